This is an optimization exercise on Yosys and OpenROAD, whose aim is small area, not a production implementation.
RTL that was checked went through simulation tests only; none was proved equivalent to the original.
Order is by start time. A run may have started before the one above it ended, and the first run may already hold edits.
Some runs may be left out. An edit can pass the tests and still lose a function that they never use.
The RTL of runs 1 to 3 was laid out without a check of its function.

==> flow/design.v <==
`timescale 1ns / 1ps
module WcaCicInterp
(
	input wire clock,
	input wire reset,
	input wire enable,
	input wire strobe_cic,
	input wire strobe_if,
	input wire [3:0] log2_rate,
	input  wire [15:0] data_in,
	output wire [15:0] data_out
);
reg [24+15:0] comb1;
reg [24+15:0] comb2;
reg [24+15:0] comb3;
reg [24+15:0] pipe1;
reg [24+15:0] pipe2;
reg [24+15:0] pipe3;
reg [24+15:0] integ1;  
reg [24+15:0] integ2;
reg [24+ 15:0] integ3;
always @(posedge clock)
	if(reset | ~enable)
		begin
			pipe1 <= 0;
			pipe2 <= 0;
			pipe3 <= 0;
			comb1 <= 0;
			comb2 <= 0;
			comb3 <= 0;	
		end
	else if (strobe_cic)
		begin
			comb1 <= data_in;
			pipe1 <= data_in - comb1;
			comb2 <= pipe1;
			pipe2 <= pipe1 - comb2;
			comb3 <= pipe2;
			pipe3 <= pipe2 - comb3;
		end
reg [15:0] data_store;
always @(posedge clock)
	if(reset | ~enable)
		begin
			integ1 <= 0;
			integ2 <= 0;
			integ3 <= 0;
		end
	else if (strobe_if)
		begin
			integ1 <= integ1 + pipe3; 
			integ2 <= integ2 + integ1; 
			integ3 <= integ3 + integ2; 
			case(log2_rate)
				4'h1:  data_store <= integ3[18:3];
				4'h2:  data_store <= integ3[21:6];
				4'h3:  data_store <= integ3[24:9];
				4'h4:  data_store <= integ3[27:12];
				4'h5:  data_store <= integ3[30:15];
				4'h6:  data_store <= integ3[33:18];
				4'h7:  data_store <= integ3[36:21];
				4'h8:  data_store <= integ3[39:24];
				default: data_store <= integ3[15:0];
			endcase
		end
assign data_out = data_store;
endmodule
`timescale 1 ns/100 ps
module WcaCordic12 (reset,ngreset,clock, strobeData, X0, Y0, A0, XN, YN, AN);
  parameter BIT_WIDTH   = 12;
  parameter ITERATIONS  = 12;
  parameter MODE        = 0;  
  input clock, reset, ngreset,strobeData;
  input signed  [BIT_WIDTH-1:0] X0, Y0, A0;
  output signed [BIT_WIDTH-1:0] XN, YN, AN;
  wire signed [BIT_WIDTH-1:0] x_w [ITERATIONS-1:1];
  wire signed [BIT_WIDTH-1:0] y_w [ITERATIONS-1:1];
  wire signed [BIT_WIDTH-1:0] a_w [ITERATIONS-1:1];
    localparam [143:0] arctanLUT = { 12'h0, 12'h1, 12'h1, 12'h3, 12'h5, 12'ha, 12'h14, 12'h29, 12'h51, 12'ha0, 12'h12e,  12'h200  };
    CordicCalc #(0,MODE,BIT_WIDTH) pcc_0(.reset(reset), .ngreset(ngreset), .clock(clock), .strobeData( strobeData),
               .X0(X0), .Y0(Y0), .A0(A0), .aRom(arctanLUT[BIT_WIDTH-1:0]),
               .XN(x_w[1]), .YN(y_w[1]), .AN(a_w[1])  );
    genvar i;
    generate for(i=1; i<ITERATIONS-1; i=i+1) begin: pcc_1
      CordicCalc #(i,MODE,BIT_WIDTH) pcc_1(.reset(reset), .ngreset(ngreset), .clock(clock), .strobeData( strobeData),
               .X0(x_w[i]), .Y0(y_w[i]), .A0(a_w[i]), .aRom(arctanLUT[(i+1)*BIT_WIDTH-1:i*BIT_WIDTH]),
               .XN(x_w[i+1]), .YN(y_w[i+1]), .AN(a_w[i+1])  );
    end
	endgenerate 
    CordicCalc #(ITERATIONS-1,MODE,BIT_WIDTH) pcc_2(.reset(reset),.ngreset(ngreset),.clock(clock), .strobeData( strobeData),
               .X0(x_w[ITERATIONS-1]), .Y0(y_w[ITERATIONS-1]), .A0(a_w[ITERATIONS-1]), 
               .aRom(arctanLUT[ITERATIONS*BIT_WIDTH-1:(ITERATIONS-1)*BIT_WIDTH]),
               .XN(XN), .YN(YN), .AN(AN)  );
endmodule
module CordicCalc(reset,ngreset,clock, strobeData, X0, Y0, A0, XN, YN, AN, aRom);
  parameter RSHIFT = 0;
  parameter MODE = 0;    
  parameter BIT_WIDTH = 12;
  input reset, ngreset, clock, strobeData;
  input  signed [BIT_WIDTH-1:0] X0, Y0, A0;
  input  signed [BIT_WIDTH-1:0] aRom;
  output signed [BIT_WIDTH-1:0] XN, YN, AN;
  wire d;
  reg signed [BIT_WIDTH-1:0] XN, YN, AN;
  assign d = (MODE==0)? A0[BIT_WIDTH-1] : ~Y0[BIT_WIDTH-1];  
  always @ (posedge clock) begin
      if(reset) begin
        AN <=  0;
        XN <=  0;
        YN <=  0;
      end
      else
        if (d & strobeData)    begin 
          AN <=  A0 + aRom; 
          XN <=  X0 + (Y0>>>RSHIFT);
          YN <=  Y0 - (X0>>>RSHIFT);
        end
        else if (strobeData)      begin 
          AN <=  A0 - aRom; 
          XN <=  X0 - (Y0>>>RSHIFT);
          YN <=  Y0 + (X0>>>RSHIFT);
        end       
  end   
endmodule
module WcaUpConverter
(
	input              	clock,
	input              	reset,
	input              	enable,
	input  	wire [7:0]  	cfg,				 
	input  	wire       		strobe_cic,   	 
	input  	wire [31:0] 	phase_cordic, 	 
	input		wire [3:0]  	log2_rate,
	input	  wire			strobe_if,
	input   wire	[31:0] iq_bb_in,
	output  reg		[23:0] iq_if_out
  );
  parameter MODE  =  4'hB; 		 
	wire  aclr = cfg[1];  
	wire [15:0] ihb_in = iq_bb_in[15:0];
	wire [15:0] qhb_in = iq_bb_in[31:16];
	wire [11:0] icor_in;
	wire [11:0] qcor_in;
	wire [23:0] cor_out;
	wire [15:0] icic_in;
	wire [15:0] qcic_in;
	wire hb_strobe_out;
	wire cic_strobe_out;
assign icic_in 		= ihb_in; 
assign qcic_in 		= qhb_in;
generate if( MODE & 3'h2)
  begin
  	wire [15:0] icic_out;
   wire [15:0] qcic_out;
   reg [15:0] icic_latch;
	reg [15:0] qcic_latch;
	WcaCicInterp cic_i (
	 .clock(clock), 
    .reset(reset | aclr), 
    .enable(enable), 
    .strobe_cic(strobe_cic), 
    .strobe_if(strobe_if), 
    .log2_rate(log2_rate), 
    .data_in(icic_in), 
    .data_out(icic_out)
    );
	WcaCicInterp cic_q (
    .clock(clock), 
    .reset(reset | aclr), 
    .enable(enable), 
    .strobe_cic(strobe_cic), 
    .strobe_if(strobe_if), 
    .log2_rate(log2_rate), 
    .data_in(qcic_in), 
    .data_out(qcic_out)
    );
	always @(posedge clock)
	begin
		if( strobe_if)
		 begin
			icic_latch<= icic_out;
			qcic_latch<= qcic_out;
		 end
	end	 
	wire bypassCic    	=  MODE[3] & cfg[3];
   assign icor_in 		= (bypassCic) ? icic_in[15:4] : icic_latch[15:4];
	assign qcor_in 		= (bypassCic) ? qcic_in[15:4] : qcic_latch[15:4] ;
	end
else 
 begin 
    assign icor_in 			= icic_in[15:4] ;
    assign qcor_in 			= qcic_in[15:4] ;
  end   
endgenerate
generate if( MODE & 3'h1)
  begin
  wire [11:0] icordicout_internal;
  wire [11:0] qcordicout_internal;
    reg [11:0] X0;
    reg [11:0] Y0;
    reg [11:0] A0;
    always @(posedge clock) 
     case({strobe_if, phase_cordic[31:30]})
       3'b101 :   
        begin            
            X0 <= -qcor_in;
            Y0 <= icor_in;
            A0 <= phase_cordic[31:20] - 12'h400;                    
        end
       3'b110 :  
        begin
            X0 <= qcor_in;
            Y0 <= -icor_in;
            A0 <= phase_cordic[31:20] + 12'h400;                    
        end
       3'b100:  
			begin
            X0 <= icor_in;
            Y0 <= qcor_in;
            A0 <= phase_cordic [31:20];
        end
       3'b111:  
			begin
            X0 <= icor_in;
            Y0 <= qcor_in;
            A0 <= phase_cordic [31:20];
        end
    endcase
    WcaCordic12  #(12,12,0) cordic
    ( 
       .ngreset(1'b1), .clock(clock),.reset(reset | aclr), .strobeData(strobe_if),
       .X0(X0), .Y0(Y0),.A0(A0),
       .XN(icordicout_internal), .YN(qcordicout_internal), .AN() 
    );	 
	wire bypassCordic    = MODE[3] & cfg[2];
	assign cor_out = (bypassCordic) ? {qcor_in, icor_in} : {qcordicout_internal, icordicout_internal};
  end
else  
  begin
    assign cor_out = {qcor_in, icor_in};
  end
endgenerate 
	always @(posedge clock)
	begin
		if( strobe_if)	iq_if_out <= cor_out;
	end
endmodule  
==> flow/run.sh <==
#!/bin/bash
# synth_recipe.tcl (not shown) runs the flow's synth.tcl, then flattens the netlist and writes it again
# the make line also repeats each setting of config.mk as NAME=value (left out here)
make -C /OpenROAD-flow-scripts/flow DESIGN_CONFIG=/design/flow/config.mk WORK_HOME=/design/flow/orfs CLKGATE_MAP_FILE= SYNTH_SCRIPT=/design/flow/synth_recipe.tcl finish
==> flow/config.mk <==
export PLATFORM = sky130hd
export DESIGN_NAME = WcaUpConverter
export DESIGN_NICKNAME = WcaUpConverter
export VERILOG_FILES = /design/flow/design.v
export SDC_FILE = /design/flow/constraint.sdc
export NUM_CORES = 4
export LEC_CHECK = 0
export CAP_MARGIN = 20
export CORE_MARGIN = 2
export CORE_UTILIZATION = 40
export SLEW_MARGIN = 20
==> flow/constraint.sdc <==
create_clock -name core_clock -period 8.0 [get_ports {clock}]
set_input_delay 1.6000 -clock core_clock [delete_from_list [all_inputs] [get_ports {clock}]]
set_output_delay 1.6000 -clock core_clock [all_outputs]
set_load 0.01 [all_outputs]
==> results.cfg, run 1 <==
[finish]
n_fill_cell = 18400
mostFrequentLayoutCells = nor2_1 (1236), dfxtp_1 (988), ha_1 (793), a21oi_1 (790), nand2_1 (592)
nets = 9881
mostFrequentLayoutCell = nor2_1
register_area_mm2 = 0.0230
multi_input_area_mm2 = 0.0487
finalInstanceArea_mm2 = 0.0828
drive_gt1_frac = 0.0402
area_growth_pct = 10.3

[worst_setup_path]
crit_path_max_incr_delay_ns = 0.95
slowest_stage = mux2i_1
crit_arrival_ns = 5.77
critPathKind = input port to flip-flop
crit_fanout = 53
worstPathRequired_ns = 8.63
crit_top_cell = o21ai_0
cp-end-kind = flip-flop
cp_cell_sequence = buf_8 -> nand2_1 -> mux2i_1 -> ha_1 -> o21ai_0 -> a21boi_0 -> o21ai_0 -> a21boi_0 -> o21ai_0 -> a21boi_0 -> o21ai_0 -> a21oi_1 -> xnor2_1 -> a21oi_1
start_kind = input port

[die]
rows = 159
die_h_um = 437
core_area_mm2 = 0.187
die_w_um = 437
top_level_ports = 105
initial_utilization = 0.401
die-area_mm2 = 0.191

[routing]
drtPass1Iterations = 10
detail-route-antenna-nets = 0
route.detailed.drc = 0
via_per_inst = 5.36
drt_iter0_markers = 3617
vias = 62000
routed_wl_mm = 193
routedWlPerCell_um = 16.7

[placed_design]
place_ws_ns = 2.08
numPortBuffers = 79
finalWeightedCongestion = 0.900
postPlaceCellArea_mm2 = 0.0782
post-dp-hpwl_mm = 143

[synthesis]
synth_edf_count = 108
syn_nets = 9986
yosys_most_used_dff = dfxtp_1
synth_area_leaders = dfxtp_1 (26%), ha_1 (13%), mux2i_1 (7.0%)
ys_types = 92
postSynthAreaPerCell_um2 = 8.29
yosysWarnings = 15
yosysSeqAreaShare = 0.307
synth_top_cell_area_share = 0.263
ys_ff_latch = 1096
synthCells = 9061
yosysTopAreaCell = dfxtp_1
synthArstFlopShare = 0
syn-cell-area_mm2 = 0.0751

[sta]
slew_violations = 0
rsz0062_at_grt = no
finalWorstSetupSlack_ns = 2.87
period_needed_ns = 5.13
max_freq_mhz = 195
tightest_slew_ns = 1.09
fin_hold_ws_ns = 0.416
skew_ns = 0.0309
slew_headroom = 0.268
final-setup-viol-count = 0
hold_violations = 0
fin_crit_sh = 0.642
fin_tns_setup_ns = 0

[cts]
cts_root_buf = clkbuf_16
postCtsHoldBufs = 0
tritoncts = built
numClockSinks = 1096
htree_levels = 4
clk_path_buf_depth = 3
clkSlewWorstSetupHoldPaths_ns = 0.06
cts_setup_buffers = 0
numCtsBuffers = 136
insertion_delay_ns = 0.78
ctsResizeCount = 0

[grt]
grt_usage = 0.198
grt_max_degree = 158
grt.overflow.total = 0
grt_pass1_vias = 60500
grt_pass1_wl_mm = 314
antenna_found_initial = 13

[outcome]
status = complete, no violations

[min_path]
hold_path.class = flip-flop to flip-flop

[run]
max_cap_violations = 0
[synth_stat cells, drive strengths merged, types with 13 or more instances]
cell and n:
inv 534, a22o 30, nand2 595, a211oi 126, o211ai 23, nor2b 101, nand4 59, a31oi 59
mux2 13, ha 793, and2 22, nand3 134, nor2 1240, dfxtp 988, a21o 297, o22ai 20
nand2b 75, clkbuf 339, or4 15, o21bai 137, fa 51, a221oi 23, and3 39, a22oi 51
o21ai 573, xnor2 454, or3 44, o31a 14, o31ai 50, edfxtp 108, mux2i 527, nor4 16
o21a 55, nand3b 15, or2 16, a21oi 792, buf 51, a21boi 54, xor2 217, nor3 131
[area by class of cell]
type	instances	share of cell area
clock inverter	55	0.00668
inverter	538	0.0245
timing repair buffer	147	0.0166
clock buffer	193	0.0487
antenna	2	0.0000604
sequential	1096	0.278
tap	2495	0.0377
multi-input combinational	7037	0.588
[critical path: cells and delay by family]
family / cells / cell delay (ns)
AOI/OAI and AO/OA: 9 / 1.50
xor gates and xnor gates: 1 / 0.17
adders and majority gates: 1 / 0.42
buffers and inverters: 1 / 0.38
muxes: 1 / 0.95
and+or+nand+nor: 1 / 0.66
[final timing paths]
kind	cells after the start	start	slack (ns)	endpoint
max	14	strobe_if	2.87	genblk2.cordic.pcc_1[10].pcc_1.YN[11]
min reg2reg	0	genblk1.cic_q.data_store[6]	0.42	genblk1.qcic_latch[6]
min	0	genblk1.cic_q.data_store[6]	0.42	genblk1.qcic_latch[6]
max reg2reg	13	genblk2.cordic.pcc_1[9].pcc_1.AN[11]	4.01	genblk2.cordic.pcc_1[10].pcc_1.YN[11]
[kinds of logic after synthesis]
family,Yosys count,synth area share
flops,1096,0.307
simple gates,2537,0.147
buf+inv,928,0.0467
xor+xnor,672,0.0785
compound gates,2444,0.203
fa+ha+maj,844,0.146
mux,540,0.0722
[stage by stage]
step	instances	utilization
final	11600	0.442
after global routing	11600	0.442
after CTS	11600	0.442
after detailed placement	11300	0.418
after global placement	11300	0.418
after floorplan	9061	-
[state kept, by name, summed over array words and instances (netlist names), 40 cells and up]
| register | flops |
|---|---|
| genblk1.cic_i.pipe3 | 40 |
| genblk1.cic_i.pipe2 | 40 |
| genblk1.cic_i.comb3 | 40 |
| genblk1.cic_q.integ1 | 40 |
| genblk1.cic_q.pipe3 | 40 |
| genblk2.cordic.pcc_1.pcc_1.AN | 109 |
| genblk2.cordic.pcc_1.pcc_1.YN | 120 |
| genblk1.cic_i.integ2 | 40 |
| genblk1.cic_i.integ3 | 40 |
| genblk1.cic_q.integ2 | 40 |
| genblk1.cic_q.pipe2 | 40 |
| genblk1.cic_q.integ3 | 40 |
| genblk1.cic_i.integ1 | 40 |
| genblk1.cic_q.comb3 | 40 |
| genblk2.cordic.pcc_1.pcc_1.XN | 120 |
[routing by layer]
layer / track usage / wire length (um) / vias to the layer above
met1: 0.253 / 89000 / 28800
met3: 0.0241 / 6700 / 324
met5: 0 / 0 / -
met4: 0.0709 / 6310 / 0
met2: 0.342 / 91200 / 1104
li1: - / - / 31800
Power of run 1 is not shown: the default activity estimate is doubtful for this run.
==> run 2: changes to the inputs <==
==> flow/design.v (replaced) <==
module WcaCicInterp
(
	input  wire        clock,
	input  wire        reset,
	input  wire        strobe_cic,
	input  wire        strobe_if,
	input  wire [3:0]  log2_rate,
	input  wire [15:0] data_in,
	output reg  [11:0] data_out
);
	reg [15:0] ncomb1;
	reg [16:0] pipe1, ncomb2;
	reg [17:0] pipe2, ncomb3;
	reg [18:0] pipe3;
	wire [16:0] d1;
	wire [17:0] d2;
	wire [18:0] d3;
	WcaAddInc #(17, 9) sub1 (.a({1'b0, data_in}), .b({1'b1, ncomb1}), .ci(1'b1), .s(d1));
	WcaAddInc #(18, 10) sub2 (.a({pipe1[16], pipe1}), .b({ncomb2[16], ncomb2}), .ci(1'b1), .s(d2));
	WcaAddInc #(19, 10) sub3 (.a({pipe2[17], pipe2}), .b({ncomb3[17], ncomb3}), .ci(1'b1), .s(d3));
	always @(posedge clock)
		if (reset) begin
			ncomb1 <= ~16'd0; pipe1 <= 0; ncomb2 <= ~17'd0; pipe2 <= 0; ncomb3 <= ~18'd0; pipe3 <= 0;
		end else if (strobe_cic) begin
			ncomb1 <= ~data_in;
			pipe1  <= d1;
			ncomb2 <= ~pipe1;
			pipe2  <= d2;
			ncomb3 <= ~pipe2;
			pipe3  <= d3;
		end
	reg [39:0] integ1, integ2, integ3;
	wire [39:0] s1, s2, s3;
	WcaAdd40 add1 (.a(integ1), .b({{21{pipe3[18]}}, pipe3}), .s(s1));
	WcaAdd40 add2 (.a(integ2), .b(integ1), .s(s2));
	WcaAdd40 add3 (.a(integ3), .b(integ2), .s(s3));
	always @(posedge clock)
		if (reset) begin
			integ1 <= 0; integ2 <= 0; integ3 <= 0;
		end else if (strobe_if) begin
			integ1 <= s1;
			integ2 <= s2;
			integ3 <= s3;
			case (log2_rate)
				4'h1: data_out <= integ3[18:7];
				4'h2: data_out <= integ3[21:10];
				4'h3: data_out <= integ3[24:13];
				4'h4: data_out <= integ3[27:16];
				4'h5: data_out <= integ3[30:19];
				4'h6: data_out <= integ3[33:22];
				4'h7: data_out <= integ3[36:25];
				4'h8: data_out <= integ3[39:28];
				default: data_out <= integ3[15:4];
			endcase
		end
endmodule
module WcaRipple #(parameter W = 8)
(
	input  wire [W-1:0] a,
	input  wire [W-1:0] b,
	input  wire         ci,
	output wire [W-1:0] s,
	output wire         co
);
	wire [W:0] c;
	assign c[0] = ci;
	genvar k;
	generate for (k = 0; k < W; k = k + 1) begin : gb
		assign s[k]   = a[k] ^ b[k] ^ c[k];
		assign c[k+1] = (a[k] & b[k]) | (a[k] & c[k]) | (b[k] & c[k]);
	end endgenerate
	assign co = c[W];
endmodule
module WcaIncSeg #(parameter W = 8)
(
	input  wire [W-1:0] a,
	input  wire [W-1:0] b,
	input  wire         ci,
	output wire [W-1:0] s,
	output wire         co
);
	wire [W-1:0] s0;
	wire         c0;
	WcaRipple #(W) r (.a(a), .b(b), .ci(1'b0), .s(s0), .co(c0));
	wire [W:0] p;
	assign p[0] = 1'b1;
	genvar k;
	generate for (k = 0; k < W; k = k + 1) begin : gb
		assign s[k]   = s0[k] ^ (ci & p[k]);
		assign p[k+1] = p[k] & s0[k];
	end endgenerate
	assign co = c0 | (ci & p[W]);
endmodule
module WcaAddInc #(parameter W = 16, parameter L = 8)
(
	input  wire [W-1:0] a,
	input  wire [W-1:0] b,
	input  wire         ci,
	output wire [W-1:0] s
);
	wire c1;
	WcaRipple #(L)     g0 (.a(a[L-1:0]), .b(b[L-1:0]), .ci(ci), .s(s[L-1:0]), .co(c1));
	WcaIncSeg #(W - L) g1 (.a(a[W-1:L]), .b(b[W-1:L]), .ci(c1), .s(s[W-1:L]), .co());
endmodule
module WcaAdd40
(
	input  wire [39:0] a,
	input  wire [39:0] b,
	output wire [39:0] s
);
	wire c1, c2;
	WcaRipple #(12) g0 (.a(a[11:0]),  .b(b[11:0]),  .ci(1'b0), .s(s[11:0]),  .co(c1));
	WcaIncSeg #(14) g1 (.a(a[25:12]), .b(b[25:12]), .ci(c1),   .s(s[25:12]), .co(c2));
	WcaIncSeg #(14) g2 (.a(a[39:26]), .b(b[39:26]), .ci(c2),   .s(s[39:26]), .co());
endmodule
module WcaCordic12
(
	input  wire        clock,
	input  wire        reset,
	input  wire        strobe,
	input  wire [11:0] X0,
	input  wire [11:0] Y0,
	input  wire [10:0] A0,
	output wire [11:0] XN,
	output wire [11:0] YN,
	output wire        zero
);
	reg [11:0] x1, x2, x3, x4, x5, x6, x7, x8, x9, x10, x11, x12;
	reg [11:0] y1, y2, y3, y4, y5, y6, y7, y8, y9, y10, y11, y12;
	reg [9:0] a1;
	reg [9:0] a2;
	reg [8:0] a3;
	reg [7:0] a4;
	reg [6:0] a5;
	reg [5:0] a6;
	reg [4:0] a7;
	reg [3:0] a8;
	reg [2:0] a9;
	reg [1:0] a10;
	reg       a11;
	wire d0 = A0[10], d1 = a1[9], d2 = a2[9], d3 = a3[8], d4 = a4[7], d5 = a5[6];
	wire d6 = a6[5], d7 = a7[4], d8 = a8[3], d9 = a9[2], d10 = a10[1], d11 = a11;
	wire [11:0] nx1, ny1;
	WcaRipple #(12) ax1 (.a(X0), .b(Y0 ^ {12{~d0}}), .ci(~d0), .s(nx1), .co());
	WcaRipple #(12) ay1 (.a(Y0), .b(X0 ^ {12{d0}}), .ci(d0), .s(ny1), .co());
	wire [11:0] nx2, ny2;
	WcaRipple #(12) ax2 (.a(x1), .b({{1{y1[11]}}, y1[11:1]} ^ {12{~d1}}), .ci(~d1), .s(nx2), .co());
	WcaRipple #(12) ay2 (.a(y1), .b({{1{x1[11]}}, x1[11:1]} ^ {12{d1}}), .ci(d1), .s(ny2), .co());
	wire [11:0] nx3, ny3;
	WcaRipple #(12) ax3 (.a(x2), .b({{2{y2[11]}}, y2[11:2]} ^ {12{~d2}}), .ci(~d2), .s(nx3), .co());
	WcaRipple #(12) ay3 (.a(y2), .b({{2{x2[11]}}, x2[11:2]} ^ {12{d2}}), .ci(d2), .s(ny3), .co());
	wire [11:0] nx4, ny4;
	WcaRipple #(12) ax4 (.a(x3), .b({{3{y3[11]}}, y3[11:3]} ^ {12{~d3}}), .ci(~d3), .s(nx4), .co());
	WcaRipple #(12) ay4 (.a(y3), .b({{3{x3[11]}}, x3[11:3]} ^ {12{d3}}), .ci(d3), .s(ny4), .co());
	wire [11:0] nx5, ny5;
	WcaRipple #(12) ax5 (.a(x4), .b({{4{y4[11]}}, y4[11:4]} ^ {12{~d4}}), .ci(~d4), .s(nx5), .co());
	WcaRipple #(12) ay5 (.a(y4), .b({{4{x4[11]}}, x4[11:4]} ^ {12{d4}}), .ci(d4), .s(ny5), .co());
	wire [11:0] nx6, ny6;
	WcaRipple #(12) ax6 (.a(x5), .b({{5{y5[11]}}, y5[11:5]} ^ {12{~d5}}), .ci(~d5), .s(nx6), .co());
	WcaRipple #(12) ay6 (.a(y5), .b({{5{x5[11]}}, x5[11:5]} ^ {12{d5}}), .ci(d5), .s(ny6), .co());
	wire [11:0] nx7, ny7;
	WcaRipple #(12) ax7 (.a(x6), .b({{6{y6[11]}}, y6[11:6]} ^ {12{~d6}}), .ci(~d6), .s(nx7), .co());
	WcaRipple #(12) ay7 (.a(y6), .b({{6{x6[11]}}, x6[11:6]} ^ {12{d6}}), .ci(d6), .s(ny7), .co());
	wire [11:0] nx8, ny8;
	WcaRipple #(12) ax8 (.a(x7), .b({{7{y7[11]}}, y7[11:7]} ^ {12{~d7}}), .ci(~d7), .s(nx8), .co());
	WcaRipple #(12) ay8 (.a(y7), .b({{7{x7[11]}}, x7[11:7]} ^ {12{d7}}), .ci(d7), .s(ny8), .co());
	wire [11:0] nx9, ny9;
	WcaRipple #(12) ax9 (.a(x8), .b({{8{y8[11]}}, y8[11:8]} ^ {12{~d8}}), .ci(~d8), .s(nx9), .co());
	WcaRipple #(12) ay9 (.a(y8), .b({{8{x8[11]}}, x8[11:8]} ^ {12{d8}}), .ci(d8), .s(ny9), .co());
	wire [11:0] nx10, ny10;
	WcaRipple #(12) ax10 (.a(x9), .b({{9{y9[11]}}, y9[11:9]} ^ {12{~d9}}), .ci(~d9), .s(nx10), .co());
	WcaRipple #(12) ay10 (.a(y9), .b({{9{x9[11]}}, x9[11:9]} ^ {12{d9}}), .ci(d9), .s(ny10), .co());
	wire [11:0] nx11, ny11;
	WcaRipple #(12) ax11 (.a(x10), .b({{10{y10[11]}}, y10[11:10]} ^ {12{~d10}}), .ci(~d10), .s(nx11), .co());
	WcaRipple #(12) ay11 (.a(y10), .b({{10{x10[11]}}, x10[11:10]} ^ {12{d10}}), .ci(d10), .s(ny11), .co());
	wire [11:0] nx12, ny12;
	WcaRipple #(12) ax12 (.a(x11), .b({{11{y11[11]}}, y11[11:11]} ^ {12{~d11}}), .ci(~d11), .s(nx12), .co());
	WcaRipple #(12) ay12 (.a(y11), .b({{11{x11[11]}}, x11[11:11]} ^ {12{d11}}), .ci(d11), .s(ny12), .co());
	always @(posedge clock)
		if (strobe) begin
			x1 <= nx1; y1 <= ny1;
			x2 <= nx2; y2 <= ny2;
			x3 <= nx3; y3 <= ny3;
			x4 <= nx4; y4 <= ny4;
			x5 <= nx5; y5 <= ny5;
			x6 <= nx6; y6 <= ny6;
			x7 <= nx7; y7 <= ny7;
			x8 <= nx8; y8 <= ny8;
			x9 <= nx9; y9 <= ny9;
			x10 <= nx10; y10 <= ny10;
			x11 <= nx11; y11 <= ny11;
			x12 <= nx12; y12 <= ny12;
			a1  <= d0  ? A0[9:0] + 10'h200 : A0[9:0] - 10'h200;
			a2  <= d1  ? a1 + 10'h12e : a1 - 10'h12e;
			a3  <= d2  ? a2[8:0] + 9'h0a0 : a2[8:0] - 9'h0a0;
			a4  <= d3  ? a3[7:0] + 8'h51 : a3[7:0] - 8'h51;
			a5  <= d4  ? a4[6:0] + 7'h29 : a4[6:0] - 7'h29;
			a6  <= d5  ? a5[5:0] + 6'h14 : a5[5:0] - 6'h14;
			a7  <= d6  ? a6[4:0] + 5'h0a : a6[4:0] - 5'h0a;
			a8  <= d7  ? a7[3:0] + 4'h5 : a7[3:0] - 4'h5;
			a9  <= d8  ? a8[2:0] + 3'h3 : a8[2:0] - 3'h3;
			a10 <= d9  ? a9[1:0] + 2'h1 : a9[1:0] - 2'h1;
			a11 <= d10 ? a10[0] ^ 1'b1 : a10[0] ^ 1'b1;
		end
	reg [3:0] cnt;
	always @(posedge clock)
		if (reset)
			cnt <= 4'd0;
		else if (strobe && cnt != 4'd12)
			cnt <= cnt + 4'd1;
	assign zero = (cnt != 4'd12);
	assign XN = x12;
	assign YN = y12;
endmodule
module WcaUpConverter
(
	input              clock,
	input              reset,
	input              enable,
	input  wire [7:0]  cfg,
	input  wire        strobe_cic,
	input  wire [31:0] phase_cordic,
	input  wire [3:0]  log2_rate,
	input  wire        strobe_if,
	input  wire [31:0] iq_bb_in,
	output reg  [23:0] iq_if_out
);
	wire aclr     = cfg[1];
	wire rst_cic  = reset | aclr | ~enable;
	wire rst_cor  = reset | aclr;
	wire [11:0] icic_out, qcic_out;
	WcaCicInterp cic_i (.clock(clock), .reset(rst_cic), .strobe_cic(strobe_cic), .strobe_if(strobe_if),
		.log2_rate(log2_rate), .data_in(iq_bb_in[15:0]), .data_out(icic_out));
	WcaCicInterp cic_q (.clock(clock), .reset(rst_cic), .strobe_cic(strobe_cic), .strobe_if(strobe_if),
		.log2_rate(log2_rate), .data_in(iq_bb_in[31:16]), .data_out(qcic_out));
	reg [11:0] icic_latch, qcic_latch;
	always @(posedge clock)
		if (strobe_if) begin
			icic_latch <= icic_out;
			qcic_latch <= qcic_out;
		end
	wire [11:0] icor_in = cfg[3] ? iq_bb_in[15:4]  : icic_latch;
	wire [11:0] qcor_in = cfg[3] ? iq_bb_in[31:20] : qcic_latch;
	reg [11:0] X0, Y0;
	reg [10:0] A0;
	always @(posedge clock)
		if (strobe_if) begin
			case (phase_cordic[31:30])
				2'b01:   begin X0 <= -qcor_in; Y0 <= icor_in;  end
				2'b10:   begin X0 <= qcor_in;  Y0 <= -icor_in; end
				default: begin X0 <= icor_in;  Y0 <= qcor_in;  end
			endcase
			A0 <= {phase_cordic[31], phase_cordic[29:20]};
		end
	wire [11:0] xn, yn;
	wire        zero;
	WcaCordic12 cordic (.clock(clock), .reset(rst_cor), .strobe(strobe_if),
		.X0(X0), .Y0(Y0), .A0(A0), .XN(xn), .YN(yn), .zero(zero));
	always @(posedge clock)
		if (strobe_if)
			iq_if_out <= cfg[2] ? {qcor_in, icor_in} : (zero ? 24'd0 : {yn, xn});
endmodule
==> run 2 against run 1 <==
  * Now fails the layout checks on antenna violations
  * Die area fell by 29%
  * Worst hold slack about the same
  * Synthesized cell count fell by 47%
  * Sequential share of layout area is 11 points higher
  * Routed wire length shrank 45%
  * Register-to-register slack lost 3.7 ns
  * Final cell count down 42%
  * Count of clock-buffer cells in the layout fell by 56
  * Via count decreased by 48%
  * Synthesized area is 30% lower
  * Global-route usage down 3.6 points
  * Worst setup slack worse by 2.6 ns
  * Critical endpoint is now cic_q.integ3[35]
==> results.cfg, run 2 <==
[outcome]
status = failed layout checks
violatedChecks = antenna violations

[synthesis]
synth_top_family_by_area = adder cells
synth_edf_count = 460
muxShareOfSynthArea = 0.0450
yosysWarnings = 3
yosysTopAreaCell = edfxtp_1
synth_fa_ha_area_frac = 0.231
synth_compound_area_frac = 0.0657
synthCells = 4786
synth_area_leaders = edfxtp_1 (26%), fa_1 (21%), dfxtp_1 (17%)
yosysSeqAreaShare = 0.434
yosys_most_used_dff = edfxtp_1
synth_xor_area_frac = 0.0650
ys_top_cells_by_count = inv_1 (841), fa_1 (556), edfxtp_1 (460), dfxtp_1 (454), nor2_1 (405)
synth_top_cell_area_share = 0.262
ys_ff_latch = 914
yosysMostFrequentCell = inv_1
syn-cell-area_mm2 = 0.0528
syn_nets = 5507
synthArstFlopShare = 0
ys_types = 68
postSynthAreaPerCell_um2 = 11.0
yosys.area_share.simple = 0.0855

[run]
max_cap_violations = 0

[grt]
grt_pass1_wl_mm = 176
antenna_found_initial = 4
grt_max_degree = 212
grt_pass1_vias = 32600
grt.overflow.total = 0
grt_usage = 0.162

[sta]
hold_violations = 0
slew_headroom = 0.234
period_needed_ns = 7.68
finalWorstSetupSlack_ns = 0.315
skew_ns = 0.0408
slew_violations = 0
max_freq_mhz = 130
tightest_slew_ns = 1.15
fin_crit_sh = 0.961
final-setup-viol-count = 0

[die]
core_area_mm2 = 0.131
die_h_um = 367
top_level_ports = 105
die-area_mm2 = 0.135
die_w_um = 367
initial_utilization = 0.402
rows = 133

[cts]
numClockSinks = 914
clkSlewWorstSetupHoldPaths_ns = 0.06
insertion_delay_ns = 0.72
htree_levels = 3
clk_path_buf_depth = 3
numCtsBuffers = 101
tritoncts = built
cts_root_buf = clkbuf_16

[routing]
route.detailed.drc = 0
via_per_inst = 4.82
vias = 32200
drtPass1Iterations = 9
routed_wl_mm = 106
routedWlPerCell_um = 15.9
drt_iter0_markers = 2396
detail-route-antenna-nets = 1

[worst_setup_path]
critPathKind = flip-flop to flip-flop
crit_arrival_ns = 8.26
cp-end-kind = flip-flop
start_kind = flip-flop
crit_fanout = 6
worstPathRequired_ns = 8.58

[placed_design]
post-dp-hpwl_mm = 76.0
place_ws_ns = -0.222
numPortBuffers = 79
finalWeightedCongestion = 0.822

[finish]
drive_gt1_frac = 0.0648
area_growth_pct = 12.3
mostFrequentLayoutCell = inv_1
mostFrequentLayoutCells = inv_1 (839), fa_1 (530), edfxtp_1 (460), dfxtp_1 (454), nor2_1 (404)
nets = 5557

[min_path]
hold_path.class = flip-flop to flip-flop
[run 2: changes by cell type after synthesis, sizes merged, moves of 188 or more]
cell and change:
nor2 -835, ha -709, a21oi -670, dfxtp -534
fa +505, o21ai -400, edfxtp +352, mux2i -318
inv +307, a21o -280, nand2 -259, xnor2 -259
clkbuf -188
[run 2: layer usage]
layer / GRT usage / vias up / share of wire
met5: 0 / - / 0.00032
li1: - / 15600 / -
met1: 0.236 / 15800 / 0.48
met2: 0.252 / 648 / 0.45
met4: 0.0414 / 4 / 0.020
met3: 0.0276 / 141 / 0.049
[run 2: area by class of cell]
cell class	instances	area (um2)
fillers	12000	72000
clock inverters	50	657
clock buffers	137	2810
flip-flops and latches	914	22900
well taps	1755	2200
multi-input cells	2832	26200
diodes	5	12.5
inverters	844	3170
repair buffers	143	1360
[run 2: final timing paths]
path / from / end / slack [ns] / cells past startpoint
setup reg to reg: cic_q.integ2[12] / cic_q.integ3[35] / 0.32 / 23
setup / recovery: cic_q.integ2[12] / cic_q.integ3[35] / 0.32 / 23
hold / removal: A0[1] / cordic.a1[1] / 0.42 / 0
hold reg to reg: A0[1] / cordic.a1[1] / 0.42 / 0
[run 2: critical path: stages, from the launching register on]
cell      delay, ns
dfxtp_1        0.36
ha_1           0.16
inv_1          0.05
fa_1           0.44
fa_1           0.48
fa_2           0.42
fa_1           0.47
fa_2           0.42
fa_2           0.40
fa_2           0.40
fa_1           0.45
fa_1           0.46
fa_1           0.46
fa_2           0.41
fa_1           0.50
or4_1          0.45
nor4_2         0.28
buf_4          0.19
a21o_4         0.15
buf_4          0.13
nand4b_1       0.11
xor2_1         0.16
mux2i_1        0.13
nor2_1         0.06
[run 2: timing repair]
item                                    4_1_cts  5_1_grt
pin swaps                                     4       10
buffers inserted                              2        1
endpoints found under the setup margin       16       67
resized for setup                            10       36
hold buffers                                  0        0
[run 2: cell families (layout without fill, tap and decap cells)]
logic type | after synthesis | count (layout)
and+or+nand+nor | 1024 | 1024
xor gates and xnor gates | 392 | 392
buffers and inverters | 1040 | 1174
other | 0 | 5
DFF | 914 | 914
adders and majority gates | 640 | 640
AOI/OAI and AO/OA | 542 | 542
muxes | 234 | 234
[run 2: stage by stage]
stage                     hold WS [ns]  utilization  TNS (ns)  std cells  instance area [um2]
final                            0.416        0.452         0       6680                59300
after global routing             0.426        0.451    -0.243       6675                59300
after CTS                        0.417        0.450         0       6673                59100
after detailed placement         0.405        0.423     -1.33       6484                55600
after global placement           0.400        0.423    -0.351       6484                55600
after floorplan                  0.400            -         0       4786                52800
Power of run 2 is not shown: the default activity estimate is doubtful for this run.
==> run 3: changes to the inputs <==
==> flow/flow/run.sh (new file) <==
#!/bin/bash
# Layout flow: the standard layout (standard.sh), with one change to
# synthesis: yosys 'synth' runs with -noabc, so its generic ABC pass does not
# restructure the explicitly written ripple-carry adders before extract_fa
# maps them to full-adder cells (that pass leaves them with an inverter on an
# input and on the sum of most bits). Registers, their names and cell types
# are the same as in the standard synthesis. Each tool's output is logged
# here (make.log) and by ORFS under orfs/logs/.
set -euo pipefail
here=$(pwd)
std_first='proc synth {args} { yosys synth -nofsm -noshare {*}$args }'
if [[ "$(head -1 synth_recipe.tcl)" != "$std_first" ]]; then
  echo "unexpected first line in synth_recipe.tcl" >&2
  exit 1
fi
{ echo 'proc synth {args} { yosys synth -nofsm -noshare -noabc {*}$args }'; tail -n +2 synth_recipe.tcl; } > "$here/synth_recipe_noabc.tcl"
sed "s#SYNTH_SCRIPT=[^ ]*#SYNTH_SCRIPT=$here/synth_recipe_noabc.tcl#" standard.sh > "$here/standard_noabc.sh"
grep -q "SYNTH_SCRIPT=$here/synth_recipe_noabc.tcl" "$here/standard_noabc.sh"
bash "$here/standard_noabc.sh" > "$here/make.log" 2>&1
==> flow/standard.sh (new file) <==
#!/bin/bash
# synth_recipe.tcl (not shown) runs the flow's synth.tcl, then flattens the netlist and writes it again
# the make line also repeats each setting of config.mk as NAME=value (left out here)
make -C /OpenROAD-flow-scripts/flow DESIGN_CONFIG=/design/flow/config.mk WORK_HOME=/design/flow/orfs CLKGATE_MAP_FILE= SYNTH_SCRIPT=/design/flow/synth_recipe.tcl "${@:-finish}"
--- a/flow/config.mk
+++ b/flow/config.mk
@@ -8,4 +8,4 @@
 export CAP_MARGIN = 20
 export CORE_MARGIN = 2
-export CORE_UTILIZATION = 40
+export CORE_UTILIZATION = 60
 export SLEW_MARGIN = 20
removed: flow/run.sh
==> run 3 against run 2 <==
  * Now clean on timing, DRC and antenna
  * Global-route usage rose by 8.3 points
  * Worst setup slack improved by 0.040 ns
  * Sequential share of layout area is 2.4 points higher
  * Largest cell class unchanged
  * Final area down 5.9%
  * First-iteration DRC count fell by 4.5%
  * Via count decreased by 7.1%
  * Critical endpoint is now cic_q.integ2[39]
==> results.cfg, run 3 <==
[synthesis]
yosysWarnings = 3
yosysTopAreaCell = edfxtp_1
synth_edf_count = 460
ys_ff_latch = 914
yosysMostFrequentCell = fa_1
synth_area_leaders = edfxtp_1 (27%), fa_1 (23%), dfxtp_1 (18%)
ys_top_cells_by_count = fa_1 (578), edfxtp_1 (460), dfxtp_1 (454), nand2_1 (330), nor2_1 (327)
ys_types = 66
synth_top_cell_area_share = 0.273
synthArstFlopShare = 0
syn-cell-area_mm2 = 0.0506
syn_nets = 4826
yosysSeqAreaShare = 0.453
postSynthAreaPerCell_um2 = 12.4
yosys_most_used_dff = edfxtp_1
synthCells = 4063

[die]
core_area_mm2 = 0.0836
die_w_um = 294
top_level_ports = 105
initial_utilization = 0.605
die_h_um = 294
die-area_mm2 = 0.0866
rows = 106

[sta]
skew_ns = 0.0320
tightest_slew_ns = 1.16
fin_crit_sh = 0.956
slew_headroom = 0.229
final-setup-viol-count = 0
period_needed_ns = 7.65
slew_violations = 0
hold_violations = 0
max_freq_mhz = 131
rsz0062_at_grt = no
fin_tns_setup_ns = 0

[finish]
area_growth_pct = 10.3
mostFrequentLayoutCells = fa_1 (570), edfxtp_1 (460), dfxtp_1 (454), nand2_1 (330), nor2_1 (326)
mostFrequentLayoutCell = fa_1
nets = 4856
drive_gt1_frac = 0.0611
insertedDiodeCount = 0

[cts]
clk_path_buf_depth = 3
numCtsBuffers = 99
insertion_delay_ns = 0.66
numClockSinks = 914
htree_levels = 3
cts_root_buf = clkbuf_16
clkSlewWorstSetupHoldPaths_ns = 0.06
postCtsHoldBufs = 0
tritoncts = built

[worst_setup_path]
crit_arrival_ns = 8.21
start_kind = flip-flop
worstPathRequired_ns = 8.57
crit_fanout = 11
cp-end-kind = flip-flop
critPathKind = flip-flop to flip-flop

[grt]
grt.overflow.total = 0
grt_pass1_wl_mm = 168
grt_max_degree = 213
grt_usage = 0.245
antenna_found_initial = 6
grt_pass1_vias = 31100

[placed_design]
numPortBuffers = 79
post-dp-hpwl_mm = 73.7
finalWeightedCongestion = 0.856

[routing]
routedWlPerCell_um = 19.3
via_per_inst = 5.70
detail-route-antenna-nets = 0
vias = 29900
drtPass1Iterations = 7
routed_wl_mm = 102
drt_iter0_markers = 2289
route.detailed.drc = 0

[min_path]
hold_path.class = flip-flop to flip-flop

[run]
max_cap_violations = 0

[outcome]
status = complete, no violations
## run 3: path summary, 6_finish.rpt
path | start | end | slack [ns] | depth (start not counted)
min reg2reg | cic_i.data_out[11] | icic_latch[11] | 0.41 | 0
min | cic_i.data_out[11] | icic_latch[11] | 0.41 | 0
max reg2reg | cic_q.integ2[12] | cic_q.integ2[39] | 0.35 | 19
max | cic_q.integ2[12] | cic_q.integ2[39] | 0.35 | 19
## run 3: kinds of logic (layout without fill, tap and decap cells)
| group | count (synthesis) | in the layout | synth area share |
|---|---|---|---|
| compound gates | 614 | 614 | 0.0770 |
| fa+ha+maj | 682 | 682 | 0.255 |
| buf+inv | 340 | 451 | 0.0257 |
| mux | 192 | 192 | 0.0385 |
| xor+xnor | 419 | 419 | 0.0726 |
| flops | 914 | 914 | 0.453 |
| simple gates | 902 | 902 | 0.0788 |
## run 3: timing repair
action / CTS / global route
setup buffers: 0 / 1
resized for setup: 1 / 18
hold endpoints to repair: 0 / 0
pin swaps: 0 / 2
endpoints found under the setup margin: 1 / 30
## run 3: area by class of cell
| type | count | area (um2) |
|---|---|---|
| fill | 6094 | 27800 |
| multi-input combinational | 2809 | 26500 |
| sequential | 914 | 22900 |
| clock buffer | 140 | 2780 |
| tap | 1080 | 1350 |
| timing repair buffer | 125 | 1200 |
| inverter | 144 | 542 |
| clock inverter | 42 | 472 |
## run 3: metal layers
metal / GRT usage / routed length [um]
met3: 0.0416 / 6080
met2: 0.377 / 46400
met5: 0 / 21
met4: 0.0571 / 1730
met1: 0.369 / 47400
## run 3: metrics by stage
step | instance area (um2) | worst slack (ns) | instances | hold slack, ns | utilization
6_report | 55800 | 0.355 | 5254 | 0.412 | 0.667
5_1_grt | 55800 | 0.00402 | 5254 | 0.427 | 0.667
4_1_cts | 55600 | 0.0105 | 5252 | 0.415 | 0.666
3_5_place_dp | 52400 | -0.0107 | 5070 | 0.405 | 0.627
3_3_place_gp | 52400 | 0.254 | 5070 | 0.402 | 0.627
2_1_floorplan | 50600 | 0.576 | 4063 | 0.400 | -
## run 3: worst max-delay path, cell delays in order (launching register included)
cell and delay (ns):
dfxtp_1 0.33, ha_1 0.22, fa_1 0.42, fa_1 0.44, fa_1 0.43, fa_1 0.43
fa_1 0.42, fa_1 0.42, fa_1 0.43, fa_1 0.45, fa_1 0.45, fa_1 0.43
fa_1 0.42, fa_1 0.43, fa_1 0.58, and4_4 0.25, a21oi_4 0.11, or4_4 0.57
a31o_1 0.22, a21oi_1 0.11
Power of run 3 is not shown: the default activity estimate is doubtful for this run.
==> run 4: changes to the inputs <==
--- a/flow/design.v
+++ b/flow/design.v
@@ -30,28 +30,79 @@
 			pipe3  <= d3;
 		end
-	reg [39:0] integ1, integ2, integ3;
-	wire [39:0] s1, s2, s3;
-	WcaAdd40 add1 (.a(integ1), .b({{21{pipe3[18]}}, pipe3}), .s(s1));
-	WcaAdd40 add2 (.a(integ2), .b(integ1), .s(s2));
-	WcaAdd40 add3 (.a(integ3), .b(integ2), .s(s3));
+	reg [12:0] i1_0, i2_0, i3_0;
+	reg [12:0] i1_1, i2_1, i3_1;
+	reg [13:0] i1_2, i2_2, i3_2;
+	reg        k1_0, k2_0, k3_0, k1_1, k2_1, k3_1;
+	reg [5:0]  p3d1;
+	reg        p3d2;
+	wire [12:0] s1_0, s2_0, s3_0, s1_1, s2_1, s3_1;
+	wire [13:0] s1_2, s2_2, s3_2;
+	wire        c1_0, c2_0, c3_0, c1_1, c2_1, c3_1;
+	WcaRipple #(13) a1_0 (.a(i1_0), .b(pipe3[12:0]), .ci(1'b0), .s(s1_0), .co(c1_0));
+	WcaRipple #(13) a2_0 (.a(i2_0), .b(i1_0), .ci(1'b0), .s(s2_0), .co(c2_0));
+	WcaRipple #(13) a3_0 (.a(i3_0), .b(i2_0), .ci(1'b0), .s(s3_0), .co(c3_0));
+	WcaRipple #(13) a1_1 (.a(i1_1), .b({{7{p3d1[5]}}, p3d1}), .ci(k1_0), .s(s1_1), .co(c1_1));
+	WcaRipple #(13) a2_1 (.a(i2_1), .b(i1_1), .ci(k2_0), .s(s2_1), .co(c2_1));
+	WcaRipple #(13) a3_1 (.a(i3_1), .b(i2_1), .ci(k3_0), .s(s3_1), .co(c3_1));
+	WcaRipple #(14) a1_2 (.a(i1_2), .b({14{p3d2}}), .ci(k1_1), .s(s1_2), .co());
+	WcaRipple #(14) a2_2 (.a(i2_2), .b(i1_2), .ci(k2_1), .s(s2_2), .co());
+	WcaRipple #(14) a3_2 (.a(i3_2), .b(i2_2), .ci(k3_1), .s(s3_2), .co());
 	always @(posedge clock)
 		if (reset) begin
-			integ1 <= 0; integ2 <= 0; integ3 <= 0;
+			i1_0 <= 0; i2_0 <= 0; i3_0 <= 0;
+			i1_1 <= 0; i2_1 <= 0; i3_1 <= 0;
+			i1_2 <= 0; i2_2 <= 0; i3_2 <= 0;
+			k1_0 <= 0; k2_0 <= 0; k3_0 <= 0; k1_1 <= 0; k2_1 <= 0; k3_1 <= 0;
+			p3d1 <= 0; p3d2 <= 0;
 		end else if (strobe_if) begin
-			integ1 <= s1;
-			integ2 <= s2;
-			integ3 <= s3;
-			case (log2_rate)
-				4'h1: data_out <= integ3[18:7];
-				4'h2: data_out <= integ3[21:10];
-				4'h3: data_out <= integ3[24:13];
-				4'h4: data_out <= integ3[27:16];
-				4'h5: data_out <= integ3[30:19];
-				4'h6: data_out <= integ3[33:22];
-				4'h7: data_out <= integ3[36:25];
-				4'h8: data_out <= integ3[39:28];
-				default: data_out <= integ3[15:4];
-			endcase
-		end
+			i1_0 <= s1_0; i2_0 <= s2_0; i3_0 <= s3_0;
+			i1_1 <= s1_1; i2_1 <= s2_1; i3_1 <= s3_1;
+			i1_2 <= s1_2; i2_2 <= s2_2; i3_2 <= s3_2;
+			k1_0 <= c1_0; k2_0 <= c2_0; k3_0 <= c3_0; k1_1 <= c1_1; k2_1 <= c2_1; k3_1 <= c3_1;
+			p3d1 <= pipe3[18:13];
+			p3d2 <= p3d1[5];
+		end
+	wire [39:0] lo = {14'd0, s3_1, i3_0};
+	reg  [11:0] part;
+	always @(*)
+		case (log2_rate)
+			4'h1: part = lo[18:7];
+			4'h2: part = lo[21:10];
+			4'h3: part = lo[24:13];
+			4'h4: part = lo[27:16];
+			4'h5: part = lo[30:19];
+			4'h6: part = lo[33:22];
+			4'h7: part = lo[36:25];
+			4'h8: part = lo[39:28];
+			default: part = lo[15:4];
+		endcase
+	reg [11:0] data_store;
+	reg [3:0]  rate_d;
+	reg        pend;
+	wire [39:0] hi = {s3_2, 26'd0};
+	reg  [11:0] hsel;
+	reg  [11:0] hmask;
+	always @(*)
+		case (rate_d)
+			4'h1: begin hsel = hi[18:7];  hmask = 12'h000; end
+			4'h2: begin hsel = hi[21:10]; hmask = 12'h000; end
+			4'h3: begin hsel = hi[24:13]; hmask = 12'h000; end
+			4'h4: begin hsel = hi[27:16]; hmask = 12'hc00; end
+			4'h5: begin hsel = hi[30:19]; hmask = 12'hf80; end
+			4'h6: begin hsel = hi[33:22]; hmask = 12'hff0; end
+			4'h7: begin hsel = hi[36:25]; hmask = 12'hffe; end
+			4'h8: begin hsel = hi[39:28]; hmask = 12'hfff; end
+			default: begin hsel = hi[15:4]; hmask = 12'h000; end
+		endcase
+	wire [11:0] done = pend ? ((data_store & ~hmask) | (hsel & hmask)) : data_store;
+	always @(posedge clock) begin
+		pend <= strobe_if & ~reset;
+		if (strobe_if & ~reset) begin
+			data_store <= part;
+			rate_d     <= log2_rate;
+		end else if (pend)
+			data_store <= done;
+	end
+	assign data_out = done;
 endmodule
 module WcaRipple #(parameter W = 8)
==> run 4 against run 3 <==
  * Worst hold slack got worse by 0.014 ns
  * Via count decreased by 5.1%
  * Fmax increased by 1.0%
  * Routed wire length fell by 0.59%
  * Critical path depth shrank 2
  * Core utilization shrank 0.32 points
  * Global-route usage fell by 0.21 points
  * Final cell count shrank 3.4%
  * Largest cell class unchanged
  * Highest routed layer is now met4
==> results.cfg, run 4 <==
[outcome]
status = complete, no violations

[sta]
tightest_slew_ns = 1.24
final-setup-viol-count = 0
slew_violations = 0
period_needed_ns = 7.57
hold_violations = 0
rsz0062_at_grt = no
fin_tns_setup_ns = 0
fin_crit_sh = 0.946
slew_headroom = 0.174
skew_ns = 0.0293
max_freq_mhz = 132

[run]
max_cap_violations = 0

[worst_setup_path]
cp-end-kind = flip-flop
worstPathRequired_ns = 8.41
reg2reg_depth = 17
r2r-end = cic_i.data_store[3]
crit_arrival_ns = 7.98
rr_startpoint = cic_i.i3_1[0]
r2r_slack_ns = 0.43
crit_fanout = 5
critPathKind = flip-flop to flip-flop
start_kind = flip-flop

[finish]
top_register = iq_if_out
nets = 4660
largest_register_ff_count = 24
area_growth_pct = 9.90
largestRegisters = iq_if_out (24), cic_i.pipe3 (19), cic_q.pipe3 (19)
insertedDiodeCount = 0
drive_gt1_frac = 0.0631
finalInstanceArea_mm2 = 0.0554
mostFrequentLayoutCells = fa_1 (590), dfxtp_1 (481), edfxtp_1 (464), nor2_1 (424), mux2i_1 (346)
mostFrequentLayoutCell = fa_1

[synthesis]
postSynthAreaPerCell_um2 = 13.0
synthCells = 3889
synth_top_cell_area_share = 0.276
syn_nets = 4640
syn-cell-area_mm2 = 0.0504
synthArstFlopShare = 0
synth_edf_count = 464
synth_area_leaders = edfxtp_1 (28%), fa_1 (23%), dfxtp_1 (19%)
yosysTopAreaCell = edfxtp_1
yosysMostFrequentCell = fa_1
ys_types = 74
ys_ff_latch = 945
yosysWarnings = 4
ys_top_cells_by_count = fa_1 (590), dfxtp_1 (481), edfxtp_1 (464), nor2_1 (424), mux2i_1 (348)
yosysSeqAreaShare = 0.467
yosys_most_used_dff = dfxtp_1

[cts]
ctsResizeCount = 0
cts_setup_buffers = 0
numCtsBuffers = 100
cts_root_buf = clkbuf_16
insertion_delay_ns = 0.68
numClockSinks = 945
htree_levels = 3
clk_path_buf_depth = 3
postCtsHoldBufs = 0
tritoncts = built
clkSlewWorstSetupHoldPaths_ns = 0.06

[routing]
via_per_inst = 5.60
routed_wl_mm = 101
route.detailed.drc = 0
detail-route-antenna-nets = 0
vias = 28400
routedWlPerCell_um = 19.9
drt_iter0_markers = 1971
drtPass1Iterations = 5

[placed_design]
finalWeightedCongestion = 0.884
numPortBuffers = 79
post-dp-hpwl_mm = 73.7
postPlaceCellArea_mm2 = 0.0521

[grt]
grt.overflow.total = 0
antenna_found_initial = 3
grt_pass1_vias = 29600
grt_usage = 0.243
grt_pass1_wl_mm = 163
grt_max_degree = 187

[die]
die_h_um = 294
top_level_ports = 105
die-area_mm2 = 0.0864
core_area_mm2 = 0.0834
rows = 106
die_w_um = 294
initial_utilization = 0.604

[min_path]
hold_path.class = flip-flop to flip-flop
worstHoldStart = cordic.a5[1]
holdPathEnd = cordic.a6[1]
holdPathStages = 0
run 4: cell types whose count changed after synthesis, sizes merged, moves of 24 or more:
cell and delta:
mux2i +177, xnor2 -111, nor2 +97, a211oi -81, a21oi -73, nand2 -48
nand4 -42, xor2 -37, nand3 -33, o21ai -33, clkbuf -32, buf +31
dfxtp +27, ha -24
run 4: layout make-up:
| class | count | area [um2] |
|---|---|---|
| sequential | 945 | 23600 |
| inverter | 135 | 507 |
| clock buffer | 142 | 2850 |
| tap | 1080 | 1350 |
| multi-input combinational | 2614 | 25600 |
| timing repair buffer | 113 | 1100 |
| clock inverter | 44 | 460 |
| fill | 6043 | 28000 |
run 4: how the worst max path moves through the flow:
stage	start	endpoint	slack (ns)
after floorplan	cic_q.i3_1[0]	cic_q.data_store[3]	1.02
after global placement	cic_i.i3_1[0]	cic_i.data_store[3]	0.55
after detailed placement	cic_i.i3_1[0]	cic_i.data_store[3]	0.43
after CTS	cic_i.i3_1[0]	cic_i.data_store[3]	0.38
after global routing	cic_i.i3_1[0]	cic_i.data_store[3]	0.09
final	cic_i.i3_1[0]	cic_i.data_store[3]	0.43
run 4: cells by family (layout without fill, tap and decap cells):
group	Yosys count	after routing	share of synthesized area
xor gates and xnor gates	271	271	0.0471
DFF	945	945	0.467
adders and majority gates	670	670	0.254
muxes	390	390	0.0789
buffers and inverters	330	434	0.0259
and+or+nand+nor	834	834	0.0690
AOI/OAI and AO/OA	449	449	0.0576
run 4: critical path, stage by stage (launching register included):
cell,delay [ns]
dfxtp_1,0.33
fa_1,0.44
fa_1,0.43
fa_1,0.44
fa_1,0.43
fa_1,0.53
fa_1,0.47
fa_1,0.43
fa_1,0.42
fa_1,0.45
fa_1,0.44
fa_1,0.43
fa_1,0.43
fa_1,0.61
a22oi_1,0.23
nor2_1,0.06
a2111oi_0,0.52
o21ba_2,0.24
run 4: layer usage:
metal  global-route usage  vias up  wire length [um]
li1                     -    13300                 -
met1                0.356    14300             45800
met2                0.372      713             46100
met3               0.0509      144              6510
met4               0.0668        0              2500
met5                    0        -                 0
run 4: metrics by stage:
stage                util  hold WS [ns]  worst slack (ns)  instances
finish              0.664         0.399             0.433       5073
global route        0.664         0.411            0.0880       5073
CTS                 0.664         0.398             0.377       5073
detailed placement  0.624         0.405             0.427       4887
global placement    0.624         0.401             0.552       4887
floorplan               -         0.400              1.02       3889
Power of run 4 is not shown: the default activity estimate is doubtful for this run.
==> run 5: changes to the inputs <==
--- a/flow/config.mk
+++ b/flow/config.mk
@@ -9,3 +9,4 @@
 export CORE_MARGIN = 2
 export CORE_UTILIZATION = 60
+export CTS_BUF_LIST = sky130_fd_sc_hd__clkbuf_4 sky130_fd_sc_hd__clkbuf_8
 export SLEW_MARGIN = 20
==> run 5 against run 4 <==
  * Worst setup slack got worse by 0.031 ns
  * Sequential cell count unchanged
  * Register-to-register slack lost 0.03 ns
  * Clock skew rose by 0.011 ns
  * Count of clock-buffer cells in the layout rose by 112
  * Final area is essentially flat
  * Non-clock buffer count did not move
  * Synthesized area unchanged
  * Sequential share of layout area about the same
  * First-iteration DRC count decreased by 10%
  * Fmax decreased by 0.41%
==> results.cfg, run 5 <==
[die]
die_h_um = 294
initial_utilization = 0.604
top_level_ports = 105
die-area_mm2 = 0.0864
rows = 106
die_w_um = 294
core_area_mm2 = 0.0834

[placed_design]
numPortBuffers = 79
finalWeightedCongestion = 0.884
post-dp-hpwl_mm = 73.7
postPlaceCellArea_mm2 = 0.0521
place_ws_ns = 0.427

[cts]
ctsResizeCount = 0
clkSlewWorstSetupHoldPaths_ns = 0.06
cts_root_buf = clkbuf_8
numClockSinks = 945
numCtsBuffers = 162
clk_path_buf_depth = 3
cts_setup_buffers = 0
htree_levels = 4
postCtsHoldBufs = 0
tritoncts = built
insertion_delay_ns = 0.85

[synthesis]
syn-cell-area_mm2 = 0.0504
yosysTopAreaCell = edfxtp_1
yosysMostFrequentCell = fa_1
ys_types = 74
syn_nets = 4640
postSynthAreaPerCell_um2 = 13.0
yosysSeqAreaShare = 0.467
yosysWarnings = 4
synthArstFlopShare = 0
yosys_most_used_dff = dfxtp_1
synth_edf_count = 464
ys_top_cells_by_count = fa_1 (590), dfxtp_1 (481), edfxtp_1 (464), nor2_1 (424), mux2i_1 (348)
synthCells = 3889
synth_area_leaders = edfxtp_1 (28%), fa_1 (23%), dfxtp_1 (19%)
ys_ff_latch = 945
synth_top_cell_area_share = 0.276

[worst_setup_path]
crit_top_cell = fa_1
crit_fanout = 5
crit_buf_inv = 0
cp_cell_sequence = fa_1 -> fa_1 -> fa_1 -> fa_1 -> fa_1 -> fa_1 -> fa_1 -> fa_1 -> fa_1 -> fa_1 -> fa_1 -> fa_1 -> fa_1 -> a22oi_1 -> nor2_1 -> a2111oi_0 -> o21ba_2
cp-end-kind = flip-flop
start_kind = flip-flop
rr_startpoint = cic_i.i3_1[0]
crit_path_start = cic_i.i3_1[0]
critPathKind = flip-flop to flip-flop
cp_top_family = adder cells
reg2reg_depth = 17
crit_path_max_incr_delay_ns = 0.62
worstPathRequired_ns = 8.57
r2r-end = cic_i.data_store[3]
r2r_slack_ns = 0.40
slowest_stage = fa_1
crit_arrival_ns = 8.17

[min_path]
hold_path.class = flip-flop to flip-flop
worstHoldStart = A0[2]
holdPathEnd = cordic.a1[2]
holdPathStages = 0

[finish]
area_growth_pct = 9.86
largest_register_ff_count = 24
mostFrequentLayoutCells = fa_1 (590), dfxtp_1 (481), edfxtp_1 (464), nor2_1 (424), mux2i_1 (346)
finalInstanceArea_mm2 = 0.0554
mostFrequentLayoutCell = fa_1
drive_gt1_frac = 0.0907
largestRegisters = iq_if_out (24), cic_i.pipe3 (19), cic_q.pipe3 (19)
nets = 4722
top_register = iq_if_out

[grt]
grt.overflow.total = 0
grt_pass1_wl_mm = 164
antenna_found_initial = 4
grt_usage = 0.245
grt_max_degree = 187
grt_pass1_vias = 30100

[routing]
detail-route-antenna-nets = 0
drtPass1Iterations = 5
routed_wl_mm = 101
vias = 28500
routedWlPerCell_um = 19.5
route.detailed.drc = 0
via_per_inst = 5.52
drt_iter0_markers = 1771

[sta]
period_needed_ns = 7.60
rsz0062_at_grt = no
final-setup-viol-count = 0
finalWorstSetupSlack_ns = 0.401
fin_crit_sh = 0.950
fin_tns_setup_ns = 0
tightest_slew_ns = 1.27
hold_violations = 0
slew_violations = 0
max_freq_mhz = 132
slew_headroom = 0.153
skew_ns = 0.0405

[outcome]
status = complete, no violations

[run]
max_cap_violations = 0
run 5: cell counts after synthesis:
Identical to the previous run, type by type.
run 5: how the worst max path moves through the flow:
stage	end	slack [ns]	depth (start not counted)
floorplan	cic_q.data_store[3]	1.02	18
global placement	cic_i.data_store[3]	0.55	17
detailed placement	cic_i.data_store[3]	0.43	17
CTS	cic_i.data_store[3]	0.37	17
global route	cic_i.data_store[3]	0.1	17
finish	cic_i.data_store[3]	0.40	17
run 5: layout make-up:
type | count | area (um2)
multi-input combinational | 2614 | 25600
timing repair buffer | 113 | 1100
inverter | 135 | 507
sequential | 945 | 23600
clock inverter | 29 | 225
clock buffer | 254 | 3060
fill | 6100 | 28000
tap | 1080 | 1350
antenna | 1 | 2.50
run 5: routing by layer:
| metal | track usage | up-vias | wire [um] |
|---|---|---|---|
| met3 | 0.0621 | 156 | 6830 |
| met5 | 0 | - | 0 |
| met1 | 0.351 | 14200 | 45800 |
| met2 | 0.368 | 714 | 45800 |
| met4 | 0.0842 | 0 | 2550 |
| li1 | - | 13400 | - |
run 5: metrics by stage:
stage | hold slack, ns | cells | util
detailed placement | 0.405 | 4887 | 0.624
global route | 0.424 | 5171 | 0.664
finish | 0.410 | 5171 | 0.664
global placement | 0.401 | 4887 | 0.624
floorplan | 0.400 | 3889 | -
CTS | 0.414 | 5170 | 0.664
run 5: cells by family (layout without fill, tap and decap cells):
logic type      count (synthesis)  count (layout)  synth area share
other cells                     0               1                 0
fa+ha+maj                     670             670             0.254
mux                           390             390            0.0789
flops                         945             945             0.467
buf+inv                       330             531            0.0259
xor+xnor                      271             271            0.0471
compound gates                449             449            0.0576
simple gates                  834             834            0.0690
run 5: worst reg2reg max path, stage by stage (launching register included):
cell	delay, ns
dfxtp_1	0.33
fa_1	0.44
fa_1	0.43
fa_1	0.44
fa_1	0.43
fa_1	0.52
fa_1	0.47
fa_1	0.43
fa_1	0.42
fa_1	0.44
fa_1	0.43
fa_1	0.43
fa_1	0.44
fa_1	0.62
a22oi_1	0.22
nor2_1	0.06
a2111oi_0	0.54
o21ba_2	0.24
Power of run 5 is not shown: the default activity estimate is doubtful for this run.
==> run 6: changes to the inputs <==
--- a/flow/config.mk
+++ b/flow/config.mk
@@ -9,4 +9,5 @@
 export CORE_MARGIN = 2
 export CORE_UTILIZATION = 60
-export CTS_BUF_LIST = sky130_fd_sc_hd__clkbuf_4 sky130_fd_sc_hd__clkbuf_8
+export CTS_CLUSTER_DIAMETER = 150
+export CTS_CLUSTER_SIZE = 30
 export SLEW_MARGIN = 20
==> run 6 against run 5 <==
  * Final area is 4.0% lower
  * Still clean
  * First-iteration DRC count is 5.8% higher
  * Critical path depth stayed put
  * Sequential cell count stayed put
  * Core utilization is 2.7 points lower
==> results.cfg, run 6 <==
[sta]
slew_violations = 0
period_needed_ns = 7.62
final-setup-viol-count = 0
fin_tns_setup_ns = 0
max_freq_mhz = 131
fin_crit_sh = 0.953
tightest_slew_ns = 1.23
skew_ns = 0.0295
hold_violations = 0
slew_headroom = 0.181
rsz0062_at_grt = no

[routing]
routed_wl_mm = 98.5
drt_iter0_markers = 1873
route.detailed.drc = 0
drtPass1Iterations = 6
detail-route-antenna-nets = 0
via_per_inst = 5.65
routedWlPerCell_um = 19.9
vias = 27900

[cts]
insertion_delay_ns = 0.61
cts_setup_buffers = 0
tritoncts = built
postCtsHoldBufs = 0
ctsResizeCount = 0
htree_levels = 2
clkSlewWorstSetupHoldPaths_ns = 0.12
clk_path_buf_depth = 3
numClockSinks = 945
cts_root_buf = clkbuf_16
numCtsBuffers = 37

[finish]
top_register = iq_if_out
largestRegisters = iq_if_out (24), cic_i.pipe3 (19), cic_q.pipe3 (19)
area_growth_pct = 5.42
register_area_mm2 = 0.0236
nets = 4597
mostFrequentLayoutCells = fa_1 (590), dfxtp_1 (481), edfxtp_1 (464), nor2_1 (424), mux2i_1 (346)
n_fill_cell = 6279
mostFrequentLayoutCell = fa_1
multi_input_area_mm2 = 0.0256
insertedDiodeCount = 0
largest_register_ff_count = 24
layoutNonFillerInstCount = 4944
drive_gt1_frac = 0.0362

[synthesis]
yosysWarnings = 4
ys_ff_latch = 945
synth_top_cell_area_share = 0.276
syn_nets = 4640
synthCells = 3889
yosysTopAreaCell = edfxtp_1
yosysMostFrequentCell = fa_1
synth_edf_count = 464
synthArstFlopShare = 0
postSynthAreaPerCell_um2 = 13.0
yosys_most_used_dff = dfxtp_1
yosysSeqAreaShare = 0.467
ys_types = 74
synth_area_leaders = edfxtp_1 (28%), fa_1 (23%), dfxtp_1 (19%)
syn-cell-area_mm2 = 0.0504
ys_top_cells_by_count = fa_1 (590), dfxtp_1 (481), edfxtp_1 (464), nor2_1 (424), mux2i_1 (348)

[grt]
grt_pass1_wl_mm = 160
grt_usage = 0.237
grt_pass1_vias = 28800
grt_max_degree = 187
antenna_found_initial = 4
grt.overflow.total = 0

[die]
rows = 106
core_area_mm2 = 0.0834
die_h_um = 294
die_w_um = 294
die-area_mm2 = 0.0864
top_level_ports = 105
initial_utilization = 0.604

[worst_setup_path]
worstPathRequired_ns = 8.39
crit_arrival_ns = 8.01
critPathKind = flip-flop to flip-flop
crit_fanout = 5
start_kind = flip-flop
cp-end-kind = flip-flop

[run]
max_cap_violations = 0

[placed_design]
finalWeightedCongestion = 0.884
dpl.cell_count = 4887
post-dp-hpwl_mm = 73.7
numPortBuffers = 79

[outcome]
status = complete, no violations

[min_path]
hold_path.class = flip-flop to flip-flop
[run 6: cell families after synthesis]
group                    after synthesis  share of synthesized area
AO/OA/AOI/OAI                        449                     0.0576
XOR/XNOR                             271                     0.0471
adder cells (fa/ha/maj)              670                      0.254
buffers and inverters                330                     0.0259
flip-flops                           945                      0.467
multiplexers                         390                     0.0789
AND/OR/NAND/NOR                      834                     0.0690
[run 6: area by class of cell]
type / instances / share of cell area
multi-input cells: 2614 / 0.481
flip-flops and latches: 945 / 0.443
well taps: 1080 / 0.0254
repair buffers: 113 / 0.0208
clock buffers: 55 / 0.0191
inverters: 135 / 0.00954
clock inverters: 2 / 0.000612
[run 6: per-layer routing]
metal	wire length [um]	track usage	share of wire	vias to the layer above
met5	0	0	0	-
met4	1680	0.0436	0.017	0
met3	5500	0.0323	0.056	91
met2	45100	0.366	0.46	597
met1	46300	0.364	0.47	14100
li1	-	-	-	13100
[run 6: path summary, 6_finish.rpt]
kind | from | to | slack [ns] | cells past startpoint
max | cic_i.i3_1[0] | cic_i.data_store[3] | 0.38 | 17
min | A0[2] | cordic.a1[2] | 0.43 | 0
max reg2reg | cic_i.i3_1[0] | cic_i.data_store[3] | 0.38 | 17
min reg2reg | A0[2] | cordic.a1[2] | 0.43 | 0
[run 6: worst max-delay path: stages (launching register included)]
cell	delay (ns)
dfxtp_1	0.35
fa_1	0.44
fa_1	0.43
fa_1	0.44
fa_1	0.43
fa_1	0.52
fa_1	0.47
fa_1	0.43
fa_1	0.42
fa_1	0.45
fa_1	0.43
fa_1	0.43
fa_1	0.43
fa_1	0.61
a22oi_1	0.22
nor2_1	0.06
a2111oi_0	0.61
o21ba_2	0.25
[run 6: stage by stage]
step           utilization  hold WS [ns]  worst slack (ns)  instance area [um2]
2_1_floorplan            -         0.400              1.02                50400
3_3_place_gp         0.624         0.401             0.552                52100
3_5_place_dp         0.624         0.405             0.427                52100
4_1_cts              0.637         0.431             0.406                53100
5_1_grt              0.637         0.438             0.126                53100
6_report             0.637         0.429             0.380                53100
Power of run 6 is not shown: the default activity estimate is doubtful for this run.
==> run 7: changes to the inputs <==
--- a/flow/flow/run.sh
+++ b/flow/flow/run.sh
@@ -5,5 +5,8 @@
 # maps them to full-adder cells (that pass leaves them with an inverter on an
 # input and on the sum of most bits). Registers, their names and cell types
-# are the same as in the standard synthesis. Each tool's output is logged
+# are the same as in the standard synthesis. Every input and output port is
+# still buffered, with the smallest buffer (buf_1) instead of the cell
+# buffer_ports picks by default (clkdlybuf4s50_1, 2.7x the area); the
+# resizer still upsizes or adds buffers where timing, slew or fanout need it. Each tool's output is logged
 # here (make.log) and by ORFS under orfs/logs/.
 set -euo pipefail
@@ -17,3 +20,3 @@
 sed "s#SYNTH_SCRIPT=[^ ]*#SYNTH_SCRIPT=$here/synth_recipe_noabc.tcl#" standard.sh > "$here/standard_noabc.sh"
 grep -q "SYNTH_SCRIPT=$here/synth_recipe_noabc.tcl" "$here/standard_noabc.sh"
-bash "$here/standard_noabc.sh" > "$here/make.log" 2>&1
+BUFFER_PORTS_ARGS="-buffer_cell sky130_fd_sc_hd__buf_1" bash "$here/standard_noabc.sh" > "$here/make.log" 2>&1
--- a/flow/config.mk
+++ b/flow/config.mk
@@ -9,5 +9,5 @@
 export CORE_MARGIN = 2
 export CORE_UTILIZATION = 60
-export CTS_CLUSTER_DIAMETER = 150
-export CTS_CLUSTER_SIZE = 30
+export CTS_CLUSTER_DIAMETER = 120
+export CTS_CLUSTER_SIZE = 22
 export SLEW_MARGIN = 20
==> run 7 against run 6 <==
  * Still clean
  * Synthesized area stayed put
  * Fmax is 4.0% higher
  * Global-route usage is 0.073 points higher
  * Sequential share of layout area is 0.098 points higher
  * Final area is 0.22% lower
  * Core utilization is 0.14 points lower
  * Via count is 0.63% higher
  * Final cell count is 0.57% higher
  * Register-to-register slack better by 0.29 ns
  * Non-clock buffer count is 5 higher
  * Critical endpoint is now cic_q.data_store[3]
==> results.cfg, run 7 <==
[synthesis]
syn_nets = 4640
ys_top_cells_by_count = fa_1 (590), dfxtp_1 (481), edfxtp_1 (464), nor2_1 (424), mux2i_1 (348)
synth_area_leaders = edfxtp_1 (28%), fa_1 (23%), dfxtp_1 (19%)
yosysMostFrequentCell = fa_1
yosysTopAreaCell = edfxtp_1
yosysWarnings = 4
synthCells = 3889
synthArstFlopShare = 0
yosysSeqAreaShare = 0.467
ys_types = 74
synth_edf_count = 464
yosys_most_used_dff = dfxtp_1
postSynthAreaPerCell_um2 = 13.0
syn-cell-area_mm2 = 0.0504
ys_ff_latch = 945
synth_top_cell_area_share = 0.276

[sta]
final-setup-viol-count = 0
fin_hold_ws_ns = 0.426
tightest_slew_ns = 1.30
slew_violations = 0
max_freq_mhz = 136
slew_headroom = 0.134
finalWorstSetupSlack_ns = 0.670
hold_violations = 0
fin_tns_setup_ns = 0
fin_crit_sh = 0.916
period_needed_ns = 7.33
skew_ns = 0.0220
rsz0062_at_grt = no

[die]
top_level_ports = 105
initial_utilization = 0.604
rows = 106
die_h_um = 294
core_area_mm2 = 0.0834
die-area_mm2 = 0.0864
die_w_um = 294

[routing]
route.detailed.drc = 0
routedWlPerCell_um = 20.0
via_per_inst = 5.65
detail-route-antenna-nets = 0
routed_wl_mm = 99.4
drt_iter0_markers = 1973
vias = 28100
drtPass1Iterations = 5

[finish]
largestRegisters = iq_if_out (24), cic_i.pipe3 (19), cic_q.pipe3 (19)
register_area_mm2 = 0.0236
finalInstanceArea_mm2 = 0.0530
multi_input_area_mm2 = 0.0256
top_register = iq_if_out
mostFrequentLayoutCell = fa_1
nets = 4614
area_growth_pct = 5.18
n_fill_cell = 6273
drive_gt1_frac = 0.0409
largest_register_ff_count = 24
mostFrequentLayoutCells = fa_1 (590), dfxtp_1 (481), edfxtp_1 (464), nor2_1 (424), mux2i_1 (347)

[worst_setup_path]
worstPathRequired_ns = 8.37
r2r-end = cic_q.data_store[3]
cp-end-kind = flip-flop
r2r_slack_ns = 0.67
rr_startpoint = cic_q.i3_1[0]
start_kind = flip-flop
crit_arrival_ns = 7.70
reg2reg_depth = 18
critPathKind = flip-flop to flip-flop
crit_fanout = 5

[placed_design]
numPortBuffers = 79
place_ws_ns = 0.630
post-dp-hpwl_mm = 73.4
postPlaceCellArea_mm2 = 0.0517
finalWeightedCongestion = 0.856

[min_path]
holdPathStages = 0
hold_path.class = flip-flop to flip-flop
holdPathEnd = cordic.a1[3]
worstHoldStart = A0[3]

[grt]
antenna_found_initial = 11
grt_max_degree = 211
grt_pass1_vias = 28700
grt_pass1_wl_mm = 161
grt_usage = 0.237
grt.overflow.total = 0

[cts]
numCtsBuffers = 49
clkSlewWorstSetupHoldPaths_ns = 0.10
htree_levels = 2
clk_path_buf_depth = 3
postCtsHoldBufs = 0
insertion_delay_ns = 0.63
numClockSinks = 945
cts_setup_buffers = 0
tritoncts = built
cts_root_buf = clkbuf_16
ctsResizeCount = 0

[run]
max_cap_violations = 0

[outcome]
status = complete, no violations
[run 7: per-stage QoR]
| step | utilization | instances |
|---|---|---|
| after floorplan | - | 3889 |
| after detailed placement | 0.619 | 4892 |
| after CTS | 0.635 | 4968 |
| after global routing | 0.636 | 4969 |
| final | 0.636 | 4972 |
| after global placement | 0.619 | 4892 |
[run 7: layer usage]
metal  vias up  part of all wire  global-route usage
met5         -           0.00027                   0
met4         4             0.016              0.0426
met3       105             0.052              0.0282
met2       574              0.46               0.373
met1     14300              0.47               0.363
li1      13200                 -                   -
[run 7: area by class of cell]
cell class | instances | area share
clock buffers | 72 | 0.0248
multi-input cells | 2614 | 0.482
well taps | 1080 | 0.0255
flip-flops and latches | 945 | 0.444
repair buffers | 118 | 0.0127
diodes | 4 | 0.000189
clock inverters | 4 | 0.000849
inverters | 135 | 0.00956
[run 7: critical path: stages, from the launching register on]
cell	delay (ns)
dfxtp_1	0.33
fa_1	0.44
fa_1	0.42
fa_1	0.43
fa_1	0.43
fa_1	0.42
fa_1	0.43
fa_1	0.43
fa_1	0.43
fa_1	0.42
fa_1	0.44
fa_1	0.43
fa_1	0.43
fa_1	0.57
mux2_2	0.30
and3_1	0.17
a221oi_1	0.23
o2bb2ai_1	0.22
a21oi_1	0.11
[run 7: cell families (layout without fill, tap and decap cells)]
logic type	count (synthesis)	after routing	share of synthesized area
muxes	390	390	0.0789
DFF	945	945	0.467
xor gates and xnor gates	271	271	0.0471
buffers and inverters	330	329	0.0259
AOI/OAI and AO/OA	449	449	0.0576
and+or+nand+nor	834	834	0.0690
adders and majority gates	670	670	0.254
other	0	4	0
[run 7: how the worst max path moves through the flow]
stage | to | depth (start not counted) | startpoint
final | cic_q.data_store[3] | 18 | cic_q.i3_1[0]
after global routing | cic_q.data_store[3] | 18 | cic_q.i3_1[0]
after detailed placement | cic_q.data_store[3] | 18 | cic_q.i3_1[0]
after CTS | cic_q.data_store[3] | 18 | cic_q.i3_1[0]
after floorplan | cic_q.data_store[3] | 18 | cic_q.i3_1[0]
after global placement | cic_i.data_store[3] | 17 | cic_i.i3_1[0]
Power of run 7 is not shown: the default activity estimate is doubtful for this run.
==> run 8: changes to the inputs <==
--- a/flow/config.mk
+++ b/flow/config.mk
@@ -8,6 +8,6 @@
 export CAP_MARGIN = 20
 export CORE_MARGIN = 2
-export CORE_UTILIZATION = 60
+export CORE_UTILIZATION = 70
 export CTS_CLUSTER_DIAMETER = 120
-export CTS_CLUSTER_SIZE = 22
+export CTS_CLUSTER_SIZE = 24
 export SLEW_MARGIN = 20
==> run 8 against run 7 <==
  * First-iteration DRC count rose by 27%
  * Register-to-register slack got worse by 0.15 ns
  * Routed wire length fell by 0.75%
  * Clock skew rose by 0.012 ns
  * Fmax fell by 2.0%
  * Count of clock-buffer cells in the layout fell by 6
  * Die area fell by 14%
  * Final area fell by 0.46%
  * Final cell count fell by 2.8%
  * Worst setup slack got worse by 0.15 ns
  * Critical path type unchanged
  * Critical endpoint is now cic_i.data_store[3]
==> results.cfg, run 8 <==
[grt]
grt_usage = 0.275
grt.overflow.total = 0
antenna_found_initial = 4
grt_max_degree = 213
grt_pass1_wl_mm = 160
grt_pass1_vias = 29400

[synthesis]
yosysSeqAreaShare = 0.467
syn-cell-area_mm2 = 0.0504
ys_top_cells_by_count = fa_1 (590), dfxtp_1 (481), edfxtp_1 (464), nor2_1 (424), mux2i_1 (348)
ys_types = 74
synth_top_cell_area_share = 0.276
syn_nets = 4640
synth_edf_count = 464
yosysTopAreaCell = edfxtp_1
yosys_most_used_dff = dfxtp_1
ys_ff_latch = 945
postSynthAreaPerCell_um2 = 13.0
synthArstFlopShare = 0
synthCells = 3889
yosysWarnings = 4
synth_area_leaders = edfxtp_1 (28%), fa_1 (23%), dfxtp_1 (19%)
yosysMostFrequentCell = fa_1

[worst_setup_path]
cp_top_family = adder cells
crit_arrival_ns = 7.87
cp-end-kind = flip-flop
crit_path_max_incr_delay_ns = 0.60
crit_buf_inv = 0
worstPathRequired_ns = 8.39
cp_cell_sequence = fa_1 -> fa_1 -> fa_1 -> fa_1 -> fa_1 -> fa_1 -> fa_1 -> fa_1 -> fa_1 -> fa_1 -> fa_1 -> fa_1 -> fa_1 -> a22oi_1 -> nor2_1 -> a2111oi_0 -> o21ba_2
start_kind = flip-flop
rr_startpoint = cic_i.i3_1[0]
critPathKind = flip-flop to flip-flop
crit_top_cell = fa_1
crit_path_start = cic_i.i3_1[0]
crit_fanout = 5
slowest_stage = fa_1

[die]
initial_utilization = 0.706
die-area_mm2 = 0.0742
rows = 98
die_w_um = 272
top_level_ports = 105
die_h_um = 272
core_area_mm2 = 0.0714

[finish]
nets = 4610
mostFrequentLayoutCells = fa_1 (590), dfxtp_1 (481), edfxtp_1 (464), nor2_1 (424), mux2i_1 (348)
drive_gt1_frac = 0.0399
layoutNonFillerInstCount = 4833
largest_register_ff_count = 24
mostFrequentLayoutCell = fa_1
top_register = iq_if_out
largestRegisters = iq_if_out (24), cic_i.pipe3 (19), cic_q.pipe3 (19)
area_growth_pct = 4.69

[sta]
finalWorstSetupSlack_ns = 0.518
tightest_slew_ns = 1.18
slew_headroom = 0.216
final-setup-viol-count = 0
fin_crit_sh = 0.935
period_needed_ns = 7.48
max_freq_mhz = 134
slew_violations = 0
fin_tns_setup_ns = 0
rsz0062_at_grt = no
hold_violations = 0
skew_ns = 0.0341

[placed_design]
numPortBuffers = 79
place_ws_ns = 0.501
finalWeightedCongestion = 0.865
dpl.cell_count = 4759
post-dp-hpwl_mm = 72.5

[min_path]
hold_path.class = flip-flop to flip-flop
worstHoldStart = cordic.a2[3]

[routing]
vias = 28300
routedWlPerCell_um = 20.4
drt_iter0_markers = 2503
detail-route-antenna-nets = 0
drtPass1Iterations = 6
via_per_inst = 5.85
routed_wl_mm = 98.6
route.detailed.drc = 0

[cts]
numClockSinks = 945
htree_levels = 2
ctsResizeCount = 0
postCtsHoldBufs = 0
clk_path_buf_depth = 3
cts_setup_buffers = 0
numCtsBuffers = 45
tritoncts = built
cts_root_buf = clkbuf_16
insertion_delay_ns = 0.64
clkSlewWorstSetupHoldPaths_ns = 0.10

[run]
max_cap_violations = 0

[outcome]
status = complete, no violations
[run 8: final timing paths]
| check | endpoint | cells past startpoint | slack (ns) |
|---|---|---|---|
| setup / recovery | cic_i.data_store[3] | 17 | 0.52 |
| hold reg to reg | cordic.a3[3] | 0 | 0.43 |
| setup reg to reg | cic_i.data_store[3] | 17 | 0.52 |
| hold / removal | cordic.a3[3] | 0 | 0.43 |
[run 8: logic make-up after synthesis]
| logic type | share of synthesized area |
|---|---|
| AOI/OAI and AO/OA | 0.0576 |
| DFF | 0.467 |
| xor gates and xnor gates | 0.0471 |
| and+or+nand+nor | 0.0690 |
| muxes | 0.0789 |
| buffers and inverters | 0.0259 |
| adders and majority gates | 0.254 |
[run 8: stage by stage]
stage	hold slack, ns	utilization	instance area, um2
final	0.425	0.740	52800
after global routing	0.433	0.740	52800
after CTS	0.427	0.739	52700
after detailed placement	0.405	0.721	51400
after global placement	0.401	0.721	51400
after floorplan	0.400	-	50400
[run 8: worst register-to-register path, cell delays in order (launching register included)]
cell and delay, ns:
dfxtp_1 0.34, fa_1 0.44, fa_1 0.44, fa_1 0.43
fa_1 0.44, fa_1 0.49, fa_1 0.44, fa_1 0.43
fa_1 0.44, fa_1 0.43, fa_1 0.42, fa_1 0.44
fa_1 0.43, fa_1 0.61, a22oi_1 0.22, nor2_1 0.05
a2111oi_0 0.51, o21ba_2 0.23
[run 8: layout make-up]
class	instances	area, um2
multi-input cells	2614	25600
flip-flops and latches	945	23600
fillers	4552	18600
clock buffers	66	1200
well taps	950	1190
repair buffers	118	689
inverters	135	507
clock inverters	4	53.8
diodes	1	2.50
[run 8: layer usage]
layer / vias to the layer above / GRT usage / routed length, um
li1: 13100 / - / -
met1: 14300 / 0.402 / 42900
met2: 703 / 0.437 / 46900
met3: 121 / 0.0513 / 6630
met4: 4 / 0.0648 / 2210
met5: - / 0 / 22
Power of run 8 is not shown: the default activity estimate is doubtful for this run.
==> run 9: changes to the inputs <==
--- a/flow/design.v
+++ b/flow/design.v
@@ -19,15 +19,14 @@
 	WcaAddInc #(18, 10) sub2 (.a({pipe1[16], pipe1}), .b({ncomb2[16], ncomb2}), .ci(1'b1), .s(d2));
 	WcaAddInc #(19, 10) sub3 (.a({pipe2[17], pipe2}), .b({ncomb3[17], ncomb3}), .ci(1'b1), .s(d3));
-	always @(posedge clock)
-		if (reset) begin
-			ncomb1 <= ~16'd0; pipe1 <= 0; ncomb2 <= ~17'd0; pipe2 <= 0; ncomb3 <= ~18'd0; pipe3 <= 0;
-		end else if (strobe_cic) begin
-			ncomb1 <= ~data_in;
-			pipe1  <= d1;
-			ncomb2 <= ~pipe1;
-			pipe2  <= d2;
-			ncomb3 <= ~pipe2;
-			pipe3  <= d3;
-		end
+	wire ldc = strobe_cic & ~reset;
+	wire hdc = ~strobe_cic & ~reset;
+	always @(posedge clock) begin
+		ncomb1 <= ({16{ldc}} & ~data_in) | ({16{hdc}} & ncomb1) | {16{reset}};
+		pipe1  <= ({17{ldc}} & d1)       | ({17{hdc}} & pipe1);
+		ncomb2 <= ({17{ldc}} & ~pipe1)   | ({17{hdc}} & ncomb2) | {17{reset}};
+		pipe2  <= ({18{ldc}} & d2)       | ({18{hdc}} & pipe2);
+		ncomb3 <= ({18{ldc}} & ~pipe2)   | ({18{hdc}} & ncomb3) | {18{reset}};
+		pipe3  <= ({19{ldc}} & d3)       | ({19{hdc}} & pipe3);
+	end
 	reg [12:0] i1_0, i2_0, i3_0;
 	reg [12:0] i1_1, i2_1, i3_1;
@@ -48,19 +47,21 @@
 	WcaRipple #(14) a2_2 (.a(i2_2), .b(i1_2), .ci(k2_1), .s(s2_2), .co());
 	WcaRipple #(14) a3_2 (.a(i3_2), .b(i2_2), .ci(k3_1), .s(s3_2), .co());
-	always @(posedge clock)
-		if (reset) begin
-			i1_0 <= 0; i2_0 <= 0; i3_0 <= 0;
-			i1_1 <= 0; i2_1 <= 0; i3_1 <= 0;
-			i1_2 <= 0; i2_2 <= 0; i3_2 <= 0;
-			k1_0 <= 0; k2_0 <= 0; k3_0 <= 0; k1_1 <= 0; k2_1 <= 0; k3_1 <= 0;
-			p3d1 <= 0; p3d2 <= 0;
-		end else if (strobe_if) begin
-			i1_0 <= s1_0; i2_0 <= s2_0; i3_0 <= s3_0;
-			i1_1 <= s1_1; i2_1 <= s2_1; i3_1 <= s3_1;
-			i1_2 <= s1_2; i2_2 <= s2_2; i3_2 <= s3_2;
-			k1_0 <= c1_0; k2_0 <= c2_0; k3_0 <= c3_0; k1_1 <= c1_1; k2_1 <= c2_1; k3_1 <= c3_1;
-			p3d1 <= pipe3[18:13];
-			p3d2 <= p3d1[5];
-		end
+	wire ldi = strobe_if & ~reset;
+	wire hdi = ~strobe_if & ~reset;
+	always @(posedge clock) begin
+		i1_0 <= ({13{ldi}} & s1_0) | ({13{hdi}} & i1_0);
+		i2_0 <= ({13{ldi}} & s2_0) | ({13{hdi}} & i2_0);
+		i3_0 <= ({13{ldi}} & s3_0) | ({13{hdi}} & i3_0);
+		i1_1 <= ({13{ldi}} & s1_1) | ({13{hdi}} & i1_1);
+		i2_1 <= ({13{ldi}} & s2_1) | ({13{hdi}} & i2_1);
+		i3_1 <= ({13{ldi}} & s3_1) | ({13{hdi}} & i3_1);
+		i1_2 <= ({14{ldi}} & s1_2) | ({14{hdi}} & i1_2);
+		i2_2 <= ({14{ldi}} & s2_2) | ({14{hdi}} & i2_2);
+		i3_2 <= ({14{ldi}} & s3_2) | ({14{hdi}} & i3_2);
+		{k1_0, k2_0, k3_0, k1_1, k2_1, k3_1} <= ({6{ldi}} & {c1_0, c2_0, c3_0, c1_1, c2_1, c3_1})
+		                                      | ({6{hdi}} & {k1_0, k2_0, k3_0, k1_1, k2_1, k3_1});
+		p3d1 <= ({6{ldi}} & pipe3[18:13]) | ({6{hdi}} & p3d1);
+		p3d2 <= (ldi & p3d1[5]) | (hdi & p3d2);
+	end
 	wire [39:0] lo = {14'd0, s3_1, i3_0};
 	reg  [11:0] part;
@@ -174,6 +175,5 @@
 	input  wire [10:0] A0,
 	output wire [11:0] XN,
-	output wire [11:0] YN,
-	output wire        zero
+	output wire [11:0] YN
 );
 	reg [11:0] x1, x2, x3, x4, x5, x6, x7, x8, x9, x10, x11, x12;
@@ -228,37 +228,43 @@
 	WcaRipple #(12) ax12 (.a(x11), .b({{11{y11[11]}}, y11[11:11]} ^ {12{~d11}}), .ci(~d11), .s(nx12), .co());
 	WcaRipple #(12) ay12 (.a(y11), .b({{11{x11[11]}}, x11[11:11]} ^ {12{d11}}), .ci(d11), .s(ny12), .co());
-	always @(posedge clock)
-		if (strobe) begin
-			x1 <= nx1; y1 <= ny1;
-			x2 <= nx2; y2 <= ny2;
-			x3 <= nx3; y3 <= ny3;
-			x4 <= nx4; y4 <= ny4;
-			x5 <= nx5; y5 <= ny5;
-			x6 <= nx6; y6 <= ny6;
-			x7 <= nx7; y7 <= ny7;
-			x8 <= nx8; y8 <= ny8;
-			x9 <= nx9; y9 <= ny9;
-			x10 <= nx10; y10 <= ny10;
-			x11 <= nx11; y11 <= ny11;
-			x12 <= nx12; y12 <= ny12;
-			a1  <= d0  ? A0[9:0] + 10'h200 : A0[9:0] - 10'h200;
-			a2  <= d1  ? a1 + 10'h12e : a1 - 10'h12e;
-			a3  <= d2  ? a2[8:0] + 9'h0a0 : a2[8:0] - 9'h0a0;
-			a4  <= d3  ? a3[7:0] + 8'h51 : a3[7:0] - 8'h51;
-			a5  <= d4  ? a4[6:0] + 7'h29 : a4[6:0] - 7'h29;
-			a6  <= d5  ? a5[5:0] + 6'h14 : a5[5:0] - 6'h14;
-			a7  <= d6  ? a6[4:0] + 5'h0a : a6[4:0] - 5'h0a;
-			a8  <= d7  ? a7[3:0] + 4'h5 : a7[3:0] - 4'h5;
-			a9  <= d8  ? a8[2:0] + 3'h3 : a8[2:0] - 3'h3;
-			a10 <= d9  ? a9[1:0] + 2'h1 : a9[1:0] - 2'h1;
-			a11 <= d10 ? a10[0] ^ 1'b1 : a10[0] ^ 1'b1;
-		end
-	reg [3:0] cnt;
-	always @(posedge clock)
-		if (reset)
-			cnt <= 4'd0;
-		else if (strobe && cnt != 4'd12)
-			cnt <= cnt + 4'd1;
-	assign zero = (cnt != 4'd12);
+	wire ld = strobe & ~reset;
+	wire hd = ~strobe & ~reset;
+	always @(posedge clock) begin
+		x1 <= ({12{ld}} & nx1) | ({12{hd}} & x1);
+		y1 <= ({12{ld}} & ny1) | ({12{hd}} & y1);
+		x2 <= ({12{ld}} & nx2) | ({12{hd}} & x2);
+		y2 <= ({12{ld}} & ny2) | ({12{hd}} & y2);
+		x3 <= ({12{ld}} & nx3) | ({12{hd}} & x3);
+		y3 <= ({12{ld}} & ny3) | ({12{hd}} & y3);
+		x4 <= ({12{ld}} & nx4) | ({12{hd}} & x4);
+		y4 <= ({12{ld}} & ny4) | ({12{hd}} & y4);
+		x5 <= ({12{ld}} & nx5) | ({12{hd}} & x5);
+		y5 <= ({12{ld}} & ny5) | ({12{hd}} & y5);
+		x6 <= ({12{ld}} & nx6) | ({12{hd}} & x6);
+		y6 <= ({12{ld}} & ny6) | ({12{hd}} & y6);
+		x7 <= ({12{ld}} & nx7) | ({12{hd}} & x7);
+		y7 <= ({12{ld}} & ny7) | ({12{hd}} & y7);
+		x8 <= ({12{ld}} & nx8) | ({12{hd}} & x8);
+		y8 <= ({12{ld}} & ny8) | ({12{hd}} & y8);
+		x9 <= ({12{ld}} & nx9) | ({12{hd}} & x9);
+		y9 <= ({12{ld}} & ny9) | ({12{hd}} & y9);
+		x10 <= ({12{ld}} & nx10) | ({12{hd}} & x10);
+		y10 <= ({12{ld}} & ny10) | ({12{hd}} & y10);
+		x11 <= ({12{ld}} & nx11) | ({12{hd}} & x11);
+		y11 <= ({12{ld}} & ny11) | ({12{hd}} & y11);
+		x12 <= ({12{ld}} & nx12) | ({12{hd}} & x12);
+		y12 <= ({12{ld}} & ny12) | ({12{hd}} & y12);
+		a1 <= ({10{ld}} & (d0  ? A0[9:0] + 10'h200 : A0[9:0] - 10'h200)) | ({10{hd}} & a1);
+		a2 <= ({10{ld}} & (d1  ? a1 + 10'h12e : a1 - 10'h12e)) | ({10{hd}} & a2);
+		a3 <= ({9{ld}} & (d2  ? a2[8:0] + 9'h0a0 : a2[8:0] - 9'h0a0)) | ({9{hd}} & a3);
+		a4 <= ({8{ld}} & (d3  ? a3[7:0] + 8'h51 : a3[7:0] - 8'h51)) | ({8{hd}} & a4);
+		a5 <= ({7{ld}} & (d4  ? a4[6:0] + 7'h29 : a4[6:0] - 7'h29)) | ({7{hd}} & a5);
+		a6 <= ({6{ld}} & (d5  ? a5[5:0] + 6'h14 : a5[5:0] - 6'h14)) | ({6{hd}} & a6);
+		a7 <= ({5{ld}} & (d6  ? a6[4:0] + 5'h0a : a6[4:0] - 5'h0a)) | ({5{hd}} & a7);
+		a8 <= ({4{ld}} & (d7  ? a7[3:0] + 4'h5 : a7[3:0] - 4'h5)) | ({4{hd}} & a8);
+		a9 <= ({3{ld}} & (d8  ? a8[2:0] + 3'h3 : a8[2:0] - 3'h3)) | ({3{hd}} & a9);
+		a10 <= ({2{ld}} & (d9  ? a9[1:0] + 2'h1 : a9[1:0] - 2'h1)) | ({2{hd}} & a10);
+		a11 <= (ld & (d10 ? a10[0] ^ 1'b1 : a10[0] ^ 1'b1)) | (hd & a11);
+	end
 	assign XN = x12;
 	assign YN = y12;
@@ -305,9 +311,8 @@
 		end
 	wire [11:0] xn, yn;
-	wire        zero;
 	WcaCordic12 cordic (.clock(clock), .reset(rst_cor), .strobe(strobe_if),
-		.X0(X0), .Y0(Y0), .A0(A0), .XN(xn), .YN(yn), .zero(zero));
+		.X0(X0), .Y0(Y0), .A0(A0), .XN(xn), .YN(yn));
 	always @(posedge clock)
 		if (strobe_if)
-			iq_if_out <= cfg[2] ? {qcor_in, icor_in} : (zero ? 24'd0 : {yn, xn});
+			iq_if_out <= cfg[2] ? {qcor_in, icor_in} : {yn, xn};
 endmodule
==> flow/flow/run.sh (replaced) <==
#!/bin/bash
# Layout flow: the standard layout (standard.sh) with these changes:
# - synthesis: yosys 'synth' runs with -noabc, so its generic ABC pass does
#   not restructure the explicitly written ripple-carry adders before
#   extract_fa maps them to full-adder cells; and the final ABC mapping uses
#   flow/abc.script (area-oriented mapping, &nf -a) instead of ORFS's speed
#   script. Registers, their names and cell types are those of the standard
#   synthesis; only the combinational mapping differs.
# - every input and output port is still buffered, with the smallest buffer
#   (buf_1) instead of the cell buffer_ports picks by default
#   (clkdlybuf4s50_1); the resizer still upsizes or adds buffers where
#   timing, slew or fanout need it.
# Each tool's output is logged here (make.log) and by ORFS under orfs/logs/.
set -euo pipefail
here=$(pwd)
flowdir=$(cd "$(dirname "${BASH_SOURCE[0]}")" && pwd)
std_first='proc synth {args} { yosys synth -nofsm -noshare {*}$args }'
if [[ "$(head -1 synth_recipe.tcl)" != "$std_first" ]]; then
  echo "unexpected first line in synth_recipe.tcl" >&2
  exit 1
fi
cp "$flowdir/abc.script" "$here/abc_custom.script"
{
  echo 'proc synth {args} { yosys synth -nofsm -noshare -noabc {*}$args }'
  echo "proc abc {args} { set i [lsearch -exact \$args -script]; if {\$i >= 0} { lset args [expr {\$i+1}] $here/abc_custom.script }; yosys abc {*}\$args }"
  tail -n +2 synth_recipe.tcl
} > "$here/synth_recipe_custom.tcl"
sed "s#SYNTH_SCRIPT=[^ ]*#SYNTH_SCRIPT=$here/synth_recipe_custom.tcl#" standard.sh > "$here/standard_custom.sh"
grep -q "SYNTH_SCRIPT=$here/synth_recipe_custom.tcl" "$here/standard_custom.sh"
BUFFER_PORTS_ARGS="-buffer_cell sky130_fd_sc_hd__buf_1" bash "$here/standard_custom.sh" > "$here/make.log" 2>&1
==> flow/flow/abc.script (new file) <==
&get -n
&st
&dch
&nf -a
&put
topo
stime -c
dnsize -c
==> run 9 against run 8 <==
  * Register-to-register slack improved by 0.33 ns
  * Core utilization grew 1.3 points
  * Count of clock-buffer cells in the layout fell by 1
  * Die area down 8.4%
  * Routed wire length grew 1.7%
==> results.cfg, run 9 <==
[finish]
mostFrequentLayoutCells = dfxtp_1 (830), a22o_1 (612), fa_1 (590), nand2_1 (208), a21oi_1 (168)
mostFrequentLayoutCell = dfxtp_1
layoutNonFillerInstCount = 4626
largest_register_ff_count = 24
finalInstanceArea_mm2 = 0.0493
largestRegisters = iq_if_out (24), cic_i.pipe3 (19), cic_q.pipe3 (19)
insertedDiodeCount = 0
top_register = iq_if_out
area_growth_pct = 6.93
nets = 4491
drive_gt1_frac = 0.0311

[placed_design]
finalWeightedCongestion = 0.902
dpl.cell_count = 4557
post-dp-hpwl_mm = 71.8
postPlaceCellArea_mm2 = 0.0480
numPortBuffers = 79

[grt]
grt.overflow.total = 0
grt_usage = 0.304
grt_pass1_wl_mm = 164
antenna_found_initial = 1
grt_pass1_vias = 30900
grt_max_degree = 205

[worst_setup_path]
critPathKind = flip-flop to flip-flop
reg2reg_depth = 18
cp-end-kind = flip-flop
start_kind = flip-flop
crit_arrival_ns = 7.54
worstPathRequired_ns = 8.39
crit_fanout = 2

[min_path]
hold_path.class = flip-flop to flip-flop
holdPathStages = 1

[synthesis]
yosysSeqAreaShare = 0.432
yosysMostFrequentCell = dfxtp_1
synthArstFlopShare = 0
ys_top_cells_by_count = dfxtp_1 (830), a22o_1 (612), fa_1 (590), nand2_1 (210), a21oi_1 (168)
syn-cell-area_mm2 = 0.0461
ys_types = 57
synth_top_cell_area_share = 0.360
synthCells = 3568
syn_nets = 4317
yosysTopAreaCell = dfxtp_1
ys_ff_latch = 941
synth_area_leaders = dfxtp_1 (36%), fa_1 (26%), a22o_1 (12%)
postSynthAreaPerCell_um2 = 12.9
yosysWarnings = 4
yosys_most_used_dff = dfxtp_1
synth_edf_count = 111

[die]
initial_utilization = 0.704
core_area_mm2 = 0.0655
die_h_um = 261
top_level_ports = 105
die-area_mm2 = 0.0680
rows = 94
die_w_um = 261

[sta]
fin_hold_ws_ns = 0.447
period_needed_ns = 7.15
slew_headroom = 0.244
final-setup-viol-count = 0
hold_violations = 0
slew_violations = 0
skew_ns = 0.0265
tightest_slew_ns = 1.13
fin_crit_sh = 0.894
max_freq_mhz = 140
rsz0062_at_grt = no

[cts]
clkSlewWorstSetupHoldPaths_ns = 0.10
numClockSinks = 941
insertion_delay_ns = 0.63
cts_setup_buffers = 0
numCtsBuffers = 45
postCtsHoldBufs = 0
clk_path_buf_depth = 3
htree_levels = 2
ctsResizeCount = 0
cts_root_buf = clkbuf_16
tritoncts = built

[outcome]
status = complete, no violations

[routing]
vias = 29500
drtPass1Iterations = 5
drt_iter0_markers = 2308
routed_wl_mm = 100
route.detailed.drc = 0
routedWlPerCell_um = 21.7
via_per_inst = 6.38
detail-route-antenna-nets = 0

[run]
max_cap_violations = 0
[run 9: changes by cell type after synthesis, moves of 103 or more]
cell / delta
inv_1: -134
dfxtp_1: +349
edfxtp_1: -353
mux2i_1: -324
clkinv_1: +103
clkbuf_1: -130
nor2_1: -270
a22o_1: +601
a21oi_1: +119
[run 9: worst max-delay path, stage by stage (launching register included)]
cell	delay, ns
dfxtp_1	0.35
fa_1	0.45
fa_1	0.43
fa_1	0.47
fa_1	0.45
fa_1	0.44
fa_1	0.43
fa_1	0.43
fa_1	0.43
fa_1	0.43
fa_1	0.44
fa_1	0.43
fa_1	0.45
fa_1	0.43
xor2_1	0.17
xnor2_1	0.18
o21ai_0	0.11
o22a_1	0.22
a21o_1	0.18
[run 9: kinds of logic (layout without fill, tap and decap cells)]
group | Yosys count | in the layout | share of synthesized area
adders and majority gates | 668 | 668 | 0.277
buffers and inverters | 104 | 298 | 0.00846
muxes | 52 | 52 | 0.0120
DFF | 941 | 941 | 0.432
and+or+nand+nor | 461 | 461 | 0.0435
AOI/OAI and AO/OA | 1108 | 1108 | 0.182
xor gates and xnor gates | 234 | 234 | 0.0444
[run 9: layout make-up]
class                           count  area, um2
Clock buffer                       65       1240
Clock inverter                      2       28.8
Fill cell                        4285      16200
Inverter                          104        403
Multi-Input combinational cell   2523      25900
Sequential cell                   941      19900
Tap cell                          864       1080
Timing Repair Buffer              127        723
[run 9: through the flow]
step | util | setup WS [ns] | TNS (ns)
floorplan | - | -0.147 | -41.69
global placement | 0.733 | 0.990 | 0
detailed placement | 0.733 | 0.880 | 0
CTS | 0.752 | 0.815 | 0
global route | 0.753 | 0.624 | 0
finish | 0.753 | 0.849 | 0
[run 9: worst paths after layout]
kind,start,end,slack [ns]
worst max register to register,cic_q.i3_2[0],cic_q.data_store[11],0.85
worst min register to register,A0[9],cordic.a1[9],0.45
worst max-delay path,cic_q.i3_2[0],cic_q.data_store[11],0.85
worst min-delay path,A0[9],cordic.a1[9],0.45
[run 9: layer usage]
layer	routed length [um]	global-route usage	part of all wire	up-vias
li1	-	-	-	13400
met3	4070	0.0309	0.041	198
met1	41400	0.407	0.41	15200
met4	4540	0.128	0.045	2
met2	50300	0.510	0.50	712
met5	11	0	0.00011	-
Power of run 9 is not shown: the default activity estimate is doubtful for this run.
==> run 10: changes to the inputs <==
==> flow/flow/abc.script (replaced) <==
&get -n
&st
&dch
&nf -a
&put
topo
stime -c
buffer -c
upsize -c
dnsize -c
==> run 10 against run 9 <==
  * Die area grew 2.4%
  * Via count grew 0.51%
  * Global-route usage grew 0.27 points
  * Sequential cell count is the same
  * Critical path depth is the same
  * Final area grew 0.14%
  * Sequential share of layout area shrank 0.055 points
  * First-iteration DRC count grew 22%
  * Routed wire length grew 3.4%
  * Critical endpoint is now cic_i.data_store[11]
  * Largest cell class unchanged
  * Highest routed layer unchanged
==> results.cfg, run 10 <==
[synthesis]
yosysMostFrequentCell = dfxtp_1
synth_edf_count = 111
yosysTopAreaCell = dfxtp_1
yosysSeqAreaShare = 0.422
yosysWarnings = 4
syn-cell-area_mm2 = 0.0472
synthArstFlopShare = 0
ys_top_cells_by_count = dfxtp_1 (830), a22o_1 (612), fa_1 (590), nand2_1 (210), clkbuf_1 (194)
synth_area_leaders = dfxtp_1 (35%), fa_1 (25%), a22o_1 (11%)
ys_types = 73
synthCells = 3817
yosys_most_used_dff = dfxtp_1
ys_ff_latch = 941
postSynthAreaPerCell_um2 = 12.4
syn_nets = 4566
synth_top_cell_area_share = 0.352

[grt]
grt_usage = 0.306
grt_pass1_vias = 30900
grt_max_degree = 181
grt.overflow.total = 0
antenna_found_initial = 6
grt_pass1_wl_mm = 169

[routing]
drtPass1Iterations = 8
routed_wl_mm = 104
drt_iter0_markers = 2820
detail-route-antenna-nets = 0
route.detailed.drc = 0
vias = 29600
routedWlPerCell_um = 22.4
via_per_inst = 6.40

[sta]
fin_tns_setup_ns = 0
slew_headroom = 0.275
hold_violations = 0
final-setup-viol-count = 0
period_needed_ns = 7.08
rsz0062_at_grt = no
slew_violations = 0
max_freq_mhz = 141
fin_hold_ws_ns = 0.458
tightest_slew_ns = 1.09
fin_crit_sh = 0.885
skew_ns = 0.0260

[worst_setup_path]
reg2reg_depth = 18
critPathKind = flip-flop to flip-flop
start_kind = flip-flop
cp-end-kind = flip-flop
crit_arrival_ns = 7.47
worstPathRequired_ns = 8.39
crit_fanout = 2

[outcome]
status = complete, no violations

[finish]
drive_gt1_frac = 0.0436
mostFrequentLayoutCell = dfxtp_1
nets = 4487
largestRegisters = iq_if_out (24), cic_i.pipe3 (19), cic_q.pipe3 (19)
area_growth_pct = 4.54
finalInstanceArea_mm2 = 0.0494
top_register = iq_if_out
largest_register_ff_count = 24
mostFrequentLayoutCells = dfxtp_1 (829), a22o_1 (612), fa_1 (590), nand2_1 (208), a21oi_1 (166)

[placed_design]
finalWeightedCongestion = 0.890
post-dp-hpwl_mm = 74.8
numPortBuffers = 79
postPlaceCellArea_mm2 = 0.0481

[cts]
htree_levels = 2
numClockSinks = 941
clkSlewWorstSetupHoldPaths_ns = 0.10
postCtsHoldBufs = 0
insertion_delay_ns = 0.62
clk_path_buf_depth = 3
tritoncts = built
cts_root_buf = clkbuf_16
numCtsBuffers = 45
ctsResizeCount = 0
cts_setup_buffers = 0

[die]
die_w_um = 264
core_area_mm2 = 0.0670
top_level_ports = 105
initial_utilization = 0.705
die-area_mm2 = 0.0696
rows = 95
die_h_um = 264

[min_path]
hold_path.class = flip-flop to flip-flop
holdPathStages = 1

[run]
max_cap_violations = 0
==> run 10: metrics by stage <==
step / instances / util / setup slack (ns)
after global placement: 4561 / 0.717 / 1.01
final: 4635 / 0.737 / 0.919
after floorplan: 3817 / - / 1.25
after global routing: 4635 / 0.737 / 0.625
after CTS: 4628 / 0.736 / 0.862
after detailed placement: 4561 / 0.717 / 0.895
==> run 10: critical path, stage by stage (launching register included) <==
cell	delay, ns
dfxtp_1	0.34
fa_1	0.45
fa_1	0.43
fa_1	0.44
fa_1	0.43
fa_1	0.43
fa_1	0.42
fa_1	0.44
fa_1	0.43
fa_1	0.44
fa_1	0.46
fa_1	0.45
fa_1	0.43
fa_1	0.42
xor2_1	0.16
xnor2_1	0.18
o21ai_0	0.11
o22a_1	0.21
a21o_1	0.18
==> run 10: final cells by class <==
| cell class | instances | area, um2 |
|---|---|---|
| multi-input cells | 2523 | 26000 |
| flip-flops and latches | 941 | 20000 |
| fillers | 4532 | 17600 |
| clock buffers | 65 | 1240 |
| well taps | 873 | 1090 |
| repair buffers | 123 | 694 |
| inverters | 104 | 398 |
| clock inverters | 2 | 28.8 |
| diodes | 4 | 10.0 |
==> run 10: metal layers <==
metal | GRT usage | up-vias | routed length (um)
met5 | 0 | - | 30
met4 | 0.119 | 4 | 4590
met3 | 0.0303 | 175 | 4400
met2 | 0.517 | 765 | 51900
met1 | 0.415 | 15300 | 42800
li1 | - | 13400 | -
==> run 10: path summary, 6_finish.rpt <==
path	endpoint	slack (ns)	start
hold reg to reg	cic_q.ncomb2[0]	0.46	cic_q.pipe1[0]
setup / recovery	cic_i.data_store[11]	0.92	cic_i.i3_2[0]
setup reg to reg	cic_i.data_store[11]	0.92	cic_i.i3_2[0]
hold / removal	cic_q.ncomb2[0]	0.46	cic_q.pipe1[0]
==> run 10: logic make-up after synthesis <==
group,Yosys count,share of synthesized area
AND/OR/NAND/NOR,461,0.0432
XOR/XNOR,234,0.0434
multiplexers,52,0.0127
AO/OA/AOI/OAI,1108,0.178
buffers and inverters,353,0.0300
adder cells (fa/ha/maj),668,0.271
flip-flops,941,0.422
Power of run 10 is not shown: the default activity estimate is doubtful for this run.
==> run 11: changes to the inputs <==
==> flow/flow/abc.script (replaced) <==
&get -n
&st
&dch
&nf -a
&st
&dc2
&dch
&nf -a
&put
topo
stime -c
buffer -c
upsize -c
dnsize -c
==> run 11 against run 10 <==
  * Still clean on timing, DRC and antenna
  * Core utilization up 0.69 points
  * Synthesized cell count up 0.73%
  * Global-route usage up 0.072 points
  * Via count up 0.79%
  * Largest cell class unchanged
==> results.cfg, run 11 <==
[worst_setup_path]
crit_path_max_incr_delay_ns = 0.45
cp-end-kind = flip-flop
worstPathRequired_ns = 8.38
crit_buf_inv = 1
slowest_stage = fa_1
crit_arrival_ns = 7.45
start_kind = flip-flop
critPathKind = flip-flop to flip-flop
crit_fanout = 2
cp_top_family = adder cells
crit_top_cell = fa_1
cp_cell_sequence = fa_1 -> fa_1 -> fa_1 -> fa_1 -> fa_1 -> fa_1 -> fa_1 -> fa_1 -> fa_1 -> fa_1 -> fa_1 -> fa_1 -> fa_1 -> xor2_1 -> xnor2_1 -> inv_1 -> a221oi_1 -> a21oi_1 -> nand2_1 -> nand2_1

[synthesis]
synthArstFlopShare = 0
ys_ff_latch = 941
syn_nets = 4594
synth_area_leaders = dfxtp_1 (35%), fa_1 (25%), a22o_1 (11%)
yosysSeqAreaShare = 0.426
yosysTopAreaCell = dfxtp_1
yosys_most_used_dff = dfxtp_1
synth_top_cell_area_share = 0.355
ys_types = 62
synth_edf_count = 111
syn-cell-area_mm2 = 0.0469
postSynthAreaPerCell_um2 = 12.2
yosysMostFrequentCell = dfxtp_1
yosysWarnings = 4
ys_top_cells_by_count = dfxtp_1 (830), a22o_1 (606), fa_1 (590), nand2_1 (232), a21oi_1 (220)
synthCells = 3845

[die]
top_level_ports = 105
die_w_um = 263
die-area_mm2 = 0.0690
core_area_mm2 = 0.0660
rows = 94
die_h_um = 263
initial_utilization = 0.710

[run]
max_cap_violations = 0

[finish]
layoutNonFillerInstCount = 4660
drive_gt1_frac = 0.0382
multi_input_area_mm2 = 0.0256
mostFrequentLayoutCell = dfxtp_1
nets = 4527
register_area_mm2 = 0.0199
top_register = iq_if_out
final_core_util = 0.744
mostFrequentLayoutCells = dfxtp_1 (830), a22o_1 (606), fa_1 (590), nand2_1 (231), a21oi_1 (220)
largestRegisters = iq_if_out (24), cic_i.pipe3 (19), cic_q.pipe3 (19)
area_growth_pct = 4.70
largest_register_ff_count = 24
n_fill_cell = 4371

[outcome]
status = complete, no violations

[sta]
slew_violations = 0
slew_headroom = 0.211
tightest_slew_ns = 1.15
final-setup-viol-count = 0
max_freq_mhz = 141
rsz0062_at_grt = no
period_needed_ns = 7.07
skew_ns = 0.0321
fin_crit_sh = 0.884
fin_tns_setup_ns = 0
hold_violations = 0

[grt]
grt_max_degree = 208
grt_pass1_vias = 31200
grt.overflow.total = 0
grt_usage = 0.307
antenna_found_initial = 3
grt_pass1_wl_mm = 169

[routing]
via_per_inst = 6.41
detail-route-antenna-nets = 0
routed_wl_mm = 103
drtPass1Iterations = 7
route.detailed.drc = 0
vias = 29900
drt_iter0_markers = 2537
routedWlPerCell_um = 22.1

[cts]
clkSlewWorstSetupHoldPaths_ns = 0.10
numCtsBuffers = 45
cts_setup_buffers = 0
numClockSinks = 941
clk_path_buf_depth = 3
insertion_delay_ns = 0.63
tritoncts = built
ctsResizeCount = 0
htree_levels = 2
cts_root_buf = clkbuf_16
postCtsHoldBufs = 0

[min_path]
hold_path.class = flip-flop to flip-flop

[placed_design]
post-dp-hpwl_mm = 74.3
numPortBuffers = 79
dpl.cell_count = 4592
finalWeightedCongestion = 0.901
-- run 11: cell types whose count changed after synthesis, sizes merged, moves of 18 or more --
| cell | before | now |
|---|---|---|
| a21oi | 168 | 221 |
| xnor2 | 133 | 92 |
| nor2 | 154 | 192 |
| buf | 55 | 26 |
| nand2 | 210 | 232 |
| clkbuf | 194 | 214 |
| xor2 | 101 | 81 |
| nand4 | 25 | 7 |
-- run 11: through the flow --
| step | worst slack [ns] | instance area [um2] | hold slack (ns) |
|---|---|---|---|
| 2_1_floorplan | 1.19 | 46900 | 0.416 |
| 3_3_place_gp | 0.975 | 47800 | 0.428 |
| 3_5_place_dp | 0.901 | 47800 | 0.434 |
| 4_1_cts | 0.910 | 49000 | 0.448 |
| 5_1_grt | 0.603 | 49100 | 0.468 |
| 6_report | 0.931 | 49100 | 0.444 |
-- run 11: kinds of logic (layout without fill, tap and decap cells) --
logic type                 count (synthesis)  in the layout  synth area share
and+or+nand+nor                          518            518            0.0471
other                                      0              1                 0
muxes                                     39             39           0.00918
AOI/OAI and AO/OA                       1152           1152             0.184
DFF                                      941            941             0.426
xor gates and xnor gates                 173            173            0.0323
adders and majority gates                668            668             0.273
buffers and inverters                    354            304            0.0288
-- run 11: final cells by class --
type / count / area share
Antenna cell: 1 / 0.0000510
Clock buffer: 60 / 0.0241
Clock inverter: 4 / 0.00125
Inverter: 114 / 0.00887
Multi-Input combinational cell: 2550 / 0.523
Sequential cell: 941 / 0.407
Tap cell: 864 / 0.0220
Timing Repair Buffer: 126 / 0.0146
-- run 11: worst paths after layout --
| path | startpoint | endpoint | slack, ns | cells past startpoint |
|---|---|---|---|---|
| setup reg to reg | cic_q.i3_2[0] | cic_q.data_store[11] | 0.93 | 20 |
| hold / removal | cic_i.pipe3[18] | cic_i.pipe3[18] | 0.44 | 2 |
| setup / recovery | cic_q.i3_2[0] | cic_q.data_store[11] | 0.93 | 20 |
| hold reg to reg | cic_i.pipe3[18] | cic_i.pipe3[18] | 0.44 | 2 |
-- run 11: per-layer routing --
layer | vias to the layer above | part of all wire | routed length, um | track usage
met4 | 0 | 0.043 | 4390 | 0.119
met1 | 15400 | 0.40 | 41100 | 0.403
met5 | - | 0 | 0 | 0
met2 | 745 | 0.52 | 53100 | 0.531
li1 | 13500 | - | - | -
met3 | 185 | 0.043 | 4470 | 0.0316
-- run 11: worst min-delay path, cell delays in order (launching register included) --
cell and delay [ns]:
dfxtp_1 0.32, nand2_1 0.05, nand2_1 0.04
Power of run 11 is not shown: the default activity estimate is doubtful for this run.
==> run 12: changes to the inputs <==
--- a/flow/config.mk
+++ b/flow/config.mk
@@ -8,5 +8,5 @@
 export CAP_MARGIN = 20
 export CORE_MARGIN = 2
-export CORE_UTILIZATION = 70
+export CORE_UTILIZATION = 80
 export CTS_CLUSTER_DIAMETER = 120
 export CTS_CLUSTER_SIZE = 24
==> run 12 against run 11 <==
  * Sequential share of layout area increased by 0.13 points
  * Core utilization increased by 10 points
  * Global-route usage increased by 7.0 points
  * Synthesized area did not move
  * Critical endpoint unchanged
  * Largest cell class unchanged
==> results.cfg, run 12 <==
[finish]
drive_gt1_frac = 0.0375
largest_register_ff_count = 24
insertedDiodeCount = 0
final_core_util = 0.846
area_growth_pct = 4.39
layoutNonFillerInstCount = 4553
largestRegisters = iq_if_out (24), cic_i.pipe3 (19), cic_q.pipe3 (19)
mostFrequentLayoutCell = dfxtp_1
mostFrequentLayoutCells = dfxtp_1 (829), a22o_1 (606), fa_1 (590), nand2_1 (231), a21oi_1 (220)
finalInstanceArea_mm2 = 0.0489
top_register = iq_if_out
nets = 4521

[worst_setup_path]
crit_top_cell = fa_1
rr_startpoint = cic_q.i3_2[0]
cp-end-kind = flip-flop
cp.depth = 20
cp-endpoint = cic_q.data_store[11]
reg2reg_depth = 20
cp_cell_sequence = fa_1 -> fa_1 -> fa_1 -> fa_1 -> fa_1 -> fa_1 -> fa_1 -> fa_1 -> fa_1 -> fa_1 -> fa_1 -> fa_1 -> fa_1 -> xor2_1 -> xnor2_1 -> inv_1 -> a221oi_1 -> a21oi_1 -> nand2_1 -> nand2_1
crit_arrival_ns = 7.62
critPathKind = flip-flop to flip-flop
r2r_slack_ns = 0.76
r2r-end = cic_q.data_store[11]
start_kind = flip-flop
crit_path_max_incr_delay_ns = 0.46
crit_path_start = cic_q.i3_2[0]
crit_fanout = 2
cp_top_family = adder cells
slowest_stage = fa_1
crit_buf_inv = 1
worstPathRequired_ns = 8.38

[die]
die_h_um = 246
top_level_ports = 105
initial_utilization = 0.811
die-area_mm2 = 0.0605
die_w_um = 246
core_area_mm2 = 0.0578
rows = 88

[cts]
insertion_delay_ns = 0.63
numClockSinks = 941
tritoncts = built
clkSlewWorstSetupHoldPaths_ns = 0.10
cts_root_buf = clkbuf_16
numCtsBuffers = 45
ctsResizeCount = 0
clk_path_buf_depth = 3
postCtsHoldBufs = 0
cts_setup_buffers = 0
htree_levels = 2

[sta]
rsz0062_at_grt = no
fin_crit_sh = 0.905
skew_ns = 0.0269
slew_headroom = 0.0237
max_freq_mhz = 138
final-setup-viol-count = 0
fin_tns_setup_ns = 0
hold_violations = 0
slew_violations = 0
period_needed_ns = 7.24
tightest_slew_ns = 1.46

[synthesis]
synth_top_cell_area_share = 0.355
syn-cell-area_mm2 = 0.0469
yosysTopAreaCell = dfxtp_1
synthArstFlopShare = 0
synthCells = 3845
ys_types = 62
yosysSeqAreaShare = 0.426
ys_top_cells_by_count = dfxtp_1 (830), a22o_1 (606), fa_1 (590), nand2_1 (232), a21oi_1 (220)
yosysMostFrequentCell = dfxtp_1
yosysWarnings = 4
ys_ff_latch = 941
syn_nets = 4594
synth_edf_count = 111
yosys_most_used_dff = dfxtp_1
postSynthAreaPerCell_um2 = 12.2
synth_area_leaders = dfxtp_1 (35%), fa_1 (25%), a22o_1 (11%)

[grt]
grtUsageMet1 = 0.460
grtUsageMet2 = 0.645
antenna_found_initial = 0
grt_usage = 0.378
grt_pass1_wl_mm = 178
grt_pass1_vias = 33000
busiest_layer = met2
grt_max_degree = 241
grt.overflow.total = 0
grtUsageMet3 = 0.0521

[routing]
detail-route-antenna-nets = 0
route.detailed.drc = 0
drt_iter0_markers = 3187
vias = 30900
routedWlPerCell_um = 24.7
via_per_inst = 6.79
routed_wl_mm = 112
drtPass1Iterations = 10

[placed_design]
post-dp-hpwl_mm = 78.2
numPortBuffers = 79
finalWeightedCongestion = 0.933
postPlaceCellArea_mm2 = 0.0476
dpl.cell_count = 4487

[run]
max_cap_violations = 0

[outcome]
status = complete, no violations

[min_path]
hold_path.class = flip-flop to flip-flop
==> run 12: cell count changes in the layout (fill, tap and decap cells not counted) <==
cell      before  now
buf_4         42   35
nor2_1       190  188
buf_16         1    2
dfxtp_2        0    1
clkbuf_1      15   14
nor2_2         0    2
dfxtp_1      830  829
diode_2        1    0
==> run 12: tightest hold or removal path, cell delays in order (launching register included) <==
cell and delay (ns):
dfxtp_1 0.32, nand2_1 0.05, nand2_1 0.04
==> run 12: worst min path at each step <==
| stage | depth (start not counted) | slack, ns | end | start |
|---|---|---|---|---|
| floorplan | 2 | 0.42 | cic_i.pipe3[18] | cic_i.pipe3[18] |
| global placement | 1 | 0.43 | cordic.a1[9] | A0[9] |
| detailed placement | 2 | 0.44 | cic_q.pipe3[14] | cic_q.pipe3[14] |
| CTS | 2 | 0.45 | cic_i.pipe3[18] | cic_i.pipe3[18] |
| global route | 2 | 0.46 | cic_i.pipe3[18] | cic_i.pipe3[18] |
| finish | 2 | 0.45 | cic_q.pipe3[18] | cic_q.pipe3[18] |
==> run 12: stage by stage <==
step | hold slack, ns | setup slack [ns]
6_report | 0.448 | 0.760
5_1_grt | 0.460 | 0.468
4_1_cts | 0.448 | 0.751
3_5_place_dp | 0.435 | 0.813
3_3_place_gp | 0.425 | 1.01
2_1_floorplan | 0.416 | 1.19
==> run 12: metal layers <==
| layer | routed length, um | up-vias |
|---|---|---|
| met4 | 7790 | 0 |
| li1 | - | 13500 |
| met5 | 0 | - |
| met2 | 57300 | 1360 |
| met1 | 40100 | 15700 |
| met3 | 7320 | 388 |
==> run 12: logic make-up (layout without fill, tap and decap cells) <==
logic type	after synthesis	in the layout	share of synthesized area
buf+inv	354	297	0.0288
fa+ha+maj	668	668	0.273
flops	941	941	0.426
mux	39	39	0.00918
compound gates	1152	1152	0.184
xor+xnor	173	173	0.0323
simple gates	518	518	0.0471
==> run 12: area by class of cell <==
| type | count | area (um2) |
|---|---|---|
| Fill cell | 2807 | 8880 |
| Tap cell | 765 | 957 |
| Inverter | 114 | 435 |
| Clock buffer | 59 | 1180 |
| Timing Repair Buffer | 120 | 692 |
| Sequential cell | 941 | 20000 |
| Multi-Input combinational cell | 2550 | 25600 |
| Clock inverter | 4 | 61.3 |
Power of run 12 is not shown: the default activity estimate is doubtful for this run.
==> run 13: changes to the inputs <==
--- a/flow/config.mk
+++ b/flow/config.mk
@@ -8,6 +8,7 @@
 export CAP_MARGIN = 20
 export CORE_MARGIN = 2
-export CORE_UTILIZATION = 80
-export CTS_CLUSTER_DIAMETER = 120
-export CTS_CLUSTER_SIZE = 24
+export CORE_UTILIZATION = 70
+export CTS_BUF_LIST = sky130_fd_sc_hd__clkbuf_8
+export CTS_CLUSTER_DIAMETER = 100
+export CTS_CLUSTER_SIZE = 14
 export SLEW_MARGIN = 20
==> run 13 against run 12 <==
  * Via count is 3.1% lower
  * First-iteration DRC count down 17%
  * Global-route usage decreased by 7.0 points
  * Highest routed layer is now met5
  * Routed wire length is 8.5% lower
  * Final area up 0.27%
  * Synthesized cell count did not move
  * Worst hold slack got worse by 0.0046 ns
  * Register-to-register slack improved by 0.16 ns
  * Final cell count increased by 3.3%
  * Sequential share of layout area fell by 0.11 points
  * Die area rose by 14%
==> results.cfg, run 13 <==
[cts]
tritoncts = built
insertion_delay_ns = 0.72
numCtsBuffers = 77
cts_root_buf = clkbuf_8
postCtsHoldBufs = 0
cts_setup_buffers = 0
numClockSinks = 941
clk_path_buf_depth = 3
ctsResizeCount = 0
clkSlewWorstSetupHoldPaths_ns = 0.10
htree_levels = 3

[routing]
drtPass1Iterations = 9
routed_wl_mm = 103
vias = 29900
drt_iter0_markers = 2657
via_per_inst = 6.37
route.detailed.drc = 0
detail-route-antenna-nets = 0
routedWlPerCell_um = 21.9

[sta]
skew_ns = 0.0369
max_freq_mhz = 141
hold_violations = 0
fin_crit_sh = 0.885
slew_violations = 0
final-setup-viol-count = 0
rsz0062_at_grt = no
tightest_slew_ns = 1.14
period_needed_ns = 7.08
slew_headroom = 0.220
fin_tns_setup_ns = 0

[finish]
top_register = iq_if_out
largestRegisters = iq_if_out (24), cic_i.pipe3 (19), cic_q.pipe3 (19)
drive_gt1_frac = 0.0472
n_fill_cell = 4387
area_growth_pct = 4.67
largest_register_ff_count = 24
mostFrequentLayoutCell = dfxtp_1
nets = 4559
mostFrequentLayoutCells = dfxtp_1 (830), a22o_1 (606), fa_1 (590), nand2_1 (231), a21oi_1 (220)

[worst_setup_path]
start_kind = flip-flop
worstPathRequired_ns = 8.46
critPathKind = flip-flop to flip-flop
slowest_stage = fa_1
cp-end-kind = flip-flop
crit_arrival_ns = 7.55
crit_buf_inv = 1
cp_top_family = adder cells
cp_cell_sequence = fa_1 -> fa_1 -> fa_1 -> fa_1 -> fa_1 -> fa_1 -> fa_1 -> fa_1 -> fa_1 -> fa_1 -> fa_1 -> fa_1 -> fa_1 -> xor2_1 -> xnor2_1 -> inv_1 -> a221oi_1 -> a21oi_1 -> nand2_1 -> nand2_1
crit_fanout = 2
crit_top_cell = fa_1
crit_path_max_incr_delay_ns = 0.45

[synthesis]
ys_ff_latch = 941
yosys_most_used_dff = dfxtp_1
syn_nets = 4594
synth_edf_count = 111
yosysWarnings = 4
yosysTopAreaCell = dfxtp_1
synth_area_leaders = dfxtp_1 (35%), fa_1 (25%), a22o_1 (11%)
yosysMostFrequentCell = dfxtp_1
ys_types = 62
ys_top_cells_by_count = dfxtp_1 (830), a22o_1 (606), fa_1 (590), nand2_1 (232), a21oi_1 (220)
syn-cell-area_mm2 = 0.0469
synth_top_cell_area_share = 0.355
synthArstFlopShare = 0
yosysSeqAreaShare = 0.426
synthCells = 3845
postSynthAreaPerCell_um2 = 12.2

[die]
die-area_mm2 = 0.0690
die_w_um = 263
core_area_mm2 = 0.0660
rows = 94
initial_utilization = 0.710
top_level_ports = 105
die_h_um = 263

[min_path]
hold_path.class = flip-flop to flip-flop

[placed_design]
finalWeightedCongestion = 0.901
numPortBuffers = 79
post-dp-hpwl_mm = 74.3

[grt]
grt_max_degree = 208
antenna_found_initial = 3
grt_pass1_wl_mm = 169
grt_pass1_vias = 31500
grt.overflow.total = 0
grt_usage = 0.308

[outcome]
status = complete, no violations

[run]
max_cap_violations = 0
==> run 13: cell counts after synthesis <==
Identical to the previous run, type by type.
==> run 13: metrics by stage <==
step	util	hold WS (ns)	worst slack, ns	instance area [um2]	std cells
final	0.743	0.444	0.918	49100	4703
after global placement	0.724	0.428	0.975	47800	4592
after detailed placement	0.724	0.434	0.901	47800	4592
after floorplan	-	0.416	1.19	46900	3845
after CTS	0.742	0.447	0.904	49000	4698
after global routing	0.743	0.467	0.592	49100	4703
==> run 13: worst min-delay path, cell delays in order (launching register included) <==
cell and delay, ns:
dfxtp_1 0.32, nand2_1 0.05, nand2_1 0.04
==> run 13: final timing paths <==
kind	endpoint	cells after the start	slack (ns)	startpoint
worst min-delay path	cic_i.pipe3[18]	2	0.44	cic_i.pipe3[18]
worst max register to register	cic_q.data_store[11]	20	0.92	cic_q.i3_2[0]
worst min register to register	cic_i.pipe3[18]	2	0.44	cic_i.pipe3[18]
worst max-delay path	cic_q.data_store[11]	20	0.92	cic_q.i3_2[0]
==> run 13: cell families after synthesis <==
group / count (synthesis) / share of synthesized area
multiplexers: 39 / 0.00918
buffers and inverters: 354 / 0.0288
adder cells (fa/ha/maj): 668 / 0.273
XOR/XNOR: 173 / 0.0323
AO/OA/AOI/OAI: 1152 / 0.184
AND/OR/NAND/NOR: 518 / 0.0471
flip-flops: 941 / 0.426
==> run 13: routing by layer <==
metal / wire length, um / vias up / share of wire / track usage
met5: 16 / - / 0.00016 / 0
met1: 40800 / 15300 / 0.40 / 0.402
li1: - / 13600 / - / -
met2: 52600 / 855 / 0.51 / 0.529
met3: 4930 / 230 / 0.048 / 0.0373
met4: 4520 / 2 / 0.044 / 0.123
==> run 13: layout make-up <==
cell class	count	area (um2)	share of cell area
clock buffers	78	1070	0.0219
clock inverters	28	151	0.00309
well taps	864	1080	0.0220
flip-flops and latches	941	19900	0.407
inverters	114	435	0.00888
diodes	2	5.00	0.000102
multi-input cells	2550	25600	0.523
repair buffers	126	717	0.0146
Power of run 13 is not shown: the default activity estimate is doubtful for this run.
==> run 14: changes to the inputs <==
--- a/flow/config.mk
+++ b/flow/config.mk
@@ -9,6 +9,5 @@
 export CORE_MARGIN = 2
 export CORE_UTILIZATION = 70
-export CTS_BUF_LIST = sky130_fd_sc_hd__clkbuf_8
-export CTS_CLUSTER_DIAMETER = 100
-export CTS_CLUSTER_SIZE = 14
+export CTS_CLUSTER_DIAMETER = 90
+export CTS_CLUSTER_SIZE = 27
 export SLEW_MARGIN = 20
==> run 14 against run 13 <==
  * First-iteration DRC count about the same
  * Clock skew fell by 0.0087 ns
  * Still clean on timing, DRC and antenna
  * Critical path depth unchanged
  * Critical path type unchanged
  * Register-to-register slack hardly changed
  * Worst setup slack improved by 0.0091 ns
  * Count of clock-buffer cells in the layout down 22
  * Worst hold slack improved by 0.00089 ns
==> results.cfg, run 14 <==
[synthesis]
synth_top_family_by_area = adder cells
ys_ff_latch = 941
yosysMostFrequentCell = dfxtp_1
syn-cell-area_mm2 = 0.0469
muxShareOfSynthArea = 0.00918
synth_edf_count = 111
synth_top_cell_area_share = 0.355
yosysWarnings = 4
yosys_most_used_dff = dfxtp_1
yosys.area_share.simple = 0.0471
synthArstFlopShare = 0
ys_top_cells_by_count = dfxtp_1 (830), a22o_1 (606), fa_1 (590), nand2_1 (232), a21oi_1 (220)
synthCells = 3845
yosysTopAreaCell = dfxtp_1
synth_area_leaders = dfxtp_1 (35%), fa_1 (25%), a22o_1 (11%)
ys_types = 62
yosysSeqAreaShare = 0.426
syn_nets = 4594
synth_fa_ha_area_frac = 0.273
postSynthAreaPerCell_um2 = 12.2
synth_xor_area_frac = 0.0323
synth_compound_area_frac = 0.184

[cts]
clkSlewWorstSetupHoldPaths_ns = 0.11
insertion_delay_ns = 0.63
ctsResizeCount = 0
tritoncts = built
cts_root_buf = clkbuf_16
numClockSinks = 941
postCtsHoldBufs = 0
htree_levels = 2
numCtsBuffers = 42
clk_path_buf_depth = 3
cts_setup_buffers = 0

[grt]
grt.overflow.total = 0
grt_usage = 0.306
grt_pass1_vias = 31000
grt_max_degree = 208
grt_pass1_wl_mm = 168
antenna_found_initial = 3

[worst_setup_path]
reg2reg_depth = 20
crit_arrival_ns = 7.46
cp-end-kind = flip-flop
crit_path_start = cic_q.i3_2[0]
rr_startpoint = cic_q.i3_2[0]
start_kind = flip-flop
worstPathRequired_ns = 8.38
crit_fanout = 2
critPathKind = flip-flop to flip-flop

[finish]
drive_gt1_frac = 0.0390
largest_register_ff_count = 24
top_register = iq_if_out
mostFrequentLayoutCells = dfxtp_1 (830), a22o_1 (606), fa_1 (590), nand2_1 (231), a21oi_1 (220)
area_growth_pct = 4.73
n_fill_cell = 4370
mostFrequentLayoutCell = dfxtp_1
largestRegisters = iq_if_out (24), cic_i.pipe3 (19), cic_q.pipe3 (19)
nets = 4524

[die]
top_level_ports = 105
initial_utilization = 0.710
die_w_um = 263
die_h_um = 263
core_area_mm2 = 0.0660
die-area_mm2 = 0.0690
rows = 94

[routing]
drt_iter0_markers = 2658
drtPass1Iterations = 9
detail-route-antenna-nets = 0
routed_wl_mm = 102
routedWlPerCell_um = 21.9
vias = 29800
route.detailed.drc = 0
via_per_inst = 6.39

[sta]
skew_ns = 0.0283
final-setup-viol-count = 0
max_freq_mhz = 141
period_needed_ns = 7.07
tightest_slew_ns = 1.13
slew_violations = 0
fin_crit_sh = 0.884
rsz0062_at_grt = no
hold_violations = 0
fin_tns_setup_ns = 0
slew_headroom = 0.223

[placed_design]
finalWeightedCongestion = 0.901
numPortBuffers = 79
post-dp-hpwl_mm = 74.3

[min_path]
holdPathStages = 2
hold_path.class = flip-flop to flip-flop
worstHoldStart = cordic.y12[11]

[outcome]
status = complete, no violations

[run]
max_cap_violations = 0
==> run 14: cell types whose count changed in the layout (fill, tap and decap cells not counted) <==
cell / before / now
clkinv_8: 1 / 0
clkbuf_1: 0 / 10
clkinv_4: 0 / 1
inv_12: 0 / 1
inv_1: 133 / 112
inv_6: 3 / 2
clkinvlp_4: 1 / 0
clkbuf_16: 0 / 46
clkbuf_8: 78 / 0
==> run 14: critical path, stage by stage, from the launching register on <==
cell and delay [ns]:
dfxtp_1 0.34, fa_1 0.45, fa_1 0.43, fa_1 0.42, fa_1 0.42, fa_1 0.43
fa_1 0.43, fa_1 0.43, fa_1 0.43, fa_1 0.42, fa_1 0.43, fa_1 0.42
fa_1 0.42, fa_1 0.41, xor2_1 0.16, xnor2_1 0.19, inv_1 0.07, a221oi_1 0.26
a21oi_1 0.12, nand2_1 0.09, nand2_1 0.05
==> run 14: cell families (layout without fill, tap and decap cells) <==
family	count (synthesis)	in the layout
AO/OA/AOI/OAI	1152	1152
flip-flops	941	941
adder cells (fa/ha/maj)	668	668
AND/OR/NAND/NOR	518	518
buffers and inverters	354	302
XOR/XNOR	173	173
multiplexers	39	39
other	0	2
==> run 14: layout make-up <==
cell class / count / area [um2] / share of cell area
antenna: 2 / 5.00 / 0.000102
clock buffer: 56 / 1190 / 0.0242
clock inverter: 6 / 65.1 / 0.00133
inverter: 114 / 435 / 0.00887
multi-input combinational: 2550 / 25600 / 0.522
sequential: 941 / 19900 / 0.406
tap: 864 / 1080 / 0.0220
timing repair buffer: 126 / 717 / 0.0146
==> run 14: metal layers <==
layer,wire [um],up-vias,global-route usage
li1,-,13500,-
met1,41200,15300,0.405
met2,52800,773,0.531
met3,4370,189,0.0280
met4,3880,0,0.110
met5,0,-,0
==> run 14: path summary, 6_finish.rpt <==
check / slack [ns] / to
setup / recovery: 0.93 / cic_q.data_store[11]
hold / removal: 0.44 / cordic.y12[11]
setup reg to reg: 0.93 / cic_q.data_store[11]
hold reg to reg: 0.44 / cordic.y12[11]
==> run 14: per-stage QoR <==
stage          utilization  setup slack [ns]  hold WS [ns]  cell area (um2)  cells
2_1_floorplan            -              1.19         0.416            46900   3845
3_5_place_dp         0.724             0.901         0.434            47800   4592
3_3_place_gp         0.724             0.975         0.428            47800   4592
6_report             0.744             0.927         0.445            49100   4659
5_1_grt              0.744             0.591         0.469            49100   4658
4_1_cts              0.743             0.903         0.444            49000   4654
Power of run 14 is not shown: the default activity estimate is doubtful for this run.
==> run 15: changes to the inputs <==
--- a/flow/design.v
+++ b/flow/design.v
@@ -16,7 +16,7 @@
 	wire [17:0] d2;
 	wire [18:0] d3;
-	WcaAddInc #(17, 9) sub1 (.a({1'b0, data_in}), .b({1'b1, ncomb1}), .ci(1'b1), .s(d1));
-	WcaAddInc #(18, 10) sub2 (.a({pipe1[16], pipe1}), .b({ncomb2[16], ncomb2}), .ci(1'b1), .s(d2));
-	WcaAddInc #(19, 10) sub3 (.a({pipe2[17], pipe2}), .b({ncomb3[17], ncomb3}), .ci(1'b1), .s(d3));
+	WcaAddInc #(17, 13) sub1 (.a({1'b0, data_in}), .b({1'b1, ncomb1}), .ci(1'b1), .s(d1));
+	WcaAddInc #(18, 14) sub2 (.a({pipe1[16], pipe1}), .b({ncomb2[16], ncomb2}), .ci(1'b1), .s(d2));
+	WcaAddInc #(19, 14) sub3 (.a({pipe2[17], pipe2}), .b({ncomb3[17], ncomb3}), .ci(1'b1), .s(d3));
 	wire ldc = strobe_cic & ~reset;
 	wire hdc = ~strobe_cic & ~reset;
--- a/flow/config.mk
+++ b/flow/config.mk
@@ -9,5 +9,5 @@
 export CORE_MARGIN = 2
 export CORE_UTILIZATION = 70
-export CTS_CLUSTER_DIAMETER = 90
-export CTS_CLUSTER_SIZE = 27
+export CTS_CLUSTER_DIAMETER = 120
+export CTS_CLUSTER_SIZE = 24
 export SLEW_MARGIN = 20
==> run 15 against run 14 <==
  * Still clean on timing, DRC and antenna
  * Synthesized area is 0.49% lower
  * Final area is 0.63% lower
  * Critical path depth is 2 lower
  * Via count is 1.5% lower
  * Non-clock buffer count is 5 lower
  * First-iteration DRC count is 5.3% lower
  * Register-to-register slack worse by 0.22 ns
  * Critical path type unchanged
==> results.cfg, run 15 <==
[die]
die_w_um = 262
core_area_mm2 = 0.0659
initial_utilization = 0.708
die-area_mm2 = 0.0687
die_h_um = 262
top_level_ports = 105
rows = 94

[worst_setup_path]
cp-end-kind = flip-flop
rr_startpoint = cic_q.pipe2[0]
crit_path_start = cic_q.pipe2[0]
start_kind = flip-flop
r2r_slack_ns = 0.71
r2r-end = cic_q.pipe3[14]
reg2reg_depth = 18
worstPathRequired_ns = 8.51
cp-endpoint = cic_q.pipe3[14]
crit_arrival_ns = 7.80
crit_fanout = 3
critPathKind = flip-flop to flip-flop

[placed_design]
numPortBuffers = 79
post-dp-hpwl_mm = 74.2
finalWeightedCongestion = 0.879

[synthesis]
synthArstFlopShare = 0
ys_ff_latch = 941
yosysMostFrequentCell = dfxtp_1
synth_area_leaders = dfxtp_1 (36%), fa_1 (25%), a22o_1 (12%)
synth_edf_count = 111
postSynthAreaPerCell_um2 = 12.3
ys_types = 61
syn-cell-area_mm2 = 0.0466
yosysTopAreaCell = dfxtp_1
yosys_most_used_dff = dfxtp_1
synth_top_cell_area_share = 0.356
synthCells = 3788
yosysWarnings = 4
yosysSeqAreaShare = 0.428
ys_top_cells_by_count = dfxtp_1 (830), a22o_1 (632), fa_1 (590), a21oi_1 (216)
syn_nets = 4537

[routing]
drt_iter0_markers = 2517
detail-route-antenna-nets = 0
vias = 29300
routed_wl_mm = 103
drtPass1Iterations = 10
route.detailed.drc = 0
via_per_inst = 6.38
routedWlPerCell_um = 22.4

[grt]
grt_pass1_wl_mm = 167
grt.overflow.total = 0
grt_pass1_vias = 30700
grt_max_degree = 195
antenna_found_initial = 3
grt_usage = 0.310

[cts]
numClockSinks = 941
tritoncts = built
cts_setup_buffers = 0
cts_root_buf = clkbuf_16
insertion_delay_ns = 0.63
clkSlewWorstSetupHoldPaths_ns = 0.09
ctsResizeCount = 0
numCtsBuffers = 45
clk_path_buf_depth = 3
htree_levels = 2
postCtsHoldBufs = 0

[min_path]
holdPathStages = 2
hold_path.class = flip-flop to flip-flop

[run]
max_cap_violations = 0

[finish]
nets = 4464
top_register = iq_if_out
mostFrequentLayoutCell = dfxtp_1
mostFrequentLayoutCells = dfxtp_1 (830), a22o_1 (632), fa_1 (590), a21oi_1 (216), nand2_1 (211)
largestRegisters = iq_if_out (24), cic_i.pipe3 (19), cic_q.pipe3 (19)
insertedDiodeCount = 0
drive_gt1_frac = 0.0391
n_fill_cell = 4427
largest_register_ff_count = 24
area_growth_pct = 4.59

[sta]
period_needed_ns = 7.29
final-setup-viol-count = 0
fin_crit_sh = 0.911
fin_tns_setup_ns = 0
hold_violations = 0
rsz0062_at_grt = no
slew_violations = 0
slew_headroom = 0.263
max_freq_mhz = 137
skew_ns = 0.0349
tightest_slew_ns = 1.10

[outcome]
status = complete, no violations
## run 15: critical path, stage by stage, from the launching register on
cell     delay, ns
dfxtp_1       0.32
inv_1         0.07
ha_1          0.15
inv_1         0.05
fa_1          0.44
fa_1          0.46
fa_1          0.48
fa_1          0.47
fa_1          0.47
fa_1          0.47
fa_1          0.46
fa_1          0.47
fa_1          0.46
fa_1          0.46
fa_1          0.47
fa_1          0.48
fa_1          0.48
ha_1          0.31
a22o_1        0.21
## run 15: through the flow
| step | cells | util | setup WS [ns] | hold slack [ns] | instance area (um2) |
|---|---|---|---|---|---|
| 2_1_floorplan | 3788 | - | 0.556 | 0.412 | 46600 |
| 5_1_grt | 4595 | 0.741 | 0.368 | 0.473 | 48800 |
| 4_1_cts | 4592 | 0.739 | 0.671 | 0.447 | 48700 |
| 3_5_place_dp | 4529 | 0.721 | 0.249 | 0.434 | 47500 |
| 3_3_place_gp | 4529 | 0.721 | 0.341 | 0.427 | 47500 |
| 6_report | 4595 | 0.741 | 0.709 | 0.445 | 48800 |
## run 15: metal layers
metal / GRT usage / up-vias / part of all wire
met2: 0.532 / 754 / 0.51
met5: 0 / - / 0.00044
met4: 0.113 / 6 / 0.039
met1: 0.411 / 15100 / 0.40
li1: - / 13200 / -
met3: 0.0331 / 189 / 0.049
## run 15: worst min path at each step
stage,startpoint,endpoint
after floorplan,cordic.x12[11],cordic.x12[11]
after global placement,cordic.a2[4],cordic.a2[4]
after detailed placement,cordic.a2[4],cordic.a2[4]
after CTS,cordic.a2[4],cordic.a2[4]
after global routing,cordic.y12[11],cordic.y12[11]
final,cordic.a2[4],cordic.a2[4]
## run 15: final cells by class
class | count | area (um2) | area share
multi-input combinational | 2492 | 25400 | 0.521
sequential | 941 | 19900 | 0.409
clock buffer | 60 | 1180 | 0.0242
tap | 864 | 1080 | 0.0222
timing repair buffer | 121 | 692 | 0.0142
inverter | 114 | 435 | 0.00893
clock inverter | 3 | 37.5 | 0.000770
## run 15: cell families (layout without fill, tap and decap cells)
logic type	after synthesis	after routing	synth area share
AO/OA/AOI/OAI	1150	1150	0.185
XOR/XNOR	172	172	0.0323
adder cells (fa/ha/maj)	668	668	0.274
buffers and inverters	355	298	0.0294
flip-flops	941	941	0.428
multiplexers	36	36	0.00961
AND/OR/NAND/NOR	466	466	0.0416
Power of run 15 is not shown: the default activity estimate is doubtful for this run.
==> run 16: changes to the inputs <==
--- a/flow/design.v
+++ b/flow/design.v
@@ -7,5 +7,5 @@
 	input  wire [3:0]  log2_rate,
 	input  wire [15:0] data_in,
-	output reg  [11:0] data_out
+	output wire [11:0] data_out
 );
 	reg [15:0] ncomb1;
@@ -155,15 +155,4 @@
 	WcaIncSeg #(W - L) g1 (.a(a[W-1:L]), .b(b[W-1:L]), .ci(c1), .s(s[W-1:L]), .co());
 endmodule
-module WcaAdd40
-(
-	input  wire [39:0] a,
-	input  wire [39:0] b,
-	output wire [39:0] s
-);
-	wire c1, c2;
-	WcaRipple #(12) g0 (.a(a[11:0]),  .b(b[11:0]),  .ci(1'b0), .s(s[11:0]),  .co(c1));
-	WcaIncSeg #(14) g1 (.a(a[25:12]), .b(b[25:12]), .ci(c1),   .s(s[25:12]), .co(c2));
-	WcaIncSeg #(14) g2 (.a(a[39:26]), .b(b[39:26]), .ci(c2),   .s(s[39:26]), .co());
-endmodule
 module WcaCordic12
 (
==> run 16 against run 15 <==
  * Clock skew did not move
  * Global-route usage did not move
  * Critical path depth did not move
  * Fmax did not move
  * Die area did not move
  * Core utilization did not move
  * Worst hold slack did not move
  * Via count did not move
==> results.cfg, run 16 <==
[grt]
grt_usage = 0.310
grt.overflow.total = 0
antenna_found_initial = 3
grt_pass1_wl_mm = 167
grt_pass1_vias = 30700
grt_max_degree = 195

[sta]
tightest_slew_ns = 1.10
final-setup-viol-count = 0
period_needed_ns = 7.29
hold_violations = 0
fin_crit_sh = 0.911
max_freq_mhz = 137
slew_headroom = 0.263
slew_violations = 0
rsz0062_at_grt = no
fin_hold_ws_ns = 0.445
skew_ns = 0.0349
fin_tns_setup_ns = 0

[routing]
dr_wl_met2_mm = 52.5
via_per_inst = 6.38
detail-route-antenna-nets = 0
route.detailed.drc = 0
vias = 29300
drt_iter0_markers = 2517
drtPass1Iterations = 10
dr_wl_met3_mm = 5.05
top_layer_used = met5
routed_wl_mm = 103
wl_met1_mm = 41.4
routedWlPerCell_um = 22.4

[finish]
final_core_util = 0.741
mostFrequentLayoutCell = dfxtp_1
drive_gt1_frac = 0.0391
largestRegisters = iq_if_out (24), cic_i.pipe3 (19), cic_q.pipe3 (19)
finalInstanceArea_mm2 = 0.0488
top_register = iq_if_out
area_growth_pct = 4.59
mostFrequentLayoutCells = dfxtp_1 (830), a22o_1 (632), fa_1 (590), a21oi_1 (216), nand2_1 (211)
nets = 4464
insertedDiodeCount = 0
n_fill_cell = 4427
largest_register_ff_count = 24

[placed_design]
post-dp-hpwl_mm = 74.2
finalWeightedCongestion = 0.879
postPlaceCellArea_mm2 = 0.0475
numPortBuffers = 79

[synthesis]
syn-cell-area_mm2 = 0.0466
ys_types = 61
synth_edf_count = 111
ys_ff_latch = 941
ys_top_cells_by_count = dfxtp_1 (830), a22o_1 (632), fa_1 (590), a21oi_1 (216)
yosys_most_used_dff = dfxtp_1
syn_nets = 4537
synth_area_leaders = dfxtp_1 (36%), fa_1 (25%), a22o_1 (12%)
synthCells = 3788
synth_top_cell_area_share = 0.356
yosysSeqAreaShare = 0.428
yosysMostFrequentCell = dfxtp_1
yosysWarnings = 3
yosysTopAreaCell = dfxtp_1
postSynthAreaPerCell_um2 = 12.3
synthArstFlopShare = 0

[worst_setup_path]
start_kind = flip-flop
crit_fanout = 3
cp-end-kind = flip-flop
worstPathRequired_ns = 8.51
crit_arrival_ns = 7.80
critPathKind = flip-flop to flip-flop

[cts]
htree_levels = 2
clk_path_buf_depth = 3
postCtsHoldBufs = 0
cts_root_buf = clkbuf_16
numCtsBuffers = 45
tritoncts = built
cts_setup_buffers = 0
ctsResizeCount = 0
numClockSinks = 941
clkSlewWorstSetupHoldPaths_ns = 0.09
insertion_delay_ns = 0.63

[die]
top_level_ports = 105
die_w_um = 262
initial_utilization = 0.708
die-area_mm2 = 0.0687
die_h_um = 262
rows = 94
core_area_mm2 = 0.0659

[min_path]
hold_path.class = flip-flop to flip-flop

[outcome]
status = complete, no violations

[run]
max_cap_violations = 0
[run 16: cells by family (layout without fill, tap and decap cells)]
family / count (synthesis) / count (layout) / synth area share
and+or+nand+nor: 466 / 466 / 0.0416
adders and majority gates: 668 / 668 / 0.274
buffers and inverters: 355 / 298 / 0.0294
muxes: 36 / 36 / 0.00961
DFF: 941 / 941 / 0.428
xor gates and xnor gates: 172 / 172 / 0.0323
AOI/OAI and AO/OA: 1150 / 1150 / 0.185
[run 16: path summary, 6_finish.rpt]
kind | start | endpoint | slack, ns | cells after the start
setup / recovery | cic_q.pipe2[0] | cic_q.pipe3[14] | 0.71 | 18
hold / removal | cordic.a2[4] | cordic.a2[4] | 0.44 | 2
setup reg to reg | cic_q.pipe2[0] | cic_q.pipe3[14] | 0.71 | 18
hold reg to reg | cordic.a2[4] | cordic.a2[4] | 0.44 | 2
[run 16: per-stage QoR]
stage          instances  worst slack [ns]
2_1_floorplan       3788             0.556
3_3_place_gp        4529             0.341
3_5_place_dp        4529             0.249
4_1_cts             4592             0.671
5_1_grt             4595             0.368
6_report            4595             0.709
[run 16: cell type report]
type	instances	area, um2	share of cell area
inverter	114	435	0.00893
tap	864	1080	0.0222
sequential	941	19900	0.409
multi-input combinational	2492	25400	0.521
clock inverter	3	37.5	0.000770
clock buffer	60	1180	0.0242
timing repair buffer	121	692	0.0142
[run 16: critical path, cell delays in order (launching register included)]
cell,delay (ns)
dfxtp_1,0.32
inv_1,0.07
ha_1,0.15
inv_1,0.05
fa_1,0.44
fa_1,0.46
fa_1,0.48
fa_1,0.47
fa_1,0.47
fa_1,0.47
fa_1,0.46
fa_1,0.47
fa_1,0.46
fa_1,0.46
fa_1,0.47
fa_1,0.48
fa_1,0.48
ha_1,0.31
a22o_1,0.21
[run 16: routing by layer]
metal,global-route usage,vias up
li1,-,13200
met1,0.411,15100
met2,0.532,754
met3,0.0331,189
met4,0.113,6
met5,0,-
Power of run 16 is not shown: the default activity estimate is doubtful for this run.
==> run 17: changes to the inputs <==
--- a/flow/design.v
+++ b/flow/design.v
@@ -29,40 +29,41 @@
 		pipe3  <= ({19{ldc}} & d3)       | ({19{hdc}} & pipe3);
 	end
-	reg [12:0] i1_0, i2_0, i3_0;
+	reg [14:0] i1_0, i2_0, i3_0;
 	reg [12:0] i1_1, i2_1, i3_1;
-	reg [13:0] i1_2, i2_2, i3_2;
+	reg [11:0] i1_2, i2_2, i3_2;
 	reg        k1_0, k2_0, k3_0, k1_1, k2_1, k3_1;
-	reg [5:0]  p3d1;
+	reg [3:0]  p3d1;
 	reg        p3d2;
-	wire [12:0] s1_0, s2_0, s3_0, s1_1, s2_1, s3_1;
-	wire [13:0] s1_2, s2_2, s3_2;
+	wire [14:0] s1_0, s2_0, s3_0;
+	wire [12:0] s1_1, s2_1, s3_1;
+	wire [11:0] s1_2, s2_2, s3_2;
 	wire        c1_0, c2_0, c3_0, c1_1, c2_1, c3_1;
-	WcaRipple #(13) a1_0 (.a(i1_0), .b(pipe3[12:0]), .ci(1'b0), .s(s1_0), .co(c1_0));
-	WcaRipple #(13) a2_0 (.a(i2_0), .b(i1_0), .ci(1'b0), .s(s2_0), .co(c2_0));
-	WcaRipple #(13) a3_0 (.a(i3_0), .b(i2_0), .ci(1'b0), .s(s3_0), .co(c3_0));
-	WcaRipple #(13) a1_1 (.a(i1_1), .b({{7{p3d1[5]}}, p3d1}), .ci(k1_0), .s(s1_1), .co(c1_1));
+	WcaRipple #(15) a1_0 (.a(i1_0), .b(pipe3[14:0]), .ci(1'b0), .s(s1_0), .co(c1_0));
+	WcaRipple #(15) a2_0 (.a(i2_0), .b(i1_0), .ci(1'b0), .s(s2_0), .co(c2_0));
+	WcaRipple #(15) a3_0 (.a(i3_0), .b(i2_0), .ci(1'b0), .s(s3_0), .co(c3_0));
+	WcaRipple #(13) a1_1 (.a(i1_1), .b({{9{p3d1[3]}}, p3d1}), .ci(k1_0), .s(s1_1), .co(c1_1));
 	WcaRipple #(13) a2_1 (.a(i2_1), .b(i1_1), .ci(k2_0), .s(s2_1), .co(c2_1));
 	WcaRipple #(13) a3_1 (.a(i3_1), .b(i2_1), .ci(k3_0), .s(s3_1), .co(c3_1));
-	WcaRipple #(14) a1_2 (.a(i1_2), .b({14{p3d2}}), .ci(k1_1), .s(s1_2), .co());
-	WcaRipple #(14) a2_2 (.a(i2_2), .b(i1_2), .ci(k2_1), .s(s2_2), .co());
-	WcaRipple #(14) a3_2 (.a(i3_2), .b(i2_2), .ci(k3_1), .s(s3_2), .co());
+	WcaRipple #(12) a1_2 (.a(i1_2), .b({12{p3d2}}), .ci(k1_1), .s(s1_2), .co());
+	WcaRipple #(12) a2_2 (.a(i2_2), .b(i1_2), .ci(k2_1), .s(s2_2), .co());
+	WcaRipple #(12) a3_2 (.a(i3_2), .b(i2_2), .ci(k3_1), .s(s3_2), .co());
 	wire ldi = strobe_if & ~reset;
 	wire hdi = ~strobe_if & ~reset;
 	always @(posedge clock) begin
-		i1_0 <= ({13{ldi}} & s1_0) | ({13{hdi}} & i1_0);
-		i2_0 <= ({13{ldi}} & s2_0) | ({13{hdi}} & i2_0);
-		i3_0 <= ({13{ldi}} & s3_0) | ({13{hdi}} & i3_0);
+		i1_0 <= ({15{ldi}} & s1_0) | ({15{hdi}} & i1_0);
+		i2_0 <= ({15{ldi}} & s2_0) | ({15{hdi}} & i2_0);
+		i3_0 <= ({15{ldi}} & s3_0) | ({15{hdi}} & i3_0);
 		i1_1 <= ({13{ldi}} & s1_1) | ({13{hdi}} & i1_1);
 		i2_1 <= ({13{ldi}} & s2_1) | ({13{hdi}} & i2_1);
 		i3_1 <= ({13{ldi}} & s3_1) | ({13{hdi}} & i3_1);
-		i1_2 <= ({14{ldi}} & s1_2) | ({14{hdi}} & i1_2);
-		i2_2 <= ({14{ldi}} & s2_2) | ({14{hdi}} & i2_2);
-		i3_2 <= ({14{ldi}} & s3_2) | ({14{hdi}} & i3_2);
+		i1_2 <= ({12{ldi}} & s1_2) | ({12{hdi}} & i1_2);
+		i2_2 <= ({12{ldi}} & s2_2) | ({12{hdi}} & i2_2);
+		i3_2 <= ({12{ldi}} & s3_2) | ({12{hdi}} & i3_2);
 		{k1_0, k2_0, k3_0, k1_1, k2_1, k3_1} <= ({6{ldi}} & {c1_0, c2_0, c3_0, c1_1, c2_1, c3_1})
 		                                      | ({6{hdi}} & {k1_0, k2_0, k3_0, k1_1, k2_1, k3_1});
-		p3d1 <= ({6{ldi}} & pipe3[18:13]) | ({6{hdi}} & p3d1);
-		p3d2 <= (ldi & p3d1[5]) | (hdi & p3d2);
+		p3d1 <= ({4{ldi}} & pipe3[18:15]) | ({4{hdi}} & p3d1);
+		p3d2 <= (ldi & p3d1[3]) | (hdi & p3d2);
 	end
-	wire [39:0] lo = {14'd0, s3_1, i3_0};
+	wire [39:0] lo = {12'd0, s3_1, i3_0};
 	reg  [11:0] part;
 	always @(*)
@@ -81,5 +82,5 @@
 	reg [3:0]  rate_d;
 	reg        pend;
-	wire [39:0] hi = {s3_2, 26'd0};
+	wire [39:0] hi = {s3_2, 28'd0};
 	reg  [11:0] hsel;
 	reg  [11:0] hmask;
@@ -89,8 +90,8 @@
 			4'h2: begin hsel = hi[21:10]; hmask = 12'h000; end
 			4'h3: begin hsel = hi[24:13]; hmask = 12'h000; end
-			4'h4: begin hsel = hi[27:16]; hmask = 12'hc00; end
-			4'h5: begin hsel = hi[30:19]; hmask = 12'hf80; end
-			4'h6: begin hsel = hi[33:22]; hmask = 12'hff0; end
-			4'h7: begin hsel = hi[36:25]; hmask = 12'hffe; end
+			4'h4: begin hsel = hi[27:16]; hmask = 12'h000; end
+			4'h5: begin hsel = hi[30:19]; hmask = 12'he00; end
+			4'h6: begin hsel = hi[33:22]; hmask = 12'hfc0; end
+			4'h7: begin hsel = hi[36:25]; hmask = 12'hff8; end
 			4'h8: begin hsel = hi[39:28]; hmask = 12'hfff; end
 			default: begin hsel = hi[15:4]; hmask = 12'h000; end
==> run 17 against run 16 <==
  * Still clean
  * Worst setup slack better by 0.020 ns
  * Sequential share of layout area fell by 0.087 points
  * Die area down 0.38%
  * Final cell count fell by 0.48%
  * Synthesized area decreased by 0.38%
  * Global-route usage shrank 0.96 points
  * Clock skew shrank 0.0083 ns
  * Synthesized cell count down 0.71%
  * Critical endpoint is now cic_i.pipe3[14]
  * Highest routed layer unchanged
==> results.cfg, run 17 <==
[outcome]
status = complete, no violations

[synthesis]
yosysTopAreaCell = dfxtp_1
synth_top_cell_area_share = 0.356
synth_edf_count = 111
yosysSeqAreaShare = 0.428
syn-cell-area_mm2 = 0.0465
syn_nets = 4510
ys_types = 60
postSynthAreaPerCell_um2 = 12.4
yosys_most_used_dff = dfxtp_1
synthCells = 3761
ys_ff_latch = 937
yosysWarnings = 3
synth_area_leaders = dfxtp_1 (36%), fa_1 (25%), a22o_1 (12%)
synthArstFlopShare = 0
yosysMostFrequentCell = dfxtp_1
ys_top_cells_by_count = dfxtp_1 (826), a22o_1 (628), fa_1 (590), a21oi_1 (222), clkbuf_1 (210)

[sta]
fin_tns_setup_ns = 0
fin_crit_sh = 0.909
period_needed_ns = 7.27
max_freq_mhz = 138
fin_hold_ws_ns = 0.448
final-setup-viol-count = 0
skew_ns = 0.0266
slew_headroom = 0.250
hold_violations = 0
slew_violations = 0
tightest_slew_ns = 1.13
rsz0062_at_grt = no

[finish]
finalInstanceArea_mm2 = 0.0487
top_register = iq_if_out
largestRegisters = iq_if_out (24), cic_i.pipe3 (19), cic_q.pipe3 (19)
area_growth_pct = 4.79
drive_gt1_frac = 0.0388
multi_input_area_mm2 = 0.0253
nets = 4438
largest_register_ff_count = 24
mostFrequentLayoutCells = dfxtp_1 (826), a22o_1 (628), fa_1 (590), a21oi_1 (222), nand2_1 (205)
n_fill_cell = 4389
final_core_util = 0.740
register_area_mm2 = 0.0199
mostFrequentLayoutCell = dfxtp_1

[worst_setup_path]
r2r-end = cic_i.pipe3[14]
rr_startpoint = cic_i.pipe2[0]
critPathKind = flip-flop to flip-flop
cp-end-kind = flip-flop
start_kind = flip-flop
crit_fanout = 3
worstPathRequired_ns = 8.53
cp_top_family = adder cells
crit_path_max_incr_delay_ns = 0.51
cp_cell_sequence = inv_1 -> ha_1 -> inv_1 -> fa_1 -> fa_1 -> fa_1 -> fa_1 -> fa_1 -> fa_1 -> fa_1 -> fa_1 -> fa_1 -> fa_1 -> fa_1 -> fa_1 -> fa_1 -> ha_1 -> a22o_1
reg2reg_depth = 18
r2r_slack_ns = 0.73
slowest_stage = fa_1
crit_buf_inv = 2
cp.depth = 18
crit_arrival_ns = 7.80
cp-endpoint = cic_i.pipe3[14]
crit_path_start = cic_i.pipe2[0]
crit_top_cell = fa_1

[placed_design]
post-dp-hpwl_mm = 72.0
numPortBuffers = 79
postPlaceCellArea_mm2 = 0.0473
finalWeightedCongestion = 0.939

[routing]
routedWlPerCell_um = 21.9
vias = 29100
drt_iter0_markers = 3011
drtPass1Iterations = 8
detail-route-antenna-nets = 0
via_per_inst = 6.37
routed_wl_mm = 100
route.detailed.drc = 0

[cts]
cts_setup_buffers = 0
postCtsHoldBufs = 0
cts_root_buf = clkbuf_16
numClockSinks = 937
ctsResizeCount = 0
htree_levels = 2
tritoncts = built
numCtsBuffers = 45
clk_path_buf_depth = 3
insertion_delay_ns = 0.63
clkSlewWorstSetupHoldPaths_ns = 0.09

[die]
die_w_um = 262
core_area_mm2 = 0.0657
die_h_um = 262
die-area_mm2 = 0.0684
initial_utilization = 0.707
rows = 94
top_level_ports = 105

[grt]
grt_pass1_vias = 30100
grt_usage = 0.300
grt_pass1_wl_mm = 161
grt.overflow.total = 0
antenna_found_initial = 4
grt_max_degree = 227

[min_path]
worstHoldStart = A0[9]
hold_path.class = flip-flop to flip-flop

[run]
max_cap_violations = 0
==> run 17: worst reg2reg max path, delay by kind of cell, from the launching register on <==
family	cells	cell delay [ns]
buffers and inverters	2	0.12
flip-flops	1	0.33
AO/OA/AOI/OAI	1	0.20
adder cells (fa/ha/maj)	15	6.55
==> run 17: cell type report <==
cell class / count / area share
clock inverter: 2 / 0.000797
sequential: 937 / 0.408
multi-input combinational: 2469 / 0.520
clock buffer: 63 / 0.0254
antenna: 2 / 0.000103
timing repair buffer: 122 / 0.0145
tap: 864 / 0.0222
inverter: 114 / 0.00894
==> run 17: worst min-delay path by stage <==
stage | slack, ns | cells after the start | to
2_1_floorplan | 0.41 | 2 | cordic.y12[11]
4_1_cts | 0.45 | 1 | cordic.a1[9]
3_3_place_gp | 0.43 | 2 | cordic.a2[4]
5_1_grt | 0.47 | 2 | cordic.a2[4]
6_report | 0.45 | 1 | cordic.a1[9]
3_5_place_dp | 0.44 | 1 | cordic.a1[9]
==> run 17: through the flow <==
| step | instances | setup WS, ns |
|---|---|---|
| detailed placement | 4503 | 0.154 |
| CTS | 4568 | 0.684 |
| global placement | 4502 | 0.202 |
| global route | 4573 | 0.391 |
| floorplan | 3761 | 0.556 |
| finish | 4573 | 0.729 |
==> run 17: cells by family after synthesis <==
| kind of cell | share of synthesized area |
|---|---|
| flops | 0.428 |
| xor+xnor | 0.0332 |
| simple gates | 0.0400 |
| fa+ha+maj | 0.275 |
| buf+inv | 0.0291 |
| compound gates | 0.185 |
| mux | 0.0103 |
==> run 17: per-layer routing <==
| metal | track usage | wire (um) | up-vias |
|---|---|---|---|
| met1 | 0.392 | 40100 | 14900 |
| met3 | 0.0322 | 4610 | 223 |
| li1 | - | - | 13200 |
| met4 | 0.126 | 4540 | 4 |
| met5 | 0 | 33 | - |
| met2 | 0.516 | 50700 | 813 |
Power of run 17 is not shown: the default activity estimate is doubtful for this run.

[port drivers added, routing unchanged]
How much do the figures lean on ideal ports? The routed layouts below were timed once more, with nothing changed but the port constraints. Step 1, drivers: a clkbuf_16 drives clock and a buf_2 each remaining input, both assumed. Step 2, shift: input delay + t, output delay - t, t = (earliest + latest rising clock arrival at the registers) / 2. This alone moves slack from input paths to output paths. Slacks: ideal / step 1 / step 2; pairs: ideal / step 1.
run | shift t [ns] | setup WS [ns] | worst register clock-pin slew, ns
run 1 | 0.849 | 2.866 / 2.894 / 2.045 | 0.06 / 0.06
run 2 | 0.778 | 0.315 / 0.315 / 0.315 | 0.07 / 0.07
run 3 | 0.710 | 0.355 / 0.355 / 0.355 | 0.06 / 0.06
run 4 | 0.724 | 0.433 / 0.433 / 0.433 | 0.07 / 0.07
run 5 | 0.885 | 0.401 / 0.401 / 0.401 | 0.06 / 0.06
run 6 | 0.668 | 0.380 / 0.380 / 0.380 | 0.12 / 0.12
run 7 | 0.680 | 0.670 / 0.670 / 0.670 | 0.10 / 0.10
run 8 | 0.689 | 0.518 / 0.518 / 0.518 | 0.10 / 0.10
run 9 | 0.680 | 0.849 / 0.849 / 0.849 | 0.10 / 0.10
run 10 | 0.675 | 0.919 / 0.919 / 0.919 | 0.10 / 0.10
run 11 | 0.682 | 0.931 / 0.931 / 0.931 | 0.10 / 0.10
run 12 | 0.685 | 0.760 / 0.760 / 0.760 | 0.10 / 0.10
run 13 | 0.766 | 0.918 / 0.918 / 0.918 | 0.10 / 0.10
run 14 | 0.687 | 0.927 / 0.927 / 0.927 | 0.11 / 0.11
run 15 | 0.680 | 0.709 / 0.709 / 0.235 | 0.11 / 0.11
run 16 | 0.680 | 0.709 / 0.709 / 0.235 | 0.11 / 0.11
run 17 | 0.681 | 0.729 / 0.729 / 0.163 | 0.11 / 0.11
The setup slack of run 1, which loses most, moves by +0.028 ns with the drivers and by -0.821 ns with both steps.
